What follows belongs to an exercise in optimizing a design on an open flow for small area; a production flow would make more cautious choices. Where RTL was checked, it was by simulation tests only, not by an equivalence proof against the original. Runs are listed by start time; runs that overlapped did not see each other's results, and the first one shown may already differ from the original design. The series may have gaps, and a smaller design here may also do less where the tests do not look. Function not checked in run 1: the RTL went through the layout flow alone. In runs 14 to 16 the design's own scripts or RTL, not TritonCTS, make the clock network. The clock input has no modelled driver; a real chip could not lean on it and would need a root buffer or a full tree.

--- design/flow/constraint.sdc ---
create_clock -name core_clock -period 20.0 [get_ports {i_clk}]
set_input_delay 4.0000 -clock core_clock [delete_from_list [all_inputs] [get_ports {i_clk}]]
set_output_delay 4.0000 -clock core_clock [all_outputs]
set_load 0.01 [all_outputs]
--- design/flow/config.mk ---
export PLATFORM = sky130hd
export DESIGN_NAME = cmd_ctrl_top
export DESIGN_NICKNAME = cmd_ctrl_top
export VERILOG_FILES = /design/flow/design.v
export SDC_FILE = /design/flow/constraint.sdc
export NUM_CORES = 4
export LEC_CHECK = 0
export CAP_MARGIN = 20
export CORE_MARGIN = 2
export CORE_UTILIZATION = 40
export SLEW_MARGIN = 20
--- design/flow/run.sh ---
#!/bin/bash
# synth_recipe.tcl (not shown) runs the flow's synth.tcl, then flattens the netlist and writes it again
# the make line also repeats each setting of config.mk as NAME=value (left out here)
make -C /OpenROAD-flow-scripts/flow DESIGN_CONFIG=/design/flow/config.mk WORK_HOME=/design/flow/orfs CLKGATE_MAP_FILE= SYNTH_SCRIPT=/design/flow/synth_recipe.tcl finish
--- design/flow/design.v ---
module clk_div #(
    parameter       p_input_freq,
    parameter       p_output_freq
) (
    input           i_clk,
    input           i_rst,
    output          o_clk
);
localparam p_count =        (p_input_freq + p_output_freq) / (p_output_freq * 2);
localparam p_count_size =   $clog2(p_count);
reg [p_count_size-1:0]  r_count;
reg                     r_clk;
always @(posedge i_clk) begin
    if (~i_rst) begin
        r_count <= {p_count_size{1'b0}};
        r_clk   <= 1'b0;
    end
    else begin
        if (r_count >= p_count-1) begin
            r_count <= {p_count_size{1'b0}};
            r_clk   <= ~r_clk;
        end
        else begin
            r_count <= r_count + 1'b1;
        end
    end
end
assign o_clk = r_clk;
endmodule
module rx #(
    parameter       p_clk_freq,
    parameter       p_baud_freq
) (
    input           i_clk,
    input           i_rst,
    input           i_rx,
    output          o_new,
    output          o_err,
    output [7:0]    o_data
);
wire w_baud_clk;
wire w_sync_baud_clk;
assign w_sync_baud_clk = ~(i_rx & (r_state == s_IDLE));
clk_div #(
    .p_input_freq(p_clk_freq),
    .p_output_freq(p_baud_freq)
) baud_clk (
    .i_clk(i_clk),
    .i_rst(w_sync_baud_clk & i_rst),
    .o_clk(w_baud_clk)
);
parameter 
    s_IDLE      = 3'd0,
    s_RECV      = 3'd1,
    s_PARITY    = 3'd2,
    s_STOP1     = 3'd3,
    s_STOP2     = 3'd4;
reg [2:0] r_state;
reg [7:0] r_data;
reg [2:0] r_bit;
reg       r_new;
reg       r_parity;
reg  r_baud_clk_prev;
wire w_baud_clk_rising = ~r_baud_clk_prev & w_baud_clk;
always @(posedge i_clk or negedge i_rst) begin
    if (~i_rst) begin
        r_baud_clk_prev <= 1'b0;
    end
    else begin
        r_baud_clk_prev <= w_baud_clk;
    end
end
always @(posedge i_clk or negedge i_rst) begin
    if (~i_rst) begin
        r_state  <= s_IDLE;
        r_data   <= 8'd0;
        r_bit    <= 3'd0;
        r_new    <= 1'b0;
        r_parity <= 1'b0;
    end
    else if (w_baud_clk_rising) begin
        case (r_state) 
            s_IDLE: begin
                r_state <= s_RECV;
                r_bit <= 3'd0;
                r_new <= 1'b0;
            end
            s_RECV: begin
                r_data[r_bit] <= i_rx;
                r_bit <= r_bit + 1'b1;
                if (r_bit == 3'd7) 
                    r_state <= s_PARITY;
            end
            s_PARITY: begin
                r_state <= s_STOP1;
                r_parity <= i_rx;
            end
            s_STOP1: begin
                r_state <= s_IDLE; 
                r_new <= 1'b1;
            end
            s_STOP2: begin
                r_state <= s_IDLE;
            end
        endcase
    end
end
assign o_data = r_data;
assign o_new  = r_new;
assign o_err  = r_new & (^r_data ^ r_parity);
endmodule
module tx #(
    parameter       p_clk_freq,
    parameter       p_baud_freq
) (
    input           i_clk,
    input           i_rst,
    output          o_tx,
    output          o_done,
    input           i_start,
    input [7:0]     i_data
);
wire w_baud_clk;
clk_div #(
    .p_input_freq(p_clk_freq),
    .p_output_freq(p_baud_freq)
) baud_clk (
    .i_clk(i_clk),
    .i_rst(i_rst),
    .o_clk(w_baud_clk)
);
reg r_baud_clk_prev;
wire w_baud_clk_rising = ~r_baud_clk_prev & w_baud_clk;
always @(posedge i_clk or negedge i_rst) begin
    if (~i_rst) begin
        r_baud_clk_prev <= 1'b0;
    end
    else begin
        r_baud_clk_prev <= w_baud_clk;
    end
end
reg r_start_rising;
always @(posedge i_clk or negedge i_rst) begin
    if (~i_rst) begin
        r_start_rising <= 1'b0;
    end
    else begin
        if (~r_start_rising) begin
            r_start_rising <= i_start;
        end
        if (w_baud_clk_rising && r_start_rising) begin
            r_start_rising <= i_start;
        end
    end
end
parameter 
    s_IDLE      = 2'd0,
    s_SEND      = 2'd1,
    s_PARITY    = 2'd2,
    s_STOP      = 2'd3;
reg [1:0] r_state;
reg [7:0] r_data;
reg [2:0] r_bit;
reg       r_tx;
reg       r_done;
wire w_parity = ^r_data;
always @(posedge i_clk or negedge i_rst) begin
    if (~i_rst) begin
        r_state  <= s_IDLE;
        r_data   <= 8'd0;
        r_bit    <= 3'd0;
        r_tx     <= 1'b1;
        r_done   <= 1'b0;
    end
    else if (w_baud_clk_rising) begin
        case (r_state) 
            s_IDLE: begin
                if (r_start_rising == 1'b1) begin
                    r_state <= s_SEND;
                    r_tx    <= 1'b0;
                    r_data  <= i_data;
                    r_done  <= 1'b0;
                    r_bit   <= 3'd0;
                end
                else begin
                    r_done  <= 1'b1;
                end
            end
            s_SEND: begin
                r_tx <= r_data[r_bit];
                r_bit <= r_bit + 1'b1;
                if (r_bit == 3'd7) 
                    r_state <= s_PARITY;
            end
            s_PARITY: begin
                r_tx <= w_parity;
                r_state <= s_STOP;
            end
            s_STOP: begin
                r_tx <= 1'b1;
                r_state <= s_IDLE; 
            end
        endcase
    end
end
assign o_tx = r_tx;
assign o_done = r_done;
endmodule
module uart #(
    parameter       p_clk_freq,
    parameter       p_baud_freq
) (
    input           i_clk,
    input           i_rst,
    input           i_loopback,
    output          o_tx,
    output          o_tx_done,
    input           i_tx_start,
    input [7:0]     i_tx_data,
    input           i_rx,
    output          o_rx_new,
    output          o_rx_err,
    output [7:0]    o_rx_data
);
rx #(
    .p_clk_freq(p_clk_freq),
    .p_baud_freq(p_baud_freq)
) recvier (
    .i_clk(i_clk),
    .i_rst(i_rst),
    .i_rx(i_rx),
    .o_new(o_rx_new),
    .o_err(o_rx_err),
    .o_data(o_rx_data)
);
wire w_tx;
assign o_tx = (i_loopback) ? i_rx : w_tx;
tx #(
    .p_clk_freq(p_clk_freq),
    .p_baud_freq(p_baud_freq)
) transmitter (
    .i_clk(i_clk),
    .i_rst(i_rst),
    .o_tx(w_tx),
    .o_done(o_tx_done),
    .i_start(i_tx_start),
    .i_data(i_tx_data)
);
endmodule
module cmd_controller (
    input           i_clk,
    input           i_rst,
    input           i_resp_ready,
    input  [63:0]   i_resp_data,
    output [7:0]    o_cmd,
    output [63:0]   o_cmd_data,
    output          o_cmd_new,
    input  [7:0]    i_rx_data,
    input           i_rx_new,
    input           i_rx_err,
    input           i_tx_done,
    output          o_tx_start,
    output [7:0]    o_tx_data,
    output          o_loopback
);
localparam p_num_commands = 1;
localparam p_max_cmd_data_bytes = 64;
localparam p_max_resp_data_bytes = 64;
localparam p_size_cmd_data_bytes = $clog2(p_max_cmd_data_bytes);
localparam p_size_resp_data_bytes = $clog2(p_max_resp_data_bytes);
localparam p_cmd_settings_size = p_size_cmd_data_bytes + p_size_resp_data_bytes + 1;
localparam [p_cmd_settings_size-1:0] 
    p_cmd_ping  = {1'b1, 5'd1, 5'd1},
    p_cmd_read  = {1'b1, 5'd0, 5'd1},
    p_cmd_write = {1'b1, 5'd1, 5'd0},
    p_cmd_none  = {1'b0, 5'd0, 5'd0};
assign {w_cmd_cli, w_cmd_data_bytes, w_resp_data_bytes} = 
    r_cmd == 8'h70 ? p_cmd_ping  :
    r_cmd == 8'h72 ? p_cmd_read  :
    r_cmd == 8'h77 ? p_cmd_write :
                     p_cmd_none  ;
wire [4:0] w_cmd_data_bytes;
wire [4:0] w_resp_data_bytes;
wire       w_cmd_cli;
wire [3:0] w_rx_data_hex = 
    (i_rx_data == 8'h30) ? 4'h0 :
    (i_rx_data == 8'h31) ? 4'h1 :
    (i_rx_data == 8'h32) ? 4'h2 :
    (i_rx_data == 8'h33) ? 4'h3 :
    (i_rx_data == 8'h34) ? 4'h4 :
    (i_rx_data == 8'h35) ? 4'h5 :
    (i_rx_data == 8'h36) ? 4'h6 :
    (i_rx_data == 8'h37) ? 4'h7 :
    (i_rx_data == 8'h38) ? 4'h8 :
    (i_rx_data == 8'h39) ? 4'h9 :
    (i_rx_data == 8'h41) ? 4'hA :
    (i_rx_data == 8'h42) ? 4'hB :
    (i_rx_data == 8'h43) ? 4'hC :
    (i_rx_data == 8'h44) ? 4'hD :
    (i_rx_data == 8'h45) ? 4'hE :
                           4'hF ;
wire [7:0] w_tx_data_hex = 
    (r_resp_data[3:0] == 4'h0) ? 8'h30 :
    (r_resp_data[3:0] == 4'h1) ? 8'h31 :
    (r_resp_data[3:0] == 4'h2) ? 8'h32 :
    (r_resp_data[3:0] == 4'h3) ? 8'h33 :
    (r_resp_data[3:0] == 4'h4) ? 8'h34 :
    (r_resp_data[3:0] == 4'h5) ? 8'h35 :
    (r_resp_data[3:0] == 4'h6) ? 8'h36 :
    (r_resp_data[3:0] == 4'h7) ? 8'h37 :
    (r_resp_data[3:0] == 4'h8) ? 8'h38 :
    (r_resp_data[3:0] == 4'h9) ? 8'h39 :
    (r_resp_data[3:0] == 4'hA) ? 8'h41 :
    (r_resp_data[3:0] == 4'hB) ? 8'h42 :
    (r_resp_data[3:0] == 4'hC) ? 8'h43 :
    (r_resp_data[3:0] == 4'hD) ? 8'h44 :
    (r_resp_data[3:0] == 4'hE) ? 8'h45 :
                                 8'h46 ;
reg r_rx_new_prev;
wire w_rx_new_rising = ~r_rx_new_prev & i_rx_new;
always @(posedge i_clk or negedge i_rst) begin
    if (~i_rst) begin
        r_rx_new_prev <= 1'b0;
    end
    else begin
        r_rx_new_prev <= i_rx_new;
    end
end
reg r_tx_done_prev;
wire w_tx_done_rising = ~r_tx_done_prev & i_tx_done;
always @(posedge i_clk or negedge i_rst) begin
    if (~i_rst) begin
        r_tx_done_prev <= 1'b0;
    end
    else begin
        r_tx_done_prev <= i_tx_done;
    end
end
reg [7:0]  r_cmd;
reg [63:0] r_cmd_data;
reg        r_cmd_new;
reg [7:0]  r_tx_data;
reg        r_tx_start;
reg        r_loopback;
parameter [3:0]
    s_idle         = 4'd0,
    s_cmd          = 4'd1,
    s_data         = 4'd2,
    s_cmd_process  = 4'd3,
    s_resp         = 4'd4,
    s_tx_wait      = 4'd5,
    s_pre_data_cli = 4'd6,
    s_pre_resp_cli = 4'd7,
    s_post_cli_cr  = 4'd8,
    s_post_cli_nl  = 4'd9;
reg [3:0]  r_state;
reg [3:0]  r_next_state;
reg [63:0] r_resp_data;
reg [3:0]  r_cmd_data_count;
reg [3:0]  r_resp_data_count;
always @(posedge i_clk or negedge i_rst) begin
    if (~i_rst) begin
        r_cmd      <= 8'd0;
        r_cmd_data <= 64'd0;
        r_cmd_new  <= 1'b0;
        r_tx_data  <= 8'd0;
        r_tx_start <= 1'b0;
        r_loopback <= 1'b1;
        r_state           <= s_idle;
        r_next_state      <= s_idle;
        r_resp_data       <= 64'd0; 
        r_cmd_data_count  <= 4'd0;
        r_resp_data_count <= 4'd0;
    end
    else begin
        r_cmd_new <= 1'b0;
        case (r_state)
            s_idle: begin
                if (w_rx_new_rising) begin
                    r_state <= s_cmd;
                    r_cmd <= i_rx_data;
                end
            end 
            s_cmd: begin
                r_state <= (w_cmd_cli) ? s_pre_data_cli : s_data;
                r_cmd_data_count <= (w_cmd_cli) ? w_cmd_data_bytes << 1 : w_cmd_data_bytes;
                r_resp_data_count <= (w_cmd_cli) ? w_resp_data_bytes << 1 : w_resp_data_bytes;
            end 
            s_pre_data_cli: begin
                r_tx_start   <= 1'b1;
                r_tx_data    <= 8'h3A;
                r_state      <= s_tx_wait;
                r_next_state <= s_data;
            end
            s_data: begin
                if (r_cmd_data_count == 0) begin
                    r_state <= (w_cmd_cli && r_resp_data_count) ? s_pre_resp_cli : s_cmd_process;
                    r_cmd_new <= 1'b1;
                end 
                else if (w_rx_new_rising) begin
                    r_cmd_data <= (w_cmd_cli) ? ((r_cmd_data << 4) | w_rx_data_hex) : ((r_cmd_data << 8) | i_rx_data);
                    r_cmd_data_count <= r_cmd_data_count - 1;
                end
            end 
            s_pre_resp_cli: begin
                r_tx_start   <= 1'b1;
                r_tx_data    <= 8'h3E;
                r_state      <= s_tx_wait;
                r_next_state <= s_cmd_process;
            end
            s_cmd_process: begin
                if (i_resp_ready) begin
                    r_state      <= s_resp;
                    r_resp_data  <= i_resp_data;
                    r_loopback   <= 1'b0;
                end
            end
            s_resp: begin
                if (r_resp_data_count == 0) begin
                    r_state    <= (w_cmd_cli) ? s_post_cli_cr : s_idle;
                    r_tx_start <= 1'b0;
                    r_loopback <= 1'b1;
                end 
                else begin
                    r_resp_data      <= (w_cmd_cli) ? (r_resp_data >> 4) : (r_resp_data >> 8);
                    r_tx_data        <= (w_cmd_cli) ? w_tx_data_hex : r_resp_data[7:0];
                    r_state          <= s_tx_wait;
                    r_next_state     <= s_resp;
                    r_tx_start       <= 1'b1;
                    r_resp_data_count <= r_resp_data_count - 1;
                end
            end
            s_post_cli_cr: begin
                r_tx_start   <= 1'b1;
                r_tx_data    <= 8'h0D;
                r_state      <= s_tx_wait;
                r_next_state <= s_post_cli_nl;
            end
            s_post_cli_nl: begin
                r_tx_start   <= 1'b1;
                r_tx_data    <= 8'h0A;
                r_state      <= s_tx_wait;
                r_next_state <= s_idle;
            end
            s_tx_wait: begin
                r_loopback <= 1'b0;
                r_tx_start <= 1'b0;
                if (w_tx_done_rising) begin
                    r_loopback <= 1'b1;
                    r_state    <= r_next_state;
                end
            end
        endcase
    end
end
assign o_tx_data  = r_tx_data;
assign o_tx_start = r_tx_start;
assign o_cmd      = r_cmd;
assign o_cmd_data = r_cmd_data;
assign o_cmd_new  = r_cmd_new;
assign o_loopback = r_loopback;
endmodule
module cmd_ctrl_top #(
    parameter       p_clk_freq  = 50000000,
    parameter       p_baud_freq = 115200
) (
    input           i_clk,
    input           i_rst,
    output          o_tx,
    input           i_rx
);
wire [7:0]  w_cmd;
wire [63:0] w_cmd_data;
wire [63:0] w_resp_data;
wire        w_cmd_new;
wire        w_loopback;
assign w_resp_data = 
    (w_cmd == 8'h70) ? w_cmd_data     :
    (w_cmd == 8'h72) ? {56'd0, r_reg} :
    (w_cmd == 8'h77) ? 64'd0          :
                       64'd0          ;
reg [7:0] r_reg;
always @(posedge i_clk or negedge i_rst) begin
    if (~i_rst) begin
        r_reg <= 8'd0;
    end
    else if (w_cmd_new && (w_cmd == 8'h77)) begin
        r_reg <= w_cmd_data[7:0];
    end
end
cmd_controller ctrl (
    .i_clk(i_clk),
    .i_rst(i_rst),
    .i_resp_ready(1'b1),
    .i_resp_data(w_resp_data),
    .o_cmd(w_cmd),
    .o_cmd_data(w_cmd_data),
    .o_cmd_new(w_cmd_new),
    .i_rx_data(w_rx_data),
    .i_rx_new(w_rx_new),
    .i_rx_err(w_rx_err),
    .i_tx_done(w_tx_done),
    .o_tx_start(w_tx_start),
    .o_tx_data(w_tx_data),
    .o_loopback(w_loopback)
);
wire [7:0] w_rx_data;
wire       w_rx_new;
wire       w_rx_err;
wire       o_rx_err;
wire       w_tx_done;
wire       w_tx_start;
wire [7:0] w_tx_data;
uart #(
    .p_clk_freq(p_clk_freq),
    .p_baud_freq(p_baud_freq)
) controller (
    .i_clk(i_clk),
    .i_rst(i_rst),
    .i_loopback(w_loopback),
    .o_tx(o_tx),
    .o_tx_done(w_tx_done),
    .i_tx_start(w_tx_start),
    .i_tx_data(w_tx_data),
    .i_rx(i_rx),
    .o_rx_new(w_rx_new),
    .o_rx_err(o_rx_err),
    .o_rx_data(w_rx_data)
);
endmodule
==> flow_summary.toml, run 1 <==
[grt]
grt_antenna_before_repair = 0
grt_pass1_vias = 8228
track_usage_pct = 16.53
grt_max_degree = 81
grt-ovfl-total = 0
grt_first_pass_wirelength_mm = 40.95

[detailed_routing]
totalWireLength_mm = 23.41
drc_violations = 0
drt_pre_antenna_iters = 5
vias_per_instance = 5.378
drt-initial-drc-count = 583
routedWlPerCell_um = 15.07
via_count = 8357
route.antenna.remaining_nets = 0

[die]
placementRows = 61
floorplan.io_pins = 4
initial_utilization_pct = 40.70
core_area_mm2 = 0.02778
die-width_um = 172.1
die_area_mm2 = 0.02963
floorplan.die.height_um = 172.1

[clocking]
tritoncts_num_sinks = 223
number_of_buffers_added_by_the_clock_tree_synthesis_step = 24
postCtsSetupBuffers = 0
clock_path_buffers = 3
holdBufCountCts = 0
clk_latency_ns = 0.52
cts.reportedPaths.clkPinSlew_ns = 0.06
cts_max_level = 1
root_buffer = "sky130_fd_sc_hd__clkbuf_16"
post_cts.resized_instances = 0
tritoncts = "built"

[yosys]
synth-seq-area-share_pct = 48.58
post_synth_main_area_contributors = "sky130_fd_sc_hd__dfrtp_1 45%, sky130_fd_sc_hd__mux2_2 9.2%, sky130_fd_sc_hd__nor2_1 7.9%, sky130_fd_sc_hd__nand2_1 5.2%, sky130_fd_sc_hd__a221oi_1 4.8%"
yosys_most_used_dff = "sky130_fd_sc_hd__dfrtp_1"
ys_types = 64
post_synthesis_cells = 1197
synth_edf_count = 0
ys_ff_latch = 223
synth_async_sr_flop_share_pct = 91.93
mappedNetlistArea_mm2 = 0.01131
synth.top_cell.area_share_pct = 44.93
number_of_nets_produced_by_synthesis = 1223
synthesis.yosys.warnings = 5
most_frequent_cell_after_synthesis = "sky130_fd_sc_hd__nor2_1"
synth_top_area_cell = "sky130_fd_sc_hd__dfrtp_1"
mean_post_synth_cell_area_um2 = 9.446
synth_top_cells_by_count = "239 x sky130_fd_sc_hd__nor2_1, 203 x sky130_fd_sc_hd__dfrtp_1, 158 x sky130_fd_sc_hd__nand2_1"

[timing]
clock-skew-final_ns = 0.009693
fin_crit_sh_pct = 47.15
layout_min_cycle_time_ns = 9.431
slew_headroom_pct = 35.44
tightestPinTransition_ns = 0.9684
fmax_mhz = 106.0
timing.final.setup_violations = 0
hold_viol = 0
setup_tns_ns = 0
rsz0062_at_grt = "false"
timing_max_transition_violations_final = 0

[setup_path]
critical_path.endpoint_type = "primary output"
reg2reg_from = "ctrl.r_cmd[1]"
timing.critical_path.from = "i_rx"
critical_path_required_ns = 16.00
timing_worst_setup_path_type = "in -> out"
regToRegSetupSlack_ns = 16.47
crit_fanout = 8
worst_setup_path_start_kind = "input pin"
worstSetupEndpoint = "o_tx"
worstRegToRegCells = 7
worstPathArrival_ns = 5.43
worstReg2RegEnd = "ctrl.r_resp_data[3]"

[outcome]
status = "finished clean"

[placement]
dp_hpwl_mm = 13.92
place.gp.congestion = 0.7914
port-buffer-count = 3

[cells_and_area]
antenna-diode-count = 0
multi_input_comb_area_mm2 = 0.005325
fillers = 2747
post_route_cells_drive_above_1_share_pct = 13.27
post_layout_nets = 1184
sequential_cell_area_in_the_final_layout_mm2 = 0.005493
largest_registers = "ctrl.r_cmd_data (64), ctrl.r_resp_data (64)"
syn_to_final_growth_pct = 8.996

[worst_hold_path]
source_of_the_worst_hold_timing_path = "controller.transmitter.baud_clk.r_clk"
hp-class = "reg -> reg"

[run]
drv.max_cap_violation_count = 0
==> routing by layer <==
layer	GRT usage (%)	vias up	share of wire, %
li1	-	4139	-
met1	23.50	4061	50
met2	27.17	134	45
met3	2.197	23	3.6
met4	3.361	0	1.2
met5	0	-	0
==> how the worst min path moves through the flow <==
stage / endpoint / slack (ns) / cells after the start
floorplan: controller.transmitter.r_baud_clk_prev / 0.35 / 0
global placement: controller.transmitter.r_baud_clk_prev / 0.36 / 0
detailed placement: controller.transmitter.r_baud_clk_prev / 0.36 / 0
CTS: controller.transmitter.r_baud_clk_prev / 0.37 / 0
global route: controller.transmitter.r_baud_clk_prev / 0.38 / 0
finish: controller.transmitter.r_baud_clk_prev / 0.37 / 0
==> critical path, stage by stage <==
cell                              delay (ns)
sky130_fd_sc_hd__clkdlybuf4s50_1        0.68
sky130_fd_sc_hd__mux2_2                 0.22
sky130_fd_sc_hd__clkdlybuf4s50_1        0.52
==> cells by family (layout without fill, tap and decap cells) <==
kind of cell    count (synthesis)  after routing  share of synthesized area, %
mux                            94             94                         9.450
fa+ha+maj                      23             23                         2.545
xor+xnor                       24             24                         1.859
flops                         223            223                         48.58
simple gates                  476            476                         17.65
buf+inv                       108             87                         4.626
compound gates                249            249                         15.29
==> cell type report <==
type	count	share of cell area, %
clock buffer	38	5.787
clock inverter	6	0.7614
inverter	29	0.8832
multi-input combinational	866	43.21
sequential	223	44.57
tap	378	3.838
timing repair buffer	14	0.9543
==> per-stage QoR <==
step / hold WS, ns / std cells / instance area (um2) / util, % / setup WS [ns]
5_1_grt: 0.3848 / 1554 / 12320 / 44.36 / 10.50
2_1_floorplan: 0.3519 / 1197 / 11310 / - / 11.72
6_report: 0.3712 / 1554 / 12320 / 44.36 / 10.57
4_1_cts: 0.3735 / 1554 / 12320 / 44.36 / 10.53
3_3_place_gp: 0.3604 / 1510 / 11520 / 41.46 / 10.54
3_5_place_dp: 0.3648 / 1510 / 11520 / 41.46 / 10.53
==> layout by cell type (no fill, tap or decap), drive strengths merged, types with 7 or more instances in the layout <==
| cell type | n |
|---|---|
| a22o | 10 |
| ha | 23 |
| o21ai | 39 |
| a221oi | 62 |
| mux2 | 92 |
| a21oi | 29 |
| buf | 12 |
| nor2 | 239 |
| dfrtp | 203 |
| nand3 | 24 |
| a211oi | 10 |
| clkbuf | 38 |
| xnor2 | 13 |
| nand2 | 158 |
| inv | 28 |
| a31oi | 69 |
| xor2 | 11 |
| and2 | 7 |
| nor2b | 7 |
| dfxtp | 18 |
Power of run 1 is not shown: the default activity estimate is doubtful for this run.
==> inputs of run 2 (changes only) <==
==> design/flow/design.v (replaced) <==
module cmd_ctrl_top #(
    parameter       p_clk_freq  = 50000000,
    parameter       p_baud_freq = 115200
) (
    input           i_clk,
    input           i_rst,
    output          o_tx,
    input           i_rx
);
reg  [8:0] rxp;
reg  [3:0] rxs;      
reg  [7:0] rxd;
wire       rx_idle = (rxs == 4'd0);
wire       rx_tick = (rxp == 9'd217);
wire       rx_done = rx_idle & (rxp == 9'd218);    
wire       freeze;
always @(posedge i_clk) begin
    if (~i_rst | (i_rx & rx_idle) | (rxp == 9'd433))
        rxp <= 9'd0;
    else
        rxp <= rxp + 1'b1;
end
always @(posedge i_clk or negedge i_rst) begin
    if (~i_rst)
        rxs <= 4'd0;
    else if (rx_tick)
        rxs <= (rxs == 4'd10) ? 4'd0 : rxs + 1'b1;
end
always @(posedge i_clk) begin
    if (rx_tick & (rxs != 4'd0) & (rxs <= 4'd8) & ~freeze)
        rxd <= {i_rx, rxd[7:1]};
end
wire [3:0] rx_hex =
    (rxd[7:4] == 4'h3 && rxd[3:0] <= 4'h9)                     ? rxd[3:0] :
    (rxd[7:4] == 4'h4 && rxd[3:0] >= 4'h1 && rxd[3:0] <= 4'h5) ? rxd[3:0] + 4'h9 :
                                                                 4'hF;
reg  [8:0] txp;
reg  [3:0] ts;
wire       tx_tick = (txp == 9'd217);
wire       tx_rise = (ts == 4'd12);
wire       tx_go;
wire [7:0] ch;
always @(posedge i_clk) begin
    if (~i_rst | (txp == 9'd433))
        txp <= 9'd0;
    else
        txp <= txp + 1'b1;
end
always @(posedge i_clk or negedge i_rst) begin
    if (~i_rst)
        ts <= 4'd0;
    else if (tx_tick) begin
        if (ts == 4'd0)
            ts <= 4'd12;
        else if (ts == 4'd11)
            ts <= tx_go ? 4'd1 : 4'd11;
        else if (ts == 4'd10)
            ts <= 4'd0;
        else
            ts <= ts + 1'b1;
    end
    else if (ts == 4'd12)
        ts <= 4'd11;
end
wire [3:0] tsb = ts - 4'd2;
wire tx_out = (ts == 4'd1)                  ? 1'b0 :
              (ts >= 4'd2 && ts <= 4'd9)    ? ch[tsb[2:0]] :
              (ts == 4'd10)                 ? ^ch :
                                              1'b1;
localparam [4:0]
    S_IDLE  = 5'd0,
    S_CMD   = 5'd1,
    S_PRE_C = 5'd2,  S_W1_C  = 5'd3,  S_W_C  = 5'd4,
    S_D2    = 5'd5,  S_D1    = 5'd6,  S_D0   = 5'd7,
    S_PRE_G = 5'd8,  S_W1_G  = 5'd9,  S_W_G  = 5'd10,
    S_PROC  = 5'd11,
    S_R2    = 5'd12, S_W1_L  = 5'd13, S_W_L  = 5'd14,
    S_R1    = 5'd15, S_W1_H  = 5'd16, S_W_H  = 5'd17,
    S_R0    = 5'd18,
    S_PRE_CR= 5'd19, S_W1_CR = 5'd20, S_W_CR = 5'd21,
    S_PRE_LF= 5'd22, S_W1_LF = 5'd23, S_W_LF = 5'd24;
reg  [4:0] st;
reg        ca;       
reg        cb;       
reg  [7:0] r_reg;
reg  [3:0] pb_hi;    
wire in_w = (st == S_W_C) | (st == S_W_G) | (st == S_W_L) |
            (st == S_W_H) | (st == S_W_CR) | (st == S_W_LF);
assign tx_go = in_w;
always @(posedge i_clk or negedge i_rst) begin
    if (~i_rst)
        st <= S_IDLE;
    else case (st)
        S_IDLE:   if (rx_done) st <= S_CMD;
        S_CMD:    st <= (ca | cb) ? S_PRE_C : S_D0;
        S_PRE_C:  st <= S_W1_C;
        S_W1_C:   st <= S_W_C;
        S_W_C:    if (tx_rise) st <= ca ? S_D2 : S_D0;
        S_D2:     if (rx_done) st <= S_D1;
        S_D1:     if (rx_done) st <= S_D0;
        S_D0:     st <= cb ? S_PRE_G : S_PROC;
        S_PRE_G:  st <= S_W1_G;
        S_W1_G:   st <= S_W_G;
        S_W_G:    if (tx_rise) st <= S_PROC;
        S_PROC:   st <= cb ? S_R2 : S_R0;
        S_R2:     st <= S_W1_L;
        S_W1_L:   st <= S_W_L;
        S_W_L:    if (tx_rise) st <= S_R1;
        S_R1:     st <= S_W1_H;
        S_W1_H:   st <= S_W_H;
        S_W_H:    if (tx_rise) st <= S_R0;
        S_R0:     st <= (ca | cb) ? S_PRE_CR : S_IDLE;
        S_PRE_CR: st <= S_W1_CR;
        S_W1_CR:  st <= S_W_CR;
        S_W_CR:   if (tx_rise) st <= S_PRE_LF;
        S_PRE_LF: st <= S_W1_LF;
        S_W1_LF:  st <= S_W_LF;
        S_W_LF:   if (tx_rise) st <= S_IDLE;
        default:  st <= S_IDLE;
    endcase
end
always @(posedge i_clk) begin
    if (st == S_IDLE) begin
        ca <= (rxd == 8'h70) | (rxd == 8'h77);
        cb <= (rxd == 8'h70) | (rxd == 8'h72);
    end
end
always @(posedge i_clk or negedge i_rst) begin
    if (~i_rst)
        r_reg <= 8'd0;
    else if (((st == S_D2) | (st == S_D1)) & rx_done & ~cb)
        r_reg <= {r_reg[3:0], rx_hex};
end
always @(posedge i_clk) begin
    if ((st == S_D2) & rx_done)
        pb_hi <= rx_hex;
end
assign freeze = ca & cb & (st >= S_D0) & (st <= S_W_L);
wire       ping = ca & cb;
wire [3:0] dig  = (st == S_W_L) ? (ping ? rx_hex : r_reg[3:0])
                                : (ping ? pb_hi  : r_reg[7:4]);
wire [7:0] dig_ch = (dig <= 4'h9) ? {4'h3, dig} : {4'h4, dig - 4'h9};
assign ch = (st == S_W_C)  ? 8'h3A :
            (st == S_W_G)  ? 8'h3E :
            (st == S_W_CR) ? 8'h0D :
            (st == S_W_LF) ? 8'h0A :
                             dig_ch;
wire lb = ~(in_w | (st == S_W1_L) | (st == S_R2) | ((st == S_R0) & ~cb));
assign o_tx = lb ? i_rx : tx_out;
endmodule
==> run 2 against run 1 <==
Fmax fell by 5.2%; synthesized cell count down 66%; clock skew up 0.0054 ns; critical path type unchanged.
==> flow_summary.toml, run 2 <==
[outcome]
status = "finished clean"

[die]
placementRows = 34
floorplan.die.height_um = 98.44
die-width_um = 98.44
initial_utilization_pct = 41.10
core_area_mm2 = 0.008678
die_area_mm2 = 0.009689
floorplan.io_pins = 4

[detailed_routing]
via_count = 2977
drt_pre_antenna_iters = 5
totalWireLength_mm = 7.589
drt-initial-drc-count = 243
routedWlPerCell_um = 14.82
drc_violations = 0
route.antenna.remaining_nets = 0
vias_per_instance = 5.814

[cells_and_area]
most-common-layout-cells = "44 x sky130_fd_sc_hd__nor2_1, 34 x sky130_fd_sc_hd__nand2_1, 23 x sky130_fd_sc_hd__a21oi_1"
post_layout_nets = 418
syn_to_final_growth_pct = 5.858
finalCoreUtilization_pct = 43.51
multi_input_comb_area_mm2 = 0.002112
antenna-diode-count = 0
commonest_non_fill_non_tap_cell_in_the_layout = "sky130_fd_sc_hd__nor2_1"
sequential_cell_area_in_the_final_layout_mm2 = 0.001306
fillers = 881
largest_registers = "rxp (9), txp (9)"
post_route_cells_drive_above_1_share_pct = 8.168

[setup_path]
regToRegSetupSlack_ns = 17.29
worst_setup_path_start_kind = "input pin"
critPathSlowestCell = "sky130_fd_sc_hd__clkdlybuf4s50_1"
worstReg2RegEnd = "r_reg[0]"
crit_fanout = 4
crit_path_cell_trace = "clkdlybuf4s50_1 > and2_1 > or3_1 > nor4_1 > a211oi_1 > clkdlybuf4s50_1"
reg2reg_from = "st[2]"
path_common_cell = "sky130_fd_sc_hd__clkdlybuf4s50_1"
worst_path_largest_cell_delay_ns = 0.50
critical_path_required_ns = 16.00
worstPathArrival_ns = 5.95
timing_worst_setup_path_type = "in -> out"
worstRegToRegCells = 4
timing.critical_path.from = "i_rx"
worstSetupEndpoint = "o_tx"
critical_path.endpoint_type = "primary output"

[timing]
timing_max_transition_violations_final = 0
rsz0062_at_grt = "false"
slew_headroom_pct = 38.95
fmax_mhz = 100.5
fin_crit_sh_pct = 49.73
tightestPinTransition_ns = 0.9082
hold_viol = 0
layout_min_cycle_time_ns = 9.946
setup_tns_ns = 0
hold-worst-slack_ns = 0.4798
timing.final.setup_violations = 0
clock-skew-final_ns = 0.01505

[yosys]
synth.top_cell.area_share_pct = 14.73
synth_top_area_cell = "sky130_fd_sc_hd__dfrtp_1"
ys_ff_latch = 53
synth_top_cells_by_count = "44 x sky130_fd_sc_hd__nor2_1, 34 x sky130_fd_sc_hd__nand2_1, 23 x sky130_fd_sc_hd__a21oi_1"
mappedNetlistArea_mm2 = 0.003567
synthesis.yosys.warnings = 1
number_of_nets_produced_by_synthesis = 425
synth_async_sr_flop_share_pct = 39.62
synth_edf_count = 14
yosys_most_used_dff = "sky130_fd_sc_hd__dfrtp_1"
most_frequent_cell_after_synthesis = "sky130_fd_sc_hd__nor2_1"
post_synth_main_area_contributors = "sky130_fd_sc_hd__dfrtp_1 15%, sky130_fd_sc_hd__edfxtp_1 12%, sky130_fd_sc_hd__dfxtp_1 10%, sky130_fd_sc_hd__nor2_1 4.6%, sky130_fd_sc_hd__ha_1 4.2%"
ys_types = 70
synth-seq-area-share_pct = 36.62
post_synthesis_cells = 410
mean_post_synth_cell_area_um2 = 8.700

[placement]
port-buffer-count = 3
place.gp.congestion = 0.8453
dp_hpwl_mm = 5.365

[grt]
grt_first_pass_wirelength_mm = 13.14
track_usage_pct = 16.29
grt_pass1_vias = 2706
grt_antenna_before_repair = 0
grt_max_degree = 33
grt-ovfl-total = 0

[clocking]
cts_max_level = 2
tritoncts = "built"
holdBufCountCts = 0
cts.reportedPaths.clkPinSlew_ns = 0.11
postCtsSetupBuffers = 0
clk_latency_ns = 0.33
number_of_buffers_added_by_the_clock_tree_synthesis_step = 5
post_cts.resized_instances = 0
root_buffer = "sky130_fd_sc_hd__clkbuf_8"
tritoncts_num_sinks = 53
clock_path_buffers = 2

[run]
drv.max_cap_violation_count = 0

[worst_hold_path]
hp-class = "reg -> reg"
[run 2: cell count changes after synthesis, moves of 14 or more]
cell and delta:
sky130_fd_sc_hd__nor2_1 -195, sky130_fd_sc_hd__dfrtp_1 -182, sky130_fd_sc_hd__nand2_1 -124, sky130_fd_sc_hd__mux2_2 -83
sky130_fd_sc_hd__a31oi_1 -64, sky130_fd_sc_hd__a221oi_1 -60, sky130_fd_sc_hd__clkbuf_1 -22, sky130_fd_sc_hd__buf_2 -20
sky130_fd_sc_hd__o21ai_0 -17, sky130_fd_sc_hd__edfxtp_1 +14, sky130_fd_sc_hd__inv_1 -14
[run 2: area by class of cell]
| class | instances | area share [%] |
|---|---|---|
| clock buffer | 5 | 1.822 |
| inverter | 14 | 1.392 |
| tap | 108 | 3.579 |
| sequential | 53 | 34.59 |
| multi-input combinational | 321 | 55.93 |
| clock inverter | 3 | 0.8946 |
| timing repair buffer | 8 | 1.789 |
[run 2: worst min-delay path by stage]
stage	cells past startpoint	from	end	slack (ns)
3_3_place_gp	0	rxd[6]	rxd[5]	0.46
5_1_grt	0	rxd[6]	rxd[5]	0.52
3_5_place_dp	0	rxd[6]	rxd[5]	0.44
4_1_cts	0	rxd[6]	rxd[5]	0.48
2_1_floorplan	0	rxd[2]	rxd[1]	0.43
6_report	0	rxd[6]	rxd[5]	0.48
[run 2: cell families (layout without fill, tap and decap cells)]
| group | Yosys count | in the layout | synth area share, % |
|---|---|---|---|
| flip-flops | 53 | 53 | 36.62 |
| adder cells (fa/ha/maj) | 12 | 12 | 4.209 |
| AO/OA/AOI/OAI | 111 | 111 | 21.75 |
| buffers and inverters | 36 | 30 | 4.174 |
| AND/OR/NAND/NOR | 164 | 164 | 24.10 |
| XOR/XNOR | 20 | 20 | 4.911 |
| multiplexers | 14 | 14 | 4.244 |
[run 2: critical path: cells and delay by family]
family,cells,cell delay [ns]
simple gates,3,0.86
compound gates,1,0.10
buf+inv,2,0.99
[run 2: routing by layer]
layer / share of wire, % / wire length, um / global-route usage (%)
met3: 3.3 / 248 / 2.553
met2: 46 / 3511 / 25.59
met5: 0 / 0 / 0
met4: 0.98 / 74 / 4.004
met1: 49 / 3754 / 23.66
[run 2: metrics by stage]
step | cells | instance area, um2 | setup slack, ns
2_1_floorplan | 410 | 3567 | 11.13
3_3_place_gp | 504 | 3674 | 10.10
3_5_place_dp | 504 | 3674 | 10.05
4_1_cts | 512 | 3776 | 10.04
5_1_grt | 512 | 3776 | 9.901
6_report | 512 | 3776 | 10.05
Power of run 2 is not shown: the default activity estimate is doubtful for this run.
==> inputs of run 3 (changes only) <==
--- a/design/flow/config.mk
+++ b/design/flow/config.mk
@@ -6,4 +6,5 @@
 export NUM_CORES = 4
 export LEC_CHECK = 0
+export ABC_AREA = 1
 export CAP_MARGIN = 20
 export CORE_MARGIN = 2
==> run 3 against run 2 <==
Global-route usage about the same; critical path depth fell by 2; clock skew decreased by 0.0059 ns; fmax increased by 7.2%.
==> flow_summary.toml, run 3 <==
[cells_and_area]
sequential_cell_area_in_the_final_layout_mm2 = 0.001306
finish.instance_area_mm2 = 0.003792
most-common-layout-cells = "108 x sky130_fd_sc_hd__nand2_1, 64 x sky130_fd_sc_hd__inv_1, 51 x sky130_fd_sc_hd__nor2_1"
fillers = 876
largest_registers = "rxp (9), txp (9)"
post_route_cells_drive_above_1_share_pct = 11.81
antenna-diode-count = 0
multi_input_comb_area_mm2 = 0.001908
commonest_non_fill_non_tap_cell_in_the_layout = "sky130_fd_sc_hd__nand2_1"
syn_to_final_growth_pct = 7.368
post_layout_nets = 505

[setup_path]
worst_setup_path_start_kind = "input pin"
critical_path_required_ns = 16.00
critPathSlowestCell = "sky130_fd_sc_hd__clkdlybuf4s50_1"
critPathBufInv = 2
path_common_cell = "sky130_fd_sc_hd__clkdlybuf4s50_1"
worstRegToRegCells = 12
worstPathArrival_ns = 5.28
crit_fanout = 3
crit_path_cell_trace = "clkdlybuf4s50_1 > nand4_1 > nand2_1 > clkdlybuf4s50_1"
reg2reg_from = "st[4]"
timing_worst_setup_path_type = "in -> out"
regToRegSetupSlack_ns = 17.47
worst_path_largest_cell_delay_ns = 0.55
critical_path.endpoint_type = "primary output"
worstReg2RegEnd = "st[1]"
stages_on_the_worst_setup_path = 4
cpLargestDelayFamily = "buffers and inverters"

[detailed_routing]
drt-initial-drc-count = 220
routedWlPerCell_um = 12.57
drt_pre_antenna_iters = 5
drc_violations = 0
route.antenna.remaining_nets = 0
via_count = 3108
totalWireLength_mm = 7.532
vias_per_instance = 5.189

[worst_hold_path]
hold-path-cell-count = 1
min_delay_worst_endpoint = "rxs[2]"
hp-class = "reg -> reg"
source_of_the_worst_hold_timing_path = "rxs[2]"

[clocking]
number_of_buffers_added_by_the_clock_tree_synthesis_step = 5
holdBufCountCts = 0
post_cts.resized_instances = 0
clk_latency_ns = 0.31
cts.reportedPaths.clkPinSlew_ns = 0.10
cts_max_level = 2
postCtsSetupBuffers = 0
tritoncts = "built"
root_buffer = "sky130_fd_sc_hd__clkbuf_8"
tritoncts_num_sinks = 53
clock_path_buffers = 2

[placement]
dp_hpwl_mm = 5.731
placed_cell_area_mm2 = 0.003674
port-buffer-count = 3
place.gp.congestion = 0.9975

[yosys]
synth-seq-area-share_pct = 36.98
synth.top_cell.area_share_pct = 14.88
ys_ff_latch = 53
synth_async_sr_flop_share_pct = 39.62
ys_types = 51
synth_top_area_cell = "sky130_fd_sc_hd__dfrtp_1"
most_frequent_cell_after_synthesis = "sky130_fd_sc_hd__nand2_1"
mappedNetlistArea_mm2 = 0.003532
synth_edf_count = 14
post_synth_main_area_contributors = "sky130_fd_sc_hd__dfrtp_1 15%, sky130_fd_sc_hd__edfxtp_1 12%, sky130_fd_sc_hd__nand2_1 11%, sky130_fd_sc_hd__dfxtp_1 10%, sky130_fd_sc_hd__inv_1 6.8%"
yosys_most_used_dff = "sky130_fd_sc_hd__dfrtp_1"
post_synthesis_cells = 485
synthesis.yosys.warnings = 1
number_of_nets_produced_by_synthesis = 500
synth_top_cells_by_count = "108 x sky130_fd_sc_hd__nand2_1, 64 x sky130_fd_sc_hd__inv_1, 51 x sky130_fd_sc_hd__nor2_1"
mean_post_synth_cell_area_um2 = 7.283

[grt]
grt-ovfl-total = 0
grt_max_degree = 24
grt_first_pass_wirelength_mm = 13.10
grt_pass1_vias = 2979
track_usage_pct = 16.26
grt_antenna_before_repair = 0

[timing]
fin_crit_sh_pct = 46.38
hold_viol = 0
fmax_mhz = 107.8
slew_headroom_pct = 40.17
rsz0062_at_grt = "false"
tightestPinTransition_ns = 0.8858
setup_tns_ns = 0
layout_min_cycle_time_ns = 9.277
clock-skew-final_ns = 0.009132
hold-worst-slack_ns = 0.4686
timing.final.setup_violations = 0
timing_max_transition_violations_final = 0

[die]
die_area_mm2 = 0.009598
placementRows = 34
floorplan.die.height_um = 97.97
floorplan.io_pins = 4
initial_utilization_pct = 40.90
die-width_um = 97.97
core_area_mm2 = 0.008636

[outcome]
status = "finished clean"

[run]
drv.max_cap_violation_count = 0
-- run 3: changes by cell type in the layout (fill, tap and decap cells not counted), sizes merged, moves of 7 or more --
| cell | delta |
|---|---|
| and3 | -8 |
| inv | +62 |
| mux2 | -9 |
| nand2 | +83 |
| nand3 | +29 |
| nand4 | +7 |
| nor2 | +17 |
| nor2b | -9 |
| xnor2 | -7 |
| xor2 | -9 |
-- run 3: per-stage QoR --
stage | worst slack [ns] | util (%) | instances
after floorplan | 11.82 | - | 485
after global placement | 10.71 | 42.54 | 591
after detailed placement | 10.72 | 42.54 | 591
after CTS | 10.72 | 43.91 | 599
after global routing | 10.65 | 43.91 | 599
final | 10.72 | 43.91 | 599
-- run 3: worst max path at each step --
stage               startpoint    to  slack, ns
finish                    i_rx  o_tx      10.72
global route              i_rx  o_tx      10.65
CTS                       i_rx  o_tx      10.72
detailed placement        i_rx  o_tx      10.72
global placement          i_rx  o_tx      10.71
floorplan                 i_rx  o_tx      11.82
-- run 3: worst register-to-register path, cell delays in order (launching register included) --
cell                      delay (ns)
sky130_fd_sc_hd__dfrtp_1        0.57
sky130_fd_sc_hd__inv_1          0.27
sky130_fd_sc_hd__nand2_1        0.17
sky130_fd_sc_hd__nor2_1         0.07
sky130_fd_sc_hd__inv_2          0.09
sky130_fd_sc_hd__nand2_1        0.07
sky130_fd_sc_hd__inv_2          0.10
sky130_fd_sc_hd__nand3_1        0.13
sky130_fd_sc_hd__nor2_2         0.23
sky130_fd_sc_hd__nor2_1         0.11
sky130_fd_sc_hd__a21oi_2        0.31
sky130_fd_sc_hd__nor3b_1        0.24
sky130_fd_sc_hd__o21ai_1        0.08
-- run 3: metal layers --
layer  track usage (%)  vias to the layer above  routed length [um]
li1                  -                     1608                   -
met1             22.10                     1434                3729
met2             26.71                       60                3432
met3             2.935                        6                 291
met4             4.487                        0                  79
met5                 0                        -                   0
-- run 3: logic make-up (layout without fill, tap and decap cells) --
| logic type | Yosys count | count (layout) | share of synthesized area (%) |
|---|---|---|---|
| buffers and inverters | 82 | 88 | 8.997 |
| DFF | 53 | 53 | 36.98 |
| and+or+nand+nor | 263 | 263 | 34.89 |
| xor gates and xnor gates | 4 | 4 | 0.9920 |
| AOI/OAI and AO/OA | 71 | 71 | 13.89 |
| adders and majority gates | 12 | 12 | 4.251 |
-- run 3: area by class of cell --
cell class | count | share of cell area (%)
multi-input cells | 350 | 50.31
flip-flops and latches | 53 | 34.44
inverters | 76 | 7.555
well taps | 108 | 3.563
clock buffers | 7 | 2.837
repair buffers | 4 | 0.9898
clock inverters | 1 | 0.2969
Power of run 3 is not shown: the default activity estimate is doubtful for this run.
==> inputs of run 4 (changes only) <==
==> design/flow/design.v (replaced) <==
module cmd_ctrl_top #(
    parameter       p_clk_freq  = 50000000,
    parameter       p_baud_freq = 115200
) (
    input           i_clk,
    input           i_rst,
    output          o_tx,
    input           i_rx
);
localparam [8:0] L_TICK = 9'b001001101;    
localparam [8:0] L_LAST = 9'b010110110;    
reg  [8:0] rxp;
reg  [3:0] rxs;
reg  [7:0] rxd;
wire       rx_idle = (rxs[3:1] == 3'b001);      
wire       rx_tick = (rxp == L_TICK);
wire       rx_done = (rxs == 4'd2);
wire       freeze;
always @(posedge i_clk) begin
    if (~i_rst | (i_rx & rx_idle) | (rxp == L_LAST))
        rxp <= 9'd0;
    else
        rxp <= {rxp[7:0], ~(rxp[8] ^ rxp[4])};
end
always @(posedge i_clk or negedge i_rst) begin
    if (~i_rst)
        rxs <= 4'd3;
    else if (rx_tick | rx_done)
        rxs <= (rxs == 4'd3) ? 4'd8 : rxs + 1'b1;
end
always @(posedge i_clk) begin
    if (rx_tick & rxs[3] & ~freeze)
        rxd <= {i_rx, rxd[7:1]};
end
wire [3:0] rx_hex =
    (rxd[7:4] == 4'h3 && rxd[3:0] <= 4'h9)                     ? rxd[3:0] :
    (rxd[7:4] == 4'h4 && rxd[3:0] >= 4'h1 && rxd[3:0] <= 4'h5) ? rxd[3:0] + 4'h9 :
                                                                 4'hF;
reg  [8:0] txp;
reg  [3:0] ts;
wire       tx_tick = (txp == L_TICK);
wire       tx_rise = (ts == 4'd2);
wire       tx_go;
wire [7:0] ch;
always @(posedge i_clk) begin
    if (~i_rst | (txp == L_LAST))
        txp <= 9'd0;
    else
        txp <= {txp[7:0], ~(txp[8] ^ txp[4])};
end
always @(posedge i_clk or negedge i_rst) begin
    if (~i_rst)
        ts <= 4'd1;
    else if (tx_tick | tx_rise) begin
        if (ts == 4'd3)
            ts <= tx_go ? 4'd7 : 4'd3;
        else
            ts <= ts + 1'b1;
    end
end
wire tx_out = ts[3]        ? ch[ts[2:0]] :
              (ts == 4'd7) ? 1'b0 :
              (ts == 4'd0) ? ^ch :
                             1'b1;
localparam [2:0] I_C = 3'd0, I_CR = 3'd1, I_G = 3'd2, I_L = 3'd3,
                 I_LF = 3'd4, I_X = 3'd5, I_D2 = 3'd6, I_H = 3'd7;
localparam [4:0]
    S_CMD  = {I_C,  2'd3},
    S_D0   = {I_G,  2'd3},
    S_PROC = {I_L,  2'd3},
    S_R0   = {I_CR, 2'd3},
    S_IDLE = {I_X,  2'd3},
    S_D2   = {I_D2, 2'd3},
    S_D1   = {I_H,  2'd3};
reg  [4:0] st;
reg        ca;       
reg        cb;       
reg  [7:0] r_reg;
reg  [3:0] pb_hi;    
wire [2:0] idx = st[4:2];
wire [1:0] ph  = st[1:0];
wire       in_w = (ph == 2'd2);
assign tx_go = in_w;
always @(posedge i_clk or negedge i_rst) begin
    if (~i_rst)
        st <= S_IDLE;
    else if (ph == 2'd0 || ph == 2'd1)
        st <= st + 1'b1;
    else if (ph == 2'd2) begin
        if (tx_rise) case (idx)
            I_C:     st <= ca ? S_D2 : S_D0;
            I_G:     st <= S_PROC;
            I_L:     st <= {I_H, 2'd0};
            I_H:     st <= S_R0;
            I_CR:    st <= {I_LF, 2'd0};
            default: st <= S_IDLE;
        endcase
    end
    else case (st)
        S_IDLE:  if (rx_done) st <= S_CMD;
        S_CMD:   st <= (ca | cb) ? {I_C, 2'd0} : S_D0;
        S_D2:    if (rx_done) st <= S_D1;
        S_D1:    if (rx_done) st <= S_D0;
        S_D0:    st <= cb ? {I_G, 2'd0} : S_PROC;
        S_PROC:  st <= cb ? {I_L, 2'd0} : S_R0;
        S_R0:    st <= (ca | cb) ? {I_CR, 2'd0} : S_IDLE;
        default: st <= S_IDLE;
    endcase
end
always @(posedge i_clk) begin
    if (st == S_IDLE) begin
        ca <= (rxd == 8'h70) | (rxd == 8'h77);
        cb <= (rxd == 8'h70) | (rxd == 8'h72);
    end
end
always @(posedge i_clk or negedge i_rst) begin
    if (~i_rst)
        r_reg <= 8'd0;
    else if (((st == S_D2) | (st == S_D1)) & rx_done & ~cb)
        r_reg <= {r_reg[3:0], rx_hex};
end
always @(posedge i_clk) begin
    if ((st == S_D2) & rx_done)
        pb_hi <= rx_hex;
end
wire ping = ca & cb;
assign freeze = ping & (idx[2:1] == 2'b01);
wire [3:0] dig  = ~idx[2] ? (ping ? rx_hex : r_reg[3:0])
                          : (ping ? pb_hi  : r_reg[7:4]);
wire [7:0] dig_ch = (dig <= 4'h9) ? {4'h3, dig} : {4'h4, dig - 4'h9};
assign ch = (idx == I_C)  ? 8'h3A :
            (idx == I_G)  ? 8'h3E :
            (idx == I_CR) ? 8'h0D :
            (idx == I_LF) ? 8'h0A :
                            dig_ch;
wire lb = ~(in_w | ((idx == I_L) & (ph != 2'd3)) | ((st == S_R0) & ~cb));
assign o_tx = lb ? i_rx : tx_out;
endmodule
--- a/design/flow/config.mk
+++ b/design/flow/config.mk
@@ -6,5 +6,4 @@
 export NUM_CORES = 4
 export LEC_CHECK = 0
-export ABC_AREA = 1
 export CAP_MARGIN = 20
 export CORE_MARGIN = 2
==> run 4 against run 3 <==
Synthesized cell count is 37% lower; via count is 28% lower; first-iteration DRC count is 36% lower; routed wire length is 22% lower; critical endpoint unchanged.
==> flow_summary.toml, run 4 <==
[cells_and_area]
syn_to_final_growth_pct = 7.514
post_route_cells_drive_above_1_share_pct = 11.65
post_layout_nets = 324
antenna-diode-count = 0
layout.cells.non_filler = 408
largest_registers = "rxp (9), txp (9)"
most-common-layout-cells = "29 x sky130_fd_sc_hd__nor2_1, 21 x sky130_fd_sc_hd__nand2_1, 18 x sky130_fd_sc_hd__dfxtp_1"
finish.instance_area_mm2 = 0.003187
finalCoreUtilization_pct = 44.17
fillers = 712
commonest_non_fill_non_tap_cell_in_the_layout = "sky130_fd_sc_hd__nor2_1"

[grt]
grt_first_pass_wirelength_mm = 10.52
grt_max_degree = 29
grt_pass1_vias = 2170
grt-ovfl-total = 0
track_usage_pct = 15.55
grt_antenna_before_repair = 0

[clocking]
number_of_buffers_added_by_the_clock_tree_synthesis_step = 5
post_cts.resized_instances = 0
holdBufCountCts = 0
tritoncts_num_sinks = 53
root_buffer = "sky130_fd_sc_hd__clkbuf_8"
postCtsSetupBuffers = 0
cts.reportedPaths.clkPinSlew_ns = 0.11
cts_max_level = 2
clock_path_buffers = 2
tritoncts = "built"
clk_latency_ns = 0.31

[die]
die-width_um = 90.08
floorplan.io_pins = 4
floorplan.die.height_um = 90.08
placementRows = 31
die_area_mm2 = 0.008114
core_area_mm2 = 0.007214
initial_utilization_pct = 41.09

[detailed_routing]
route.antenna.remaining_nets = 0
drt-initial-drc-count = 140
vias_per_instance = 5.488
drt_pre_antenna_iters = 4
totalWireLength_mm = 5.900
drc_violations = 0
via_count = 2239
routedWlPerCell_um = 14.46

[setup_path]
worstRegToRegCells = 5
worst_path_largest_cell_delay_ns = 0.53
crit_path_cell_trace = "clkdlybuf4s50_1 > inv_1 > o22ai_1 > a21o_1 > clkdlybuf4s50_1"
critical_path.endpoint_type = "primary output"
worstPathArrival_ns = 5.36
regToRegSetupSlack_ns = 17.56
worst_setup_path_start_kind = "input pin"
path_common_cell = "sky130_fd_sc_hd__clkdlybuf4s50_1"
timing_worst_setup_path_type = "in -> out"
critical_path_required_ns = 16.00
crit_fanout = 3
critPathSlowestCell = "sky130_fd_sc_hd__clkdlybuf4s50_1"
reg2reg_from = "st[4]"
worstReg2RegEnd = "r_reg[0]"

[placement]
place.gp.congestion = 0.8123
placed_cell_area_mm2 = 0.003089
dp_hpwl_mm = 4.319
port-buffer-count = 3
placed_cells = 400

[timing]
clock-skew-final_ns = 0.005953
timing.final.setup_violations = 0
fmax_mhz = 106.8
slew_headroom_pct = 49.70
layout_min_cycle_time_ns = 9.359
setup_tns_ns = 0
tightestPinTransition_ns = 0.7476
hold_viol = 0
rsz0062_at_grt = "false"
fin_crit_sh_pct = 46.80
timing_max_transition_violations_final = 0

[yosys]
synth_async_sr_flop_share_pct = 39.62
ys_types = 66
number_of_nets_produced_by_synthesis = 322
synthesis.yosys.warnings = 1
synth_top_area_cell = "sky130_fd_sc_hd__edfxtp_1"
mappedNetlistArea_mm2 = 0.002964
synth.top_cell.area_share_pct = 14.18
synth-seq-area-share_pct = 44.36
synth_top_cells_by_count = "29 x sky130_fd_sc_hd__nor2_1, 21 x sky130_fd_sc_hd__nand2_1, 18 x sky130_fd_sc_hd__dfxtp_1"
ys_ff_latch = 53
mean_post_synth_cell_area_um2 = 9.687
post_synthesis_cells = 306
post_synth_main_area_contributors = "sky130_fd_sc_hd__edfxtp_1 14%, sky130_fd_sc_hd__dfxtp_1 12%, sky130_fd_sc_hd__dfrtp_1 12%, sky130_fd_sc_hd__dfstp_2 6.2%, sky130_fd_sc_hd__ha_1 5.5%"
synth_edf_count = 14
yosys_most_used_dff = "sky130_fd_sc_hd__dfxtp_1"
most_frequent_cell_after_synthesis = "sky130_fd_sc_hd__nor2_1"

[worst_hold_path]
min_delay_worst_endpoint = "rxd[5]"
source_of_the_worst_hold_timing_path = "rxd[6]"
hp-class = "reg -> reg"
hold-path-cell-count = 0

[outcome]
status = "finished clean"

[run]
drv.max_cap_violation_count = 0
## run 4: cell count changes after synthesis, sizes merged, moves of 9 or more
cell	before	now
nand4	11	1
nor3	15	5
nor2	61	29
mux2	0	11
o21ai	23	14
and2	1	16
nand3	44	9
inv	75	16
nand2	118	21
## run 4: per-layer routing
layer	vias up	GRT usage (%)	share of wire (%)
li1	1125	-	-
met1	1076	22.26	51
met3	7	3.018	3.0
met5	-	0	0
met4	0	3.590	0.97
met2	31	24.44	45
## run 4: stage by stage
step | hold WS [ns] | setup WS, ns
after floorplan | 0.4309 | 11.70
after global routing | 0.4913 | 10.53
final | 0.4726 | 10.64
after detailed placement | 0.4501 | 10.65
after CTS | 0.4757 | 10.64
after global placement | 0.4366 | 10.70
## run 4: cells by family (layout without fill, tap and decap cells)
group | after synthesis | in the layout | share of synthesized area [%]
AOI/OAI and AO/OA | 77 | 77 | 17.94
buffers and inverters | 25 | 28 | 3.419
xor gates and xnor gates | 6 | 6 | 1.773
DFF | 53 | 53 | 44.37
adders and majority gates | 13 | 13 | 5.488
and+or+nand+nor | 119 | 119 | 21.74
muxes | 13 | 13 | 5.276
## run 4: cell type report
| type | instances | area (um2) | share of cell area [%] |
|---|---|---|---|
| multi-input cells | 228 | 1553 | 48.72 |
| flip-flops and latches | 53 | 1315 | 41.26 |
| well taps | 99 | 123.9 | 3.887 |
| clock buffers | 5 | 68.82 | 2.159 |
| inverters | 16 | 60.06 | 1.885 |
| repair buffers | 4 | 37.54 | 1.178 |
| clock inverters | 3 | 28.78 | 0.9030 |
## run 4: critical path, delay by kind of cell
family                 cells  cell delay, ns
AOI/OAI and AO/OA          2            0.28
buffers and inverters      3            1.08
## run 4: worst max path at each step
stage | start | slack (ns) | end
after global routing | rxd[0] | 10.53 | o_tx
after floorplan | i_rx | 11.70 | o_tx
after global placement | i_rx | 10.70 | o_tx
after detailed placement | i_rx | 10.65 | o_tx
final | i_rx | 10.64 | o_tx
after CTS | i_rx | 10.64 | o_tx
Power of run 4 is not shown: the default activity estimate is doubtful for this run.
==> inputs of run 5 (changes only) <==
--- a/design/flow/design.v
+++ b/design/flow/design.v
@@ -26,6 +26,18 @@
     if (~i_rst)
         rxs <= 4'd3;
-    else if (rx_tick | rx_done)
-        rxs <= (rxs == 4'd3) ? 4'd8 : rxs + 1'b1;
+    else if (rx_tick | rx_done) case (rxs)
+        4'd3:  rxs <= 4'd8;
+        4'd8:  rxs <= 4'd9;
+        4'd9:  rxs <= 4'd10;
+        4'd10: rxs <= 4'd11;
+        4'd11: rxs <= 4'd12;
+        4'd12: rxs <= 4'd13;
+        4'd13: rxs <= 4'd14;
+        4'd14: rxs <= 4'd15;
+        4'd15: rxs <= 4'd0;
+        4'd0:  rxs <= 4'd1;
+        4'd1:  rxs <= 4'd2;
+        default: rxs <= 4'd3;
+    endcase
 end
 always @(posedge i_clk) begin
@@ -33,8 +45,9 @@
         rxd <= {i_rx, rxd[7:1]};
 end
-wire [3:0] rx_hex =
-    (rxd[7:4] == 4'h3 && rxd[3:0] <= 4'h9)                     ? rxd[3:0] :
-    (rxd[7:4] == 4'h4 && rxd[3:0] >= 4'h1 && rxd[3:0] <= 4'h5) ? rxd[3:0] + 4'h9 :
-                                                                 4'hF;
+wire [3:0] lo = rxd[3:0];
+wire       is_dig = (rxd[7:4] == 4'h3) & ~(lo[3] & (lo[2] | lo[1]));
+wire       is_let = (rxd[7:4] == 4'h4) & ~lo[3] & (lo[2:0] != 3'b000) & (lo[2:0] != 3'b111);
+wire [3:0] rx_hex = is_dig ? (lo[3] ? {1'b1, lo[0], lo[0], lo[0]} : lo) :
+                    is_let ? {1'b1, lo[2:0]} : 4'b1110;
 reg  [8:0] txp;
 reg  [3:0] ts;
@@ -43,4 +56,5 @@
 wire       tx_go;
 wire [7:0] ch;
+wire       par;
 always @(posedge i_clk) begin
     if (~i_rst | (txp == L_LAST))
@@ -52,14 +66,23 @@
     if (~i_rst)
         ts <= 4'd1;
-    else if (tx_tick | tx_rise) begin
-        if (ts == 4'd3)
-            ts <= tx_go ? 4'd7 : 4'd3;
-        else
-            ts <= ts + 1'b1;
-    end
+    else if (tx_tick | tx_rise) case (ts)
+        4'd1:  ts <= 4'd2;
+        4'd2:  ts <= 4'd3;
+        4'd3:  ts <= tx_go ? 4'd7 : 4'd3;
+        4'd7:  ts <= 4'd8;
+        4'd8:  ts <= 4'd9;
+        4'd9:  ts <= 4'd10;
+        4'd10: ts <= 4'd11;
+        4'd11: ts <= 4'd12;
+        4'd12: ts <= 4'd13;
+        4'd13: ts <= 4'd14;
+        4'd14: ts <= 4'd15;
+        4'd15: ts <= 4'd0;
+        default: ts <= 4'd1;
+    endcase
 end
 wire tx_out = ts[3]        ? ch[ts[2:0]] :
               (ts == 4'd7) ? 1'b0 :
-              (ts == 4'd0) ? ^ch :
+              (ts == 4'd0) ? par :
                              1'b1;
 localparam [2:0] I_C = 3'd0, I_CR = 3'd1, I_G = 3'd2, I_L = 3'd3,
@@ -85,6 +108,8 @@
     if (~i_rst)
         st <= S_IDLE;
-    else if (ph == 2'd0 || ph == 2'd1)
-        st <= st + 1'b1;
+    else if (ph == 2'd0)
+        st <= {idx, 2'd1};
+    else if (ph == 2'd1)
+        st <= {idx, 2'd2};
     else if (ph == 2'd2) begin
         if (tx_rise) case (idx)
@@ -126,7 +151,17 @@
 wire ping = ca & cb;
 assign freeze = ping & (idx[2:1] == 2'b01);
-wire [3:0] dig  = ~idx[2] ? (ping ? rx_hex : r_reg[3:0])
-                          : (ping ? pb_hi  : r_reg[7:4]);
-wire [7:0] dig_ch = (dig <= 4'h9) ? {4'h3, dig} : {4'h4, dig - 4'h9};
+wire [3:0] dig = ~idx[2] ? (ping ? rx_hex : r_reg[3:0])
+                         : (ping ? pb_hi  : r_reg[7:4]);
+wire       dl  = dig[3] & (dig[2:0] != 3'b000) & (dig[2:0] != 3'b111);
+wire       d9  = (dig == 4'b1111);
+wire [7:0] dig_ch = {1'b0, dl, ~dl, ~dl, dig[3] & ~dl, dig[2] & ~d9, dig[1] & ~d9, dig[0]};
+reg        dig_par;
+always @(*) begin
+    case (dig)
+        4'b0000, 4'b0011, 4'b0101, 4'b0110, 4'b1111,
+        4'b1001, 4'b1010, 4'b1100: dig_par = 1'b0;
+        default:                   dig_par = 1'b1;
+    endcase
+end
 assign ch = (idx == I_C)  ? 8'h3A :
             (idx == I_G)  ? 8'h3E :
@@ -134,4 +169,9 @@
             (idx == I_LF) ? 8'h0A :
                             dig_ch;
+assign par = (idx == I_C)  ? 1'b0 :
+             (idx == I_G)  ? 1'b1 :
+             (idx == I_CR) ? 1'b1 :
+             (idx == I_LF) ? 1'b0 :
+                             dig_par;
 wire lb = ~(in_w | ((idx == I_L) & (ph != 2'd3)) | ((st == S_R0) & ~cb));
 assign o_tx = lb ? i_rx : tx_out;
--- a/design/flow/config.mk
+++ b/design/flow/config.mk
@@ -6,4 +6,5 @@
 export NUM_CORES = 4
 export LEC_CHECK = 0
+export ABC_AREA = 1
 export CAP_MARGIN = 20
 export CORE_MARGIN = 2
==> run 5 against run 4 <==
Still clean; synthesized area shrank 2.7%; register-to-register slack gained 0.26 ns; worst setup slack gained 0.0046 ns; via count grew 5.3%; routed wire length shrank 4.9%; highest routed layer unchanged; non-clock buffer count is the same; cell count grew 18%.
==> flow_summary.toml, run 5 <==
[outcome]
status = "finished clean"

[setup_path]
reg2reg_from = "st[4]"
worstPathArrival_ns = 5.35
critical_path_required_ns = 16.00
crit_fanout = 3
timing_worst_setup_path_type = "in -> out"
critical_path.endpoint_type = "primary output"
timing.critical_path.from = "i_rx"
worst_setup_path_start_kind = "input pin"

[cells_and_area]
antenna-diode-count = 0
multi_input_comb_area_mm2 = 0.001299
most-common-layout-cells = "73 x sky130_fd_sc_hd__nand2_1, 65 x sky130_fd_sc_hd__inv_1, 52 x sky130_fd_sc_hd__nor2_1"
finish.instance_area_mm2 = 0.003141
post_layout_nets = 392
post_route_cells_drive_above_1_share_pct = 10.16
commonest_non_fill_non_tap_cell_in_the_layout = "sky130_fd_sc_hd__nand2_1"
fillers = 686
syn_to_final_growth_pct = 8.941
sequential_cell_area_in_the_final_layout_mm2 = 0.001315
largest_registers = "rxp (9), txp (9)"

[grt]
track_usage_pct = 16.03
grt_antenna_before_repair = 0
grt_max_degree = 23
grt_first_pass_wirelength_mm = 9.867
grt-ovfl-total = 0
grt_pass1_vias = 2177

[yosys]
mean_post_synth_cell_area_um2 = 7.708
ys_ff_latch = 53
synth_top_cells_by_count = "73 x sky130_fd_sc_hd__nand2_1, 65 x sky130_fd_sc_hd__inv_1, 52 x sky130_fd_sc_hd__nor2_1"
number_of_nets_produced_by_synthesis = 383
synthesis.yosys.warnings = 1
post_synth_main_area_contributors = "sky130_fd_sc_hd__edfxtp_1 15%, sky130_fd_sc_hd__dfxtp_1 13%, sky130_fd_sc_hd__dfrtp_1 12%, sky130_fd_sc_hd__nand2_1 9.5%, sky130_fd_sc_hd__inv_1 8.5%"
post_synthesis_cells = 374
synth_edf_count = 14
most_frequent_cell_after_synthesis = "sky130_fd_sc_hd__nand2_1"
synth.top_cell.area_share_pct = 14.58
synth_async_sr_flop_share_pct = 39.62
ys_types = 42
synth_top_area_cell = "sky130_fd_sc_hd__edfxtp_1"
synth-seq-area-share_pct = 45.62
yosys_most_used_dff = "sky130_fd_sc_hd__dfxtp_1"
mappedNetlistArea_mm2 = 0.002883

[clocking]
clock_path_buffers = 2
tritoncts = "built"
post_cts.resized_instances = 0
root_buffer = "sky130_fd_sc_hd__clkbuf_8"
holdBufCountCts = 0
clk_latency_ns = 0.32
cts_max_level = 2
cts.reportedPaths.clkPinSlew_ns = 0.09
number_of_buffers_added_by_the_clock_tree_synthesis_step = 5
tritoncts_num_sinks = 53
postCtsSetupBuffers = 0

[timing]
rsz0062_at_grt = "false"
layout_min_cycle_time_ns = 9.355
clock-skew-final_ns = 0.01167
tightestPinTransition_ns = 0.9126
hold_viol = 0
fin_crit_sh_pct = 46.77
setup_tns_ns = 0
slew_headroom_pct = 38.88
timing_max_transition_violations_final = 0
timing.final.setup_violations = 0
fmax_mhz = 106.9

[die]
floorplan.die.height_um = 88.90
placementRows = 30
initial_utilization_pct = 41.97
core_area_mm2 = 0.006869
die_area_mm2 = 0.007902
die-width_um = 88.90
floorplan.io_pins = 4

[detailed_routing]
vias_per_instance = 4.910
via_count = 2357
drc_violations = 0
drt_pre_antenna_iters = 4
route.antenna.remaining_nets = 0
totalWireLength_mm = 5.610
drt-initial-drc-count = 148
routedWlPerCell_um = 11.69

[run]
drv.max_cap_violation_count = 0

[placement]
placed_cell_area_mm2 = 0.003032
port-buffer-count = 3
dp_hpwl_mm = 4.159
place.gp.congestion = 0.8925

[worst_hold_path]
source_of_the_worst_hold_timing_path = "txp[3]"
hp-class = "reg -> reg"
-- run 5: cell count changes after synthesis, moves of 8 or more --
cell                      delta
sky130_fd_sc_hd__nand2_1    +52
sky130_fd_sc_hd__inv_1      +50
sky130_fd_sc_hd__nor2_1     +23
sky130_fd_sc_hd__and2_1     -16
sky130_fd_sc_hd__nand3_1    +13
sky130_fd_sc_hd__mux2_2     -10
sky130_fd_sc_hd__and3_1      -8
-- run 5: worst paths after layout --
check | cells past startpoint | to | slack (ns)
max | 5 | o_tx | 10.65
min | 2 | txp[4] | 0.45
max reg2reg | 4 | r_reg[5] | 17.82
min reg2reg | 2 | txp[4] | 0.45
max in group asynchronous | 2 | rxs[1] | 15.65
min in group asynchronous | 2 | r_reg[1] | 4.04
-- run 5: cell families (layout without fill, tap and decap cells) --
family,count (synthesis),in the layout,share of synthesized area (%)
DFF,53,53,45.62
xor gates and xnor gates,1,1,0.3039
muxes,1,1,0.3906
buffers and inverters,70,80,9.331
and+or+nand+nor,187,187,29.73
AOI/OAI and AO/OA,56,56,12.02
adders and majority gates,6,6,2.604
-- run 5: critical path: stages --
cell and delay [ns]:
sky130_fd_sc_hd__clkdlybuf4s50_1 0.47, sky130_fd_sc_hd__or2_2 0.32, sky130_fd_sc_hd__nand2_1 0.07, sky130_fd_sc_hd__inv_1 0.04
sky130_fd_sc_hd__clkdlybuf4s50_1 0.46
-- run 5: final cells by class --
cell class | count | area share [%]
Clock inverter | 2 | 0.4781
Inverter | 68 | 8.287
Sequential cell | 53 | 41.87
Tap cell | 96 | 3.825
Multi-Input combinational cell | 251 | 41.35
Clock buffer | 6 | 2.988
Timing Repair Buffer | 4 | 1.195
-- run 5: metal layers --
layer	global-route usage [%]	up-vias	part of all wire (%)
met1	23.24	1080	52
met4	4.132	0	1.1
met3	3.878	7	3.4
met2	24.08	31	44
met5	0	-	0
li1	-	1239	-
-- run 5: stage by stage --
| step | cells | setup slack, ns | utilization (%) | hold WS, ns |
|---|---|---|---|---|
| after global routing | 480 | 10.59 | 45.72 | 0.4733 |
| after floorplan | 374 | 11.61 | - | 0.4216 |
| after CTS | 480 | 10.64 | 45.72 | 0.4517 |
| after global placement | 472 | 10.65 | 44.13 | 0.4293 |
| after detailed placement | 472 | 10.64 | 44.13 | 0.4349 |
| final | 480 | 10.65 | 45.72 | 0.4520 |
Power of run 5 is not shown: the default activity estimate is doubtful for this run.
==> inputs of run 6 (changes only) <==
--- a/design/flow/config.mk
+++ b/design/flow/config.mk
@@ -6,5 +6,4 @@
 export NUM_CORES = 4
 export LEC_CHECK = 0
-export ABC_AREA = 1
 export CAP_MARGIN = 20
 export CORE_MARGIN = 2
==> run 6 against run 5 <==
Cell count is 19% lower; non-clock buffer count stayed put; synthesized cell count is 22% lower; design area is 3.0% lower; fmax is 0.33% lower; clock skew is 0.00094 ns higher; utilization is 1.1 points lower; synthesized area is 1.4% lower; worst setup slack worse by 0.031 ns; via count is 11% lower; first-iteration DRC count is 6.1% lower; critical path type unchanged.
==> flow_summary.toml, run 6 <==
[outcome]
status = "finished clean"

[cells_and_area]
post_layout_nets = 299
antenna-diode-count = 0
syn_to_final_growth_pct = 7.130
largest_registers = "rxp (9), txp (9)"
post_route_cells_drive_above_1_share_pct = 14.78
fillers = 664
most-common-layout-cells = "28 x sky130_fd_sc_hd__nor2_1, 20 x sky130_fd_sc_hd__nand2_1, 18 x sky130_fd_sc_hd__and2_1, 18 x sky130_fd_sc_hd__a21oi_1, 18 x sky130_fd_sc_hd__dfxtp_1"
commonest_non_fill_non_tap_cell_in_the_layout = "sky130_fd_sc_hd__nor2_1"

[yosys]
synth_compound_gate_area_share_pct = 19.72
post_synth_main_area_contributors = "sky130_fd_sc_hd__edfxtp_1 15%, sky130_fd_sc_hd__dfxtp_1 13%, sky130_fd_sc_hd__dfrtp_1 12%, sky130_fd_sc_hd__dfstp_2 6.5%, sky130_fd_sc_hd__and2_1 4.0%"
yosys_most_used_dff = "sky130_fd_sc_hd__dfxtp_1"
mappedNetlistArea_mm2 = 0.002843
adder_cell_share_of_the_synthesized_area_pct = 2.641
mean_post_synth_cell_area_um2 = 9.702
synth_edf_count = 14
synth-seq-area-share_pct = 46.26
most_frequent_cell_after_synthesis = "sky130_fd_sc_hd__nor2_1"
synthXorXnorAreaFrac_pct = 1.232
number_of_nets_produced_by_synthesis = 302
yosys-mux-area-fraction_pct = 3.873
synth_top_area_cell = "sky130_fd_sc_hd__edfxtp_1"
synthesis.yosys.warnings = 1
synth_async_sr_flop_share_pct = 39.62
ys_ff_latch = 53
dominant_combinational_cell_family_by_area_after_synthesis = "simple AND/OR/NAND/NOR gates"
post_synthesis_cells = 293
yosys.area_share.simple_pct = 22.40
synth_top_cells_by_count = "28 x sky130_fd_sc_hd__nor2_1, 20 x sky130_fd_sc_hd__nand2_1, 18 x sky130_fd_sc_hd__a21oi_1, 18 x sky130_fd_sc_hd__and2_1, 18 x sky130_fd_sc_hd__dfxtp_1"
synth.top_cell.area_share_pct = 14.79
ys_types = 65

[timing]
timing.final.setup_violations = 0
slew_headroom_pct = 39.42
fmax_mhz = 106.5
clock-skew-final_ns = 0.01261
tightestPinTransition_ns = 0.9044
rsz0062_at_grt = "false"
layout_min_cycle_time_ns = 9.385
hold_viol = 0
setup_tns_ns = 0
fin_crit_sh_pct = 46.93
timing_max_transition_violations_final = 0

[die]
die-width_um = 88.30
floorplan.io_pins = 4
placementRows = 30
initial_utilization_pct = 41.61
core_area_mm2 = 0.006832
die_area_mm2 = 0.007797
floorplan.die.height_um = 88.30

[clocking]
number_of_buffers_added_by_the_clock_tree_synthesis_step = 5
root_buffer = "sky130_fd_sc_hd__clkbuf_8"
clk_latency_ns = 0.31
cts_max_level = 2
tritoncts = "built"
cts.reportedPaths.clkPinSlew_ns = 0.09
clock_path_buffers = 2
postCtsSetupBuffers = 0
tritoncts_num_sinks = 53
post_cts.resized_instances = 0
holdBufCountCts = 0

[setup_path]
critical_path_required_ns = 16.00
regToRegSetupSlack_ns = 17.30
worstPathArrival_ns = 5.39
cpLargestDelayFamily = "buffers and inverters"
critical_path.endpoint_type = "primary output"
crit_fanout = 3
worst_path_largest_cell_delay_ns = 0.58
worst_setup_path_start_kind = "input pin"
critPathBufInv = 2
timing_worst_setup_path_type = "in -> out"
crit_path_cell_trace = "clkdlybuf4s50_1 > nor2_1 > a31oi_1 > clkdlybuf4s50_1"
path_common_cell = "sky130_fd_sc_hd__clkdlybuf4s50_1"
critPathSlowestCell = "sky130_fd_sc_hd__clkdlybuf4s50_1"

[detailed_routing]
vias_per_instance = 5.426
totalWireLength_mm = 5.401
drc_violations = 0
routedWlPerCell_um = 13.96
drt-initial-drc-count = 139
route.antenna.remaining_nets = 0
via_count = 2100
drt_pre_antenna_iters = 4

[grt]
track_usage_pct = 15.16
grt_antenna_before_repair = 0
grt-ovfl-total = 0
grt_first_pass_wirelength_mm = 9.349
grt_max_degree = 29
grt_pass1_vias = 2008

[worst_hold_path]
hp-class = "reg -> reg"

[placement]
place.gp.congestion = 0.7796
port-buffer-count = 3
dp_hpwl_mm = 3.790

[run]
drv.max_cap_violation_count = 0
[run 6: cell types whose count changed after synthesis, moves of 5 or more]
cell                       change
sky130_fd_sc_hd__nor4_1        -5
sky130_fd_sc_hd__nor2_1       -24
sky130_fd_sc_hd__nand3_1      -13
sky130_fd_sc_hd__clkbuf_1      +7
sky130_fd_sc_hd__nand4_1       -5
sky130_fd_sc_hd__mux2_2        +7
sky130_fd_sc_hd__and2_1       +18
sky130_fd_sc_hd__nand2_1      -53
sky130_fd_sc_hd__nand2_2       -5
sky130_fd_sc_hd__nand2b_1      +5
sky130_fd_sc_hd__inv_1        -52
[run 6: cell families after synthesis]
group,after synthesis
compound gates,77
xor+xnor,4
fa+ha+maj,6
buf+inv,27
flops,53
mux,10
simple gates,116
[run 6: final timing paths]
| check | start | endpoint | depth (start not counted) |
|---|---|---|---|
| setup / recovery | i_rx | o_tx | 4 |
| hold / removal | txp[2] | txp[3] | 1 |
| setup reg to reg | rxp[1] | rxd[6] | 4 |
| hold reg to reg | txp[2] | txp[3] | 1 |
| max in group asynchronous | i_rst | rxs[0] | 2 |
| min in group asynchronous | i_rst | r_reg[4] | 2 |
[run 6: per-stage QoR]
| stage | hold slack (ns) | area, um2 | std cells | utilization [%] | setup WS [ns] |
|---|---|---|---|---|---|
| finish | 0.4674 | 3045 | 387 | 44.58 | 10.61 |
| global route | 0.4800 | 3045 | 387 | 44.58 | 10.51 |
| CTS | 0.4723 | 3045 | 387 | 44.58 | 10.57 |
| detailed placement | 0.4436 | 2939 | 379 | 43.02 | 10.57 |
| global placement | 0.4463 | 2939 | 379 | 43.02 | 10.56 |
| floorplan | 0.4309 | 2843 | 293 | - | 11.74 |
[run 6: layer usage]
layer	routed length, um	part of all wire [%]	GRT usage, %
met1	2746	51	20.50
met2	2443	45	24.61
met3	133	2.5	3.078
met4	77	1.4	4.545
met5	0	0	0
[run 6: cell type report]
type                            count  area (um2)  area share (%)
Clock inverter                      1       8.758          0.2876
Multi-Input combinational cell    213        1418           46.55
Timing Repair Buffer                4       37.54           1.233
Tap cell                           96       120.1           3.944
Clock buffer                        7       97.59           3.205
Sequential cell                    53        1315           43.18
Inverter                           13       48.80           1.602
Power of run 6 is not shown: the default activity estimate is doubtful for this run.
==> inputs of run 7 (changes only) <==
==> design/flow/flow/run.sh (new file) <==
#!/bin/bash
# Standard layout, except that synthesis maps the logic with an area-oriented
# ABC script (flow/area.abc) in place of ORFS's speed script. Registers,
# their names and cell types are those of the standard synthesis.
set -euo pipefail
W=$(pwd)
sed "s#SYNTH_SCRIPT=[^ ]*#SYNTH_SCRIPT=$W/flow/synth_wrap.tcl#" standard.sh > run_standard.sh
grep -q "synth_wrap.tcl" run_standard.sh
export FLOW_ABC_SCRIPT="$W/flow/area.abc"
export FLOW_SYNTH_TCL="$W/synth_recipe.tcl"
bash run_standard.sh > "$W/make_flow.log" 2>&1
==> design/flow/flow/area.abc (new file) <==
&get -n
&st
&syn2
&dch -f
&nf -R 1000
&put
==> design/flow/flow/synth_wrap.tcl (new file) <==
# synth_recipe.tcl with the final technology mapping's ABC script replaced.
proc abc {args} {
  set i [lsearch -exact $args -script]
  if { $i >= 0 } {
    set args [lreplace $args $i [expr { $i + 1 }]]
  }
  yosys abc -script $::env(FLOW_ABC_SCRIPT) {*}$args
}
source $::env(FLOW_SYNTH_TCL)
==> design/flow/standard.sh (new file) <==
#!/bin/bash
# synth_recipe.tcl (not shown) runs the flow's synth.tcl, then flattens the netlist and writes it again
# the make line also repeats each setting of config.mk as NAME=value (left out here)
make -C /OpenROAD-flow-scripts/flow DESIGN_CONFIG=/design/flow/config.mk WORK_HOME=/design/flow/orfs CLKGATE_MAP_FILE= SYNTH_SCRIPT=/design/flow/synth_recipe.tcl "${@:-finish}"
removed: design/flow/run.sh
==> run 7 against run 6 <==
Non-clock buffer count rose by 1; synthesized cell count fell by 11%; worst setup slack improved by 0.028 ns; first-iteration DRC count rose by 4.3%.
==> flow_summary.toml, run 7 <==
[cells_and_area]
largest_registers = "rxp (9), txp (9)"
post_layout_nets = 282
antenna-diode-count = 0
layout.cells.non_filler = 351
post_route_cells_drive_above_1_share_pct = 7.299
fillers = 609
syn_to_final_growth_pct = 8.704
most-common-layout-cells = "21 x sky130_fd_sc_hd__nand2_1, 21 x sky130_fd_sc_hd__nor2_1, 19 x sky130_fd_sc_hd__a21oi_1"

[detailed_routing]
vias_per_instance = 5.439
routedWlPerCell_um = 13.79
drt_pre_antenna_iters = 4
route.antenna.remaining_nets = 0
drt-initial-drc-count = 145
drc_violations = 0
via_count = 1909
totalWireLength_mm = 4.842

[die]
placementRows = 29
die-width_um = 84.88
core_area_mm2 = 0.006350
floorplan.die.height_um = 84.88
initial_utilization_pct = 41.20
floorplan.io_pins = 4
die_area_mm2 = 0.007204

[yosys]
yosys-mux-area-fraction_pct = 7.269
ys_types = 38
yosys_most_used_dff = "sky130_fd_sc_hd__dfxtp_1"
synth.top_cell.area_share_pct = 16.07
synth_edf_count = 14
ys_ff_latch = 53
synth_compound_gate_area_share_pct = 13.68
post_synth_main_area_contributors = "sky130_fd_sc_hd__edfxtp_1 16%, sky130_fd_sc_hd__dfxtp_1 14%, sky130_fd_sc_hd__dfrtp_1 13%, sky130_fd_sc_hd__dfstp_2 7.0%, sky130_fd_sc_hd__and2_0 4.3%"
synth_async_sr_flop_share_pct = 39.62
synthesis.yosys.warnings = 1
yosys.area_share.simple_pct = 22.38
dominant_combinational_cell_family_by_area_after_synthesis = "simple AND/OR/NAND/NOR gates"
synthXorXnorAreaFrac_pct = 1.674
synth_top_area_cell = "sky130_fd_sc_hd__edfxtp_1"
synth-seq-area-share_pct = 50.26
number_of_nets_produced_by_synthesis = 270
synth_top_cells_by_count = "21 x sky130_fd_sc_hd__nand2_1, 21 x sky130_fd_sc_hd__nor2_1, 19 x sky130_fd_sc_hd__a21oi_1"
mean_post_synth_cell_area_um2 = 10.02
mappedNetlistArea_mm2 = 0.002616
post_synthesis_cells = 261
adder_cell_share_of_the_synthesized_area_pct = 2.869

[timing]
setup_tns_ns = 0
layout_min_cycle_time_ns = 9.357
hold_viol = 0
timing.final.setup_violations = 0
fin_crit_sh_pct = 46.79
post-route-worst-setup-slack_ns = 10.64
clock-skew-final_ns = 0.01387
timing_max_transition_violations_final = 0
rsz0062_at_grt = "false"
slew_headroom_pct = 43.35
fmax_mhz = 106.9
tightestPinTransition_ns = 0.8420

[placement]
placed_cells = 343
dp_hpwl_mm = 3.442
place.gp.congestion = 0.8056
worst_setup_slack_post_dpl_ns = 10.62
port-buffer-count = 3

[grt]
track_usage_pct = 14.48
grt_antenna_before_repair = 0
grt_first_pass_wirelength_mm = 8.411
grt-ovfl-total = 0
grt_max_degree = 27
grt_pass1_vias = 1798

[setup_path]
worstPathArrival_ns = 5.36
timing_worst_setup_path_type = "in -> out"
worst_setup_path_start_kind = "input pin"
crit_fanout = 3
critPathSlowestCell = "sky130_fd_sc_hd__clkdlybuf4s50_1"
crit_path_cell_trace = "clkdlybuf4s50_1 > clkinv_1 > a22oi_1 > clkdlybuf4s50_1"
critical_path.endpoint_type = "primary output"
worstRegToRegCells = 5
path_common_cell = "sky130_fd_sc_hd__clkdlybuf4s50_1"
critical_path_required_ns = 16.00
worst_path_largest_cell_delay_ns = 0.55

[clocking]
postCtsSetupBuffers = 0
cts.reportedPaths.clkPinSlew_ns = 0.10
post_cts.resized_instances = 0
number_of_buffers_added_by_the_clock_tree_synthesis_step = 5
clock_path_buffers = 2
cts_max_level = 2
holdBufCountCts = 0
clk_latency_ns = 0.30
tritoncts = "built"
tritoncts_num_sinks = 53
root_buffer = "sky130_fd_sc_hd__clkbuf_8"

[run]
drv.max_cap_violation_count = 0

[worst_hold_path]
hp-class = "reg -> reg"
hold-path-cell-count = 1

[outcome]
status = "finished clean"
## run 7: cell count changes after synthesis, moves of 5 or more
cell | previous run | this run
sky130_fd_sc_hd__mux2_2 | 8 | 0
sky130_fd_sc_hd__or2_2 | 5 | 0
sky130_fd_sc_hd__nand4_1 | 0 | 5
sky130_fd_sc_hd__inv_1 | 13 | 0
sky130_fd_sc_hd__clkbuf_1 | 8 | 0
sky130_fd_sc_hd__and2_0 | 0 | 18
sky130_fd_sc_hd__nor2_1 | 28 | 21
sky130_fd_sc_hd__clkinv_1 | 0 | 13
sky130_fd_sc_hd__mux2_1 | 0 | 8
sky130_fd_sc_hd__and2_1 | 18 | 0
## run 7: worst paths after layout
| path | from | to | slack [ns] |
|---|---|---|---|
| worst max-delay path | i_rx | o_tx | 10.64 |
| worst min-delay path | txp[2] | txp[3] | 0.46 |
| worst max register to register | rxp[2] | rxd[7] | 17.55 |
| worst min register to register | txp[2] | txp[3] | 0.46 |
| max in group asynchronous | i_rst | st[1] | 15.64 |
| min in group asynchronous | i_rst | ts[2] | 4.05 |
## run 7: worst max-delay path, delay by kind of cell
kind            cells  cell delay, ns
compound gates      1            0.18
buf+inv             3            1.17
## run 7: stage by stage
| stage | instance area, um2 | hold slack [ns] | utilization [%] |
|---|---|---|---|
| floorplan | 2616 | 0.4228 | - |
| CTS | 2844 | 0.4630 | 44.79 |
| detailed placement | 2758 | 0.4392 | 43.43 |
| global route | 2844 | 0.4828 | 44.79 |
| global placement | 2750 | 0.4329 | 43.31 |
| finish | 2844 | 0.4581 | 44.79 |
## run 7: cells by family (layout without fill, tap and decap cells)
kind of cell	count (synthesis)	after routing
AOI/OAI and AO/OA	58	58
xor gates and xnor gates	5	5
adders and majority gates	6	6
buffers and inverters	13	26
DFF	53	53
muxes	13	13
and+or+nand+nor	113	113
## run 7: final cells by class
class	instances	area (um2)	area share [%]
Clock buffer	7	77.57	2.728
Clock inverter	1	8.758	0.3080
Inverter	13	48.80	1.716
Multi-Input combinational cell	195	1252	44.04
Sequential cell	53	1315	46.24
Tap cell	77	96.34	3.388
Timing Repair Buffer	5	45.04	1.584
## run 7: per-layer routing
layer	part of all wire, %	track usage, %	routed length, um	vias up
met2	44	22.19	2128	16
li1	-	-	-	982
met4	0.93	4.762	45	0
met3	2.3	2.918	113	2
met1	53	20.70	2554	909
met5	0	0	0	-
Power of run 7 is not shown: the default activity estimate is doubtful for this run.
==> inputs of run 8 (changes only) <==
--- a/design/flow/design.v
+++ b/design/flow/design.v
@@ -8,6 +8,6 @@
     input           i_rx
 );
-localparam [8:0] L_TICK = 9'b001001101;    
-localparam [8:0] L_LAST = 9'b010110110;    
+localparam [8:0] L_TICK  = 9'b111010101;
+localparam [8:0] L_START = 9'b010000010;
 reg  [8:0] rxp;
 reg  [3:0] rxs;
@@ -18,8 +18,8 @@
 wire       freeze;
 always @(posedge i_clk) begin
-    if (~i_rst | (i_rx & rx_idle) | (rxp == L_LAST))
-        rxp <= 9'd0;
+    if (~i_rst | (i_rx & rx_idle))
+        rxp <= L_START;
     else
-        rxp <= {rxp[7:0], ~(rxp[8] ^ rxp[4])};
+        rxp <= {rxp[7:0], ~(rxp[8] ^ rxp[4] ^ rx_tick)};
 end
 always @(posedge i_clk or negedge i_rst) begin
@@ -58,8 +58,8 @@
 wire       par;
 always @(posedge i_clk) begin
-    if (~i_rst | (txp == L_LAST))
-        txp <= 9'd0;
+    if (~i_rst)
+        txp <= L_START;
     else
-        txp <= {txp[7:0], ~(txp[8] ^ txp[4])};
+        txp <= {txp[7:0], ~(txp[8] ^ txp[4] ^ tx_tick)};
 end
 always @(posedge i_clk or negedge i_rst) begin
==> design/flow/flow/area.abc (replaced) <==
&get -n
&st
&deepsyn -T 20
&dch -f
&nf -R 1000
&put
==> run 8 against run 7 <==
Fmax grew 1.1%; clock skew is 0.0066 ns lower; register-to-register slack better by 0.08 ns; non-clock buffer count decreased by 1; highest routed layer unchanged.
==> flow_summary.toml, run 8 <==
[clocking]
clk_latency_ns = 0.30
post_cts.resized_instances = 0
cts.reportedPaths.clkPinSlew_ns = 0.09
number_of_buffers_added_by_the_clock_tree_synthesis_step = 5
tritoncts_num_sinks = 53
cts_max_level = 2
holdBufCountCts = 0
postCtsSetupBuffers = 0
root_buffer = "sky130_fd_sc_hd__clkbuf_8"
tritoncts = "built"
clock_path_buffers = 2

[timing]
hold_viol = 0
tightestPinTransition_ns = 0.8245
slew_headroom_pct = 44.83
hold-worst-slack_ns = 0.4481
layout_min_cycle_time_ns = 9.257
rsz0062_at_grt = "false"
timing.final.setup_violations = 0
fin_crit_sh_pct = 46.29
fmax_mhz = 108.0
post-route-worst-setup-slack_ns = 10.74
clock-skew-final_ns = 0.007233
timing_max_transition_violations_final = 0
setup_tns_ns = 0

[detailed_routing]
routedWlPerCell_um = 12.70
drt-initial-drc-count = 93
vias_per_instance = 5.198
drc_violations = 0
totalWireLength_mm = 4.229
via_count = 1731
drt_pre_antenna_iters = 4
route.antenna.remaining_nets = 0

[yosys]
dominant_combinational_cell_family_by_area_after_synthesis = "simple AND/OR/NAND/NOR gates"
adder_cell_share_of_the_synthesized_area_pct = 2.593
synth-seq-area-share_pct = 54.51
yosys-mux-area-fraction_pct = 3.216
synth_async_sr_flop_share_pct = 39.62
synth_edf_count = 14
most_frequent_cell_after_synthesis = "sky130_fd_sc_hd__nor2_1"
synthesis.yosys.warnings = 1
mappedNetlistArea_mm2 = 0.002412
synth_top_cells_by_count = "33 x sky130_fd_sc_hd__nor2_1, 26 x sky130_fd_sc_hd__nand2_1, 18 x sky130_fd_sc_hd__dfxtp_1"
yosys_most_used_dff = "sky130_fd_sc_hd__dfxtp_1"
post_synth_main_area_contributors = "sky130_fd_sc_hd__edfxtp_1 17%, sky130_fd_sc_hd__dfxtp_1 15%, sky130_fd_sc_hd__dfrtp_1 15%, sky130_fd_sc_hd__dfstp_2 7.6%, sky130_fd_sc_hd__nor2_1 5.1%"
mean_post_synth_cell_area_um2 = 9.806
ys_ff_latch = 53
synth_top_area_cell = "sky130_fd_sc_hd__edfxtp_1"
synth_compound_gate_area_share_pct = 14.47
yosys.area_share.simple_pct = 21.73
synth.top_cell.area_share_pct = 17.43
post_synthesis_cells = 246
ys_types = 42
number_of_nets_produced_by_synthesis = 254
synthXorXnorAreaFrac_pct = 1.452

[cells_and_area]
fillers = 583
commonest_non_fill_non_tap_cell_in_the_layout = "sky130_fd_sc_hd__nor2_1"
sequential_cell_area_in_the_final_layout_mm2 = 0.001315
post_layout_nets = 265
post_route_cells_drive_above_1_share_pct = 5.814
finalCoreUtilization_pct = 44.64
antenna-diode-count = 0
largest_registers = "rxp (9), txp (9)"
most-common-layout-cells = "33 x sky130_fd_sc_hd__nor2_1, 26 x sky130_fd_sc_hd__nand2_1, 18 x sky130_fd_sc_hd__dfxtp_1"
syn_to_final_growth_pct = 8.921
multi_input_comb_area_mm2 = 0.001049

[grt]
grt_max_degree = 31
grt-ovfl-total = 0
grt_first_pass_wirelength_mm = 7.231
grt_antenna_before_repair = 0
track_usage_pct = 13.87
grt_pass1_vias = 1625

[worst_hold_path]
hp-class = "reg -> reg"
hold-path-cell-count = 1

[setup_path]
worst_setup_path_start_kind = "input pin"
worstRegToRegCells = 5
timing_worst_setup_path_type = "in -> out"
worstPathArrival_ns = 5.26
critical_path.endpoint_type = "primary output"
crit_fanout = 3
critical_path_required_ns = 16.00

[outcome]
status = "finished clean"

[die]
floorplan.die.height_um = 81.66
die_area_mm2 = 0.006668
floorplan.io_pins = 4
placementRows = 28
core_area_mm2 = 0.005886
die-width_um = 81.66
initial_utilization_pct = 40.99

[run]
drv.max_cap_violation_count = 0

[placement]
place.gp.congestion = 0.8304
port-buffer-count = 3
worst_setup_slack_post_dpl_ns = 10.76
dp_hpwl_mm = 3.008
-- run 8: cell types whose count changed after synthesis, moves of 4 or more --
cell	previous run	this run
sky130_fd_sc_hd__nor2_1	21	33
sky130_fd_sc_hd__o21ai_0	10	14
sky130_fd_sc_hd__nor2b_1	7	2
sky130_fd_sc_hd__a21oi_1	19	15
sky130_fd_sc_hd__nand2_1	21	26
sky130_fd_sc_hd__and2_0	18	14
sky130_fd_sc_hd__or3_1	4	0
sky130_fd_sc_hd__nor3_1	13	5
sky130_fd_sc_hd__mux4_2	4	0
-- run 8: worst paths after layout --
path                       slack [ns]    from  endpoint
max                             10.74    i_rx      o_tx
min                              0.45  txp[6]    txp[7]
max reg2reg                     17.63   st[4]  r_reg[7]
min reg2reg                      0.45  txp[6]    txp[7]
max in group asynchronous       15.61   i_rst     st[0]
min in group asynchronous        4.07   i_rst     ts[3]
-- run 8: critical path, cell delays in order --
cell and delay [ns]:
sky130_fd_sc_hd__clkdlybuf4s50_1 0.50, sky130_fd_sc_hd__nor2_1 0.06, sky130_fd_sc_hd__a21oi_1 0.14, sky130_fd_sc_hd__clkdlybuf4s50_1 0.56
-- run 8: area by class of cell --
| class | instances | share of cell area [%] |
|---|---|---|
| sequential | 53 | 50.05 |
| tap | 75 | 3.571 |
| multi-input combinational | 180 | 39.90 |
| timing repair buffer | 4 | 1.429 |
| inverter | 13 | 1.857 |
| clock buffer | 7 | 2.952 |
| clock inverter | 1 | 0.2381 |
-- run 8: logic make-up after synthesis --
group	after synthesis
adder cells (fa/ha/maj)	5
AO/OA/AOI/OAI	55
AND/OR/NAND/NOR	109
XOR/XNOR	4
flip-flops	53
buffers and inverters	13
multiplexers	7
-- run 8: metrics by stage --
stage,instances,area (um2)
2_1_floorplan,246,2412
3_3_place_gp,325,2544
3_5_place_dp,325,2544
4_1_cts,333,2628
5_1_grt,333,2628
6_report,333,2628
-- run 8: metal layers --
layer  wire, um  global-route usage (%)
met5          0                       0
met4         35                   3.500
met3         81                   2.967
met2       1953                   22.54
met1       2159                   18.95
Power of run 8 is not shown: the default activity estimate is doubtful for this run.
==> inputs of run 9 (changes only) <==
--- a/design/flow/design.v
+++ b/design/flow/design.v
@@ -23,5 +23,5 @@
         rxp <= {rxp[7:0], ~(rxp[8] ^ rxp[4] ^ rx_tick)};
 end
-always @(posedge i_clk or negedge i_rst) begin
+always @(posedge i_clk) begin
     if (~i_rst)
         rxs <= 4'd3;
@@ -51,11 +51,6 @@
                     is_let ? {1'b1, lo[2:0]} : 4'b1110;
 reg  [8:0] txp;
-reg  [3:0] ts;
 wire       tx_tick = (txp == L_TICK);
-wire       tx_rise = (ts == 4'd2);
-wire       tx_go;
-wire [7:0] ch;
-wire       par;
-always @(posedge i_clk) begin
+always @(posedge i_clk or negedge i_rst) begin
     if (~i_rst)
         txp <= L_START;
@@ -63,72 +58,60 @@
         txp <= {txp[7:0], ~(txp[8] ^ txp[4] ^ tx_tick)};
 end
-always @(posedge i_clk or negedge i_rst) begin
-    if (~i_rst)
-        ts <= 4'd1;
-    else if (tx_tick | tx_rise) case (ts)
-        4'd1:  ts <= 4'd2;
-        4'd2:  ts <= 4'd3;
-        4'd3:  ts <= tx_go ? 4'd7 : 4'd3;
-        4'd7:  ts <= 4'd8;
-        4'd8:  ts <= 4'd9;
-        4'd9:  ts <= 4'd10;
-        4'd10: ts <= 4'd11;
-        4'd11: ts <= 4'd12;
-        4'd12: ts <= 4'd13;
-        4'd13: ts <= 4'd14;
-        4'd14: ts <= 4'd15;
-        4'd15: ts <= 4'd0;
-        default: ts <= 4'd1;
-    endcase
-end
-wire tx_out = ts[3]        ? ch[ts[2:0]] :
-              (ts == 4'd7) ? 1'b0 :
-              (ts == 4'd0) ? par :
-                             1'b1;
 localparam [2:0] I_C = 3'd0, I_CR = 3'd1, I_G = 3'd2, I_L = 3'd3,
                  I_LF = 3'd4, I_X = 3'd5, I_D2 = 3'd6, I_H = 3'd7;
-localparam [4:0]
-    S_CMD  = {I_C,  2'd3},
-    S_D0   = {I_G,  2'd3},
-    S_PROC = {I_L,  2'd3},
-    S_R0   = {I_CR, 2'd3},
-    S_IDLE = {I_X,  2'd3},
-    S_D2   = {I_D2, 2'd3},
-    S_D1   = {I_H,  2'd3};
-reg  [4:0] st;
+localparam [3:0] P_REQ = 4'd4, P_OTHER = 4'd3;
+localparam [6:0]
+    S_CMD  = {I_C,  P_OTHER},
+    S_D0   = {I_G,  P_OTHER},
+    S_PROC = {I_L,  P_OTHER},
+    S_R0   = {I_CR, P_OTHER},
+    S_IDLE = {I_X,  P_OTHER},
+    S_D2   = {I_D2, P_OTHER},
+    S_D1   = {I_H,  P_OTHER};
+reg  [6:0] st;
 reg        ca;       
 reg        cb;       
 reg  [7:0] r_reg;
 reg  [3:0] pb_hi;    
-wire [2:0] idx = st[4:2];
-wire [1:0] ph  = st[1:0];
-wire       in_w = (ph == 2'd2);
-assign tx_go = in_w;
+wire [2:0] idx = st[6:4];
+wire [3:0] ph  = st[3:0];
+wire [7:0] ch;
+wire       par;
 always @(posedge i_clk or negedge i_rst) begin
     if (~i_rst)
         st <= S_IDLE;
-    else if (ph == 2'd0)
-        st <= {idx, 2'd1};
-    else if (ph == 2'd1)
-        st <= {idx, 2'd2};
-    else if (ph == 2'd2) begin
-        if (tx_rise) case (idx)
+    else case (ph)
+        4'd4:  st <= {idx, 4'd5};
+        4'd5:  st <= {idx, 4'd6};
+        4'd6:  if (tx_tick) st <= {idx, 4'd7};
+        4'd7:  if (tx_tick) st <= {idx, 4'd8};
+        4'd8:  if (tx_tick) st <= {idx, 4'd9};
+        4'd9:  if (tx_tick) st <= {idx, 4'd10};
+        4'd10: if (tx_tick) st <= {idx, 4'd11};
+        4'd11: if (tx_tick) st <= {idx, 4'd12};
+        4'd12: if (tx_tick) st <= {idx, 4'd13};
+        4'd13: if (tx_tick) st <= {idx, 4'd14};
+        4'd14: if (tx_tick) st <= {idx, 4'd15};
+        4'd15: if (tx_tick) st <= {idx, 4'd0};
+        4'd0:  if (tx_tick) st <= {idx, 4'd1};
+        4'd1:  if (tx_tick) st <= {idx, 4'd2};
+        4'd2:  case (idx)
             I_C:     st <= ca ? S_D2 : S_D0;
             I_G:     st <= S_PROC;
-            I_L:     st <= {I_H, 2'd0};
+            I_L:     st <= {I_H, P_REQ};
             I_H:     st <= S_R0;
-            I_CR:    st <= {I_LF, 2'd0};
+            I_CR:    st <= {I_LF, P_REQ};
             default: st <= S_IDLE;
         endcase
-    end
-    else case (st)
-        S_IDLE:  if (rx_done) st <= S_CMD;
-        S_CMD:   st <= (ca | cb) ? {I_C, 2'd0} : S_D0;
-        S_D2:    if (rx_done) st <= S_D1;
-        S_D1:    if (rx_done) st <= S_D0;
-        S_D0:    st <= cb ? {I_G, 2'd0} : S_PROC;
-        S_PROC:  st <= cb ? {I_L, 2'd0} : S_R0;
-        S_R0:    st <= (ca | cb) ? {I_CR, 2'd0} : S_IDLE;
-        default: st <= S_IDLE;
+        default: case (idx)
+            I_X:     if (rx_done) st <= S_CMD;
+            I_C:     st <= (ca | cb) ? {I_C, P_REQ} : S_D0;
+            I_D2:    if (rx_done) st <= S_D1;
+            I_H:     if (rx_done) st <= S_D0;
+            I_G:     st <= cb ? {I_G, P_REQ} : S_PROC;
+            I_L:     st <= cb ? {I_L, P_REQ} : S_R0;
+            I_CR:    st <= (ca | cb) ? {I_CR, P_REQ} : S_IDLE;
+            default: st <= S_IDLE;
+        endcase
     endcase
 end
@@ -139,5 +122,5 @@
     end
 end
-always @(posedge i_clk or negedge i_rst) begin
+always @(posedge i_clk) begin
     if (~i_rst)
         r_reg <= 8'd0;
@@ -174,5 +157,10 @@
              (idx == I_LF) ? 1'b0 :
                              dig_par;
-wire lb = ~(in_w | ((idx == I_L) & (ph != 2'd3)) | ((st == S_R0) & ~cb));
+wire tx_out = ph[3]       ? ch[ph[2:0]] :
+              (ph == 4'd7) ? 1'b0 :
+              (ph == 4'd0) ? par :
+                             1'b1;
+wire waiting = (ph != 4'd3) & (ph != 4'd4) & (ph != 4'd5);
+wire lb = ~(waiting | ((idx == I_L) & (ph != 4'd3)) | ((st == S_R0) & ~cb));
 assign o_tx = lb ? i_rx : tx_out;
 endmodule
==> design/flow/flow/run.sh (replaced) <==
#!/bin/bash
# Standard layout, except that synthesis maps the logic with an area-oriented
# ABC script (flow/area.abc) in place of ORFS's speed script, and leaves
# half/full adders to ABC (no extract_fa pass). Registers, their names and
# cell types are those of the standard synthesis.
set -euo pipefail
W=$(pwd)
sed -e "s#SYNTH_SCRIPT=[^ ]*#SYNTH_SCRIPT=$W/flow/synth_wrap.tcl#" \
    -e "s#CLKGATE_MAP_FILE= #CLKGATE_MAP_FILE= ADDER_MAP_FILE= #" standard.sh > run_standard.sh
grep -q "ADDER_MAP_FILE= " run_standard.sh
grep -q "synth_wrap.tcl" run_standard.sh
export FLOW_ABC_SCRIPT="$W/flow/area.abc"
export FLOW_SYNTH_TCL="$W/synth_recipe.tcl"
bash run_standard.sh > "$W/make_flow.log" 2>&1
==> run 9 against run 8 <==
Synthesized area shrank 10%; hold slack worse by 0.062 ns; global-route usage up 0.40 points; die area is 9.8% lower; cell count down 12%; via count decreased by 9.0%; clock skew fell by 0.00051 ns; count of clock-buffer cells in the layout shrank 2; highest routed layer unchanged.
==> flow_summary.toml, run 9 <==
[outcome]
status = "finished clean"

[clocking]
clock_path_buffers = 2
root_buffer = "sky130_fd_sc_hd__clkbuf_8"
cts_max_level = 2
tritoncts_num_sinks = 51
clk_latency_ns = 0.30
post_cts.resized_instances = 0
number_of_buffers_added_by_the_clock_tree_synthesis_step = 5
tritoncts = "built"
cts.reportedPaths.clkPinSlew_ns = 0.10
holdBufCountCts = 0
postCtsSetupBuffers = 0

[setup_path]
worst_path_largest_cell_delay_ns = 0.53
cpLargestDelayFamily = "buffers and inverters"
crit_path_cell_trace = "clkdlybuf4s50_1 > o221a_1 > clkdlybuf4s50_1"
critPathSlowestCell = "sky130_fd_sc_hd__clkdlybuf4s50_1"
critical_path.endpoint_type = "primary output"
worst_setup_path_start_kind = "input pin"
critPathBufInv = 2
timing_worst_setup_path_type = "in -> out"
path_common_cell = "sky130_fd_sc_hd__clkdlybuf4s50_1"
critical_path_required_ns = 16.00
worstPathArrival_ns = 5.23
crit_fanout = 3

[timing]
post-route-worst-setup-slack_ns = 10.77
timing.final.setup_violations = 0
tightestPinTransition_ns = 0.9477
fin_crit_sh_pct = 46.17
clock-skew-final_ns = 0.006720
rsz0062_at_grt = "false"
setup_tns_ns = 0
slew_headroom_pct = 36.68
fmax_mhz = 108.3
timing_max_transition_violations_final = 0
hold_viol = 0
layout_min_cycle_time_ns = 9.234

[cells_and_area]
syn_to_final_growth_pct = 10.00
post_route_cells_drive_above_1_share_pct = 6.696
antenna-diode-count = 0
commonest_non_fill_non_tap_cell_in_the_layout = "sky130_fd_sc_hd__nor2_1"
sequential_cell_area_in_the_final_layout_mm2 = 0.001249
finalCoreUtilization_pct = 46.03
fillers = 486
largest_registers = "rxp (9), txp (9)"
multi_input_comb_area_um2 = 889.6
most-common-layout-cells = "22 x sky130_fd_sc_hd__nor2_1, 21 x sky130_fd_sc_hd__dfxtp_1, 19 x sky130_fd_sc_hd__nand2_1"
post_layout_nets = 226
layout.cells.non_filler = 294

[yosys]
synthesis.yosys.warnings = 1
most_frequent_cell_after_synthesis = "sky130_fd_sc_hd__nor2_1"
synth_top_area_cell = "sky130_fd_sc_hd__dfxtp_1"
yosys_most_used_dff = "sky130_fd_sc_hd__dfxtp_1"
number_of_nets_produced_by_synthesis = 215
synth_top_cells_by_count = "22 x sky130_fd_sc_hd__nor2_1, 21 x sky130_fd_sc_hd__dfxtp_1, 19 x sky130_fd_sc_hd__nand2_1"
synth-seq-area-share_pct = 57.69
synth_edf_count = 14
synth.top_cell.area_share_pct = 19.42
synth_async_sr_flop_share_pct = 31.37
ys_types = 36
post_synthesis_cells = 212
ys_ff_latch = 51
post_synth_main_area_contributors = "sky130_fd_sc_hd__dfxtp_1 19%, sky130_fd_sc_hd__edfxtp_1 19%, sky130_fd_sc_hd__dfrtp_1 12%, sky130_fd_sc_hd__dfstp_2 7.3%, sky130_fd_sc_hd__nor2_1 3.8%"
mean_post_synth_cell_area_um2 = 10.21
mappedNetlistArea_mm2 = 0.002165

[grt]
grt_max_degree = 22
grt_antenna_before_repair = 0
grt_pass1_vias = 1530
grt-ovfl-total = 0
grt_first_pass_wirelength_mm = 6.824
track_usage_pct = 14.27

[detailed_routing]
via_count = 1576
drc_violations = 0
routedWlPerCell_um = 13.35
route.antenna.remaining_nets = 0
vias_per_instance = 5.361
drt-initial-drc-count = 127
drt_pre_antenna_iters = 4
totalWireLength_mm = 3.924

[die]
placementRows = 26
die_area_mm2 = 0.006016
floorplan.io_pins = 4
initial_utilization_pct = 41.85
core_area_mm2 = 0.005172
die-width_um = 77.56
floorplan.die.height_um = 77.56

[run]
drv.max_cap_violation_count = 0

[placement]
port-buffer-count = 3
place.gp.congestion = 0.8640
placed_cells = 286
worst_setup_slack_post_dpl_ns = 10.77
dp_hpwl_mm = 2.757

[worst_hold_path]
hp-class = "reg -> reg"
-- run 9: changes by cell type after synthesis, sizes merged, moves of 7 or more --
cell	change
nand2	-7
a21oi	-12
nor2	-11
nor3	+8
a22o	+7
-- run 9: metal layers --
layer	track usage, %	up-vias	wire length (um)
met2	22.43	20	1818
met4	6.429	0	75
met5	0	-	0
li1	-	803	-
met3	3.953	7	130
met1	18.34	746	1900
-- run 9: logic make-up (layout without fill, tap and decap cells) --
logic type	Yosys count	after routing	share of synthesized area, %
AND/OR/NAND/NOR	103	103	24.28
XOR/XNOR	6	6	2.428
flip-flops	51	51	57.69
buffers and inverters	7	19	1.214
AO/OA/AOI/OAI	45	45	14.39
-- run 9: layout make-up --
type	count	share of cell area [%]
flip-flops and latches	51	52.44
multi-input cells	154	37.36
well taps	70	3.678
clock buffers	5	2.890
clock inverters	3	0.9459
inverters	7	1.104
repair buffers	4	1.576
-- run 9: metrics by stage --
stage,instance area [um2],hold WS (ns)
2_1_floorplan,2165,0.3542
4_1_cts,2381,0.3893
5_1_grt,2381,0.4068
3_3_place_gp,2290,0.3620
3_5_place_dp,2290,0.3628
6_report,2381,0.3858
-- run 9: worst paths after layout --
path | from | end | slack (ns) | cells past startpoint
min in group asynchronous | i_rst | st[2] | 4.02 | 2
worst max register to register | st[1] | r_reg[4] | 17.06 | 5
max in group asynchronous | i_rst | st[6] | 15.70 | 2
worst min-delay path | txp[6] | txp[7] | 0.39 | 0
worst max-delay path | i_rx | o_tx | 10.77 | 3
worst min register to register | txp[6] | txp[7] | 0.39 | 0
Power of run 9 is not shown: the default activity estimate is doubtful for this run.
==> inputs of run 10 (changes only) <==
--- a/design/flow/flow/run.sh
+++ b/design/flow/flow/run.sh
@@ -10,4 +10,5 @@
 grep -q "ADDER_MAP_FILE= " run_standard.sh
 grep -q "synth_wrap.tcl" run_standard.sh
+export CTS_ARGS="-sink_clustering_enable -repair_clock_nets -dont_use_dummy_load"
 export FLOW_ABC_SCRIPT="$W/flow/area.abc"
 export FLOW_SYNTH_TCL="$W/synth_recipe.tcl"
==> run 10 against run 9 <==
Routed wire length down 1.9%; global-route usage fell by 0.23 points; fmax hardly changed; first-iteration DRC count shrank 13%; synthesized area did not move; count of clock-buffer cells in the layout did not move; critical path depth unchanged; design area decreased by 0.95%; cell count is 1.0% lower; clock skew increased by 0.016 ns; worst setup slack got worse by 0.00090 ns; critical path type unchanged.
==> flow_summary.toml, run 10 <==
[detailed_routing]
route.antenna.remaining_nets = 0
routedWlPerCell_um = 13.22
totalWireLength_mm = 3.848
drt_pre_antenna_iters = 4
drc_violations = 0
via_count = 1564
drt-initial-drc-count = 111
vias_per_instance = 5.375

[placement]
port-buffer-count = 3
place.gp.congestion = 0.8640
placed_cells = 286
dp_hpwl_mm = 2.757

[die]
die_area_mm2 = 0.006016
core_area_mm2 = 0.005172
placementRows = 26
floorplan.io_pins = 4
die-width_um = 77.56
initial_utilization_pct = 41.85
floorplan.die.height_um = 77.56

[yosys]
synthesis.yosys.warnings = 1
synth-seq-area-share_pct = 57.69
post_synth_main_area_contributors = "sky130_fd_sc_hd__dfxtp_1 19%, sky130_fd_sc_hd__edfxtp_1 19%, sky130_fd_sc_hd__dfrtp_1 12%, sky130_fd_sc_hd__dfstp_2 7.3%, sky130_fd_sc_hd__nor2_1 3.8%"
mean_post_synth_cell_area_um2 = 10.21
yosys_most_used_dff = "sky130_fd_sc_hd__dfxtp_1"
synth_top_area_cell = "sky130_fd_sc_hd__dfxtp_1"
post_synthesis_cells = 212
most_frequent_cell_after_synthesis = "sky130_fd_sc_hd__nor2_1"
synth.top_cell.area_share_pct = 19.42
ys_ff_latch = 51
number_of_nets_produced_by_synthesis = 215
synth_top_cells_by_count = "22 x sky130_fd_sc_hd__nor2_1, 21 x sky130_fd_sc_hd__dfxtp_1, 19 x sky130_fd_sc_hd__nand2_1"
synth_edf_count = 14
ys_types = 36
synth_async_sr_flop_share_pct = 31.37
mappedNetlistArea_mm2 = 0.002165

[setup_path]
crit_path_cell_trace = "clkdlybuf4s50_1 > o221a_1 > clkdlybuf4s50_1"
cpLargestDelayFamily = "buffers and inverters"
worst_path_largest_cell_delay_ns = 0.53
path_common_cell = "sky130_fd_sc_hd__clkdlybuf4s50_1"
worstPathArrival_ns = 5.23
critPathBufInv = 2
timing_worst_setup_path_type = "in -> out"
timing.critical_path.from = "i_rx"
reg2reg_from = "st[1]"
worst_setup_path_start_kind = "input pin"
crit_fanout = 3
critical_path_required_ns = 16.00
critPathSlowestCell = "sky130_fd_sc_hd__clkdlybuf4s50_1"
critical_path.endpoint_type = "primary output"

[cells_and_area]
most-common-layout-cells = "22 x sky130_fd_sc_hd__nor2_1, 21 x sky130_fd_sc_hd__dfxtp_1, 19 x sky130_fd_sc_hd__nand2_1"
commonest_non_fill_non_tap_cell_in_the_layout = "sky130_fd_sc_hd__nor2_1"
largest_registers = "rxp (9), txp (9)"
layout.cells.non_filler = 291
syn_to_final_growth_pct = 8.959
fillers = 487
post_route_cells_drive_above_1_share_pct = 5.430
antenna-diode-count = 0
post_layout_nets = 226

[worst_hold_path]
source_of_the_worst_hold_timing_path = "txp[6]"
hp-class = "reg -> reg"

[timing]
setup_tns_ns = 0
layout_min_cycle_time_ns = 9.234
timing.final.setup_violations = 0
clock-skew-final_ns = 0.02301
tightestPinTransition_ns = 0.9438
timing_max_transition_violations_final = 0
fin_crit_sh_pct = 46.17
slew_headroom_pct = 36.94
hold_viol = 0
hold-worst-slack_ns = 0.3857
fmax_mhz = 108.3
rsz0062_at_grt = "false"

[clocking]
post_cts.resized_instances = 0
postCtsSetupBuffers = 0
tritoncts = "built"
tritoncts_num_sinks = 51
clk_latency_ns = 0.30
holdBufCountCts = 0
cts_max_level = 2
number_of_buffers_added_by_the_clock_tree_synthesis_step = 5
root_buffer = "sky130_fd_sc_hd__clkbuf_8"
cts.reportedPaths.clkPinSlew_ns = 0.10
clock_path_buffers = 2

[run]
drv.max_cap_violation_count = 0

[outcome]
status = "finished clean"

[grt]
grt_first_pass_wirelength_mm = 6.713
grt_max_degree = 22
grt_pass1_vias = 1498
grt-ovfl-total = 0
track_usage_pct = 14.04
grt_antenna_before_repair = 0
run 10: final timing paths:
check / to / slack, ns / cells past startpoint
worst max-delay path: o_tx / 10.77 / 3
worst min-delay path: txp[7] / 0.39 / 0
worst max register to register: r_reg[3] / 17.07 / 5
worst min register to register: txp[7] / 0.39 / 0
max in group asynchronous: st[0] / 15.68 / 2
min in group asynchronous: txp[6] / 4.03 / 2
run 10: final cells by class:
class / count / area, um2 / share of cell area [%]
Timing Repair Buffer: 4 / 37.54 / 1.592
Multi-Input combinational cell: 154 / 889.6 / 37.72
Inverter: 7 / 26.28 / 1.114
Tap cell: 70 / 87.58 / 3.714
Sequential cell: 51 / 1249 / 52.94
Clock buffer: 5 / 68.82 / 2.918
run 10: per-stage QoR:
step / utilization (%) / setup slack [ns] / area (um2)
floorplan: - / 11.77 / 2165
global placement: 44.27 / 10.80 / 2290
detailed placement: 44.27 / 10.77 / 2290
CTS: 45.60 / 10.76 / 2359
global route: 45.60 / 10.73 / 2359
finish: 45.60 / 10.77 / 2359
run 10: cell families after synthesis:
| family | share of synthesized area (%) |
|---|---|
| AND/OR/NAND/NOR | 24.28 |
| flip-flops | 57.69 |
| AO/OA/AOI/OAI | 14.39 |
| buffers and inverters | 1.214 |
| XOR/XNOR | 2.428 |
run 10: metal layers:
metal | routed length, um | track usage, % | up-vias | part of all wire (%)
met3 | 123 | 3.953 | 6 | 3.2
met2 | 1759 | 21.48 | 21 | 46
met5 | 0 | 0 | - | 0
met1 | 1895 | 18.46 | 738 | 49
met4 | 70 | 6.429 | 0 | 1.8
li1 | - | - | 799 | -
Power of run 10 is not shown: the default activity estimate is doubtful for this run.
==> inputs of run 11 (changes only) <==
--- a/design/flow/flow/run.sh
+++ b/design/flow/flow/run.sh
@@ -10,5 +10,5 @@
 grep -q "ADDER_MAP_FILE= " run_standard.sh
 grep -q "synth_wrap.tcl" run_standard.sh
-export CTS_ARGS="-sink_clustering_enable -repair_clock_nets -dont_use_dummy_load"
+export CTS_ARGS="-sink_clustering_enable -repair_clock_nets -dont_use_dummy_load -buf_list sky130_fd_sc_hd__clkbuf_8 -root_buf sky130_fd_sc_hd__clkbuf_8"
 export FLOW_ABC_SCRIPT="$W/flow/area.abc"
 export FLOW_SYNTH_TCL="$W/synth_recipe.tcl"
==> run 11 against run 10 <==
Sequential cell count stayed put; register-to-register slack hardly changed; global-route usage stayed put; synthesized cell count stayed put; largest cell class unchanged; highest routed layer unchanged; critical path type unchanged; via count stayed put; critical endpoint unchanged.
==> flow_summary.toml, run 11 <==
[outcome]
status = "finished clean"

[yosys]
synth.top_cell.area_share_pct = 19.42
synth-seq-area-share_pct = 57.69
yosys-mux-area-fraction_pct = 0
synthesis.yosys.warnings = 1
mappedNetlistArea_mm2 = 0.002165
ys_types = 36
yosys.area_share.simple_pct = 24.28
post_synthesis_cells = 212
synth_compound_gate_area_share_pct = 14.39
synthXorXnorAreaFrac_pct = 2.428
post_synth_main_area_contributors = "sky130_fd_sc_hd__dfxtp_1 19%, sky130_fd_sc_hd__edfxtp_1 19%, sky130_fd_sc_hd__dfrtp_1 12%, sky130_fd_sc_hd__dfstp_2 7.3%, sky130_fd_sc_hd__nor2_1 3.8%"
ys_ff_latch = 51
synth_top_area_cell = "sky130_fd_sc_hd__dfxtp_1"
synth_async_sr_flop_share_pct = 31.37
synth_top_cells_by_count = "22 x sky130_fd_sc_hd__nor2_1, 21 x sky130_fd_sc_hd__dfxtp_1, 19 x sky130_fd_sc_hd__nand2_1"
synth_edf_count = 14
dominant_combinational_cell_family_by_area_after_synthesis = "simple AND/OR/NAND/NOR gates"
yosys_most_used_dff = "sky130_fd_sc_hd__dfxtp_1"
adder_cell_share_of_the_synthesized_area_pct = 0
most_frequent_cell_after_synthesis = "sky130_fd_sc_hd__nor2_1"
number_of_nets_produced_by_synthesis = 215
mean_post_synth_cell_area_um2 = 10.21

[detailed_routing]
drt_pre_antenna_iters = 4
drc_violations = 0
totalWireLength_mm = 3.848
drt-initial-drc-count = 111
routedWlPerCell_um = 13.22
vias_per_instance = 5.375
route.antenna.remaining_nets = 0
via_count = 1564

[setup_path]
timing.critical_path.from = "i_rx"
cpLargestDelayFamily = "buffers and inverters"
critical_path_required_ns = 16.00
worstPathArrival_ns = 5.23
worst_path_largest_cell_delay_ns = 0.53
path_common_cell = "sky130_fd_sc_hd__clkdlybuf4s50_1"
critical_path.endpoint_type = "primary output"
critPathSlowestCell = "sky130_fd_sc_hd__clkdlybuf4s50_1"
critPathBufInv = 2
worst_setup_path_start_kind = "input pin"
crit_fanout = 3
reg2reg_from = "st[1]"
crit_path_cell_trace = "clkdlybuf4s50_1 > o221a_1 > clkdlybuf4s50_1"
timing_worst_setup_path_type = "in -> out"

[cells_and_area]
post_layout_nets = 226
syn_to_final_growth_pct = 8.959
post_route_cells_drive_above_1_share_pct = 5.430
antenna-diode-count = 0
commonest_non_fill_non_tap_cell_in_the_layout = "sky130_fd_sc_hd__nor2_1"
most-common-layout-cells = "22 x sky130_fd_sc_hd__nor2_1, 21 x sky130_fd_sc_hd__dfxtp_1, 19 x sky130_fd_sc_hd__nand2_1"
largest_registers = "rxp (9), txp (9)"

[grt]
grt_first_pass_wirelength_mm = 6.713
gr-usage-met3_pct = 3.953
grtUsageMet2_pct = 21.48
grt.met1_usage_pct = 18.46
grt_max_degree = 22
most_crowded_layer_gr = "met2"
grt_antenna_before_repair = 0
grt-ovfl-total = 0
track_usage_pct = 14.04
grt_pass1_vias = 1498

[timing]
setup_tns_ns = 0
clock-skew-final_ns = 0.02301
hold_viol = 0
fin_crit_sh_pct = 46.17
tightestPinTransition_ns = 0.9438
fmax_mhz = 108.3
timing.final.setup_violations = 0
timing_max_transition_violations_final = 0
rsz0062_at_grt = "false"
slew_headroom_pct = 36.94
layout_min_cycle_time_ns = 9.234

[die]
placementRows = 26
floorplan.die.height_um = 77.56
die-width_um = 77.56
die_area_mm2 = 0.006016
initial_utilization_pct = 41.85
floorplan.io_pins = 4
core_area_mm2 = 0.005172

[clocking]
cts_max_level = 2
holdBufCountCts = 0
tritoncts = "built"
cts.reportedPaths.clkPinSlew_ns = 0.10
tritoncts_num_sinks = 51
clk_latency_ns = 0.30
clock_path_buffers = 2
post_cts.resized_instances = 0
postCtsSetupBuffers = 0
number_of_buffers_added_by_the_clock_tree_synthesis_step = 5
root_buffer = "sky130_fd_sc_hd__clkbuf_8"

[worst_hold_path]
source_of_the_worst_hold_timing_path = "txp[6]"
hp-class = "reg -> reg"

[placement]
dp_hpwl_mm = 2.757
port-buffer-count = 3
place.gp.congestion = 0.8640

[run]
drv.max_cap_violation_count = 0
-- run 11: cell counts in the layout (fill, tap and decap cells not counted) --
No cell type changed its count.
-- run 11: cells by family (layout without fill, tap and decap cells) --
group                     count (synthesis)  count (layout)
and+or+nand+nor                         103             103
DFF                                      51              51
AOI/OAI and AO/OA                        45              45
buffers and inverters                     7              16
xor gates and xnor gates                  6               6
-- run 11: cell type report --
cell class	instances	area (um2)
Clock buffer	5	68.82
Fill cell	487	2814
Inverter	7	26.28
Multi-Input combinational cell	154	889.6
Sequential cell	51	1249
Tap cell	70	87.58
Timing Repair Buffer	4	37.54
-- run 11: metrics by stage --
| stage | util [%] | std cells | setup slack [ns] | hold slack, ns | instance area (um2) |
|---|---|---|---|---|---|
| global placement | 44.27 | 286 | 10.80 | 0.3620 | 2290 |
| finish | 45.60 | 291 | 10.77 | 0.3857 | 2359 |
| global route | 45.60 | 291 | 10.73 | 0.4068 | 2359 |
| floorplan | - | 212 | 11.77 | 0.3542 | 2165 |
| CTS | 45.60 | 291 | 10.76 | 0.3893 | 2359 |
| detailed placement | 44.27 | 286 | 10.77 | 0.3628 | 2290 |
-- run 11: metal layers --
metal,vias up,part of all wire (%)
met5,-,0
met4,0,1.8
met3,6,3.2
met2,21,46
met1,738,49
li1,799,-
-- run 11: worst register-to-register path, stage by stage, from the launching register on --
cell,delay [ns]
sky130_fd_sc_hd__dfstp_2,0.65
sky130_fd_sc_hd__nor3b_1,0.57
sky130_fd_sc_hd__nand4_1,0.20
sky130_fd_sc_hd__nor3b_1,0.82
sky130_fd_sc_hd__nor2b_1,0.32
sky130_fd_sc_hd__a22o_1,0.26
-- run 11: path summary, 6_finish.rpt --
path | end | slack (ns) | cells past startpoint
setup / recovery | o_tx | 10.77 | 3
hold / removal | txp[7] | 0.39 | 0
setup reg to reg | r_reg[3] | 17.07 | 5
hold reg to reg | txp[7] | 0.39 | 0
max in group asynchronous | st[0] | 15.68 | 2
min in group asynchronous | txp[6] | 4.03 | 2
Power of run 11 is not shown: the default activity estimate is doubtful for this run.
==> inputs of run 12 (changes only) <==
==> design/flow/flow/run.sh (replaced) <==
#!/bin/bash
# Standard layout, except that synthesis maps the logic with an area-oriented
# ABC script (flow/area.abc) in place of ORFS's speed script, and leaves
# half/full adders to ABC (no extract_fa pass). Registers, their names and
# cell types are those of the standard synthesis. Clock tree synthesis adds
# no dummy loads, and the port buffers are buf_1.
set -euo pipefail
W=$(pwd)
sed -e "s#SYNTH_SCRIPT=[^ ]*#SYNTH_SCRIPT=$W/flow/synth_wrap.tcl#" \
    -e "s#CLKGATE_MAP_FILE= #CLKGATE_MAP_FILE= ADDER_MAP_FILE= #" standard.sh > run_standard.sh
grep -q "ADDER_MAP_FILE= " run_standard.sh
grep -q "synth_wrap.tcl" run_standard.sh
export CTS_ARGS="-sink_clustering_enable -repair_clock_nets -dont_use_dummy_load -sink_clustering_size 60 -sink_clustering_max_diameter 500 -buf_list sky130_fd_sc_hd__clkbuf_16 -root_buf sky130_fd_sc_hd__clkbuf_16"
export BUFFER_PORTS_ARGS="-inputs -outputs -buffer_cell sky130_fd_sc_hd__buf_1"
export FLOW_ABC_SCRIPT="$W/flow/area.abc"
export FLOW_SYNTH_TCL="$W/synth_recipe.tcl"
bash run_standard.sh > "$W/make_flow.log" 2>&1
==> run 12 against run 11 <==
Register-to-register slack worse by 0.08 ns; worst setup slack improved by 0.77 ns; synthesized area unchanged; sequential share of layout area is 0.83 points lower.
==> flow_summary.toml, run 12 <==
[outcome]
status = "finished clean"

[yosys]
yosys_most_used_dff = "sky130_fd_sc_hd__dfxtp_1"
mappedNetlistArea_mm2 = 0.002165
ys_types = 36
synth.top_cell.area_share_pct = 19.42
number_of_nets_produced_by_synthesis = 215
mean_post_synth_cell_area_um2 = 10.21
synth_top_area_cell = "sky130_fd_sc_hd__dfxtp_1"
synth_edf_count = 14
most_frequent_cell_after_synthesis = "sky130_fd_sc_hd__nor2_1"
synth-seq-area-share_pct = 57.69
synthesis.yosys.warnings = 1
post_synth_main_area_contributors = "sky130_fd_sc_hd__dfxtp_1 19%, sky130_fd_sc_hd__edfxtp_1 19%, sky130_fd_sc_hd__dfrtp_1 12%, sky130_fd_sc_hd__dfstp_2 7.3%, sky130_fd_sc_hd__nor2_1 3.8%"
post_synthesis_cells = 212
synth_top_cells_by_count = "22 x sky130_fd_sc_hd__nor2_1, 21 x sky130_fd_sc_hd__dfxtp_1, 19 x sky130_fd_sc_hd__nand2_1"
synth_async_sr_flop_share_pct = 31.37
ys_ff_latch = 51

[clocking]
number_of_buffers_added_by_the_clock_tree_synthesis_step = 5
post_cts.resized_instances = 0
cts_max_level = 2
holdBufCountCts = 0
clock_path_buffers = 2
tritoncts_num_sinks = 51
clk_latency_ns = 0.29
postCtsSetupBuffers = 0
root_buffer = "sky130_fd_sc_hd__clkbuf_16"
cts.reportedPaths.clkPinSlew_ns = 0.07
tritoncts = "built"

[die]
floorplan.die.height_um = 77.56
initial_utilization_pct = 41.85
placementRows = 26
floorplan.io_pins = 4
die_area_mm2 = 0.006016
core_area_mm2 = 0.005172
die-width_um = 77.56

[cells_and_area]
most-common-layout-cells = "22 x sky130_fd_sc_hd__nor2_1, 21 x sky130_fd_sc_hd__dfxtp_1, 19 x sky130_fd_sc_hd__nand2_1"
post_layout_nets = 226
layout.cells.non_filler = 291
largest_registers = "rxp (9), txp (9)"
syn_to_final_growth_pct = 10.69
antenna-diode-count = 0
post_route_cells_drive_above_1_share_pct = 5.430
commonest_non_fill_non_tap_cell_in_the_layout = "sky130_fd_sc_hd__nor2_1"
finalCoreUtilization_pct = 46.32
fillers = 474

[detailed_routing]
drt-initial-drc-count = 97
routedWlPerCell_um = 13.58
drt_pre_antenna_iters = 4
via_count = 1567
vias_per_instance = 5.385
totalWireLength_mm = 3.952
route.antenna.remaining_nets = 0
drc_violations = 0

[placement]
place.gp.congestion = 0.8621
placed_cells = 286
dp_hpwl_mm = 2.854
port-buffer-count = 3

[run]
drv.max_cap_violation_count = 0

[setup_path]
critPathSlowestCell = "sky130_fd_sc_hd__o221a_1"
worstPathArrival_ns = 4.46
crit_path_cell_trace = "buf_1 > o221a_1 > buf_1"
cpLargestDelayFamily = "buffers and inverters"
path_common_cell = "sky130_fd_sc_hd__buf_1"
worst_path_largest_cell_delay_ns = 0.19
timing_worst_setup_path_type = "in -> out"
crit_fanout = 3
critical_path.endpoint_type = "primary output"
worst_setup_path_start_kind = "input pin"
critPathBufInv = 2
critical_path_required_ns = 16.00

[grt]
grt_max_degree = 22
track_usage_pct = 14.70
grt_antenna_before_repair = 0
grt_pass1_vias = 1474
grt-ovfl-total = 0
grt_first_pass_wirelength_mm = 6.955

[worst_hold_path]
hp-class = "reg -> reg"

[timing]
slew_headroom_pct = 35.34
timing.final.setup_violations = 0
tightestPinTransition_ns = 0.9678
clock-skew-final_ns = 0.01630
fmax_mhz = 118.2
layout_min_cycle_time_ns = 8.460
rsz0062_at_grt = "false"
fin_crit_sh_pct = 42.30
setup_tns_ns = 0
hold_viol = 0
timing_max_transition_violations_final = 0
-- run 12: metrics by stage --
step	area (um2)	setup slack, ns	hold slack [ns]
after global placement	2271	11.57	0.3615
after detailed placement	2271	11.54	0.3645
after global routing	2396	11.48	0.3880
after CTS	2396	11.54	0.3810
after floorplan	2165	11.77	0.3542
final	2396	11.54	0.3792
-- run 12: cells by family after synthesis --
group                     after synthesis  synth area share, %
and+or+nand+nor                       103                24.28
DFF                                    51                57.69
xor gates and xnor gates                6                2.428
AOI/OAI and AO/OA                      45                14.39
buffers and inverters                   7                1.214
-- run 12: layout make-up --
type | count | area (um2) | share of cell area, %
Timing Repair Buffer | 4 | 18.77 | 0.7833
Multi-Input combinational cell | 154 | 889.6 | 37.13
Sequential cell | 51 | 1249 | 52.11
Clock buffer | 5 | 125.1 | 5.222
Tap cell | 70 | 87.58 | 3.655
Inverter | 7 | 26.28 | 1.097
-- run 12: metal layers --
layer  up-vias  share of wire (%)  track usage [%]
met5         -                  0                0
met4         0                2.0            7.321
met3         8                3.1            4.419
met2        18                 44            21.91
met1       739                 51            19.42
li1        802                  -                -
-- run 12: worst paths after layout --
path                             start        to  slack (ns)  cells after the start
worst max-delay path              i_rx      o_tx       11.54                      3
worst min-delay path            txp[2]    txp[3]        0.38                      0
worst max register to register   st[1]  r_reg[7]       16.99                      5
worst min register to register  txp[2]    txp[3]        0.38                      0
max in group asynchronous        i_rst     st[0]       16.06                      2
min in group asynchronous        i_rst    txp[2]        3.66                      2
-- run 12: worst register-to-register path: stages (launching register included) --
cell and delay [ns]:
sky130_fd_sc_hd__dfstp_2 0.65, sky130_fd_sc_hd__nor3b_1 0.62, sky130_fd_sc_hd__nand4_1 0.22, sky130_fd_sc_hd__nor3b_1 0.84, sky130_fd_sc_hd__nor2b_1 0.32, sky130_fd_sc_hd__a22o_1 0.26
Power of run 12 is not shown: the default activity estimate is doubtful for this run.
==> inputs of run 13 (changes only) <==
--- a/design/flow/flow/run.sh
+++ b/design/flow/flow/run.sh
@@ -11,5 +11,5 @@
 grep -q "ADDER_MAP_FILE= " run_standard.sh
 grep -q "synth_wrap.tcl" run_standard.sh
-export CTS_ARGS="-sink_clustering_enable -repair_clock_nets -dont_use_dummy_load -sink_clustering_size 60 -sink_clustering_max_diameter 500 -buf_list sky130_fd_sc_hd__clkbuf_16 -root_buf sky130_fd_sc_hd__clkbuf_16"
+export CTS_ARGS="-sink_clustering_enable -repair_clock_nets -dont_use_dummy_load"
 export BUFFER_PORTS_ARGS="-inputs -outputs -buffer_cell sky130_fd_sc_hd__buf_1"
 export FLOW_ABC_SCRIPT="$W/flow/area.abc"
==> run 13 against run 12 <==
Hold slack better by 0.0066 ns; critical path depth unchanged; global-route usage down 0.22 points; design area down 2.4%; worst setup slack better by 0.00060 ns; largest cell class unchanged.
==> flow_summary.toml, run 13 <==
[die]
die-width_um = 77.56
placementRows = 26
initial_utilization_pct = 41.85
floorplan.io_pins = 4
floorplan.die.height_um = 77.56
core_area_mm2 = 0.005172
die_area_mm2 = 0.006016

[outcome]
status = "finished clean"

[detailed_routing]
drt_pre_antenna_iters = 4
drt-initial-drc-count = 104
via_count = 1555
routedWlPerCell_um = 13.55
totalWireLength_mm = 3.943
vias_per_instance = 5.344
drc_violations = 0
route.antenna.remaining_nets = 0

[cells_and_area]
commonest_non_fill_non_tap_cell_in_the_layout = "sky130_fd_sc_hd__nor2_1"
post_route_cells_drive_above_1_share_pct = 5.430
antenna-diode-count = 0
largest_registers = "rxp (9), txp (9)"
most-common-layout-cells = "22 x sky130_fd_sc_hd__nor2_1, 21 x sky130_fd_sc_hd__dfxtp_1, 19 x sky130_fd_sc_hd__nand2_1"
syn_to_final_growth_pct = 8.092
post_layout_nets = 226

[setup_path]
crit_fanout = 3
worstReg2RegEnd = "r_reg[7]"
reg2reg_from = "st[1]"
worstRegToRegCells = 5
critical_path_required_ns = 16.00
regToRegSetupSlack_ns = 17.00
critical_path.endpoint_type = "primary output"
worstPathArrival_ns = 4.46
timing_worst_setup_path_type = "in -> out"
worst_setup_path_start_kind = "input pin"

[yosys]
synth-seq-area-share_pct = 57.69
synth.top_cell.area_share_pct = 19.42
synth_top_area_cell = "sky130_fd_sc_hd__dfxtp_1"
yosys_most_used_dff = "sky130_fd_sc_hd__dfxtp_1"
most_frequent_cell_after_synthesis = "sky130_fd_sc_hd__nor2_1"
synth_edf_count = 14
synth_async_sr_flop_share_pct = 31.37
post_synth_main_area_contributors = "sky130_fd_sc_hd__dfxtp_1 19%, sky130_fd_sc_hd__edfxtp_1 19%, sky130_fd_sc_hd__dfrtp_1 12%, sky130_fd_sc_hd__dfstp_2 7.3%, sky130_fd_sc_hd__nor2_1 3.8%"
post_synthesis_cells = 212
ys_types = 36
ys_ff_latch = 51
synth_top_cells_by_count = "22 x sky130_fd_sc_hd__nor2_1, 21 x sky130_fd_sc_hd__dfxtp_1, 19 x sky130_fd_sc_hd__nand2_1"
mappedNetlistArea_mm2 = 0.002165
number_of_nets_produced_by_synthesis = 215
mean_post_synth_cell_area_um2 = 10.21
synthesis.yosys.warnings = 1

[timing]
timing_max_transition_violations_final = 0
tightestPinTransition_ns = 0.9719
fin_crit_sh_pct = 42.30
layout_min_cycle_time_ns = 8.460
hold_viol = 0
rsz0062_at_grt = "false"
timing.final.setup_violations = 0
fmax_mhz = 118.2
setup_tns_ns = 0
clock-skew-final_ns = 0.02503
slew_headroom_pct = 35.06

[grt]
track_usage_pct = 14.47
grt_pass1_vias = 1463
grt_max_degree = 22
grt-ovfl-total = 0
grt_antenna_before_repair = 0
grt_first_pass_wirelength_mm = 6.913

[clocking]
root_buffer = "sky130_fd_sc_hd__clkbuf_8"
post_cts.resized_instances = 0
number_of_buffers_added_by_the_clock_tree_synthesis_step = 5
cts.reportedPaths.clkPinSlew_ns = 0.10
clock_path_buffers = 2
tritoncts = "built"
tritoncts_num_sinks = 51
postCtsSetupBuffers = 0
holdBufCountCts = 0
clk_latency_ns = 0.31
cts_max_level = 2

[placement]
dp_hpwl_mm = 2.854
port-buffer-count = 3
place.gp.congestion = 0.8621

[worst_hold_path]
source_of_the_worst_hold_timing_path = "txp[2]"
hp-class = "reg -> reg"
min_delay_worst_endpoint = "txp[3]"
hold-path-cell-count = 0

[run]
drv.max_cap_violation_count = 0
run 13: worst max-delay path, stage by stage:
cell	delay, ns
sky130_fd_sc_hd__buf_1	0.13
sky130_fd_sc_hd__o221a_1	0.19
sky130_fd_sc_hd__buf_1	0.15
run 13: how the worst max path moves through the flow:
stage          from    to  slack [ns]  cells past startpoint
6_report       i_rx  o_tx       11.54                      3
2_1_floorplan  i_rx  o_tx       11.77                      1
4_1_cts        i_rx  o_tx       11.54                      3
3_5_place_dp   i_rx  o_tx       11.54                      3
3_3_place_gp   i_rx  o_tx       11.57                      3
5_1_grt        i_rx  o_tx       11.48                      3
run 13: stage by stage:
| step | worst slack [ns] | util, % | std cells | hold WS, ns | instance area, um2 |
|---|---|---|---|---|---|
| finish | 11.54 | 45.23 | 291 | 0.3857 | 2340 |
| global route | 11.48 | 45.23 | 291 | 0.3971 | 2340 |
| CTS | 11.54 | 45.23 | 291 | 0.3885 | 2340 |
| detailed placement | 11.54 | 43.90 | 286 | 0.3645 | 2271 |
| global placement | 11.57 | 43.90 | 286 | 0.3615 | 2271 |
| floorplan | 11.77 | - | 212 | 0.3542 | 2165 |
run 13: cell type report:
cell class,count,area [um2]
clock buffer,5,68.82
fill,486,2833
inverter,7,26.28
multi-input combinational,154,889.6
sequential,51,1249
tap,70,87.58
timing repair buffer,4,18.77
run 13: cell families after synthesis:
family | count (synthesis) | synth area share [%]
AND/OR/NAND/NOR | 103 | 24.28
flip-flops | 51 | 57.69
AO/OA/AOI/OAI | 45 | 14.39
buffers and inverters | 7 | 1.214
XOR/XNOR | 6 | 2.428
run 13: routing by layer:
metal	vias to the layer above	track usage [%]	share of wire, %
li1	802	-	-
met4	0	4.107	0
met2	18	22.09	45
met5	-	0	0
met1	735	19.72	51
met3	0	4.767	3.8
Power of run 13 is not shown: the default activity estimate is doubtful for this run.
==> inputs of run 14 (changes only) <==
--- a/design/flow/flow/run.sh
+++ b/design/flow/flow/run.sh
@@ -3,6 +3,6 @@
 # ABC script (flow/area.abc) in place of ORFS's speed script, and leaves
 # half/full adders to ABC (no extract_fa pass). Registers, their names and
-# cell types are those of the standard synthesis. Clock tree synthesis adds
-# no dummy loads, and the port buffers are buf_1.
+# cell types are those of the standard synthesis. The port buffers are buf_1,
+# and the clock tree is three clkbuf_8 fed by the clock port (flow/cts_single.tcl).
 set -euo pipefail
 W=$(pwd)
@@ -11,5 +11,8 @@
 grep -q "ADDER_MAP_FILE= " run_standard.sh
 grep -q "synth_wrap.tcl" run_standard.sh
-export CTS_ARGS="-sink_clustering_enable -repair_clock_nets -dont_use_dummy_load"
+export PRE_CTS_TCL="$W/flow/cts_single.tcl"
+export FLOW_CLOCK_NET=i_clk
+export FLOW_CLOCK_GROUPS=3
+export FLOW_CLOCK_BUF=sky130_fd_sc_hd__clkbuf_8
 export BUFFER_PORTS_ARGS="-inputs -outputs -buffer_cell sky130_fd_sc_hd__buf_1"
 export FLOW_ABC_SCRIPT="$W/flow/area.abc"
==> design/flow/flow/cts_single.tcl (new file) <==
# Sourced before ORFS's CTS step (PRE_CTS_TCL). Replaces the clock tree
# synthesis command: the registers are split by x position into
# FLOW_CLOCK_GROUPS groups of equal size, and one FLOW_CLOCK_BUF placed at
# the centre of each group drives its clock pins from the clock port's net.
# Detailed placement legalizes the buffers afterwards.
proc clock_tree_synthesis { args } {
  set block [ord::get_db_block]
  set dbu [$block getDbUnitsPerMicron]
  set net [$block findNet $::env(FLOW_CLOCK_NET)]
  set sinks {}
  foreach iterm [$net getITerms] {
    set inst [$iterm getInst]
    set box [$inst getBBox]
    set x [expr { ([$box xMin] + [$box xMax]) / 2.0 / $dbu }]
    set y [expr { ([$box yMin] + [$box yMax]) / 2.0 / $dbu }]
    lappend sinks [list $x $y "[$inst getName]/[[$iterm getMTerm] getName]"]
  }
  set sinks [lsort -real -index 0 $sinks]
  set n [llength $sinks]
  set groups $::env(FLOW_CLOCK_GROUPS)
  for { set g 0 } { $g < $groups } { incr g } {
    set lo [expr { $g * $n / $groups }]
    set hi [expr { ($g + 1) * $n / $groups - 1 }]
    set sx 0
    set sy 0
    set pins {}
    foreach s [lrange $sinks $lo $hi] {
      set sx [expr { $sx + [lindex $s 0] }]
      set sy [expr { $sy + [lindex $s 1] }]
      lappend pins [get_pins [lindex $s 2]]
    }
    set m [expr { $hi - $lo + 1 }]
    set x [expr { $sx / $m }]
    set y [expr { $sy / $m }]
    puts "clock buffer $g for $m clock pins at ($x, $y)"
    insert_buffer -buffer_cell $::env(FLOW_CLOCK_BUF) -net $::env(FLOW_CLOCK_NET) \
      -load_pins $pins -location [list $x $y] \
      -buffer_name clkbuf_leaf_$g -net_name clk_leaf_$g
  }
}
==> run 14 against run 13 <==
Still clean on timing, DRC and antenna; routed wire length shrank 1.7%; first-iteration DRC count shrank 8.7%; clock skew shrank 0.0056 ns; cell count shrank 0.69%.
==> flow_summary.toml, run 14 <==
[outcome]
status = "finished clean"

[run]
drv.max_cap_violation_count = 0

[clocking]
holdBufCountCts = 0
post_cts.resized_instances = 0
cts.reportedPaths.clkPinSlew_ns = 0.09
postCtsSetupBuffers = 0
clk_latency_ns = 0.17

[grt]
grt-ovfl-total = 0
track_usage_pct = 13.33
grt_antenna_before_repair = 0
grt_first_pass_wirelength_mm = 6.824
grt_max_degree = 22
grt_pass1_vias = 1470

[yosys]
post_synthesis_cells = 212
synth_top_cells_by_count = "22 x sky130_fd_sc_hd__nor2_1, 21 x sky130_fd_sc_hd__dfxtp_1, 19 x sky130_fd_sc_hd__nand2_1"
synth.top_cell.area_share_pct = 19.42
ys_types = 36
mappedNetlistArea_mm2 = 0.002165
yosys_most_used_dff = "sky130_fd_sc_hd__dfxtp_1"
mean_post_synth_cell_area_um2 = 10.21
synthesis.yosys.warnings = 1
synth_top_area_cell = "sky130_fd_sc_hd__dfxtp_1"
synth_edf_count = 14
synth_async_sr_flop_share_pct = 31.37
synth-seq-area-share_pct = 57.69
number_of_nets_produced_by_synthesis = 215
post_synth_main_area_contributors = "sky130_fd_sc_hd__dfxtp_1 19%, sky130_fd_sc_hd__edfxtp_1 19%, sky130_fd_sc_hd__dfrtp_1 12%, sky130_fd_sc_hd__dfstp_2 7.3%, sky130_fd_sc_hd__nor2_1 3.8%"
ys_ff_latch = 51
most_frequent_cell_after_synthesis = "sky130_fd_sc_hd__nor2_1"

[setup_path]
worstRegToRegCells = 5
regToRegSetupSlack_ns = 16.99
critical_path_required_ns = 16.00
reg2reg_from = "st[1]"
worst_setup_path_start_kind = "input pin"
timing_worst_setup_path_type = "in -> out"
worstReg2RegEnd = "r_reg[5]"
crit_fanout = 3
critical_path.endpoint_type = "primary output"
worstPathArrival_ns = 4.46

[timing]
tightestPinTransition_ns = 0.9613
slew_headroom_pct = 35.77
setup_tns_ns = 0
fmax_mhz = 118.2
layout_min_cycle_time_ns = 8.460
timing_max_transition_violations_final = 0
fin_crit_sh_pct = 42.30
post-route-worst-setup-slack_ns = 11.54
timing.final.setup_violations = 0
clock-skew-final_ns = 0.01947
hold_viol = 0
rsz0062_at_grt = "false"

[cells_and_area]
commonest_non_fill_non_tap_cell_in_the_layout = "sky130_fd_sc_hd__nor2_1"
most-common-layout-cells = "22 x sky130_fd_sc_hd__nor2_1, 21 x sky130_fd_sc_hd__dfxtp_1, 19 x sky130_fd_sc_hd__nand2_1"
post_layout_nets = 224
fillers = 479
largest_registers = "rxp (9), txp (9)"
post_route_cells_drive_above_1_share_pct = 4.566
finalCoreUtilization_pct = 44.70
syn_to_final_growth_pct = 6.821
antenna-diode-count = 0

[placement]
port-buffer-count = 3
worst_setup_slack_post_dpl_ns = 11.54
dp_hpwl_mm = 2.854
place.gp.congestion = 0.8621

[detailed_routing]
drc_violations = 0
vias_per_instance = 5.394
totalWireLength_mm = 3.877
drt_pre_antenna_iters = 4
routedWlPerCell_um = 13.42
via_count = 1559
route.antenna.remaining_nets = 0
drt-initial-drc-count = 95

[die]
floorplan.die.height_um = 77.56
initial_utilization_pct = 41.85
core_area_mm2 = 0.005172
placementRows = 26
die-width_um = 77.56
die_area_mm2 = 0.006016
floorplan.io_pins = 4

[worst_hold_path]
hp-class = "reg -> reg"
min_delay_worst_endpoint = "txp[7]"
hold-path-cell-count = 0
source_of_the_worst_hold_timing_path = "txp[6]"
run 14: cell types whose count changed in the layout (fill, tap and decap cells not counted), sizes merged:
cell / change
clkbuf: -2
run 14: stage by stage:
step / area [um2] / hold WS, ns / std cells
global placement: 2271 / 0.3615 / 286
global route: 2312 / 0.3943 / 289
floorplan: 2165 / 0.3542 / 212
CTS: 2312 / 0.3645 / 289
finish: 2312 / 0.3840 / 289
detailed placement: 2271 / 0.3645 / 286
run 14: logic make-up after synthesis:
group                  after synthesis  synth area share, %
XOR/XNOR                             6                2.428
buffers and inverters                7                1.214
flip-flops                          51                57.69
AO/OA/AOI/OAI                       45                14.39
AND/OR/NAND/NOR                    103                24.28
run 14: worst max path at each step:
stage | start | end | slack (ns) | depth (start not counted)
2_1_floorplan | i_rx | o_tx | 11.77 | 1
3_3_place_gp | i_rx | o_tx | 11.57 | 3
3_5_place_dp | i_rx | o_tx | 11.54 | 3
4_1_cts | i_rx | o_tx | 11.54 | 3
5_1_grt | i_rx | o_tx | 11.48 | 3
6_report | i_rx | o_tx | 11.54 | 3
run 14: critical path: stages:
cell and delay [ns]:
sky130_fd_sc_hd__buf_1 0.13, sky130_fd_sc_hd__o221a_1 0.19, sky130_fd_sc_hd__buf_1 0.15
run 14: layout make-up, without the clock buffers:
class	instances	area, um2	share of cell area (%)
sequential	51	1249	54.00
tap	70	87.58	3.788
timing repair buffer	4	18.77	0.8117
inverter	7	26.28	1.136
multi-input combinational	154	889.6	38.47
run 14: metal layers:
metal  global-route usage [%]  vias up  wire (um)  share of wire (%)
li1                         -      799          -                  -
met1                    19.12      731       1985                 51
met2                    22.35       23       1742                 45
met3                    1.163        6        105                2.7
met4                    2.321        0         44                1.1
met5                        0        -          0                  0
Power of run 14 is not shown: the default activity estimate is doubtful for this run.
==> inputs of run 15 (changes only) <==
--- a/design/flow/design.v
+++ b/design/flow/design.v
@@ -147,14 +147,9 @@
     endcase
 end
-assign ch = (idx == I_C)  ? 8'h3A :
-            (idx == I_G)  ? 8'h3E :
-            (idx == I_CR) ? 8'h0D :
-            (idx == I_LF) ? 8'h0A :
-                            dig_ch;
-assign par = (idx == I_C)  ? 1'b0 :
-             (idx == I_G)  ? 1'b1 :
-             (idx == I_CR) ? 1'b1 :
-             (idx == I_LF) ? 1'b0 :
-                             dig_par;
+wire       tx_dig = idx[1] & idx[0];                      
+wire       c45    = ~(idx[0] | idx[2]);                    
+assign ch  = tx_dig ? dig_ch
+                    : {1'b0, 1'b0, c45, c45, 1'b1, idx[0] | idx[1], ~idx[0], idx[0] & ~idx[1]};
+assign par = tx_dig ? dig_par : (idx[0] | idx[1]);
 wire tx_out = ph[3]       ? ch[ph[2:0]] :
               (ph == 4'd7) ? 1'b0 :
==> run 15 against run 14 <==
Largest cell class unchanged; design area down 0.22%; global-route usage down 0.54 points; clock skew down 0.0073 ns; synthesized area down 0.23%; worst setup slack worse by 0.47 ns; sequential share of layout area up 0.12 points; critical path depth up 3; sequential cell count unchanged; first-iteration DRC count up 25%; die area down 0.22%; synthesized cell count down 1.9%.
==> flow_summary.toml, run 15 <==
[setup_path]
path_common_cell = "sky130_fd_sc_hd__buf_1"
worstReg2RegEnd = "r_reg[4]"
worstRegToRegCells = 7
worst_setup_path_start_kind = "input pin"
worstPathArrival_ns = 4.93
reg2reg_from = "st[1]"
regToRegSetupSlack_ns = 16.56
worstSetupEndpoint = "o_tx"
cpLargestDelayFamily = "compound AO/OA/AOI/OAI gates"
critical_path.endpoint_type = "primary output"
timing.critical_path.from = "i_rx"
critPathBufInv = 2
stages_on_the_worst_setup_path = 6
critical_path_required_ns = 16.00
crit_fanout = 4
timing_worst_setup_path_type = "in -> out"
critPathSlowestCell = "sky130_fd_sc_hd__buf_1"
worst_path_largest_cell_delay_ns = 0.20
crit_path_cell_trace = "buf_1 > a311oi_1 > o211ai_1 > o311ai_0 > o21ai_0 > buf_1"

[cells_and_area]
post_layout_nets = 220
post_route_cells_drive_above_1_share_pct = 5.116
largest_registers = "rxp (9), txp (9)"
finish.instance_area_mm2 = 0.002307
layout.cells.non_filler = 285
syn_to_final_growth_pct = 6.836
antenna-diode-count = 0
most-common-layout-cells = "21 x sky130_fd_sc_hd__dfxtp_1, 19 x sky130_fd_sc_hd__nor2_1, 18 x sky130_fd_sc_hd__nand2_1"
commonest_non_fill_non_tap_cell_in_the_layout = "sky130_fd_sc_hd__dfxtp_1"
fillers = 503

[detailed_routing]
drt_pre_antenna_iters = 4
drt-initial-drc-count = 119
route.antenna.remaining_nets = 0
vias_per_instance = 5.330
via_count = 1519
totalWireLength_mm = 3.670
routedWlPerCell_um = 12.88
drc_violations = 0

[timing]
hold_viol = 0
slew_headroom_pct = 40.48
fmax_mhz = 111.9
timing_max_transition_violations_final = 0
rsz0062_at_grt = "false"
fin_crit_sh_pct = 44.67
layout_min_cycle_time_ns = 8.933
timing.final.setup_violations = 0
hold-worst-slack_ns = 0.3731
tightestPinTransition_ns = 0.8909
clock-skew-final_ns = 0.01220
setup_tns_ns = 0

[yosys]
ys_types = 38
most_frequent_cell_after_synthesis = "sky130_fd_sc_hd__dfxtp_1"
mean_post_synth_cell_area_um2 = 10.38
synth_top_area_cell = "sky130_fd_sc_hd__dfxtp_1"
yosys_most_used_dff = "sky130_fd_sc_hd__dfxtp_1"
post_synth_main_area_contributors = "sky130_fd_sc_hd__dfxtp_1 19%, sky130_fd_sc_hd__edfxtp_1 19%, sky130_fd_sc_hd__dfrtp_1 12%, sky130_fd_sc_hd__dfstp_2 7.3%, sky130_fd_sc_hd__nor2_1 3.3%"
ys_ff_latch = 51
synth_edf_count = 14
synth_async_sr_flop_share_pct = 31.37
mappedNetlistArea_mm2 = 0.002160
synth-seq-area-share_pct = 57.82
synthesis.yosys.warnings = 1
synth.top_cell.area_share_pct = 19.47
number_of_nets_produced_by_synthesis = 211
post_synthesis_cells = 208
synth_top_cells_by_count = "21 x sky130_fd_sc_hd__dfxtp_1, 19 x sky130_fd_sc_hd__nor2_1, 18 x sky130_fd_sc_hd__nand2_1"

[die]
floorplan.die.height_um = 77.48
core_area_mm2 = 0.005172
initial_utilization_pct = 41.75
floorplan.io_pins = 4
placementRows = 26
die-width_um = 77.48
die_area_mm2 = 0.006002

[run]
drv.max_cap_violation_count = 0

[grt]
grt_max_degree = 22
grt_antenna_before_repair = 0
grt_first_pass_wirelength_mm = 6.637
grt_pass1_vias = 1432
grt-ovfl-total = 0
track_usage_pct = 12.79

[clocking]
cts.reportedPaths.clkPinSlew_ns = 0.10
clk_latency_ns = 0.16
postCtsSetupBuffers = 0
post_cts.resized_instances = 0
holdBufCountCts = 0

[worst_hold_path]
hp-class = "reg -> reg"
hold-path-cell-count = 0

[placement]
dp_hpwl_mm = 2.688
place.gp.congestion = 0.7865
placed_cells = 282
placed_cell_area_mm2 = 0.002266
port-buffer-count = 3

[outcome]
status = "finished clean"
run 15: cell count changes after synthesis, moves of 3 or more:
| cell | change |
|---|---|
| sky130_fd_sc_hd__a21oi_1 | +4 |
| sky130_fd_sc_hd__nand3b_1 | -3 |
| sky130_fd_sc_hd__nor2_1 | -3 |
| sky130_fd_sc_hd__nor3_1 | -5 |
| sky130_fd_sc_hd__o221ai_1 | -3 |
run 15: worst reg2reg max path: stages, from the launching register on:
cell and delay, ns:
sky130_fd_sc_hd__dfstp_2 0.65, sky130_fd_sc_hd__nor3b_1 0.55, sky130_fd_sc_hd__nand3_1 0.21, sky130_fd_sc_hd__nor3b_1 0.45, sky130_fd_sc_hd__nand2_1 0.14, sky130_fd_sc_hd__nor3b_1 0.76, sky130_fd_sc_hd__nor2b_1 0.32, sky130_fd_sc_hd__a22o_1 0.27
run 15: how the worst min path moves through the flow:
stage,from,end,slack (ns)
after floorplan,txp[5],txp[6],0.35
after global placement,txp[3],txp[4],0.36
after detailed placement,txp[3],txp[4],0.36
after CTS,txp[3],txp[4],0.36
after global routing,txp[3],txp[4],0.39
final,txp[3],txp[4],0.37
run 15: stage by stage:
stage	setup slack [ns]	util (%)
after floorplan	11.40	-
after global placement	11.11	43.81
after detailed placement	11.06	43.81
after CTS	11.06	44.61
after global routing	10.94	44.61
final	11.07	44.61
run 15: routing by layer:
metal / vias to the layer above / share of wire, % / track usage (%)
met2: 14 / 45 / 21.48
met1: 718 / 52 / 18.99
met4: 0 / 0.84 / 1.071
met5: - / 0 / 0
met3: 4 / 1.9 / 0.8140
li1: 783 / - / -
run 15: cell type report, without the clock buffers:
| cell class | instances | area (um2) | share of cell area (%) |
|---|---|---|---|
| Sequential cell | 51 | 1249 | 54.12 |
| Multi-Input combinational cell | 150 | 884.6 | 38.34 |
| Timing Repair Buffer | 4 | 18.77 | 0.8135 |
| Inverter | 7 | 26.28 | 1.139 |
| Tap cell | 70 | 87.58 | 3.796 |
run 15: kinds of logic (layout without fill, tap and decap cells):
kind of cell,after synthesis,after routing,share of synthesized area [%]
compound gates,46,46,13.96
xor+xnor,7,7,2.839
buf+inv,7,14,1.217
flops,51,51,57.82
mux,1,1,1.043
simple gates,96,96,23.12
Power of run 15 is not shown: the default activity estimate is doubtful for this run.
==> inputs of run 16 (changes only) <==
--- a/design/flow/design.v
+++ b/design/flow/design.v
@@ -78,5 +78,5 @@
 wire [7:0] ch;
 wire       par;
-always @(posedge i_clk or negedge i_rst) begin
+always @(posedge i_clk) begin
     if (~i_rst)
         st <= S_IDLE;
@@ -158,4 +158,4 @@
 wire waiting = (ph != 4'd3) & (ph != 4'd4) & (ph != 4'd5);
 wire lb = ~(waiting | ((idx == I_L) & (ph != 4'd3)) | ((st == S_R0) & ~cb));
-assign o_tx = lb ? i_rx : tx_out;
+assign o_tx = (lb | ~i_rst) ? i_rx : tx_out;    
 endmodule
==> run 16 against run 15 <==
Global-route usage increased by 0.063 points; critical path type unchanged; synthesized area is 0.87% lower; sequential share of layout area fell by 1.1 points; via count is 2.1% higher; critical path depth shrank 2; synthesized cell count grew 3.8%.
==> flow_summary.toml, run 16 <==
[outcome]
status = "finished clean"

[yosys]
synth_edf_count = 14
yosys_most_used_dff = "sky130_fd_sc_hd__dfxtp_1"
synth_top_area_cell = "sky130_fd_sc_hd__dfxtp_1"
most_frequent_cell_after_synthesis = "sky130_fd_sc_hd__dfxtp_1"
ys_types = 41
synthesis.yosys.warnings = 1
synth.top_cell.area_share_pct = 26.18
number_of_nets_produced_by_synthesis = 219
synth_async_sr_flop_share_pct = 17.65
ys_ff_latch = 51
mean_post_synth_cell_area_um2 = 9.911
post_synth_main_area_contributors = "sky130_fd_sc_hd__dfxtp_1 26%, sky130_fd_sc_hd__edfxtp_1 20%, sky130_fd_sc_hd__dfrtp_1 8.2%, sky130_fd_sc_hd__nand2_1 4.2%, sky130_fd_sc_hd__a21oi_1 3.5%"
post_synthesis_cells = 216
mappedNetlistArea_mm2 = 0.002141
synth-seq-area-share_pct = 56.46
synth_top_cells_by_count = "28 x sky130_fd_sc_hd__dfxtp_1, 24 x sky130_fd_sc_hd__nand2_1, 15 x sky130_fd_sc_hd__a21oi_1"

[timing]
clock-skew-final_ns = 0.008098
hold-worst-slack_ns = 0.3913
fmax_mhz = 109.5
timing_max_transition_violations_final = 0
timing.final.setup_violations = 0
rsz0062_at_grt = "false"
layout_min_cycle_time_ns = 9.135
tightestPinTransition_ns = 0.9392
hold_viol = 0
slew_headroom_pct = 35.77
fin_crit_sh_pct = 45.67
setup_tns_ns = 0

[clocking]
holdBufCountCts = 0
cts.reportedPaths.clkPinSlew_ns = 0.10
postCtsSetupBuffers = 0
clk_latency_ns = 0.16
post_cts.resized_instances = 0

[detailed_routing]
routedWlPerCell_um = 12.61
drt_pre_antenna_iters = 4
via_count = 1551
vias_per_instance = 5.312
drc_violations = 0
drt-initial-drc-count = 148
route.antenna.remaining_nets = 0
totalWireLength_mm = 3.683

[cells_and_area]
post_route_cells_drive_above_1_share_pct = 2.252
largest_registers = "rxp (9), txp (9)"
post_layout_nets = 227
most-common-layout-cells = "28 x sky130_fd_sc_hd__dfxtp_1, 24 x sky130_fd_sc_hd__nand2_1, 15 x sky130_fd_sc_hd__a21oi_1"
syn_to_final_growth_pct = 6.546
fillers = 516
antenna-diode-count = 0
layout.cells.non_filler = 292
commonest_non_fill_non_tap_cell_in_the_layout = "sky130_fd_sc_hd__dfxtp_1"

[setup_path]
critical_path.endpoint_type = "primary output"
worstPathArrival_ns = 5.13
critical_path_required_ns = 16.00
worst_setup_path_start_kind = "input pin"
timing_worst_setup_path_type = "in -> out"
crit_fanout = 16

[placement]
placed_cells = 289
dp_hpwl_mm = 2.680
place.gp.congestion = 0.7922
port-buffer-count = 3

[grt]
grt_antenna_before_repair = 0
grt_pass1_vias = 1464
grt_first_pass_wirelength_mm = 6.665
grt-ovfl-total = 0
track_usage_pct = 12.85
grt_max_degree = 21

[die]
initial_utilization_pct = 41.65
die_area_mm2 = 0.005953
placementRows = 26
floorplan.die.height_um = 77.16
die-width_um = 77.16
floorplan.io_pins = 4
core_area_mm2 = 0.005140

[worst_hold_path]
hp-class = "reg -> reg"

[run]
drv.max_cap_violation_count = 0
run 16: cell types whose count changed after synthesis, moves of 3 or more:
cell                       delta
sky130_fd_sc_hd__a21boi_0     -3
sky130_fd_sc_hd__clkinv_1     +3
sky130_fd_sc_hd__nand2_1      +6
sky130_fd_sc_hd__dfxtp_1      +7
sky130_fd_sc_hd__nor2b_1      -3
sky130_fd_sc_hd__nor2_1       -6
sky130_fd_sc_hd__o22ai_1      -3
sky130_fd_sc_hd__nor3b_1      -5
sky130_fd_sc_hd__a21oi_1      +8
sky130_fd_sc_hd__dfrtp_1      -3
sky130_fd_sc_hd__dfstp_2      -4
run 16: layout make-up, without the clock buffers:
class,instances,area (um2),share of cell area [%]
Inverter,10,37.54,1.646
Sequential cell,51,1209,52.99
Multi-Input combinational cell,155,894.6,39.22
Timing Repair Buffer,3,11.26,0.4937
Tap cell,70,87.58,3.840
run 16: layer usage:
metal  up-vias  GRT usage, %  share of wire (%)
met5         -             0                  0
met4         0        0.8929               0.62
met3         2        0.9412                3.3
met2        20         20.52                 42
met1       712         19.92                 54
li1        817             -                  -
run 16: worst paths after layout:
kind,to,startpoint,slack (ns),cells past startpoint
hold reg to reg,txp[1],txp[0],0.39,0
setup / recovery,o_tx,i_rst,10.87,4
hold / removal,txp[1],txp[0],0.39,0
min in group asynchronous,txp[0],i_rst,3.85,1
setup reg to reg,r_reg[5],st[1],16.80,8
max in group asynchronous,txp[5],i_rst,15.70,1
run 16: critical path: stages:
cell and delay, ns:
sky130_fd_sc_hd__buf_1 0.53, sky130_fd_sc_hd__nand3_1 0.18, sky130_fd_sc_hd__o31ai_1 0.26, sky130_fd_sc_hd__buf_1 0.17
run 16: logic make-up after synthesis:
| kind of cell | count (synthesis) | share of synthesized area [%] |
|---|---|---|
| flops | 51 | 56.46 |
| compound gates | 57 | 17.30 |
| buf+inv | 10 | 1.754 |
| simple gates | 92 | 21.92 |
| xor+xnor | 5 | 2.045 |
| mux | 1 | 0.5260 |
run 16: stage by stage:
stage / worst slack (ns) / area [um2] / util (%)
after floorplan: 11.55 / 2141 / -
after global placement: 10.84 / 2240 / 43.57
after detailed placement: 10.82 / 2240 / 43.57
after CTS: 10.80 / 2281 / 44.38
after global routing: 10.57 / 2281 / 44.38
final: 10.87 / 2281 / 44.38
Power of run 16 is not shown: the default activity estimate is doubtful for this run.

[afterwards: timing with drivers on the ports]
In the flow no input, the clock included, has a driving cell. The finished layouts below were timed again as built, in two steps.
Step 1: set_driving_cell puts a clkbuf_16 on i_clk and a buf_2 on each other input, an assumption about the parent block.
Step 2 also shifts input and output timing later by t, the mid clock arrival at the registers, as if the neighbouring blocks saw the same clock.
Three values: no drivers, after step 1, after step 2; two values: the first two.
run	shift t [ns]	setup slack, ns	hold slack, ns	slew at the worst register clock pin (ns)	worst data-port slew with drivers (ns)
run 1	0.562	10.570 / 10.544 / 10.544	0.371 / 0.371 / 0.371	0.07 / 0.07	0.05
run 2	0.351	10.054 / 10.034 / 10.034	0.480 / 0.480 / 0.480	0.11 / 0.11	0.03
run 3	0.338	10.723 / 10.700 / 10.700	0.469 / 0.469 / 0.469	0.10 / 0.10	0.03
run 4	0.339	10.641 / 10.618 / 10.618	0.473 / 0.473 / 0.473	0.11 / 0.11	0.03
run 5	0.341	10.645 / 10.623 / 10.623	0.452 / 0.452 / 0.452	0.10 / 0.10	0.03
run 6	0.335	10.615 / 10.593 / 10.593	0.467 / 0.467 / 0.467	0.10 / 0.10	0.03
run 7	0.324	10.643 / 10.621 / 10.621	0.458 / 0.458 / 0.458	0.10 / 0.10	0.03
run 8	0.319	10.743 / 10.721 / 10.721	0.448 / 0.448 / 0.448	0.09 / 0.09	0.03
run 9	0.325	10.766 / 10.744 / 10.744	0.386 / 0.386 / 0.386	0.10 / 0.10	0.03
run 10	0.317	10.766 / 10.743 / 10.743	0.386 / 0.386 / 0.386	0.10 / 0.10	0.03
run 11	0.317	10.766 / 10.743 / 10.743	0.386 / 0.386 / 0.386	0.10 / 0.10	0.03
run 12	0.312	11.540 / 11.518 / 11.518	0.379 / 0.379 / 0.379	0.07 / 0.07	0.03
run 13	0.317	11.540 / 11.519 / 11.519	0.386 / 0.386 / 0.386	0.10 / 0.10	0.03
run 14	0.204	11.540 / 11.519 / 11.519	0.384 / 0.384 / 0.384	0.11 / 0.11	0.03
run 15	0.198	11.067 / 11.046 / 11.046	0.373 / 0.373 / 0.373	0.10 / 0.10	0.03
run 16	0.198	10.865 / 10.837 / 10.837	0.391 / 0.391 / 0.391	0.10 / 0.10	0.03
After both steps every run listed still meets setup and hold. For run 16, which loses most, drivers alone change the setup slack by -0.028 ns; drivers and shift together by -0.028 ns.
